This is an optimization exercise on Yosys and OpenROAD, whose aim is a short achievable clock period, not a production implementation. Where RTL was checked, it was by simulation tests only, not by an equivalence proof against the original. Order is by start time. A run may have started before the one above it ended, and the first run may already hold edits. Some runs may be left out. An edit can pass the tests and still lose a function that they never use. The RTL of runs 4, 5, 7 and 8 was laid out without a check of its function. The clock cells of runs 7 to 14 come from the design's own scripts or RTL, not from TritonCTS. The flow treats the clock pin as an ideal source. Dropping or thinning the clock tree relies on that and would not hold on a real chip.

$ cat design.v
module mtm_Alu_deserializer (
  input wire clk,
  input wire rst_n,
  input wire sin,
  output reg [31:0] A,
  output reg [31:0] B,
  output reg [7:0] CTL
);
localparam IDLE = 2'd0;
localparam LOAD = 2'd1;
localparam DATA_ERR = 2'd2;
localparam STOP = 2'd3;
reg [7:0] bit_counter;
reg [1:0] state;
reg [98:0] OUT;
reg [7:0] bit_counter_v;
reg [1:0] state_v;
reg [3:0] CRC_v;
reg [98:0] OUT_v;
reg [7:0] CTL_v;
reg [31:0] A_v;
reg [31:0] B_v;
always @(posedge clk) begin
  state_v = state;
  bit_counter_v = bit_counter;
  CRC_v = 4'b0000;
  OUT_v = OUT;
  CTL_v = CTL;
  A_v = A;
  B_v = B;
  if (!rst_n) begin
    state_v = IDLE;
    bit_counter_v = 0;
    CTL_v = 8'b11111111;
    OUT_v = 99'b111111111111111111111111111111111111111111111111111111111111111111111111111111111111111111111111111;
  end
  else begin
    case(state_v)
      IDLE: begin
        if (sin == 0) begin
          bit_counter_v = 97;
          state_v = LOAD;
          OUT_v = {OUT_v,sin};
        end
        else begin
          state_v = IDLE;
        end
      end
      LOAD: begin
        if (bit_counter_v % 11 == 10 && sin == 1) begin
          state_v = LOAD;
        end
        else if (bit_counter_v == 9 && sin == 0) begin
          state_v = DATA_ERR;
          bit_counter_v = 9;
          CTL_v = 8'b11001001;
        end
        else if (bit_counter_v != 9 && bit_counter_v % 11 == 9 && sin == 1) begin
          state_v = DATA_ERR;
          bit_counter_v = 9;
          CTL_v = 8'b11001001;
        end
        else if (bit_counter_v % 11 == 0 && sin == 0) begin
          state_v = DATA_ERR;
          bit_counter_v = 0;
          CTL_v = 8'b11001001;
        end
        else if (bit_counter_v == 0 && sin == 1) begin
          OUT_v = {OUT_v,sin};
          CRC_v = nextCRC4_D68({OUT_v[96:89],OUT_v[85:78],OUT_v[74:67],OUT_v[63:56],OUT_v[52:45],OUT_v[41:34],OUT_v[30:23],OUT_v[19:12],1'b1,OUT_v[7:5]},4'b0000);
          bit_counter_v = 2;
          if (CRC_v == OUT_v[4:1]) begin
            A_v = {OUT_v[96:89],OUT_v[85:78],OUT_v[74:67],OUT_v[63:56]};
            B_v = {OUT_v[52:45],OUT_v[41:34],OUT_v[30:23],OUT_v[19:12]};
            CTL_v = OUT_v[8:1];
            state_v = STOP;
          end
          else begin
            CTL_v = 8'b10100101;
            state_v = DATA_ERR;
          end
        end
        else begin
          OUT_v = {OUT_v,sin};
          bit_counter_v = bit_counter_v - 1;
        end
      end
      DATA_ERR: begin
        if (bit_counter_v > 0) begin
          bit_counter_v = bit_counter_v - 1;
        end
        else begin
          state_v = IDLE;
          CTL_v = 8'b11111111;
        end
      end
      STOP: begin
        if (bit_counter_v > 0) begin
          bit_counter_v = bit_counter_v - 1;
        end
        else begin
          A_v = 32'b11111111111111111111111111111111;
          B_v = 32'b11111111111111111111111111111111;
          CTL_v = 32'b11111111;
          state_v = IDLE;
        end
      end
      endcase
    end
  state <= state_v;
  bit_counter <= bit_counter_v;
  OUT <= OUT_v;
  CTL <= CTL_v;
  A <= A_v;
  B <= B_v;
end
function [3:0] nextCRC4_D68;
  input [67:0] Data;
  input [3:0] crc;
  reg [67:0] d;
  reg [3:0] c;
  reg [3:0] newcrc;
begin
  d = Data;
  c = crc;
  newcrc[0] = d[66] ^ d[64] ^ d[63] ^ d[60] ^ d[56] ^ d[55] ^ d[54] ^ d[53] ^ d[51] ^ d[49] ^ d[48] ^ d[45] ^ d[41] ^ d[40] ^ d[39] ^ d[38] ^ d[36] ^ d[34] ^ d[33] ^ d[30] ^ d[26] ^ d[25] ^ d[24] ^ d[23] ^ d[21] ^ d[19] ^ d[18] ^ d[15] ^ d[11] ^ d[10] ^ d[9] ^ d[8] ^ d[6] ^ d[4] ^ d[3] ^ d[0] ^ c[0] ^ c[2];
  newcrc[1] = d[67] ^ d[66] ^ d[65] ^ d[63] ^ d[61] ^ d[60] ^ d[57] ^ d[53] ^ d[52] ^ d[51] ^ d[50] ^ d[48] ^ d[46] ^ d[45] ^ d[42] ^ d[38] ^ d[37] ^ d[36] ^ d[35] ^ d[33] ^ d[31] ^ d[30] ^ d[27] ^ d[23] ^ d[22] ^ d[21] ^ d[20] ^ d[18] ^ d[16] ^ d[15] ^ d[12] ^ d[8] ^ d[7] ^ d[6] ^ d[5] ^ d[3] ^ d[1] ^ d[0] ^ c[1] ^ c[2] ^ c[3];
  newcrc[2] = d[67] ^ d[66] ^ d[64] ^ d[62] ^ d[61] ^ d[58] ^ d[54] ^ d[53] ^ d[52] ^ d[51] ^ d[49] ^ d[47] ^ d[46] ^ d[43] ^ d[39] ^ d[38] ^ d[37] ^ d[36] ^ d[34] ^ d[32] ^ d[31] ^ d[28] ^ d[24] ^ d[23] ^ d[22] ^ d[21] ^ d[19] ^ d[17] ^ d[16] ^ d[13] ^ d[9] ^ d[8] ^ d[7] ^ d[6] ^ d[4] ^ d[2] ^ d[1] ^ c[0] ^ c[2] ^ c[3];
  newcrc[3] = d[67] ^ d[65] ^ d[63] ^ d[62] ^ d[59] ^ d[55] ^ d[54] ^ d[53] ^ d[52] ^ d[50] ^ d[48] ^ d[47] ^ d[44] ^ d[40] ^ d[39] ^ d[38] ^ d[37] ^ d[35] ^ d[33] ^ d[32] ^ d[29] ^ d[25] ^ d[24] ^ d[23] ^ d[22] ^ d[20] ^ d[18] ^ d[17] ^ d[14] ^ d[10] ^ d[9] ^ d[8] ^ d[7] ^ d[5] ^ d[3] ^ d[2] ^ c[1] ^ c[3];
  nextCRC4_D68 = newcrc;
end
endfunction
    endmodule
module mtm_Alu_core(
  input wire clk,
  input wire rst_n,
  input wire [31:0] A,
  input wire [31:0] B,
  input wire [7:0] CTL,
  output reg [31:0] C,
  output reg [7:0] CTL_out
  );
wire [2:0] OP;
assign OP = CTL[6:4];
localparam  AND = 3'b000;
localparam OR = 3'b001;
localparam ADD = 3'b100;
localparam SUB = 3'b101;
reg cr,of,zr,neg;
reg cr_v,of_v,zr_v,neg_v;
reg [31:0] C_v;
reg [7:0] CTL_out_v;
always @(posedge clk) begin
  cr_v = cr; of_v = of; zr_v = zr; neg_v = neg;
  C_v = C;
  CTL_out_v = CTL_out;
  if (!rst_n) begin
    cr_v = 0; of_v = 0; zr_v = 0; neg_v = 0;
    CTL_out_v = 8'b11111111;
    C_v = 0;
  end
  else if (CTL[7] == 0) begin
    case(OP)
      AND: begin
        C_v = A & B;
        CTL_out_v = {1'b0,cr_v,of_v,zr_v,neg_v,nextCRC3_D36({C_v,1'b0,cr_v,of_v,zr_v,neg_v},4'b0000)};
      end
      OR: begin
        C_v = A | B;
        CTL_out_v = {1'b0,cr_v,of_v,zr_v,neg_v,nextCRC3_D36({C_v,1'b0,cr_v,of_v,zr_v,neg_v},4'b0000)};
      end
      ADD: begin
        {cr_v,C_v} = A + B;
        zr_v = (C_v == 0);
        of_v = ((A[31] == 0 && B[31] == 0 && C_v[31] == 1) || (A[31] == 1 && B[31] == 1 && C_v[31] == 0));
        neg_v = (C_v[31] == 1);
        CTL_out_v = {1'b0,cr_v,of_v,zr_v,neg_v,nextCRC3_D36({C_v,1'b0,cr_v,of_v,zr_v,neg_v},4'b0000)};
      end
      SUB: begin
        {cr_v,C_v} = A - B;
        zr_v = (C_v == 0);
        of_v = ((A[31] == 0 && B[31] == 0 && C_v[31] == 1) || (A[31] == 1 && B[31] == 1 && C_v[31] == 0));
        neg_v = (A < B);
        CTL_out_v = {1'b0,cr_v,of_v,zr_v,neg_v,nextCRC3_D36({C_v,1'b0,cr_v,of_v,zr_v,neg_v},4'b0000)};
      end
      default: begin
        CTL_out_v = 8'b10010011;
      end
    endcase
    end
    else if( CTL == 8'b10100101 || CTL == 8'b11001001) begin
      CTL_out_v = CTL;
    end
    else begin
    cr_v = 0;  
    of_v = 0;
    zr_v = 0;
    neg_v = 0;
    CTL_out_v = 8'b11111111;
    end
  cr <= cr_v; of <= of_v; zr <= zr_v; neg <= neg_v;
  C <= C_v;
  CTL_out <= CTL_out_v;
end
function [2:0] nextCRC3_D36;
  input [35:0] Data;
  input [2:0] crc;
  reg [35:0] d;
  reg [2:0] c;
  reg [2:0] newcrc;
begin
  d = Data;
  c = crc;
  newcrc[0] = d[35] ^ d[32] ^ d[31] ^ d[30] ^ d[28] ^ d[25] ^ d[24] ^ d[23] ^ d[21] ^ d[18] ^ d[17] ^ d[16] ^ d[14] ^ d[11] ^ d[10] ^ d[9] ^ d[7] ^ d[4] ^ d[3] ^ d[2] ^ d[0] ^ c[2];
  newcrc[1] = d[35] ^ d[33] ^ d[30] ^ d[29] ^ d[28] ^ d[26] ^ d[23] ^ d[22] ^ d[21] ^ d[19] ^ d[16] ^ d[15] ^ d[14] ^ d[12] ^ d[9] ^ d[8] ^ d[7] ^ d[5] ^ d[2] ^ d[1] ^ d[0] ^ c[0] ^ c[2];
  newcrc[2] = d[34] ^ d[31] ^ d[30] ^ d[29] ^ d[27] ^ d[24] ^ d[23] ^ d[22] ^ d[20] ^ d[17] ^ d[16] ^ d[15] ^ d[13] ^ d[10] ^ d[9] ^ d[8] ^ d[6] ^ d[3] ^ d[2] ^ d[1] ^ c[1];
  nextCRC3_D36 = newcrc;
end
endfunction
endmodule
module mtm_Alu_serializer(
  input  wire clk,    
  input  wire rst_n,
  input wire [31:0] C,
  input wire [7:0] CTL_out,
  output reg sout
  );
  localparam IDLE = 4'd0;   
  localparam SERIAL_C = 4'd1;
  localparam SERIAL_CTL = 4'd2;
  localparam BEGIN = 4'd3;  
  localparam BEGIN_2 = 4'd4;   
  localparam FINISH = 4'd5;    
  localparam NEXT = 4'd6;
  reg [7:0] bit_counter;
  reg [7:0] byte_counter;
  reg [2:0] state;
  reg [31:0] C_nxt;
  reg [7:0] CTL_nxt;
  reg [7:0] bit_counter_v;
  reg [7:0] byte_counter_v;
  reg [2:0] state_v;
  reg [31:0] C_nxt_v;
  reg [7:0] CTL_nxt_v;
  reg sout_v;
  always @(posedge clk) begin
    bit_counter_v = bit_counter;
    byte_counter_v = byte_counter;
    state_v = state;
    C_nxt_v = C_nxt;
    CTL_nxt_v = CTL_nxt;
    sout_v = sout;
    if (!rst_n) begin
      state_v = IDLE;
      bit_counter_v = 0;
      byte_counter_v = 0;
      CTL_nxt_v = 0;
      C_nxt_v = 0;
      sout_v = 1;
    end
    else begin
      case(state_v)
        IDLE: begin
          if (CTL_out[7] == 0) begin
            state_v = BEGIN;
            C_nxt_v = C;
            CTL_nxt_v = CTL_out;
            byte_counter_v = 5;
            bit_counter_v = 31;
          end
          else if (CTL_out[7:0] == 8'b11001001 || CTL_out[7:0] == 8'b10010011 || CTL_out[7:0] == 8'b10100101) begin
            state_v = BEGIN;
            C_nxt_v = C;
            CTL_nxt_v = CTL_out;
            byte_counter_v = 1;
          end
          else begin
            sout_v = 1;
          end
        end
        BEGIN: begin
          state_v = BEGIN_2;
          sout_v = 0;
          end
        BEGIN_2: begin
          if (byte_counter_v > 1) begin
            sout_v = 0;
            state_v = SERIAL_C;
          end
          else begin
            sout_v = 1;
            state_v = SERIAL_CTL;
            bit_counter_v = 7;
          end
        end
        SERIAL_C: begin
          if ((bit_counter_v+1)% 8 == 1) begin
            sout_v = C_nxt_v[bit_counter_v];
            state_v = FINISH;
            byte_counter_v = byte_counter_v - 1;
            bit_counter_v = bit_counter_v - 1;
          end
          else begin
            sout_v = C_nxt_v[bit_counter_v];
            bit_counter_v = bit_counter_v - 1;
          end
        end
        SERIAL_CTL: begin
          if (bit_counter_v == 0) begin
            sout_v = CTL_nxt_v[bit_counter_v];
            state_v = FINISH;
            byte_counter_v = byte_counter_v - 1;
          end
          else begin
            sout_v = CTL_nxt_v[bit_counter_v];
            bit_counter_v = bit_counter_v - 1;
          end
        end
        FINISH: begin
          sout_v = 1;
          if (byte_counter_v == 0) begin
            state_v = IDLE;
            end
            else
          state_v = BEGIN;
          end
      endcase
    end
    bit_counter <= bit_counter_v;
    byte_counter <= byte_counter_v;
    state <= state_v;
    C_nxt <= C_nxt_v;
    CTL_nxt <= CTL_nxt_v;
    sout <= sout_v;
  end
endmodule
module mtm_Alu (
    input  wire clk,    
    input  wire rst_n,  
    input  wire sin,    
    output wire sout    
);
wire [31:0] A;
wire [31:0] B;
wire [31:0] C;
wire [7:0] CTL;
wire [7:0] CTL_out;
mtm_Alu_deserializer u_mtm_Alu_deserializer(
  .clk    (clk),
  .rst_n  (rst_n),
  .sin (sin),
  .A (A),
  .B  (B),
  .CTL(CTL)
);
mtm_Alu_core u_mtm_Alu_core(
  .clk    (clk),
  .rst_n  (rst_n),
  .A (A),
  .B  (B),
  .CTL(CTL),
  .C(C),
  .CTL_out(CTL_out)
);
mtm_Alu_serializer u_mtm_Alu_serializer(
  .clk(clk),
  .rst_n(rst_n),
  .C(C),
  .CTL_out(CTL_out),
  .sout(sout)
);
endmodule
$ cat run.sh
#!/bin/bash
# synth_recipe.tcl (not shown) runs the flow's synth.tcl, then flattens the netlist and writes it again
# the make line also repeats each setting of config.mk as NAME=value (left out here)
make -C /OpenROAD-flow-scripts/flow DESIGN_CONFIG=/design/flow/config.mk WORK_HOME=/design/flow/orfs CLKGATE_MAP_FILE= SYNTH_SCRIPT=/design/flow/synth_recipe.tcl finish
$ cat config.mk
export PLATFORM = sky130hd
export DESIGN_NAME = mtm_Alu
export DESIGN_NICKNAME = mtm_Alu
export VERILOG_FILES = /design/flow/design.v
export SDC_FILE = /design/flow/constraint.sdc
export NUM_CORES = 4
export LEC_CHECK = 0
export CAP_MARGIN = 20
export CORE_MARGIN = 2
export CORE_UTILIZATION = 40
export PLACE_DENSITY = 0.6
export SLEW_MARGIN = 20
$ cat constraint.sdc
create_clock -name core_clock -period 8.0 [get_ports {clk}]
set_input_delay 1.6000 -clock core_clock [delete_from_list [all_inputs] [get_ports {clk}]]
set_output_delay 1.6000 -clock core_clock [all_outputs]
set_load 0.01 [all_outputs]
==> results of run 1 <==
-- path summary, 6_finish.rpt --
check	startpoint	to	slack [ns]	cells after the start
max	u_mtm_Alu_deserializer.bit_counter[4]	u_mtm_Alu_deserializer.OUT[54]	0.58	28
min	u_mtm_Alu_core.C[21]	u_mtm_Alu_serializer.C_nxt[21]	0.45	2
max reg2reg	u_mtm_Alu_deserializer.bit_counter[4]	u_mtm_Alu_deserializer.OUT[54]	0.58	28
min reg2reg	u_mtm_Alu_core.C[21]	u_mtm_Alu_serializer.C_nxt[21]	0.45	2
-- Yosys cell counts, types with 7 or more instances --
cell,instances,area share
clkbuf_1,112,0.021
nor2b_1,35,0.011
a2111oi_0,8,0.0035
nor4_1,16,0.0050
and2_1,9,0.0028
mux2_2,16,0.0089
nand2b_1,87,0.027
nand4_1,14,0.0043
or4_1,10,0.0037
nand3b_1,8,0.0030
edfxtp_1,64,0.095
a21oi_1,170,0.042
o22ai_1,7,0.0022
o31ai_1,9,0.0034
nor2_1,146,0.027
o211ai_1,14,0.0052
a21o_1,14,0.0052
buf_1,10,0.0019
or3_1,14,0.0043
inv_1,135,0.025
o21ai_0,76,0.019
a211o_1,8,0.0035
a31oi_1,14,0.0043
a221oi_1,8,0.0035
ha_1,108,0.067
xor2_1,48,0.021
or2_2,7,0.0022
and3_1,11,0.0034
xnor2_1,239,0.10
nor3b_1,7,0.0026
mux2i_1,116,0.058
buf_2,8,0.0020
nand3_1,28,0.0070
dfxtp_1,218,0.22
o21a_1,10,0.0037
nor3_1,51,0.013
o21bai_1,17,0.0063
a211oi_1,42,0.016
mux4_2,27,0.030
nand2_1,284,0.053
a22oi_1,8,0.0030
-- flip-flops by register name (all words and copies together), names as in the netlist --
signal                              flops
u_mtm_Alu_core.C                       32
u_mtm_Alu_core.CTL_out                  8
u_mtm_Alu_core.cr                       1
u_mtm_Alu_core.neg                      1
u_mtm_Alu_core.of                       1
u_mtm_Alu_core.zr                       1
u_mtm_Alu_deserializer.A               32
u_mtm_Alu_deserializer.B               32
u_mtm_Alu_deserializer.CTL              8
u_mtm_Alu_deserializer.OUT             96
u_mtm_Alu_deserializer.bit_counter      8
u_mtm_Alu_deserializer.state            2
u_mtm_Alu_serializer.CTL_nxt            8
u_mtm_Alu_serializer.C_nxt             32
u_mtm_Alu_serializer.bit_counter        8
u_mtm_Alu_serializer.byte_counter       8
u_mtm_Alu_serializer.sout               1
u_mtm_Alu_serializer.state              3
-- per-stage QoR --
stage | util | area (µm²) | setup slack [ns] | std cells
6_report | 0.437 | 21800 | 0.576 | 2968
3_5_place_dp | 0.416 | 20800 | 0.666 | 2910
2_1_floorplan | - | 20300 | -0.101 | 2350
5_1_grt | 0.437 | 21800 | 0.155 | 2968
4_1_cts | 0.437 | 21800 | 0.623 | 2968
3_3_place_gp | 0.416 | 20800 | 0.845 | 2910
-- metal layers --
| layer | vias up | GRT usage | share of wire |
|---|---|---|---|
| li1 | 8027 | - | - |
| met1 | 7923 | 0.289 | 0.45 |
| met2 | 481 | 0.360 | 0.47 |
| met3 | 114 | 0.0247 | 0.045 |
| met4 | 0 | 0.0770 | 0.038 |
| met5 | - | 0 | 0 |
-- final cells by class --
cell class	instances	area [µm²]	share of cell area
clock buffers	36	805	0.0368
clock inverters	22	260	0.0119
inverters	137	514	0.0235
multi-input cells	1794	12900	0.590
flip-flops and latches	282	6290	0.288
well taps	672	841	0.0385
repair buffers	25	243	0.0111
-- kinds of logic (layout without fill, tap and decap cells) --
group,count (synthesis),count (layout),synth area share
buf+inv,274,220,0.0540
xor+xnor,292,292,0.130
fa+ha+maj,110,110,0.0691
flops,282,282,0.312
simple gates,751,751,0.180
mux,159,159,0.0968
compound gates,482,482,0.157
-- critical path: cells and delay by family (launching register included) --
kind | cells | cell delay, ns
AND/OR/NAND/NOR | 8 | 1.88
multiplexers | 2 | 0.34
flip-flops | 1 | 0.33
adder cells (fa/ha/maj) | 3 | 0.63
AO/OA/AOI/OAI | 11 | 3.12
XOR/XNOR | 1 | 0.26
buffers and inverters | 3 | 0.62
==> results.cfg, run 1 <==
[worst_setup_path]
cp-start-kind = flop
critical_path_arrival_ns = 7.85
slowest_stage = nor4_2
worstPathMaxFanout = 31
crit_required_ns = 8.43
endpoint_kind = flop
worst-setup-path-type = reg2reg
slowest_delay_ns = 0.59

[cts]
worstSkewPairLatency_ns = 0.60
post-cts-setup-buffers = 0
cts_tree = yes
root_buffer = clkbuf_16
cts.htree.levels = 1
postCtsHoldBufs = 0
cts.sinks = 282
path_clk_slew_ns = 0.06
cts_made_buffers = 31
cts_buffer_depth = 3
cts_resized = 0

[flow_run]
cap_violations = 0

[synthesis]
synthDistinctLibCells = 91
yosysSeqAreaShare = 0.312
yosys_register_bits = 282
ys_async_sr_fraction = 0
syn_inst = 2350
ys.flop_type = dfxtp_1
avgSynthCellArea_um2 = 8.57
synth-edff-count = 64
syn-cell-area_mm2 = 0.0201
synth_warnings = 3
syn_nets = 2463

[run_status]
status = timing/DRC/antenna clean

[grt]
track_usage = 0.216
antenna_found_initial = 0
overflow = 0
grt_max_degree = 103
grt_pass1_wl_um = 91000
grt_pass1_vias = 15800

[timing]
slew_violations = 0
rsz0062_at_grt = false
hold_viol_final = 0
slew_headroom = 0.311
fin_crit_ns = 7.42
setup-violations-final = 0
tightestPinTransition_ns = 1.03
whs_ns = 0.450
clock.fmax_ghz = 0.135
tns_ns = 0
fin_crit_sh = 0.928
finClkSkew_ns = 0.0147

[floorplanning]
die_area_mm2 = 0.0522
start_util = 0.403
die_x_um = 228
io_pins = 4
die_h_um = 228
num_rows = 82
core_area_mm2 = 0.0500

[routing]
wl_um = 57400
drtPass1Iterations = 6
ant_nets = 0
avgRoutedWirePerCell_um = 19.4
vias = 16500
avgViaCountPerCell = 5.57
drt_iter0_drc = 1432
drc = 0

[layout]
fin_nets = 2384
layout_common_cells = nand2_1, xnor2_1, dfxtp_1, a21oi_1, nor2_1
diodes = 0
n_fill_cell = 4906
syn2layout_area_growth_pct = 8.48
layout-drive-gt1-share = 0.0701
layout_commonest_cell = nand2_1

[min_path]
hold_class = reg2reg

[placement]
port_buffers = 3
dp_hpwl_um = 44100
routabilityCongestion = 0.989
Power of run 1 is not shown: the default activity estimate is doubtful for this run.
==> inputs of run 2 (changes only) <==
==> design.v (replaced) <==
module mtm_Alu_deserializer (
  input  wire       clk,
  input  wire       rst_n,
  input  wire       sin,
  output wire       ab_shift,  
  output wire [3:0] step,      
  output reg  [2:0] op,
  output reg        res,       
  output reg        e_c9,      
  output reg        e_a5,      
  output reg        e_93       
);
localparam IDLE     = 2'd0;
localparam LOAD     = 2'd1;
localparam DATA_ERR = 2'd2;
localparam STOP     = 2'd3;
reg [1:0] state;
reg [3:0] q;
reg [3:0] r;
reg [3:0] crc;
reg [7:0] ctl;
wire load    = (state == LOAD);
wire payload = load && (r != 4'd0) && (r <= 4'd8);
wire last    = (q == 4'd0);
assign ab_shift = payload && !last;
assign step[0]  = load && last && (r == 4'd4);
assign step[1]  = load && last && (r == 4'd3);
assign step[2]  = load && last && (r == 4'd2);
assign step[3]  = load && last && (r == 4'd1);
wire       crc_in = (last && r == 4'd8) ? 1'b1 : sin;
wire       fb     = crc[3] ^ crc_in;
wire [3:0] crc_nx = {crc[2:0], 1'b0} ^ {2'b00, fb, fb};
wire op_ok = (ctl[6:4] == 3'b000) || (ctl[6:4] == 3'b001) ||
             (ctl[6:4] == 3'b100) || (ctl[6:4] == 3'b101);
always @(posedge clk) begin
  if (!rst_n) begin
    state <= IDLE;
    q     <= 4'd0;
    r     <= 4'd0;
    res   <= 1'b0;
    e_c9  <= 1'b0;
    e_a5  <= 1'b0;
    e_93  <= 1'b0;
  end
  else begin
    case (state)
      IDLE: begin
        if (!sin) begin
          state <= LOAD;
          q     <= 4'd8;
          r     <= 4'd9;
          crc   <= 4'd0;
        end
      end
      LOAD: begin
        if (r == 4'd10) begin
          if (!sin) r <= 4'd9;
        end
        else if (r == 4'd9) begin
          if (last ? !sin : sin) begin
            state <= DATA_ERR;
            e_c9  <= 1'b1;
          end
          else begin
            r <= 4'd8;
          end
        end
        else if (r == 4'd0) begin
          if (!sin) begin
            state <= DATA_ERR;
            e_c9  <= 1'b1;
          end
          else if (!last) begin
            r <= 4'd10;
            q <= q - 4'd1;
          end
          else begin
            r <= 4'd2;
            if (crc == 4'd0) begin
              state <= STOP;
              if (!ctl[7]) begin
                if (op_ok) res  <= 1'b1;
                else       e_93 <= 1'b1;
              end
              else if (ctl == 8'b10100101) e_a5 <= 1'b1;
              else if (ctl == 8'b11001001) e_c9 <= 1'b1;
            end
            else begin
              state <= DATA_ERR;
              e_a5  <= 1'b1;
            end
          end
        end
        else begin
          r   <= r - 4'd1;
          crc <= crc_nx;
          if (last) ctl <= {ctl[6:0], sin};
          if (last && (r == 4'd7 || r == 4'd6 || r == 4'd5)) op <= {op[1:0], sin};
        end
      end
      default: begin  
        if (r != 4'd0) begin
          r <= r - 4'd1;
        end
        else begin
          state <= IDLE;
          res   <= 1'b0;
          e_c9  <= 1'b0;
          e_a5  <= 1'b0;
          e_93  <= 1'b0;
        end
      end
    endcase
  end
end
endmodule
module mtm_Alu_core(
  input  wire        clk,
  input  wire        rst_n,
  input  wire        sin,
  input  wire        ab_shift,
  input  wire [3:0]  step,
  input  wire [2:0]  op,
  input  wire        d_res,
  input  wire        d_c9,
  input  wire        d_a5,
  input  wire        d_93,
  output wire [31:0] C,
  output wire [7:0]  ctl_byte,
  output reg         o_res,
  output reg         o_c9,
  output reg         o_a5,
  output reg         o_93
);
reg [63:0] ab;
reg        cy;
reg        a31;
reg        cr, of, zr, neg;
reg [2:0]  crc3;
wire [31:0] A = ab[63:32];
wire [31:0] B = ab[31:0];
wire arith = op[2];
wire sub   = op[0];
wire [31:0] Bx    = sub ? ~B : B;
wire [31:0] lgc = sub ? (A | B) : (A & B);
wire [16:0] lo_sum = {1'b0, A[15:0]}  + {1'b0, Bx[15:0]}  + {16'd0, sub};
wire [16:0] hi_sum = {1'b0, A[31:16]} + {1'b0, Bx[31:16]} + {16'd0, cy};
assign C        = A;
assign ctl_byte = {1'b0, cr, of, zr, neg, crc3};
always @(posedge clk) begin
  if (ab_shift)
    ab <= {ab[62:0], sin};
  if (step[0]) begin
    ab[47:32] <= arith ? lo_sum[15:0] : lgc[15:0];
    cy        <= lo_sum[16];
    a31       <= A[31];
  end
  if (step[1]) begin
    ab[63:48] <= arith ? hi_sum[15:0] : lgc[31:16];
    cy        <= hi_sum[16];
  end
  if (step[2]) begin
    cr  <= arith && (sub ? !cy : cy);
    of  <= arith && (a31 == B[31]) && (A[31] != a31);
    zr  <= arith && (A == 32'd0);
    neg <= arith && (sub ? !cy : A[31]);
  end
  if (step[3])
    crc3 <= nextCRC3_D36({A, 1'b0, cr, of, zr, neg}, 3'b000);
end
always @(posedge clk) begin
  if (!rst_n) begin
    o_res <= 1'b0;
    o_c9  <= 1'b0;
    o_a5  <= 1'b0;
    o_93  <= 1'b0;
  end
  else begin
    o_res <= d_res;
    o_c9  <= d_c9;
    o_a5  <= d_a5;
    o_93  <= d_93;
  end
end
function [2:0] nextCRC3_D36;
  input [35:0] Data;
  input [2:0] crc;
  reg [35:0] d;
  reg [2:0] c;
  reg [2:0] newcrc;
begin
  d = Data;
  c = crc;
  newcrc[0] = d[35] ^ d[32] ^ d[31] ^ d[30] ^ d[28] ^ d[25] ^ d[24] ^ d[23] ^ d[21] ^ d[18] ^ d[17] ^ d[16] ^ d[14] ^ d[11] ^ d[10] ^ d[9] ^ d[7] ^ d[4] ^ d[3] ^ d[2] ^ d[0] ^ c[2];
  newcrc[1] = d[35] ^ d[33] ^ d[30] ^ d[29] ^ d[28] ^ d[26] ^ d[23] ^ d[22] ^ d[21] ^ d[19] ^ d[16] ^ d[15] ^ d[14] ^ d[12] ^ d[9] ^ d[8] ^ d[7] ^ d[5] ^ d[2] ^ d[1] ^ d[0] ^ c[0] ^ c[2];
  newcrc[2] = d[34] ^ d[31] ^ d[30] ^ d[29] ^ d[27] ^ d[24] ^ d[23] ^ d[22] ^ d[20] ^ d[17] ^ d[16] ^ d[15] ^ d[13] ^ d[10] ^ d[9] ^ d[8] ^ d[6] ^ d[3] ^ d[2] ^ d[1] ^ c[1];
  nextCRC3_D36 = newcrc;
end
endfunction
endmodule
module mtm_Alu_serializer(
  input  wire        clk,    
  input  wire        rst_n,
  input  wire [31:0] C,
  input  wire [7:0]  ctl_byte,
  input  wire        res,
  input  wire        e_c9,
  input  wire        e_a5,
  input  wire        e_93,
  output reg         sout
  );
  reg        idle;
  reg [3:0]  ph;    
  reg [2:0]  npk;   
  reg [31:0] sh;
  always @(posedge clk) begin
    if (!rst_n) begin
      idle <= 1'b1;
      sout <= 1'b1;
    end
    else if (idle) begin
      sout <= 1'b1;
      ph   <= 4'd0;
      if (res) begin
        idle <= 1'b0;
        npk  <= 3'd5;
        sh   <= C;
      end
      else if (e_c9 || e_a5 || e_93) begin
        idle <= 1'b0;
        npk  <= 3'd1;
        sh[31:24] <= e_c9 ? 8'b11001001 : (e_a5 ? 8'b10100101 : 8'b10010011);
      end
    end
    else begin
      if (ph == 4'd0)
        sout <= 1'b0;
      else if (ph == 4'd1)
        sout <= (npk == 3'd1);
      else if (ph == 4'd10)
        sout <= 1'b1;
      else begin
        sout <= sh[31];
        sh   <= {sh[30:0], 1'b0};
      end
      if (ph == 4'd10) begin
        ph  <= 4'd0;
        npk <= npk - 3'd1;
        if (npk == 3'd1) idle <= 1'b1;
        if (npk == 3'd2) sh[31:24] <= ctl_byte;
      end
      else begin
        ph <= ph + 4'd1;
      end
    end
  end
endmodule
module mtm_Alu (
    input  wire clk,    
    input  wire rst_n,  
    input  wire sin,    
    output wire sout    
);
wire        ab_shift;
wire [3:0]  step;
wire [2:0]  op;
wire        d_res, d_c9, d_a5, d_93;
wire        o_res, o_c9, o_a5, o_93;
wire [31:0] C;
wire [7:0]  ctl_byte;
mtm_Alu_deserializer u_mtm_Alu_deserializer(
  .clk      (clk),
  .rst_n    (rst_n),
  .sin      (sin),
  .ab_shift (ab_shift),
  .step     (step),
  .op       (op),
  .res      (d_res),
  .e_c9     (d_c9),
  .e_a5     (d_a5),
  .e_93     (d_93)
);
mtm_Alu_core u_mtm_Alu_core(
  .clk      (clk),
  .rst_n    (rst_n),
  .sin      (sin),
  .ab_shift (ab_shift),
  .step     (step),
  .op       (op),
  .d_res    (d_res),
  .d_c9     (d_c9),
  .d_a5     (d_a5),
  .d_93     (d_93),
  .C        (C),
  .ctl_byte (ctl_byte),
  .o_res    (o_res),
  .o_c9     (o_c9),
  .o_a5     (o_a5),
  .o_93     (o_93)
);
mtm_Alu_serializer u_mtm_Alu_serializer(
  .clk      (clk),
  .rst_n    (rst_n),
  .C        (C),
  .ctl_byte (ctl_byte),
  .res      (o_res),
  .e_c9     (o_c9),
  .e_a5     (o_a5),
  .e_93     (o_93),
  .sout     (sout)
);
endmodule
==> run 2 against run 1 <==
Compared with the run above: non-clock buffer count down 15; maximum frequency up 85%; synthesized cell count down 61%; still clean on timing, DRC and antenna; critical path depth down 15; die area down 53%; worst setup slack better by 3.4 ns; flip-flop and latch count down 135; first-iteration DRC count down 73%; global-route usage down 4.6 points; register-to-register slack better by 3.4 ns; cell area down 54%; wire length down 65%.
==> results.cfg, run 2 <==
[worst_setup_path]
crit_required_ns = 8.18
cp-start-kind = flop
critical_path_arrival_ns = 4.20
reg2regPathDepth = 13
worstPathMaxFanout = 48
worst_r2r_endpoint = u_mtm_Alu_core.ab[62]
reg2reg_slack_ns = 3.98
worst-setup-path-type = reg2reg
rr_startpoint = u_mtm_Alu_deserializer.op[0]
endpoint_kind = flop

[layout]
stdcell_count = 1189
diodes = 0
top_regs = u_mtm_Alu_core.ab (64), u_mtm_Alu_serializer.sh (32), u_mtm_Alu_deserializer.ctl (8)
regMostFlops = u_mtm_Alu_core.ab
layout_commonest_cell = edfxtp_1
layout_common_cells = edfxtp_1, a21oi_1, nand2_1, nor2_1, o21ai_0
layout-drive-gt1-share = 0.0985
fin_nets = 943
syn2layout_area_growth_pct = 9.08
largest_register_ffs = 64

[routing]
vias = 6532
drtPass1Iterations = 4
drc = 0
wl_um = 19900
avgViaCountPerCell = 5.49
drt_iter0_drc = 381
avgRoutedWirePerCell_um = 16.8
ant_nets = 0

[synthesis]
synth_top_cell_by_area = edfxtp_1
synth-edff-count = 127
yosysSeqAreaShare = 0.454
synth_top_area_frac = 0.411
ys.flop_type = edfxtp_1
synthMostInstantiatedCell = edfxtp_1
synthDistinctLibCells = 77
avgSynthCellArea_um2 = 10.2
syn-cell-area_mm2 = 0.00928
yosys_register_bits = 147
synth_warnings = 3
synth_common_cells = edfxtp_1, a21oi_1, nand2_1
syn_nets = 957
synth.area.top_cells = edfxtp_1, ha_1, a21oi_1
syn_inst = 905
ys_async_sr_fraction = 0

[min_path]
hold_depth = 0
min_from = u_mtm_Alu_deserializer.op[1]
hold_class = reg2reg
holdPathEnd = u_mtm_Alu_deserializer.op[2]

[cts]
postCtsHoldBufs = 0
path_clk_slew_ns = 0.06
cts.sinks = 147
worstSkewPairLatency_ns = 0.43
post-cts-setup-buffers = 0
cts.htree.levels = 4
cts_resized = 0
root_buffer = clkbuf_16
cts_tree = yes
cts_made_buffers = 17
cts_buffer_depth = 2

[floorplanning]
core_area_mm2 = 0.0227
io_pins = 4
die_area_mm2 = 0.0244
start_util = 0.408
num_rows = 55
die_h_um = 156
die_x_um = 156

[timing]
clock.fmax_ghz = 0.249
slew_violations = 0
tightestPinTransition_ns = 0.903
slew_headroom = 0.397
finClkSkew_ns = 0.00759
rsz0062_at_grt = false
fin_crit_ns = 4.02
hold_viol_final = 0
fin_crit_sh = 0.503
setup-violations-final = 0
tns_ns = 0

[grt]
antenna_found_initial = 0
grt_pass1_vias = 6356
overflow = 0
track_usage = 0.171
grt_max_degree = 53
grt_pass1_wl_um = 33100

[placement]
dp_cells = 1157
routabilityCongestion = 0.826
port_buffers = 3
dp_hpwl_um = 13600

[flow_run]
cap_violations = 0

[run_status]
status = timing/DRC/antenna clean
-- run 2: worst max-delay path by stage --
stage	from	end	cells past startpoint
6_report	u_mtm_Alu_deserializer.op[0]	u_mtm_Alu_core.ab[62]	13
3_3_place_gp	rst_n	u_mtm_Alu_deserializer.crc[2]	3
5_1_grt	u_mtm_Alu_deserializer.op[0]	u_mtm_Alu_core.ab[62]	13
3_5_place_dp	u_mtm_Alu_deserializer.op[0]	u_mtm_Alu_core.ab[62]	13
4_1_cts	u_mtm_Alu_deserializer.op[0]	u_mtm_Alu_core.ab[62]	13
2_1_floorplan	rst_n	u_mtm_Alu_serializer.sh[0]	3
-- run 2: routing by layer --
metal | wire length, µm | track usage | up-vias
met5 | 0 | 0 | -
met4 | 242 | 0.0454 | 0
met3 | 563 | 0.0260 | 21
met2 | 9200 | 0.275 | 97
met1 | 9910 | 0.239 | 3119
li1 | - | - | 3295
-- run 2: final cells by class --
type                       count  area (µm²)
clock buffer                  21         514
inverter                      31         116
timing repair buffer          10        82.6
multi-input combinational    684        4750
tap                          285         357
fill                        2111       12600
clock inverter                11        85.1
sequential                   147        4210
-- run 2: logic make-up (layout without fill, tap and decap cells) --
| logic type | after synthesis | after routing | share of synthesized area |
|---|---|---|---|
| compound gates | 250 | 250 | 0.168 |
| mux | 36 | 36 | 0.0424 |
| fa+ha+maj | 54 | 54 | 0.0739 |
| flops | 147 | 147 | 0.454 |
| simple gates | 250 | 250 | 0.139 |
| buf+inv | 74 | 73 | 0.0343 |
| xor+xnor | 94 | 94 | 0.0888 |
-- run 2: worst max-delay path: stages, from the launching register on --
cell and delay [ns]:
edfxtp_1 0.32, buf_4 0.43, buf_4 0.56, xor2_1 0.18
fa_1 0.44, inv_1 0.10, fa_1 0.19, nand2b_1 0.15
a21oi_1 0.13, o31ai_1 0.34, a21oi_1 0.16, a221oi_1 0.45
mux2i_1 0.23, nand2_1 0.06
-- run 2: metrics by stage --
step	setup WS, ns	hold WS (ns)	instance area, µm²	utilization
after global placement	3.88	0.403	9520	0.419
final	3.98	0.422	10100	0.446
after floorplan	4.43	0.400	9280	-
after detailed placement	3.98	0.408	9520	0.419
after global routing	3.59	0.428	10100	0.446
after CTS	3.96	0.422	10100	0.446
Power of run 2 is not shown: the default activity estimate is doubtful for this run.
==> inputs of run 3 (changes only) <==
==> flow/run.sh (new file) <==
#!/bin/bash
# Standard layout, with timing repair aimed below the clock period.
set -euo pipefail
bash standard.sh SETUP_SLACK_MARGIN=6 finish > standard_flow.log 2>&1
==> standard.sh (new file) <==
#!/bin/bash
# synth_recipe.tcl (not shown) runs the flow's synth.tcl, then flattens the netlist and writes it again
# the make line also repeats each setting of config.mk as NAME=value (left out here)
make -C /OpenROAD-flow-scripts/flow DESIGN_CONFIG=/design/flow/config.mk WORK_HOME=/design/flow/orfs CLKGATE_MAP_FILE= SYNTH_SCRIPT=/design/flow/synth_recipe.tcl "${@:-finish}"
removed: run.sh
==> run 3 against run 2 <==
Compared with the run above: cell count increased by 9.7%; first-iteration DRC count increased by 38%; critical path depth decreased by 2; still clean; via count increased by 15%; critical endpoint is now u_mtm_Alu_core.ab[46]; flip-flop and latch count unchanged; count of clock-buffer cells in the layout decreased by 3; core utilization increased by 9.7 points; maximum frequency increased by 37%; worst setup slack improved by 1.1 ns; synthesized area unchanged; non-clock buffer count increased by 106.
==> results.cfg, run 3 <==
[grt]
globalRouteMet1Util = 0.280
use_met3 = 0.0421
overflow = 0
grt_max_degree = 53
antenna_found_initial = 0
gr-usage-met2 = 0.346
grt_pass1_wl_um = 39000
grt_pass1_vias = 6927
track_usage = 0.208
top_usage_layer = met2

[layout]
top_regs = u_mtm_Alu_core.ab (64), u_mtm_Alu_serializer.sh (32), u_mtm_Alu_deserializer.ctl (8)
syn2layout_area_growth_pct = 32.8
regMostFlops = u_mtm_Alu_core.ab
layout_commonest_cell = edfxtp_1
layout_common_cells = edfxtp_1, a21oi_1, buf_4, nand2_1, nor2_1
largest_register_ffs = 64
diodes = 0
layout-drive-gt1-share = 0.322
fin_nets = 1058

[routing]
vias = 7481
drtPass1Iterations = 5
ant_nets = 0
drc = 0
avgViaCountPerCell = 5.74
wl_um = 25800
drt_iter0_drc = 527
avgRoutedWirePerCell_um = 19.8

[timing]
clock.fmax_ghz = 0.342
fin_crit_ns = 2.93
fin_crit_sh = 0.366
rsz0062_at_grt = true
hold_viol_final = 0
tightestPinTransition_ns = 0.754
tns_ns = 0
slew_headroom = 0.494
slew_violations = 0
setup-violations-final = 0
finClkSkew_ns = 0.0107

[placement]
routabilityCongestion = 0.780
dp_hpwl_um = 13900
port_buffers = 3

[cts]
cts_tree = yes
root_buffer = clkbuf_16
path_clk_slew_ns = 0.06
cts_made_buffers = 17
cts.htree.levels = 4
cts_buffer_depth = 2
cts.sinks = 147
postCtsHoldBufs = 0
worstSkewPairLatency_ns = 0.43

[synthesis]
yosys_register_bits = 147
synth_top_cell_by_area = edfxtp_1
synth_top_area_frac = 0.411
ys_async_sr_fraction = 0
synth-edff-count = 127
synthMostInstantiatedCell = edfxtp_1
syn-cell-area_mm2 = 0.00928
syn_inst = 905
synthDistinctLibCells = 77
avgSynthCellArea_um2 = 10.2
synth.area.top_cells = edfxtp_1, ha_1, a21oi_1
ys.flop_type = edfxtp_1
synth_warnings = 3
synth_common_cells = edfxtp_1, a21oi_1, nand2_1
yosysSeqAreaShare = 0.454
syn_nets = 957

[worst_setup_path]
slowest_stage = edfxtp_1
critical_path_arrival_ns = 3.22
worstPathMaxFanout = 12
setup.worst_path.start = u_mtm_Alu_deserializer.op[0]
crit_path_end = u_mtm_Alu_core.ab[46]
worst-setup-path-type = reg2reg
slowest_delay_ns = 0.46
worst_r2r_endpoint = u_mtm_Alu_core.ab[46]
crit_required_ns = 8.30
cp-start-kind = flop
reg2regPathDepth = 11
rr_startpoint = u_mtm_Alu_deserializer.op[0]
reg2reg_slack_ns = 5.07
endpoint_kind = flop
crit_chain = buf_4 > buf_4 > bufbuf_16 > xor2_1 > ha_2 > nand2_1 > a32oi_2 > o21ai_2 > xor2_1 > a221oi_1 > a21o_1

[run_status]
status = timing/DRC/antenna clean

[flow_run]
cap_violations = 0

[min_path]
hold_class = reg2reg

[floorplanning]
num_rows = 55
die_x_um = 156
die_area_mm2 = 0.0244
io_pins = 4
die_h_um = 156
core_area_mm2 = 0.0227
start_util = 0.408
-- run 3: cells by family (layout without fill, tap and decap cells) --
kind of cell	after synthesis	after routing	synth area share
DFF	147	147	0.454
buffers and inverters	74	180	0.0343
and+or+nand+nor	250	256	0.139
adders and majority gates	54	54	0.0739
muxes	36	36	0.0424
AOI/OAI and AO/OA	250	252	0.168
xor gates and xnor gates	94	94	0.0888
-- run 3: worst min path at each step --
stage | startpoint | to | slack (ns) | cells past startpoint
5_1_grt | u_mtm_Alu_deserializer.op[1] | u_mtm_Alu_deserializer.op[2] | 0.45 | 0
2_1_floorplan | u_mtm_Alu_deserializer.op[1] | u_mtm_Alu_deserializer.op[2] | 0.40 | 0
3_3_place_gp | u_mtm_Alu_deserializer.op[1] | u_mtm_Alu_deserializer.op[2] | 0.40 | 0
6_report | u_mtm_Alu_deserializer.ctl[0] | u_mtm_Alu_deserializer.ctl[1] | 0.45 | 0
4_1_cts | u_mtm_Alu_deserializer.op[1] | u_mtm_Alu_deserializer.op[2] | 0.42 | 0
3_5_place_dp | u_mtm_Alu_deserializer.op[1] | u_mtm_Alu_deserializer.op[2] | 0.41 | 0
-- run 3: metrics by stage --
stage,cells,utilization,hold WS (ns),worst slack [ns],instance area (µm²)
final,1304,0.542,0.448,5.07,12300
after global routing,1304,0.542,0.451,4.96,12300
after CTS,1270,0.514,0.422,5.13,11700
after detailed placement,1154,0.434,0.408,4.16,9850
after global placement,1154,0.434,0.400,4.15,9850
after floorplan,905,-,0.400,5.06,9770
-- run 3: cell type report --
cell class	count	area, µm²
Multi-Input combinational cell	692	5710
Tap cell	285	357
Clock inverter	14	140
Timing Repair Buffer	116	1300
Sequential cell	147	4230
Timing Repair inverter	1	7.51
Fill cell	1915	10400
Inverter	31	145
Clock buffer	18	429
-- run 3: timing repair --
| action | CTS | global route |
|---|---|---|
| resized for setup | 112 | 73 |
| gates cloned | 12 | 3 |
| setup buffers | 72 | 31 |
| endpoints found under the setup margin | 195 | 139 |
| pin swaps | 70 | 58 |
-- run 3: worst max-delay path: cells and delay by family (launching register included) --
family	cells	cell delay (ns)
AOI/OAI and AO/OA	4	0.79
buffers and inverters	3	0.63
DFF	1	0.46
adders and majority gates	1	0.42
xor gates and xnor gates	2	0.33
and+or+nand+nor	1	0.16
-- run 3: layer usage --
metal,part of all wire,wire length [µm],vias up
met5,0,0,-
met4,0.014,355,0
met3,0.044,1140,27
met2,0.49,12600,197
met1,0.45,11700,3709
li1,-,-,3548
Power of run 3 is not shown: the default activity estimate is doubtful for this run.
==> inputs of run 4 (changes only) <==
--- a/design.v
+++ b/design.v
@@ -3,11 +3,13 @@
   input  wire       rst_n,
   input  wire       sin,
-  output wire       ab_shift,  
-  output wire [3:0] step,      
-  output reg  [2:0] op,
-  output reg        res,       
-  output reg        e_c9,      
-  output reg        e_a5,      
-  output reg        e_93       
+  output wire       ab_shift,    
+  output wire [3:0] step,        
+  output wire       step_flags,  
+  output wire       step_crc,    
+  output wire [2:0] op,
+  output reg        res,         
+  output reg        e_c9,        
+  output reg        e_a5,        
+  output reg        e_93         
 );
 localparam IDLE     = 2'd0;
@@ -19,18 +21,22 @@
 reg [3:0] r;
 reg [3:0] crc;
-reg [7:0] ctl;
+reg [3:0] ctl;
+reg       m_a5, m_c9;
 wire load    = (state == LOAD);
 wire payload = load && (r != 4'd0) && (r <= 4'd8);
 wire last    = (q == 4'd0);
-assign ab_shift = payload && !last;
-assign step[0]  = load && last && (r == 4'd4);
-assign step[1]  = load && last && (r == 4'd3);
-assign step[2]  = load && last && (r == 4'd2);
-assign step[3]  = load && last && (r == 4'd1);
+assign ab_shift   = payload && !last;
+assign step[0]    = load && last && (r == 4'd4);
+assign step[1]    = load && last && (r == 4'd3);
+assign step[2]    = load && last && (r == 4'd2);
+assign step[3]    = load && last && (r == 4'd1);
+assign step_flags = load && last && (r == 4'd0);
+assign step_crc   = (state == STOP) && (r == 4'd2);
+assign op         = ctl[2:0];
 wire       crc_in = (last && r == 4'd8) ? 1'b1 : sin;
 wire       fb     = crc[3] ^ crc_in;
 wire [3:0] crc_nx = {crc[2:0], 1'b0} ^ {2'b00, fb, fb};
-wire op_ok = (ctl[6:4] == 3'b000) || (ctl[6:4] == 3'b001) ||
-             (ctl[6:4] == 3'b100) || (ctl[6:4] == 3'b101);
+wire op_ok = (ctl[2:0] == 3'b000) || (ctl[2:0] == 3'b001) ||
+             (ctl[2:0] == 3'b100) || (ctl[2:0] == 3'b101);
 always @(posedge clk) begin
   if (!rst_n) begin
@@ -79,10 +85,10 @@
             if (crc == 4'd0) begin
               state <= STOP;
-              if (!ctl[7]) begin
+              if (!ctl[3]) begin
                 if (op_ok) res  <= 1'b1;
                 else       e_93 <= 1'b1;
               end
-              else if (ctl == 8'b10100101) e_a5 <= 1'b1;
-              else if (ctl == 8'b11001001) e_c9 <= 1'b1;
+              else if (ctl == 4'b1010 && m_a5) e_a5 <= 1'b1;
+              else if (ctl == 4'b1100 && m_c9) e_c9 <= 1'b1;
             end
             else begin
@@ -95,6 +101,14 @@
           r   <= r - 4'd1;
           crc <= crc_nx;
-          if (last) ctl <= {ctl[6:0], sin};
-          if (last && (r == 4'd7 || r == 4'd6 || r == 4'd5)) op <= {op[1:0], sin};
+          if (last) begin
+            if (r >= 4'd5) ctl <= {ctl[2:0], sin};
+            case (r)
+              4'd4: begin m_a5 <= !sin;          m_c9 <= sin;          end
+              4'd3: begin m_a5 <= m_a5 && sin;   m_c9 <= m_c9 && !sin; end
+              4'd2: begin m_a5 <= m_a5 && !sin;  m_c9 <= m_c9 && !sin; end
+              4'd1: begin m_a5 <= m_a5 && sin;   m_c9 <= m_c9 && sin;  end
+              default: ;
+            endcase
+          end
         end
       end
@@ -121,4 +135,6 @@
   input  wire        ab_shift,
   input  wire [3:0]  step,
+  input  wire        step_flags,
+  input  wire        step_crc,
   input  wire [2:0]  op,
   input  wire        d_res,
@@ -142,8 +158,45 @@
 wire arith = op[2];
 wire sub   = op[0];
-wire [31:0] Bx    = sub ? ~B : B;
-wire [31:0] lgc = sub ? (A | B) : (A & B);
-wire [16:0] lo_sum = {1'b0, A[15:0]}  + {1'b0, Bx[15:0]}  + {16'd0, sub};
-wire [16:0] hi_sum = {1'b0, A[31:16]} + {1'b0, Bx[31:16]} + {16'd0, cy};
+function [8:0] add8;
+  input [7:0] a;
+  input [7:0] b;
+  input       ci;
+  reg   [7:0] g, p, gg, pp, g2, p2;
+  reg   [8:0] c;
+  integer i, d;
+begin
+  p = a ^ b;
+  g = a & b;
+  g[0] = g[0] | (p[0] & ci);
+  gg = g;
+  pp = p;
+  for (d = 1; d < 8; d = d * 2) begin
+    g2 = gg;
+    p2 = pp;
+    for (i = d; i < 8; i = i + 1) begin
+      g2[i] = gg[i] | (pp[i] & gg[i-d]);
+      p2[i] = pp[i] & pp[i-d];
+    end
+    gg = g2;
+    pp = p2;
+  end
+  c = {gg, ci};
+  add8 = {c[8], p ^ c[7:0]};
+end
+endfunction
+wire [7:0] a_byte [0:3];
+wire [7:0] b_byte [0:3];
+wire [7:0] r_byte [0:3];
+wire [3:0] co;
+genvar k;
+generate
+  for (k = 0; k < 4; k = k + 1) begin : g_byte
+    assign a_byte[k] = A[8*k+7:8*k];
+    assign b_byte[k] = B[8*k+7:8*k];
+    wire [8:0] s = add8(a_byte[k], b_byte[k] ^ {8{sub}}, (k == 0) ? sub : cy);
+    assign co[k]     = s[8];
+    assign r_byte[k] = arith ? s[7:0] : (sub ? (a_byte[k] | b_byte[k]) : (a_byte[k] & b_byte[k]));
+  end
+endgenerate
 assign C        = A;
 assign ctl_byte = {1'b0, cr, of, zr, neg, crc3};
@@ -152,13 +205,21 @@
     ab <= {ab[62:0], sin};
   if (step[0]) begin
-    ab[47:32] <= arith ? lo_sum[15:0] : lgc[15:0];
-    cy        <= lo_sum[16];
+    ab[39:32] <= r_byte[0];
+    cy        <= co[0];
     a31       <= A[31];
   end
   if (step[1]) begin
-    ab[63:48] <= arith ? hi_sum[15:0] : lgc[31:16];
-    cy        <= hi_sum[16];
+    ab[47:40] <= r_byte[1];
+    cy        <= co[1];
   end
   if (step[2]) begin
+    ab[55:48] <= r_byte[2];
+    cy        <= co[2];
+  end
+  if (step[3]) begin
+    ab[63:56] <= r_byte[3];
+    cy        <= co[3];
+  end
+  if (step_flags) begin
     cr  <= arith && (sub ? !cy : cy);
     of  <= arith && (a31 == B[31]) && (A[31] != a31);
@@ -166,5 +227,5 @@
     neg <= arith && (sub ? !cy : A[31]);
   end
-  if (step[3])
+  if (step_crc)
     crc3 <= nextCRC3_D36({A, 1'b0, cr, of, zr, neg}, 3'b000);
 end
@@ -264,4 +325,6 @@
 wire        ab_shift;
 wire [3:0]  step;
+wire        step_flags;
+wire        step_crc;
 wire [2:0]  op;
 wire        d_res, d_c9, d_a5, d_93;
@@ -270,32 +333,36 @@
 wire [7:0]  ctl_byte;
 mtm_Alu_deserializer u_mtm_Alu_deserializer(
-  .clk      (clk),
-  .rst_n    (rst_n),
-  .sin      (sin),
-  .ab_shift (ab_shift),
-  .step     (step),
-  .op       (op),
-  .res      (d_res),
-  .e_c9     (d_c9),
-  .e_a5     (d_a5),
-  .e_93     (d_93)
+  .clk        (clk),
+  .rst_n      (rst_n),
+  .sin        (sin),
+  .ab_shift   (ab_shift),
+  .step       (step),
+  .step_flags (step_flags),
+  .step_crc   (step_crc),
+  .op         (op),
+  .res        (d_res),
+  .e_c9       (d_c9),
+  .e_a5       (d_a5),
+  .e_93       (d_93)
 );
 mtm_Alu_core u_mtm_Alu_core(
-  .clk      (clk),
-  .rst_n    (rst_n),
-  .sin      (sin),
-  .ab_shift (ab_shift),
-  .step     (step),
-  .op       (op),
-  .d_res    (d_res),
-  .d_c9     (d_c9),
-  .d_a5     (d_a5),
-  .d_93     (d_93),
-  .C        (C),
-  .ctl_byte (ctl_byte),
-  .o_res    (o_res),
-  .o_c9     (o_c9),
-  .o_a5     (o_a5),
-  .o_93     (o_93)
+  .clk        (clk),
+  .rst_n      (rst_n),
+  .sin        (sin),
+  .ab_shift   (ab_shift),
+  .step       (step),
+  .step_flags (step_flags),
+  .step_crc   (step_crc),
+  .op         (op),
+  .d_res      (d_res),
+  .d_c9       (d_c9),
+  .d_a5       (d_a5),
+  .d_93       (d_93),
+  .C          (C),
+  .ctl_byte   (ctl_byte),
+  .o_res      (o_res),
+  .o_c9       (o_c9),
+  .o_a5       (o_a5),
+  .o_93       (o_93)
 );
 mtm_Alu_serializer u_mtm_Alu_serializer(
--- a/config.mk
+++ b/config.mk
@@ -8,5 +8,7 @@
 export CAP_MARGIN = 20
 export CORE_MARGIN = 2
-export CORE_UTILIZATION = 40
-export PLACE_DENSITY = 0.6
+export CORE_UTILIZATION = 60
+export CTS_CLUSTER_DIAMETER = 300
+export CTS_CLUSTER_SIZE = 50
+export PLACE_DENSITY = 0.7
 export SLEW_MARGIN = 20
==> run 4 against run 3 <==
Compared with the run above: still clean; first-iteration DRC count up 45%; count of clock-buffer cells in the layout up 2; non-clock buffer count up 16; flip-flop and latch count down 5; cell area down 2.3%; worst setup slack better by 0.11 ns; critical path depth unchanged; synthesized cell count down 0.77%; sequential share of layout area down 0.42 points; die area down 35%; core utilization up 29 points; critical path type unchanged; largest cell class unchanged.
==> results.cfg, run 4 <==
[run_status]
status = timing/DRC/antenna clean

[placement]
port_buffers = 3
dp_hpwl_um = 14200
post_dp_cell_area_mm2 = 0.00940
routabilityCongestion = 0.832
pre_cts_slack_ns = 4.05

[worst_setup_path]
slowest_delay_ns = 0.54
crit_chain = buf_6 > buf_6 > buf_6 > buf_16 > xor2_1 > ha_2 > a21oi_2 > nor3_1 > or4_1 > o32ai_2 > o21ai_1
slowest_stage = or4_1
critical_path_arrival_ns = 3.00
critPathTopFamily = simple AND/OR/NAND/NOR gates
cp.buffers_inverters = 4
cp-start-kind = flop
reg2reg_slack_ns = 5.18
worstPathMaxFanout = 8
crit_required_ns = 8.18
critPathMostFrequentCell = buf_6
endpoint_kind = flop
worst-setup-path-type = reg2reg

[synthesis]
synth_top_cell_by_area = edfxtp_1
ys_async_sr_fraction = 0
synth-edff-count = 122
yosysSeqAreaShare = 0.454
synth_warnings = 3
ys.flop_type = edfxtp_1
syn-cell-area_mm2 = 0.00896
syn_nets = 950
synthMostInstantiatedCell = edfxtp_1
synth_top_area_frac = 0.409
synth_common_cells = edfxtp_1, a21oi_1, nand2_1
avgSynthCellArea_um2 = 9.98
yosys_register_bits = 142
synthDistinctLibCells = 64
syn_inst = 898
synth.area.top_cells = edfxtp_1, ha_1, a21oi_1

[routing]
drc = 0
avgRoutedWirePerCell_um = 22.6
route.met3.wl_um = 2330
ant_nets = 0
wl_um = 27300
drt_iter0_drc = 766
wl_met2_um = 13200
wl_met1_um = 10900
vias = 7903
drtPass1Iterations = 5
avgViaCountPerCell = 6.55
topRoutingLayerUsed = met4

[cts]
root_buffer = clkbuf_16
worstSkewPairLatency_ns = 0.44
cts_buffer_depth = 2
cts.htree.levels = 4
cts.sinks = 142
cts_tree = yes
cts_made_buffers = 17
path_clk_slew_ns = 0.07

[grt]
grt_max_degree = 57
grt_pass1_vias = 7270
antenna_found_initial = 0
track_usage = 0.313
overflow = 0
grt_pass1_wl_um = 39000

[timing]
finClkSkew_ns = 0.0107
fin_crit_sh = 0.352
hold_viol_final = 0
setup-violations-final = 0
tightestPinTransition_ns = 1.19
fin_crit_ns = 2.82
setup_slack_ns = 5.18
tns_ns = 0
clock.fmax_ghz = 0.355
slew_headroom = 0.202
slew_violations = 0
rsz0062_at_grt = true

[layout]
layout_commonest_cell = edfxtp_1
fin_util = 0.828
top_regs = u_mtm_Alu_core.ab (64), u_mtm_Alu_serializer.sh (32)
layout_common_cells = edfxtp_1, buf_4, a21oi_1, nand2_1, nor2_1
design_area_mm2 = 0.0120
fin_nets = 1062
syn2layout_area_growth_pct = 34.4
layout-drive-gt1-share = 0.326
regMostFlops = u_mtm_Alu_core.ab
largest_register_ffs = 64
diodes = 0

[floorplanning]
start_util = 0.616
core_area_mm2 = 0.0145
num_rows = 44
die_h_um = 126
io_pins = 4
die_x_um = 126
die_area_mm2 = 0.0159

[min_path]
hold_class = reg2reg

[flow_run]
cap_violations = 0
[run 4: cell count changes after synthesis, moves of 6 or more]
cell,delta
nor2_1,+9
xor2_1,-10
o211a_1,+6
or3_1,+6
a21oi_1,-6
inv_1,+6
clkbuf_1,+11
a21o_1,-7
buf_2,-8
[run 4: final cells by class]
class / count / area (µm²)
multi-input combinational: 679 / 5490
sequential: 142 / 4080
fill: 758 / 2500
timing repair buffer: 132 / 1440
clock buffer: 20 / 437
tap: 184 / 230
clock inverter: 12 / 191
inverter: 37 / 158
timing repair inverter: 1 / 7.51
[run 4: path summary, 6_finish.rpt]
path,start,end,cells past startpoint
setup / recovery,u_mtm_Alu_deserializer.ctl[0],u_mtm_Alu_core.ab[39],11
hold / removal,u_mtm_Alu_deserializer.res,u_mtm_Alu_deserializer.res,2
setup reg to reg,u_mtm_Alu_deserializer.ctl[0],u_mtm_Alu_core.ab[39],11
hold reg to reg,u_mtm_Alu_deserializer.res,u_mtm_Alu_deserializer.res,2
[run 4: metal layers]
| layer | vias to the layer above | GRT usage |
|---|---|---|
| met2 | 441 | 0.515 |
| met4 | 0 | 0.0950 |
| li1 | 3507 | - |
| met3 | 89 | 0.0612 |
| met5 | - | 0 |
| met1 | 3866 | 0.424 |
[run 4: metrics by stage]
| stage | hold WS (ns) | cells |
|---|---|---|
| after global routing | 0.498 | 1207 |
| after detailed placement | 0.454 | 1047 |
| after CTS | 0.470 | 1165 |
| final | 0.483 | 1207 |
| after global placement | 0.450 | 1047 |
| after floorplan | 0.428 | 898 |
[run 4: logic make-up after synthesis]
kind of cell | count (synthesis) | share of synthesized area
AOI/OAI and AO/OA | 237 | 0.161
xor gates and xnor gates | 83 | 0.0811
adders and majority gates | 59 | 0.0855
buffers and inverters | 80 | 0.0344
DFF | 142 | 0.454
muxes | 36 | 0.0436
and+or+nand+nor | 261 | 0.141
[run 4: repair_timing]
action | 4_1_cts | 5_1_grt
pin swaps | 54 | 69
endpoints found under the setup margin | 188 | 129
cloned | 9 | 0
resized for setup | 115 | 114
buffers inserted | 77 | 42
hold buffers | 0 | 0
[run 4: worst min-delay path: cells and delay by family (launching register included)]
| family | cells | cell delay (ns) |
|---|---|---|
| AND/OR/NAND/NOR | 1 | 0.07 |
| AO/OA/AOI/OAI | 1 | 0.04 |
| flip-flops | 1 | 0.34 |
Power of run 4 is not shown: the default activity estimate is doubtful for this run.
==> inputs of run 5 (changes only) <==
--- a/config.mk
+++ b/config.mk
@@ -8,7 +8,5 @@
 export CAP_MARGIN = 20
 export CORE_MARGIN = 2
-export CORE_UTILIZATION = 60
-export CTS_CLUSTER_DIAMETER = 300
-export CTS_CLUSTER_SIZE = 50
-export PLACE_DENSITY = 0.7
+export CORE_UTILIZATION = 40
+export PLACE_DENSITY = 0.6
 export SLEW_MARGIN = 20
==> run 5 against run 4 <==
Compared with the run above: still clean on timing, DRC and antenna; flip-flop and latch count is the same; count of clock-buffer cells in the layout grew 4; register-to-register slack gained 0.05 ns; sequential share of layout area grew 0.91 points; critical path depth grew 1; critical path type unchanged; critical endpoint is now u_mtm_Alu_core.cy; largest cell class unchanged.
==> results.cfg, run 5 <==
[grt]
grt_pass1_vias = 6989
grt_max_degree = 58
globalRouteMet1Util = 0.280
overflow = 0
gr-usage-met2 = 0.334
antenna_found_initial = 0
grt_pass1_wl_um = 38100
use_met3 = 0.0395
top_usage_layer = met2
track_usage = 0.205

[synthesis]
synth-edff-count = 122
yosys_register_bits = 142
ys.flop_type = edfxtp_1
synth_top_area_frac = 0.409
synth_warnings = 3
synthXorXnorAreaFrac = 0.0811
ys_async_sr_fraction = 0
yosys.area_share.simple = 0.141
syn_inst = 898
synth.area.top_cells = edfxtp_1, ha_1, a21oi_1
syn_nets = 950
synth_common_cells = edfxtp_1, a21oi_1, nand2_1
synthMuxAreaShare = 0.0436
yosysSeqAreaShare = 0.454
synth_top_cell_by_area = edfxtp_1
synthDistinctLibCells = 64
avgSynthCellArea_um2 = 9.98
syn-cell-area_mm2 = 0.00896
synthMostInstantiatedCell = edfxtp_1
synth_top_family_by_area = compound AO/OA/AOI/OAI gates
yosys.area_share.adder = 0.0855
synth-compound-area-share = 0.161

[placement]
routabilityCongestion = 0.807
dp_hpwl_um = 14100
port_buffers = 3

[timing]
rsz0062_at_grt = true
tns_ns = 0
fin_crit_sh = 0.346
slew_headroom = 0.337
hold_viol_final = 0
fin_crit_ns = 2.77
whs_ns = 0.466
setup-violations-final = 0
tightestPinTransition_ns = 0.986
clock.fmax_ghz = 0.361
finClkSkew_ns = 0.0147
slew_violations = 0

[layout]
largest_register_ffs = 64
layout_common_cells = edfxtp_1, a21oi_1, buf_4, nand2_1, nor2_1
fin_nets = 1038
regMostFlops = u_mtm_Alu_core.ab
regArea_mm2 = 0.00408
syn2layout_area_growth_pct = 30.9
n_fill_cell = 1894
layout_commonest_cell = edfxtp_1
top_regs = u_mtm_Alu_core.ab (64), u_mtm_Alu_serializer.sh (32)
diodes = 0
layout-drive-gt1-share = 0.307
multi_input_area_mm2 = 0.00542

[worst_setup_path]
slowest_stage = edfxtp_1
cp-start-kind = flop
cp.buffers_inverters = 3
crit_required_ns = 8.17
endpoint_kind = flop
worstPathMaxFanout = 6
worst-setup-path-type = reg2reg
slowest_delay_ns = 0.44
critPathTopFamily = compound AO/OA/AOI/OAI gates
critical_path_arrival_ns = 2.95
crit_chain = buf_12 > buf_16 > xor2_2 > fa_2 > inv_2 > fa_2 > nand2b_4 > a21boi_4 > o31a_1 > o31a_1 > nor4_2 > a21oi_1

[floorplanning]
die_x_um = 154
num_rows = 54
start_util = 0.409
io_pins = 4
die_area_mm2 = 0.0236
die_h_um = 154
core_area_mm2 = 0.0219

[routing]
drc = 0
drtPass1Iterations = 5
vias = 7301
avgRoutedWirePerCell_um = 19.5
drt_iter0_drc = 569
avgViaCountPerCell = 5.71
wl_um = 24900
ant_nets = 0

[cts]
postCtsHoldBufs = 0
worstSkewPairLatency_ns = 0.43
root_buffer = clkbuf_16
path_clk_slew_ns = 0.06
cts.htree.levels = 4
cts.sinks = 142
cts_made_buffers = 17
cts_buffer_depth = 2
cts_tree = yes

[flow_run]
cap_violations = 0

[run_status]
status = timing/DRC/antenna clean

[min_path]
hold_class = reg2reg
==> run 5: final timing paths <==
check             cells after the start  slack, ns                   to                          start
hold / removal                        1       0.47  u_mtm_Alu_core.o_a5    u_mtm_Alu_deserializer.e_a5
setup reg to reg                     12       5.23    u_mtm_Alu_core.cy  u_mtm_Alu_deserializer.ctl[0]
hold reg to reg                       1       0.47  u_mtm_Alu_core.o_a5    u_mtm_Alu_deserializer.e_a5
setup / recovery                     12       5.23    u_mtm_Alu_core.cy  u_mtm_Alu_deserializer.ctl[0]
==> run 5: what timing repair did <==
item                       in CTS  in global routing
gates cloned                    9                  2
pin swaps                      61                 47
buffers inserted               64                 27
gates resized for setup       105                 70
setup endpoints to repair     191                162
==> run 5: logic make-up after synthesis <==
logic type,count (synthesis)
xor gates and xnor gates,83
adders and majority gates,59
buffers and inverters,80
and+or+nand+nor,261
muxes,36
DFF,142
AOI/OAI and AO/OA,237
==> run 5: per-stage QoR <==
step	instance area, µm²	utilization	setup slack (ns)	std cells
floorplan	9420	-	5.21	898
global placement	9530	0.435	4.52	1145
detailed placement	9530	0.435	4.46	1145
CTS	11100	0.509	5.26	1250
global route	11700	0.536	5.10	1279
finish	11700	0.536	5.23	1279
==> run 5: routing by layer <==
layer	wire, µm	share of wire
met1	11200	0.45
met2	12100	0.48
met3	1260	0.050
met4	410	0.016
met5	0	0
==> run 5: final cells by class <==
type                       instances  area share
timing repair buffer             107      0.0978
sequential                       142       0.348
timing repair inverter             1    0.000640
clock buffer                      24      0.0437
inverter                          37      0.0133
multi-input combinational        680       0.462
clock inverter                     8     0.00448
tap                              280      0.0299
Power of run 5 is not shown: the default activity estimate is doubtful for this run.
==> inputs of run 6 (changes only) <==
==> design.v (replaced) <==
module mtm_Alu_deserializer (
  input  wire       clk,
  input  wire       rst_n,
  input  wire       sin,
  output reg        rst_q_n,     
  output wire       ab_write,    
  output wire [3:0] ab_slot,
  output reg  [7:0] ab_byte,
  output wire [4:0] step,        
  output wire       step_flags,  
  output wire       step_crc,    
  output wire [2:0] op,
  output reg        res,         
  output reg        e_c9,        
  output reg        e_a5,        
  output reg        e_93         
);
localparam IDLE     = 2'd0;
localparam LOAD     = 2'd1;
localparam DATA_ERR = 2'd2;
localparam STOP     = 2'd3;
reg       sin_q;
reg [1:0] state;
reg [3:0] q;
reg [3:0] r;
reg [3:0] crc;
reg [3:0] ctl;
reg       m_a5, m_c9;
wire load    = (state == LOAD);
wire payload = load && (r != 4'd0) && (r <= 4'd8);
wire last    = (q == 4'd0);
assign ab_write   = load && !last && (r == 4'd0);
assign ab_slot    = q;
assign step[0]    = load && last && (r == 4'd4);
assign step[1]    = load && last && (r == 4'd3);
assign step[2]    = load && last && (r == 4'd2);
assign step[3]    = load && last && (r == 4'd1);
assign step[4]    = load && last && (r == 4'd0);
assign step_flags = (state == STOP) && (r == 4'd2);
assign step_crc   = (state == STOP) && (r == 4'd1);
assign op         = ctl[2:0];
wire       crc_in = (last && r == 4'd8) ? 1'b1 : sin_q;
wire       fb     = crc[3] ^ crc_in;
wire [3:0] crc_nx = {crc[2:0], 1'b0} ^ {2'b00, fb, fb};
wire op_ok = (ctl[2:0] == 3'b000) || (ctl[2:0] == 3'b001) ||
             (ctl[2:0] == 3'b100) || (ctl[2:0] == 3'b101);
always @(posedge clk) begin
  sin_q   <= sin;
  rst_q_n <= rst_n;
end
always @(posedge clk) begin
  if (!rst_q_n) begin
    state <= IDLE;
    q     <= 4'd0;
    r     <= 4'd0;
    res   <= 1'b0;
    e_c9  <= 1'b0;
    e_a5  <= 1'b0;
    e_93  <= 1'b0;
  end
  else begin
    case (state)
      IDLE: begin
        if (!sin_q) begin
          state <= LOAD;
          q     <= 4'd8;
          r     <= 4'd9;
          crc   <= 4'd0;
        end
      end
      LOAD: begin
        if (r == 4'd10) begin
          if (!sin_q) r <= 4'd9;
        end
        else if (r == 4'd9) begin
          if (last ? !sin_q : sin_q) begin
            state <= DATA_ERR;
            e_c9  <= 1'b1;
          end
          else begin
            r <= 4'd8;
          end
        end
        else if (r == 4'd0) begin
          if (!sin_q) begin
            state <= DATA_ERR;
            e_c9  <= 1'b1;
          end
          else if (!last) begin
            r <= 4'd10;
            q <= q - 4'd1;
          end
          else begin
            r <= 4'd2;
            if (crc == 4'd0) begin
              state <= STOP;
              if (!ctl[3]) begin
                if (op_ok) res  <= 1'b1;
                else       e_93 <= 1'b1;
              end
              else if (ctl == 4'b1010 && m_a5) e_a5 <= 1'b1;
              else if (ctl == 4'b1100 && m_c9) e_c9 <= 1'b1;
            end
            else begin
              state <= DATA_ERR;
              e_a5  <= 1'b1;
            end
          end
        end
        else begin
          r       <= r - 4'd1;
          crc     <= crc_nx;
          ab_byte <= {ab_byte[6:0], sin_q};
          if (last) begin
            if (r >= 4'd5) ctl <= {ctl[2:0], sin_q};
            case (r)
              4'd4: begin m_a5 <= !sin_q;           m_c9 <= sin_q;           end
              4'd3: begin m_a5 <= m_a5 && sin_q;    m_c9 <= m_c9 && !sin_q;  end
              4'd2: begin m_a5 <= m_a5 && !sin_q;   m_c9 <= m_c9 && !sin_q;  end
              4'd1: begin m_a5 <= m_a5 && sin_q;    m_c9 <= m_c9 && sin_q;   end
              default: ;
            endcase
          end
        end
      end
      default: begin  
        if (r != 4'd0) begin
          r <= r - 4'd1;
        end
        else begin
          state <= IDLE;
          res   <= 1'b0;
          e_c9  <= 1'b0;
          e_a5  <= 1'b0;
          e_93  <= 1'b0;
        end
      end
    endcase
  end
end
endmodule
module mtm_Alu_core(
  input  wire        clk,
  input  wire        ab_write,
  input  wire [3:0]  ab_slot,
  input  wire [7:0]  ab_byte,
  input  wire [4:0]  step,
  input  wire        step_flags,
  input  wire        step_crc,
  input  wire [2:0]  op,
  output wire [31:0] C,
  output wire [7:0]  ctl_byte
);
reg [63:0] ab;
reg        cy;
reg        a31;
reg        cr, of, zr, neg;
reg [2:0]  crc3;
wire [31:0] A = ab[63:32];
wire [31:0] B = ab[31:0];
wire arith = op[2];
wire sub   = op[0];
wire inv   = arith && sub;    
function [8:0] add8;
  input [7:0] a;
  input [7:0] b;
  input       ci;
  reg   [7:0] g, p, gg, pp, g2, p2;
  reg   [8:0] c;
  integer i, d;
begin
  p = a ^ b;
  g = a & b;
  g[0] = g[0] | (p[0] & ci);
  gg = g;
  pp = p;
  for (d = 1; d < 8; d = d * 2) begin
    g2 = gg;
    p2 = pp;
    for (i = d; i < 8; i = i + 1) begin
      g2[i] = gg[i] | (pp[i] & gg[i-d]);
      p2[i] = pp[i] & pp[i-d];
    end
    gg = g2;
    pp = p2;
  end
  c = {gg, ci};
  add8 = {c[8], p ^ c[7:0]};
end
endfunction
wire [7:0] r_byte [0:3];
wire [3:0] co;
genvar k;
generate
  for (k = 0; k < 4; k = k + 1) begin : g_byte
    wire [7:0] a = A[8*k+7:8*k];
    wire [7:0] b = B[8*k+7:8*k];
    wire [8:0] s = add8(a, b, (k == 0) ? inv : cy);
    assign co[k]     = s[8];
    assign r_byte[k] = arith ? s[7:0] : (sub ? (a | b) : (a & b));
  end
endgenerate
assign C        = A;
assign ctl_byte = {1'b0, cr, of, zr, neg, crc3};
integer j;
always @(posedge clk) begin
  for (j = 0; j < 8; j = j + 1)
    if (ab_write && ab_slot == j + 1)
      ab[8*j +: 8] <= ab_byte;
  if (step[0]) begin
    if (inv) ab[31:0] <= ~ab[31:0];
    a31 <= A[31];
  end
  if (step[1]) begin
    ab[39:32] <= r_byte[0];
    cy        <= co[0];
  end
  if (step[2]) begin
    ab[47:40] <= r_byte[1];
    cy        <= co[1];
  end
  if (step[3]) begin
    ab[55:48] <= r_byte[2];
    cy        <= co[2];
  end
  if (step[4]) begin
    ab[63:56] <= r_byte[3];
    cy        <= co[3];
  end
  if (step_flags) begin
    cr  <= arith && (sub ? !cy : cy);
    of  <= arith && (a31 == (B[31] ^ sub)) && (A[31] != a31);
    zr  <= arith && (A == 32'd0);
    neg <= arith && (sub ? !cy : A[31]);
  end
  if (step_crc)
    crc3 <= nextCRC3_D36({A, 1'b0, cr, of, zr, neg}, 3'b000);
end
function [2:0] nextCRC3_D36;
  input [35:0] Data;
  input [2:0] crc;
  reg [35:0] d;
  reg [2:0] c;
  reg [2:0] newcrc;
begin
  d = Data;
  c = crc;
  newcrc[0] = d[35] ^ d[32] ^ d[31] ^ d[30] ^ d[28] ^ d[25] ^ d[24] ^ d[23] ^ d[21] ^ d[18] ^ d[17] ^ d[16] ^ d[14] ^ d[11] ^ d[10] ^ d[9] ^ d[7] ^ d[4] ^ d[3] ^ d[2] ^ d[0] ^ c[2];
  newcrc[1] = d[35] ^ d[33] ^ d[30] ^ d[29] ^ d[28] ^ d[26] ^ d[23] ^ d[22] ^ d[21] ^ d[19] ^ d[16] ^ d[15] ^ d[14] ^ d[12] ^ d[9] ^ d[8] ^ d[7] ^ d[5] ^ d[2] ^ d[1] ^ d[0] ^ c[0] ^ c[2];
  newcrc[2] = d[34] ^ d[31] ^ d[30] ^ d[29] ^ d[27] ^ d[24] ^ d[23] ^ d[22] ^ d[20] ^ d[17] ^ d[16] ^ d[15] ^ d[13] ^ d[10] ^ d[9] ^ d[8] ^ d[6] ^ d[3] ^ d[2] ^ d[1] ^ c[1];
  nextCRC3_D36 = newcrc;
end
endfunction
endmodule
module mtm_Alu_serializer(
  input  wire        clk,    
  input  wire        rst_n,
  input  wire        rst_q_n,
  input  wire [31:0] C,
  input  wire [7:0]  ctl_byte,
  input  wire        res,
  input  wire        e_c9,
  input  wire        e_a5,
  input  wire        e_93,
  output reg         sout
  );
  reg       idle;
  reg [3:0] ph;    
  reg [2:0] pk;    
  reg       err;   
  reg [1:0] ecode;  
  wire       last  = err || (pk == 3'd4);
  wire [2:0] bi    = 3'd7 - (ph[2:0] - 3'd2);         
  wire [7:0] cbyte = C[8*(3 - pk[1:0]) +: 8];
  wire [7:0] code  = (ecode == 2'd0) ? 8'b11001001 : ((ecode == 2'd1) ? 8'b10100101 : 8'b10010011);
  wire [7:0] dbyte = err ? code : ((pk == 3'd4) ? ctl_byte : cbyte);
  wire       go    = rst_q_n && (res || e_c9 || e_a5 || e_93);
  always @(posedge clk) begin
    if (!rst_n) begin
      idle <= 1'b1;
      sout <= 1'b1;
    end
    else if (idle) begin
      sout <= 1'b1;
      ph   <= 4'd0;
      pk   <= 3'd0;
      err  <= !res;
      ecode <= e_c9 ? 2'd0 : (e_a5 ? 2'd1 : 2'd2);
      if (go) idle <= 1'b0;
    end
    else begin
      if (ph == 4'd0)
        sout <= 1'b0;
      else if (ph == 4'd1)
        sout <= last;
      else if (ph == 4'd10)
        sout <= 1'b1;
      else
        sout <= dbyte[bi];
      if (ph == 4'd10) begin
        ph <= 4'd0;
        pk <= pk + 3'd1;
        if (last) idle <= 1'b1;
      end
      else begin
        ph <= ph + 4'd1;
      end
    end
  end
endmodule
module mtm_Alu (
    input  wire clk,    
    input  wire rst_n,  
    input  wire sin,    
    output wire sout    
);
wire        ab_shift;
wire        ab_write;
wire [3:0]  ab_slot;
wire [7:0]  ab_byte;
wire [4:0]  step;
wire        step_flags;
wire        step_crc;
wire [2:0]  op;
wire        rst_q_n;
wire        d_res, d_c9, d_a5, d_93;
wire [31:0] C;
wire [7:0]  ctl_byte;
mtm_Alu_deserializer u_mtm_Alu_deserializer(
  .clk        (clk),
  .rst_n      (rst_n),
  .sin        (sin),
  .rst_q_n    (rst_q_n),
  .ab_write   (ab_write),
  .ab_slot    (ab_slot),
  .ab_byte    (ab_byte),
  .step       (step),
  .step_flags (step_flags),
  .step_crc   (step_crc),
  .op         (op),
  .res        (d_res),
  .e_c9       (d_c9),
  .e_a5       (d_a5),
  .e_93       (d_93)
);
mtm_Alu_core u_mtm_Alu_core(
  .clk        (clk),
  .ab_write   (ab_write),
  .ab_slot    (ab_slot),
  .ab_byte    (ab_byte),
  .step       (step),
  .step_flags (step_flags),
  .step_crc   (step_crc),
  .op         (op),
  .C          (C),
  .ctl_byte   (ctl_byte)
);
mtm_Alu_serializer u_mtm_Alu_serializer(
  .clk      (clk),
  .rst_n    (rst_n),
  .rst_q_n  (rst_q_n),
  .C        (C),
  .ctl_byte (ctl_byte),
  .res      (d_res),
  .e_c9     (d_c9),
  .e_a5     (d_a5),
  .e_93     (d_93),
  .sout     (sout)
);
endmodule
==> run 6 against run 5 <==
Compared with the run above: worst hold slack better by 0.021 ns; cell area is 0.28% higher; cell count up 7.3%; first-iteration DRC count increased by 41%; die area decreased by 0.60%; worst setup slack better by 0.17 ns; core utilization grew 0.31 points; sequential share of layout area is 8.4 points lower; global-route usage rose by 1.5 points; synthesized cell count up 10%.
==> results.cfg, run 6 <==
[synthesis]
syn_nets = 1083
synth-edff-count = 69
synthDistinctLibCells = 73
yosysSeqAreaShare = 0.345
yosys_register_bits = 119
syn_inst = 992
synth_warnings = 3
avgSynthCellArea_um2 = 8.98
synth_common_cells = nor2_1, inv_1, ha_1
synth_top_area_frac = 0.233
synth.area.top_cells = edfxtp_1, dfxtp_1, ha_1
ys.flop_type = edfxtp_1
synthMostInstantiatedCell = nor2_1
ys_async_sr_fraction = 0
synth_top_cell_by_area = edfxtp_1
syn-cell-area_mm2 = 0.00890

[routing]
ant_nets = 0
wl_um = 27100
drc = 0
drt_iter0_drc = 801
avgViaCountPerCell = 5.69
drtPass1Iterations = 7
avgRoutedWirePerCell_um = 19.7
vias = 7813

[cts]
cts_made_buffers = 17
worstSkewPairLatency_ns = 0.43
cts_tree = yes
path_clk_slew_ns = 0.06
root_buffer = clkbuf_16
cts_buffer_depth = 2
cts.sinks = 119
cts.htree.levels = 4
postCtsHoldBufs = 0

[placement]
port_buffers = 3
routabilityCongestion = 0.887
dp_hpwl_um = 16400

[layout]
top_regs = u_mtm_Alu_core.ab (64), u_mtm_Alu_deserializer.ab_byte (8)
layout_common_cells = inv_1, buf_4, nor2_1, ha_1, edfxtp_1
n_fill_cell = 1839
layout-drive-gt1-share = 0.302
multi_input_area_mm2 = 0.00610
syn2layout_area_growth_pct = 32.1
regMostFlops = u_mtm_Alu_core.ab
largest_register_ffs = 64
fin_nets = 1171
diodes = 0
layout_commonest_cell = inv_1
regArea_mm2 = 0.00310

[worst_setup_path]
critPathTopFamily = compound AO/OA/AOI/OAI gates
slowest_delay_ns = 0.42
crit_required_ns = 8.17
cp.buffers_inverters = 3
worstPathMaxFanout = 3
cp-start-kind = flop
slowest_stage = edfxtp_1
worst-setup-path-type = reg2reg
endpoint_kind = flop
crit_chain = inv_2 > buf_12 > fa_2 > inv_2 > fa_2 > a211oi_2 > nor2_2 > o31ai_4 > a211oi_2 > nor3b_2 > a21oi_1
critical_path_arrival_ns = 2.77

[floorplanning]
die_area_mm2 = 0.0235
die_h_um = 153
core_area_mm2 = 0.0218
num_rows = 54
start_util = 0.408
die_x_um = 153
io_pins = 4

[timing]
slew_violations = 0
clock.fmax_ghz = 0.384
finClkSkew_ns = 0.0129
hold_viol_final = 0
tightestPinTransition_ns = 0.715
rsz0062_at_grt = true
tns_ns = 0
fin_crit_sh = 0.325
setup-violations-final = 0
slew_headroom = 0.519
fin_crit_ns = 2.60

[grt]
antenna_found_initial = 0
grt_pass1_wl_um = 40300
overflow = 0
track_usage = 0.221
grt_max_degree = 64
grt_pass1_vias = 7201

[run_status]
status = timing/DRC/antenna clean

[flow_run]
cap_violations = 0

[min_path]
hold_class = reg2reg
run 6: cell types whose count changed in the layout (fill, tap and decap cells not counted), moves of 23 or more:
cell	delta
a221o_1	+34
xor2_1	-26
inv_1	+66
dfxtp_1	+23
a21oi_1	-30
nor2_4	+30
edfxtp_1	-53
ha_1	+38
run 6: what timing repair did:
| action | 4_1_cts | 5_1_grt |
|---|---|---|
| pin swaps | 36 | 49 |
| hold endpoints to repair | 0 | 0 |
| buffers inserted | 75 | 36 |
| cloned | 4 | 3 |
| gates resized for setup | 123 | 115 |
| endpoints found under the setup margin | 141 | 111 |
run 6: area by class of cell:
class                           instances  share of cell area
Tap cell                              280              0.0298
Multi-Input combinational cell        717               0.518
Inverter                              103              0.0338
Clock inverter                         10              0.0129
Timing Repair Buffer                  122               0.103
Sequential cell                       119               0.264
Clock buffer                           22              0.0386
run 6: final timing paths:
| check | slack, ns | endpoint | start | cells after the start |
|---|---|---|---|---|
| hold reg to reg | 0.49 | u_mtm_Alu_serializer.err | u_mtm_Alu_deserializer.res | 1 |
| setup / recovery | 5.40 | u_mtm_Alu_core.cy | u_mtm_Alu_core.cy | 11 |
| hold / removal | 0.49 | u_mtm_Alu_serializer.err | u_mtm_Alu_deserializer.res | 1 |
| setup reg to reg | 5.40 | u_mtm_Alu_core.cy | u_mtm_Alu_core.cy | 11 |
run 6: worst register-to-register path: cells and delay by family (launching register included):
family                   cells  cell delay (ns)
AO/OA/AOI/OAI                4             0.74
adder cells (fa/ha/maj)      2             0.57
buffers and inverters        3             0.28
flip-flops                   1             0.42
AND/OR/NAND/NOR              2             0.33
run 6: routing by layer:
layer	part of all wire	track usage
met1	0.44	0.304
met2	0.47	0.351
met3	0.060	0.0386
met4	0.031	0.0780
met5	0	0
run 6: kinds of logic after synthesis:
group / count (synthesis) / synth area share
xor gates and xnor gates: 56 / 0.0551
adders and majority gates: 88 / 0.130
muxes: 33 / 0.0493
DFF: 119 / 0.345
AOI/OAI and AO/OA: 234 / 0.180
buffers and inverters: 158 / 0.0715
and+or+nand+nor: 304 / 0.168
run 6: metrics by stage:
step           std cells  hold WS, ns  setup slack [ns]  utilization  instance area (µm²)
2_1_floorplan        992        0.424              5.65            -                 9110
3_3_place_gp        1223        0.467              5.14        0.422                 9210
3_5_place_dp        1223        0.471              5.06        0.422                 9210
4_1_cts             1334        0.487              5.46        0.500                10900
5_1_grt             1373        0.505              5.33        0.539                11800
6_report            1373        0.486              5.40        0.539                11800
Power of run 6 is not shown: the default activity estimate is doubtful for this run.
==> inputs of run 7 (changes only) <==
==> design.v (replaced) <==
module mtm_Alu_deserializer (
  input  wire       clk,
  input  wire       rst_n,
  input  wire       sin,
  output reg        rst_q_n,     
  output wire [7:0] ab_wr,       
  output wire [7:0] ab_byte,
  output wire       step_inv,
  output wire [6:0] step,
  output reg  [2:0] op,
  output reg        res,         
  output reg        e_c9,        
  output reg        e_a5,        
  output reg        e_93         
);
localparam IDLE     = 2'd0;
localparam LOAD     = 2'd1;
localparam DATA_ERR = 2'd2;
localparam STOP     = 2'd3;
reg       sin_q;
reg [1:0] state;
reg [3:0] q;
reg [3:0] r;
reg [3:0] crc;
reg [7:0] pbyte;
assign ab_byte = pbyte;
wire idle_s = (state == IDLE);
wire load_s = (state == LOAD);
wire derr_s = (state == DATA_ERR);
wire stop_s = (state == STOP);
wire last   = (q == 4'd0);
wire r0     = (r == 4'd0);
wire r9     = (r == 4'd9);
wire r10    = (r == 4'd10);
wire rpay   = !r0 && !r9 && !r10;
wire pay    = load_s && rpay;
wire terr   = load_s && r9 && (last ? !sin_q : sin_q);   
wire serr   = load_s && r0 && !sin_q;                    
wire pnext  = load_s && r0 && sin_q && !last;            
wire fin    = load_s && r0 && sin_q && last;             
wire crc_ok = (crc == 4'd0);
wire done   = (derr_s || stop_s) && r0;
genvar i;
generate
  for (i = 0; i < 8; i = i + 1) begin : g_wr
    assign ab_wr[i] = pnext && (q == i + 1);
  end
endgenerate
assign step_inv = load_s && last && (r == 4'd4);
assign step[0]  = load_s && last && (r == 4'd3);
assign step[1]  = load_s && last && (r == 4'd2);
assign step[2]  = load_s && last && (r == 4'd1);
assign step[3]  = load_s && last && r0;
assign step[4]  = stop_s && (r == 4'd2);
assign step[5]  = stop_s && (r == 4'd1);
assign step[6]  = stop_s && r0;
function [3:0] dec4;
  input [3:0] x;
  case (x)
    4'd1:  dec4 = 4'd0;
    4'd2:  dec4 = 4'd1;
    4'd3:  dec4 = 4'd2;
    4'd4:  dec4 = 4'd3;
    4'd5:  dec4 = 4'd4;
    4'd6:  dec4 = 4'd5;
    4'd7:  dec4 = 4'd6;
    4'd8:  dec4 = 4'd7;
    4'd9:  dec4 = 4'd8;
    4'd10: dec4 = 4'd9;
    default: dec4 = 4'd0;
  endcase
endfunction
wire       crc_in = (last && r == 4'd8) ? 1'b1 : sin_q;
wire       fb     = crc[3] ^ crc_in;
wire [3:0] crc_nx = {crc[2:0], 1'b0} ^ {2'b00, fb, fb};
wire op_ok = (pbyte[6:4] == 3'b000) || (pbyte[6:4] == 3'b001) ||
             (pbyte[6:4] == 3'b100) || (pbyte[6:4] == 3'b101);
reg [1:0] state_nx;
reg [3:0] r_nx;
always @(*) begin
  state_nx = IDLE;
  r_nx     = 4'd9;
  case (state)
    IDLE: begin
      state_nx = sin_q ? IDLE : LOAD;
      r_nx     = 4'd9;
    end
    LOAD: begin
      state_nx = LOAD;
      if (r10) begin
        r_nx = sin_q ? 4'd10 : 4'd9;
      end
      else if (r9) begin
        r_nx = terr ? 4'd9 : 4'd8;
        if (terr) state_nx = DATA_ERR;
      end
      else if (r0) begin
        if (!sin_q) begin
          r_nx     = 4'd0;
          state_nx = DATA_ERR;
        end
        else if (!last) begin
          r_nx = 4'd10;
        end
        else begin
          r_nx     = 4'd2;
          state_nx = crc_ok ? STOP : DATA_ERR;
        end
      end
      else begin
        r_nx = dec4(r);
      end
    end
    DATA_ERR: begin
      r_nx     = dec4(r);
      state_nx = r0 ? IDLE : DATA_ERR;
    end
    default: begin
      r_nx     = dec4(r);
      state_nx = r0 ? IDLE : STOP;
    end
  endcase
end
wire       q_ld   = idle_s || pnext;
wire [3:0] q_new  = idle_s ? 4'd8 : dec4(q);
wire       crc_ld = idle_s || pay;
wire [3:0] crc_new = idle_s ? 4'd0 : crc_nx;
wire       op_ld  = pay && last && (r == 4'd5);
wire [2:0] op_new = {pbyte[1:0], sin_q};
wire       cls_ld  = terr || serr || fin || done;
wire       res_new = fin && crc_ok && !pbyte[7] && op_ok;
wire       e93_new = fin && crc_ok && !pbyte[7] && !op_ok;
wire       a5_new  = fin && (!crc_ok || pbyte == 8'b10100101);
wire       c9_new  = terr || serr || (fin && crc_ok && pbyte == 8'b11001001);
always @(posedge clk) begin
  sin_q   <= sin;
  rst_q_n <= rst_n;
  pbyte   <= {pbyte[6:0], sin_q};
  op      <= ({3{op_ld}} & op_new) | ({3{!op_ld}} & op);
  crc     <= ({4{crc_ld}} & crc_new) | ({4{!crc_ld}} & crc);
  if (!rst_q_n) begin
    state <= IDLE;
    q     <= 4'd0;
    r     <= 4'd0;
    res   <= 1'b0;
    e_c9  <= 1'b0;
    e_a5  <= 1'b0;
    e_93  <= 1'b0;
  end
  else begin
    state <= state_nx;
    r     <= r_nx;
    q     <= ({4{q_ld}} & q_new) | ({4{!q_ld}} & q);
    res   <= (cls_ld & res_new) | (!cls_ld & res);
    e_c9  <= (cls_ld & c9_new)  | (!cls_ld & e_c9);
    e_a5  <= (cls_ld & a5_new)  | (!cls_ld & e_a5);
    e_93  <= (cls_ld & e93_new) | (!cls_ld & e_93);
  end
end
endmodule
module mtm_Alu_core(
  input  wire        clk,
  input  wire [7:0]  ab_wr,
  input  wire [7:0]  ab_byte,
  input  wire        step_inv,
  input  wire [6:0]  step,
  input  wire        step_flags,
  input  wire        step_crc,
  input  wire [2:0]  op,
  output wire [31:0] C,
  output wire [7:0]  ctl_byte
);
reg [63:0] ab;
reg        cy;
reg        a31;
reg        cr, of, zr, neg;
reg [2:0]  crc3;
wire [31:0] A = ab[63:32];
wire [31:0] B = ab[31:0];
wire arith = op[2];
wire sub   = op[0];
wire inv   = arith && sub;    
function [5:0] add5;
  input [4:0] a;
  input [4:0] b;
  input       ci;
  reg   [4:0] g, t;
  reg   [5:0] c;
begin
  g = a & b;
  t = a | b;
  c[0] = ci;
  c[1] = g[0] | (t[0] & ci);
  c[2] = g[1] | (t[1] & g[0]) | (t[1] & t[0] & ci);
  c[3] = g[2] | (t[2] & g[1]) | (t[2] & t[1] & g[0]) | (t[2] & t[1] & t[0] & ci);
  c[4] = g[3] | (t[3] & g[2]) | (t[3] & t[2] & g[1]) | (t[3] & t[2] & t[1] & g[0]) |
         (t[3] & t[2] & t[1] & t[0] & ci);
  c[5] = g[4] | (t[4] & g[3]) | (t[4] & t[3] & g[2]) | (t[4] & t[3] & t[2] & g[1]) |
         (t[4] & t[3] & t[2] & t[1] & g[0]) | (t[4] & t[3] & t[2] & t[1] & t[0] & ci);
  add5 = {c[5], a ^ b ^ c[4:0]};
end
endfunction
function integer glo;
  input integer k;
  glo = (k < 4) ? 5 * k : 20 + 4 * (k - 4);
endfunction
function integer gw;
  input integer k;
  gw = (k < 4) ? 5 : 4;
endfunction
wire [31:0] rs;      
wire [6:0]  co;
genvar k;
generate
  for (k = 0; k < 7; k = k + 1) begin : g_grp
    localparam integer L = glo(k);
    localparam integer W = gw(k);
    wire [4:0] a = A[L +: W];
    wire [4:0] b = B[L +: W];
    wire [5:0] s = add5(a, b, (k == 0) ? inv : cy);
    assign co[k] = s[W];
    assign rs[L +: W] = arith ? s[W-1:0] : (sub ? (a[W-1:0] | b[W-1:0]) : (a[W-1:0] & b[W-1:0]));
  end
endgenerate
wire [31:0] st_a;
generate
  for (k = 0; k < 7; k = k + 1) begin : g_st
    assign st_a[glo(k) +: gw(k)] = {gw(k){step[k]}};
  end
endgenerate
wire [63:0] wr;
generate
  for (k = 0; k < 8; k = k + 1) begin : g_wrb
    assign wr[8*k +: 8] = {8{ab_wr[k]}};
  end
endgenerate
wire [63:0] byte8 = {8{ab_byte}};
wire        do_inv = step_inv && inv;
wire [63:0] ab_nx;
assign ab_nx[63:32] = (wr[63:32] & byte8[63:32]) | (st_a & rs) |
                      (~wr[63:32] & ~st_a & ab[63:32]);
assign ab_nx[31:0]  = (wr[31:0] & byte8[31:0]) | ({32{do_inv}} & ~ab[31:0]) |
                      (~wr[31:0] & {32{!do_inv}} & ab[31:0]);
wire any_step = |step;
wire cy_nx    = (|(step & co)) | (!any_step & cy);
wire cr_new  = arith && (sub ? !cy : cy);
wire of_new  = arith && (a31 == (B[31] ^ sub)) && (A[31] != a31);
wire zr_new  = arith && (A == 32'd0);
wire neg_new = arith && (sub ? !cy : A[31]);
wire [2:0] crc_new = nextCRC3_D36({A, 1'b0, cr, of, zr, neg}, 3'b000);
assign C        = A;
assign ctl_byte = {1'b0, cr, of, zr, neg, crc3};
always @(posedge clk) begin
  ab   <= ab_nx;
  cy   <= cy_nx;
  a31  <= (step_inv & A[31]) | (!step_inv & a31);
  cr   <= (step_flags & cr_new)  | (!step_flags & cr);
  of   <= (step_flags & of_new)  | (!step_flags & of);
  zr   <= (step_flags & zr_new)  | (!step_flags & zr);
  neg  <= (step_flags & neg_new) | (!step_flags & neg);
  crc3 <= ({3{step_crc}} & crc_new) | ({3{!step_crc}} & crc3);
end
function [2:0] nextCRC3_D36;
  input [35:0] Data;
  input [2:0] crc;
  reg [35:0] d;
  reg [2:0] c;
  reg [2:0] newcrc;
begin
  d = Data;
  c = crc;
  newcrc[0] = d[35] ^ d[32] ^ d[31] ^ d[30] ^ d[28] ^ d[25] ^ d[24] ^ d[23] ^ d[21] ^ d[18] ^ d[17] ^ d[16] ^ d[14] ^ d[11] ^ d[10] ^ d[9] ^ d[7] ^ d[4] ^ d[3] ^ d[2] ^ d[0] ^ c[2];
  newcrc[1] = d[35] ^ d[33] ^ d[30] ^ d[29] ^ d[28] ^ d[26] ^ d[23] ^ d[22] ^ d[21] ^ d[19] ^ d[16] ^ d[15] ^ d[14] ^ d[12] ^ d[9] ^ d[8] ^ d[7] ^ d[5] ^ d[2] ^ d[1] ^ d[0] ^ c[0] ^ c[2];
  newcrc[2] = d[34] ^ d[31] ^ d[30] ^ d[29] ^ d[27] ^ d[24] ^ d[23] ^ d[22] ^ d[20] ^ d[17] ^ d[16] ^ d[15] ^ d[13] ^ d[10] ^ d[9] ^ d[8] ^ d[6] ^ d[3] ^ d[2] ^ d[1] ^ c[1];
  nextCRC3_D36 = newcrc;
end
endfunction
endmodule
module mtm_Alu_serializer(
  input  wire        clk,    
  input  wire        rst_n,
  input  wire        rst_q_n,
  input  wire [31:0] C,
  input  wire [7:0]  ctl_byte,
  input  wire        res,
  input  wire        e_c9,
  input  wire        e_a5,
  input  wire        e_93,
  output wire        step_flags,
  output wire        step_crc,
  output reg         sout
  );
  reg       idle;
  reg [3:0] ph;     
  reg [2:0] pk;     
  reg       err;    
  reg [1:0] ecode;  
  wire ph0  = (ph == 4'd0);
  wire ph1  = (ph == 4'd1);
  wire ph10 = (ph == 4'd10);
  wire last = err || (pk == 3'd4);
  wire go   = rst_q_n && (res || e_c9 || e_a5 || e_93);
  assign step_flags = !idle && !err && (pk == 3'd0) && (ph == 4'd3);
  assign step_crc   = !idle && !err && (pk == 3'd0) && (ph == 4'd4);
  reg [7:0] dbyte;
  always @(*) begin
    if (err)
      case (ecode)
        2'd0:    dbyte = 8'b11001001;
        2'd1:    dbyte = 8'b10100101;
        default: dbyte = 8'b10010011;
      endcase
    else
      case (pk)
        3'd0:    dbyte = C[31:24];
        3'd1:    dbyte = C[23:16];
        3'd2:    dbyte = C[15:8];
        3'd3:    dbyte = C[7:0];
        default: dbyte = ctl_byte;
      endcase
  end
  reg dbit;
  always @(*) begin
    case (ph)
      4'd2:    dbit = dbyte[7];
      4'd3:    dbit = dbyte[6];
      4'd4:    dbit = dbyte[5];
      4'd5:    dbit = dbyte[4];
      4'd6:    dbit = dbyte[3];
      4'd7:    dbit = dbyte[2];
      4'd8:    dbit = dbyte[1];
      default: dbit = dbyte[0];
    endcase
  end
  reg [3:0] ph_inc;
  always @(*) begin
    case (ph)
      4'd0:    ph_inc = 4'd1;
      4'd1:    ph_inc = 4'd2;
      4'd2:    ph_inc = 4'd3;
      4'd3:    ph_inc = 4'd4;
      4'd4:    ph_inc = 4'd5;
      4'd5:    ph_inc = 4'd6;
      4'd6:    ph_inc = 4'd7;
      4'd7:    ph_inc = 4'd8;
      4'd8:    ph_inc = 4'd9;
      4'd9:    ph_inc = 4'd10;
      default: ph_inc = 4'd0;
    endcase
  end
  reg [2:0] pk_inc;
  always @(*) begin
    case (pk)
      3'd0:    pk_inc = 3'd1;
      3'd1:    pk_inc = 3'd2;
      3'd2:    pk_inc = 3'd3;
      default: pk_inc = 3'd4;
    endcase
  end
  wire       sout_busy = ph0 ? 1'b0 : (ph1 ? last : (ph10 ? 1'b1 : dbit));
  wire       idle_nx   = idle ? !go : (ph10 && last);
  wire [3:0] ph_nx     = idle ? 4'd0 : ph_inc;
  wire       pk_ld     = idle || ph10;
  wire [2:0] pk_new    = idle ? 3'd0 : pk_inc;
  wire [1:0] ecode_new = e_c9 ? 2'd0 : (e_a5 ? 2'd1 : 2'd2);
  always @(posedge clk) begin
    sout  <= !rst_n || idle || sout_busy;
    idle  <= !rst_n || idle_nx;
    ph    <= ph_nx;
    pk    <= ({3{pk_ld}} & pk_new) | ({3{!pk_ld}} & pk);
    err   <= (idle & !res) | (!idle & err);
    ecode <= ({2{idle}} & ecode_new) | ({2{!idle}} & ecode);
  end
endmodule
module mtm_Alu (
    input  wire clk,    
    input  wire rst_n,  
    input  wire sin,    
    output wire sout    
);
wire [7:0]  ab_wr;
wire [7:0]  ab_byte;
wire        step_inv;
wire [6:0]  step;
wire        step_flags;
wire        step_crc;
wire [2:0]  op;
wire        rst_q_n;
wire        d_res, d_c9, d_a5, d_93;
wire [31:0] C;
wire [7:0]  ctl_byte;
mtm_Alu_deserializer u_mtm_Alu_deserializer(
  .clk        (clk),
  .rst_n      (rst_n),
  .sin        (sin),
  .rst_q_n    (rst_q_n),
  .ab_wr      (ab_wr),
  .ab_byte    (ab_byte),
  .step_inv   (step_inv),
  .step       (step),
  .op         (op),
  .res        (d_res),
  .e_c9       (d_c9),
  .e_a5       (d_a5),
  .e_93       (d_93)
);
mtm_Alu_core u_mtm_Alu_core(
  .clk        (clk),
  .ab_wr      (ab_wr),
  .ab_byte    (ab_byte),
  .step_inv   (step_inv),
  .step       (step),
  .step_flags (step_flags),
  .step_crc   (step_crc),
  .op         (op),
  .C          (C),
  .ctl_byte   (ctl_byte)
);
mtm_Alu_serializer u_mtm_Alu_serializer(
  .clk        (clk),
  .rst_n      (rst_n),
  .rst_q_n    (rst_q_n),
  .C          (C),
  .ctl_byte   (ctl_byte),
  .res        (d_res),
  .e_c9       (d_c9),
  .e_a5       (d_a5),
  .e_93       (d_93),
  .step_flags (step_flags),
  .step_crc   (step_crc),
  .sout       (sout)
);
endmodule
==> flow/run.sh (replaced) <==
#!/bin/bash
# Standard layout with two changes:
#  - timing repair aims below the clock period (SETUP_SLACK_MARGIN),
#  - after CTS, flow/cts_post.tcl rebuilds the clock tree as two levels
#    of clock inverters: the clock port drives 4, each drives 2, each
#    drives a cluster of flip-flops.
# All tool output goes to standard_flow.log here and ORFS's own logs.
set -euo pipefail
here=$(pwd)
bash standard.sh SETUP_SLACK_MARGIN=6 POST_CTS_TCL="$here/flow/cts_post.tcl" finish > standard_flow.log 2>&1
==> flow/cts_post.tcl (new file) <==
# POST_CTS hook: replace the clock tree TritonCTS built with a shallow,
# balanced tree of clock inverter pairs: the clock port drives 4 clock
# inverters (level 1), each at the middle of a quarter of the flip-flops
# (balanced k-means on their placed locations); each drives 2 clock
# inverters (level 2), each at the middle of half of that quarter and
# driving its flip-flops. Every flip-flop sees the clock through the same
# two inversions. Then legalize and repair timing again.
set n1 4
set n2 2
set cell1 sky130_fd_sc_hd__clkinv_16
set cell2 sky130_fd_sc_hd__clkinv_8

set db [ord::get_db]
set block [ord::get_db_block]
set clk [$block findNet clk]

# walk the clock network from the port: buffers, their nets, the sinks
set sinks {}
set bufs {}
set nets {}
set todo [list $clk]
while {[llength $todo]} {
  set n [lindex $todo 0]
  set todo [lrange $todo 1 end]
  foreach it [$n getITerms] {
    if {![$it isInputSignal] && [$it getIoType] ne "INPUT"} { continue }
    set inst [$it getInst]
    set m [$inst getMaster]
    set mname [$m getName]
    if {[$m isSequential] || [string match "*df*" $mname]} {
      lappend sinks $it
    } else {
      lappend bufs $inst
      foreach ot [$inst getITerms] {
        if {[$ot getIoType] eq "OUTPUT"} {
          set on [$ot getNet]
          if {$on ne "NULL"} { lappend nets $on; lappend todo $on }
        }
      }
    }
  }
}
puts "MYCTS: [llength $sinks] sinks, [llength $bufs] tree cells removed, [llength $nets] nets"
foreach it $sinks { $it disconnect }
foreach b $bufs { odb::dbInst_destroy $b }
foreach n $nets { odb::dbNet_destroy $n }


# balanced k-means: pts is a list of {x y}; returns {assignment centers}
proc kmeans {pts k} {
  set n [llength $pts]
  set order [lsort -real -indices [lmap p $pts {expr {[lindex $p 0] + 0.7 * [lindex $p 1]}}]]
  set cs {}
  for {set j 0} {$j < $k} {incr j} {
    lappend cs [lindex $pts [lindex $order [expr {int(($j + 0.5) * $n / $k)}]]]
  }
  set cap [expr {int(ceil(1.0 * $n / $k))}]
  set asg [lrepeat $n 0]
  for {set iter 0} {$iter < 40} {incr iter} {
    set cand {}
    for {set i 0} {$i < $n} {incr i} {
      set p [lindex $pts $i]
      for {set j 0} {$j < $k} {incr j} {
        set c [lindex $cs $j]
        lappend cand [list [expr {abs([lindex $p 0] - [lindex $c 0]) + abs([lindex $p 1] - [lindex $c 1])}] $i $j]
      }
    }
    set cand [lsort -real -index 0 $cand]
    set asg [lrepeat $n -1]
    set cnt [lrepeat $k 0]
    foreach c $cand {
      lassign $c d i j
      if {[lindex $asg $i] >= 0 || [lindex $cnt $j] >= $cap} { continue }
      lset asg $i $j
      lset cnt $j [expr {[lindex $cnt $j] + 1}]
    }
    set ncs {}
    for {set j 0} {$j < $k} {incr j} {
      set sx 0.0; set sy 0.0; set m 0
      for {set i 0} {$i < $n} {incr i} {
        if {[lindex $asg $i] == $j} {
          set sx [expr {$sx + [lindex $pts $i 0]}]
          set sy [expr {$sy + [lindex $pts $i 1]}]
          incr m
        }
      }
      if {$m} { lappend ncs [list [expr {$sx / $m}] [expr {$sy / $m}]] } else { lappend ncs [lindex $cs $j] }
    }
    set cs $ncs
  }
  return [list $asg $cs]
}

proc place_at {inst master xy} {
  lassign $xy x y
  $inst setLocation [expr {int($x - [$master getWidth] / 2)}] [expr {int($y - [$master getHeight] / 2)}]
  $inst setPlacementStatus PLACED
}

set pts {}
foreach it $sinks {
  set bb [[$it getInst] getBBox]
  lappend pts [list [expr {([$bb xMin] + [$bb xMax]) / 2.0}] [expr {([$bb yMin] + [$bb yMax]) / 2.0}]]
}
set m1 [$db findMaster $cell1]
set m2 [$db findMaster $cell2]
lassign [kmeans $pts $n1] asg1 cs1
for {set a 0} {$a < $n1} {incr a} {
  set idx {}
  for {set i 0} {$i < [llength $pts]} {incr i} {
    if {[lindex $asg1 $i] == $a} { lappend idx $i }
  }
  set inv1 [odb::dbInst_create $block $m1 "clkinv_my_$a"]
  set net1 [odb::dbNet_create $block "clknet_my_$a"]
  $net1 setSigType CLOCK
  [$inv1 findITerm A] connect $clk
  [$inv1 findITerm Y] connect $net1
  place_at $inv1 $m1 [lindex $cs1 $a]
  lassign [kmeans [lmap i $idx {lindex $pts $i}] $n2] asg2 cs2
  for {set b 0} {$b < $n2} {incr b} {
    set inv2 [odb::dbInst_create $block $m2 "clkinv_my_${a}_$b"]
    set net2 [odb::dbNet_create $block "clknet_my_${a}_$b"]
    $net2 setSigType CLOCK
    [$inv2 findITerm A] connect $net1
    [$inv2 findITerm Y] connect $net2
    place_at $inv2 $m2 [lindex $cs2 $b]
    set c 0
    for {set j 0} {$j < [llength $idx]} {incr j} {
      if {[lindex $asg2 $j] == $b} {
        [lindex $sinks [lindex $idx $j]] connect $net2
        incr c
      }
    }
    puts "MYCTS: group $a.$b: $c flip-flops"
  }
}
$clk setSigType CLOCK

detailed_placement
check_placement -verbose
estimate_parasitics -placement
report_clock_skew
repair_timing_helper
detailed_placement
check_placement -verbose
estimate_parasitics -placement
report_clock_skew
report_worst_slack -max
report_worst_slack -min
--- a/config.mk
+++ b/config.mk
@@ -8,5 +8,5 @@
 export CAP_MARGIN = 20
 export CORE_MARGIN = 2
-export CORE_UTILIZATION = 40
-export PLACE_DENSITY = 0.6
+export CORE_UTILIZATION = 60
+export PLACE_DENSITY = 0.75
 export SLEW_MARGIN = 20
==> run 7 against run 6 <==
Compared with the run above: still clean; worst setup slack improved by 0.25 ns; first-iteration DRC count increased by 2.2%; die area decreased by 36%; largest cell class unchanged.
==> results.cfg, run 7 <==
[timing]
hold_viol_final = 0
fin_crit_sh = 0.293
setup-violations-final = 0
finClkSkew_ns = 0.0136
fin_crit_ns = 2.35
slew_headroom = 0.384
tightestPinTransition_ns = 0.914
rsz0062_at_grt = true
tns_ns = 0
slew_violations = 0
clock.fmax_ghz = 0.426

[worst_setup_path]
endpoint_kind = flop
cp-start-kind = flop
critical_path_arrival_ns = 2.35
rr_startpoint = u_mtm_Alu_deserializer.q[0]
reg2regPathDepth = 12
crit_chain = nor4_4 > inv_2 > ha_4 > nor3b_4 > o21ai_1 > a21oi_1 > a21oi_2 > nor2_2 > inv_2 > ha_4 > mux2i_1 > o22ai_1
cp.buffers_inverters = 2
slowest_delay_ns = 0.35
critPathTopFamily = simple AND/OR/NAND/NOR gates
worstPathMaxFanout = 4
worst-setup-path-type = reg2reg
reg2reg_slack_ns = 5.65
slowest_stage = dfxtp_4
crit_required_ns = 8.01

[min_path]
hold_class = reg2reg
hold_depth = 1

[cts]
cts.sinks = 123
worstSkewPairLatency_ns = 0.13
path_clk_slew_ns = 0.07

[run_status]
status = timing/DRC/antenna clean

[layout]
stdcell_count = 1195
fin_nets = 1103
layout_common_cells = nor2_1, inv_1, dfxtp_1, ha_1, a21oi_1
diodes = 0
syn2layout_area_growth_pct = 21.8
layout_commonest_cell = nor2_1
layout-drive-gt1-share = 0.224

[floorplanning]
core_area_mm2 = 0.0138
start_util = 0.608
die_area_mm2 = 0.0149
die_x_um = 122
io_pins = 4
num_rows = 43
die_h_um = 122

[synthesis]
synth_warnings = 3
syn_nets = 1050
yosysSeqAreaShare = 0.318
ys.flop_type = dfxtp_1
synthMostInstantiatedCell = nor2_1
syn_inst = 964
synth.area.top_cells = dfxtp_1, ha_1, edfxtp_1
ys_async_sr_fraction = 0
yosys_register_bits = 123
synth_top_area_frac = 0.246
syn-cell-area_mm2 = 0.00837
synthDistinctLibCells = 68
synth_common_cells = nor2_1, dfxtp_1, inv_1
synth_top_cell_by_area = dfxtp_1
avgSynthCellArea_um2 = 8.68
synth-edff-count = 20

[grt]
grt_pass1_vias = 7376
overflow = 0
grt_max_degree = 35
antenna_found_initial = 0
grt_pass1_wl_um = 40200
track_usage = 0.350

[routing]
ant_nets = 0
wl_um = 26700
drtPass1Iterations = 6
avgViaCountPerCell = 6.71
drc = 0
drt_iter0_drc = 819
vias = 8015
avgRoutedWirePerCell_um = 22.3

[flow_run]
cap_violations = 0

[placement]
dp_hpwl_um = 15300
routabilityCongestion = 0.918
dp_cells = 1105
port_buffers = 3
-- run 7: cell count changes in the layout (fill, tap and decap cells not counted), moves of 12 or more --
cell,before,now
nand2_1,61,29
clkbuf_16,19,0
dfxtp_1,35,88
a21oi_1,46,58
nor2_1,82,110
mux2i_1,18,6
a211oi_1,12,24
edfxtp_1,69,20
nor2_4,33,11
buf_4,89,53
-- run 7: logic make-up after synthesis --
family / count (synthesis) / share of synthesized area
buf+inv: 140 / 0.0647
flops: 123 / 0.318
mux: 16 / 0.0312
simple gates: 284 / 0.177
fa+ha+maj: 83 / 0.130
compound gates: 254 / 0.211
xor+xnor: 64 / 0.0670
-- run 7: per-layer routing --
| layer | track usage | wire length, µm |
|---|---|---|
| met5 | 0 | 0 |
| met4 | 0.187 | 1530 |
| met3 | 0.0538 | 2300 |
| met2 | 0.582 | 12600 |
| met1 | 0.439 | 10200 |
-- run 7: metrics by stage --
step | worst slack (ns) | cell area (µm²) | hold slack, ns | util
floorplan | 5.67 | 8550 | 0.329 | -
global placement | 5.06 | 8620 | 0.455 | 0.626
global route | 5.52 | 10200 | 0.509 | 0.740
finish | 5.65 | 10200 | 0.480 | 0.740
detailed placement | 5.05 | 8620 | 0.452 | 0.626
-- run 7: cell type report --
type | instances | area [µm²]
fillers | 958 | 3580
inverters | 105 | 601
multi-input cells | 701 | 5790
flip-flops and latches | 123 | 2700
well taps | 180 | 225
repair buffers | 86 | 875
-- run 7: worst max path at each step --
stage | startpoint | to | slack [ns] | cells after the start
floorplan | rst_n | u_mtm_Alu_serializer.sout | 5.67 | 4
global placement | rst_n | u_mtm_Alu_serializer.sout | 5.06 | 5
detailed placement | rst_n | u_mtm_Alu_serializer.sout | 5.05 | 5
global route | u_mtm_Alu_deserializer.q[0] | flop | 5.52 | 12
finish | u_mtm_Alu_deserializer.q[0] | flop | 5.65 | 12
Power of run 7 is not shown: the default activity estimate is doubtful for this run.
==> inputs of run 8 (changes only) <==
--- a/design.v
+++ b/design.v
@@ -55,20 +55,30 @@
 assign step[5]  = stop_s && (r == 4'd1);
 assign step[6]  = stop_s && r0;
-function [3:0] dec4;
-  input [3:0] x;
-  case (x)
-    4'd1:  dec4 = 4'd0;
-    4'd2:  dec4 = 4'd1;
-    4'd3:  dec4 = 4'd2;
-    4'd4:  dec4 = 4'd3;
-    4'd5:  dec4 = 4'd4;
-    4'd6:  dec4 = 4'd5;
-    4'd7:  dec4 = 4'd6;
-    4'd8:  dec4 = 4'd7;
-    4'd9:  dec4 = 4'd8;
-    4'd10: dec4 = 4'd9;
-    default: dec4 = 4'd0;
+reg [3:0] r_dec, q_dec;
+always @(*) begin
+  case (r)
+    4'd1:  r_dec = 4'd0;
+    4'd2:  r_dec = 4'd1;
+    4'd3:  r_dec = 4'd2;
+    4'd4:  r_dec = 4'd3;
+    4'd5:  r_dec = 4'd4;
+    4'd6:  r_dec = 4'd5;
+    4'd7:  r_dec = 4'd6;
+    4'd8:  r_dec = 4'd7;
+    4'd9:  r_dec = 4'd8;
+    4'd10: r_dec = 4'd9;
+    default: r_dec = 4'd0;
   endcase
-endfunction
+  case (q)
+    4'd2:  q_dec = 4'd1;
+    4'd3:  q_dec = 4'd2;
+    4'd4:  q_dec = 4'd3;
+    4'd5:  q_dec = 4'd4;
+    4'd6:  q_dec = 4'd5;
+    4'd7:  q_dec = 4'd6;
+    4'd8:  q_dec = 4'd7;
+    default: q_dec = 4'd0;
+  endcase
+end
 wire       crc_in = (last && r == 4'd8) ? 1'b1 : sin_q;
 wire       fb     = crc[3] ^ crc_in;
@@ -109,13 +119,13 @@
       end
       else begin
-        r_nx = dec4(r);
+        r_nx = r_dec;
       end
     end
     DATA_ERR: begin
-      r_nx     = dec4(r);
+      r_nx     = r_dec;
       state_nx = r0 ? IDLE : DATA_ERR;
     end
     default: begin
-      r_nx     = dec4(r);
+      r_nx     = r_dec;
       state_nx = r0 ? IDLE : STOP;
     end
@@ -123,5 +133,5 @@
 end
 wire       q_ld   = idle_s || pnext;
-wire [3:0] q_new  = idle_s ? 4'd8 : dec4(q);
+wire [3:0] q_new  = idle_s ? 4'd8 : q_dec;
 wire       crc_ld = idle_s || pay;
 wire [3:0] crc_new = idle_s ? 4'd0 : crc_nx;
@@ -137,6 +147,6 @@
   rst_q_n <= rst_n;
   pbyte   <= {pbyte[6:0], sin_q};
-  op      <= ({3{op_ld}} & op_new) | ({3{!op_ld}} & op);
-  crc     <= ({4{crc_ld}} & crc_new) | ({4{!crc_ld}} & crc);
+  if (op_ld)  op  <= op_new;
+  if (crc_ld) crc <= crc_new;
   if (!rst_q_n) begin
     state <= IDLE;
@@ -151,9 +161,11 @@
     state <= state_nx;
     r     <= r_nx;
-    q     <= ({4{q_ld}} & q_new) | ({4{!q_ld}} & q);
-    res   <= (cls_ld & res_new) | (!cls_ld & res);
-    e_c9  <= (cls_ld & c9_new)  | (!cls_ld & e_c9);
-    e_a5  <= (cls_ld & a5_new)  | (!cls_ld & e_a5);
-    e_93  <= (cls_ld & e93_new) | (!cls_ld & e_93);
+    if (q_ld) q <= q_new;
+    if (cls_ld) begin
+      res  <= res_new;
+      e_c9 <= c9_new;
+      e_a5 <= a5_new;
+      e_93 <= e93_new;
+    end
   end
 end
@@ -254,10 +266,12 @@
   ab   <= ab_nx;
   cy   <= cy_nx;
-  a31  <= (step_inv & A[31]) | (!step_inv & a31);
-  cr   <= (step_flags & cr_new)  | (!step_flags & cr);
-  of   <= (step_flags & of_new)  | (!step_flags & of);
-  zr   <= (step_flags & zr_new)  | (!step_flags & zr);
-  neg  <= (step_flags & neg_new) | (!step_flags & neg);
-  crc3 <= ({3{step_crc}} & crc_new) | ({3{!step_crc}} & crc3);
+  if (step_inv) a31 <= A[31];
+  if (step_flags) begin
+    cr  <= cr_new;
+    of  <= of_new;
+    zr  <= zr_new;
+    neg <= neg_new;
+  end
+  if (step_crc) crc3 <= crc_new;
 end
 function [2:0] nextCRC3_D36;
@@ -368,7 +382,9 @@
     idle  <= !rst_n || idle_nx;
     ph    <= ph_nx;
-    pk    <= ({3{pk_ld}} & pk_new) | ({3{!pk_ld}} & pk);
-    err   <= (idle & !res) | (!idle & err);
-    ecode <= ({2{idle}} & ecode_new) | ({2{!idle}} & ecode);
+    if (pk_ld) pk <= pk_new;
+    if (idle) begin
+      err   <= !res;
+      ecode <= ecode_new;
+    end
   end
 endmodule
==> run 8 against run 7 <==
Compared with the run above: via count shrank 5.6%; critical path type is now in2reg; still clean on timing, DRC and antenna; first-iteration DRC count grew 19%; global-route usage shrank 0.068 points; critical path depth shrank 6; cell count shrank 3.0%.
==> results.cfg, run 8 <==
[flow_run]
cap_violations = 0

[layout]
stdcell_count = 1159
fin_nets = 1068
layout-drive-gt1-share = 0.165
n_fill_cell = 978
top_regs = u_mtm_Alu_core.ab (64), u_mtm_Alu_deserializer.pbyte (8)
regArea_mm2 = 0.00263
design_area_mm2 = 0.00950
layout_common_cells = nor2_1, inv_1, dfxtp_1, ha_1, a21oi_1
syn2layout_area_growth_pct = 15.6
layout_commonest_cell = nor2_1
diodes = 0
multi_input_area_mm2 = 0.00537
largest_register_ffs = 64
regMostFlops = u_mtm_Alu_core.ab

[synthesis]
ys_async_sr_fraction = 0
synthDistinctLibCells = 75
avgSynthCellArea_um2 = 8.60
synth-edff-count = 20
synth_top_cell_by_area = dfxtp_1
syn-cell-area_mm2 = 0.00822
ys.flop_type = dfxtp_1
synthMostInstantiatedCell = nor2_1
synth_common_cells = nor2_1, dfxtp_1, inv_1
yosysSeqAreaShare = 0.314
synth_top_area_frac = 0.241
syn_inst = 956
synth_warnings = 3
yosys_register_bits = 119
synth.area.top_cells = dfxtp_1, ha_1, edfxtp_1
syn_nets = 1039

[routing]
avgRoutedWirePerCell_um = 22.0
avgViaCountPerCell = 6.53
vias = 7568
drc = 0
drtPass1Iterations = 7
wl_um = 25600
drt_iter0_drc = 977
ant_nets = 0

[placement]
dp_hpwl_um = 15300
pre_cts_slack_ns = 5.05
routabilityCongestion = 0.928
dp_cells = 1092
post_dp_cell_area_mm2 = 0.00833
port_buffers = 3

[grt]
gr-usage-met2 = 0.556
top_usage_layer = met2
track_usage = 0.350
antenna_found_initial = 0
use_met3 = 0.0667
grt_max_degree = 34
grt_pass1_wl_um = 39700
grt_pass1_vias = 7286
overflow = 0
globalRouteMet1Util = 0.450

[floorplanning]
io_pins = 4
core_area_mm2 = 0.0133
start_util = 0.618
die_area_mm2 = 0.0147
die_h_um = 121
num_rows = 42
die_x_um = 121

[worst_setup_path]
rr_startpoint = u_mtm_Alu_deserializer.q[3]
worst_r2r_endpoint = u_mtm_Alu_deserializer.e_93
worstPathMaxFanout = 3
cp-start-kind = input port
endpoint_kind = flop
reg2reg_slack_ns = 5.74
crit_path_end = u_mtm_Alu_serializer.sout
setup.worst_path.start = rst_n
critical_path_arrival_ns = 2.40
worst-setup-path-type = in2reg
reg2regPathDepth = 10
crit_required_ns = 8.01

[timing]
slew_violations = 0
clock.fmax_ghz = 0.418
setup_slack_ns = 5.61
fin_crit_sh = 0.299
setup-violations-final = 0
tightestPinTransition_ns = 0.758
rsz0062_at_grt = true
fin_crit_ns = 2.39
slew_headroom = 0.494
tns_ns = 0
hold_viol_final = 0
finClkSkew_ns = 0.0266

[min_path]
hold_class = reg2reg

[cts]
worstSkewPairLatency_ns = 0.14
cts.sinks = 119
path_clk_slew_ns = 0.07

[run_status]
status = timing/DRC/antenna clean
run 8: worst min path at each step:
| stage | depth (start not counted) | end | slack, ns | start |
|---|---|---|---|---|
| after floorplan | 0 | u_mtm_Alu_deserializer.pbyte[1] | 0.33 | u_mtm_Alu_deserializer.pbyte[0] |
| after global placement | 1 | u_mtm_Alu_serializer.err | 0.46 | u_mtm_Alu_deserializer.res |
| after detailed placement | 1 | u_mtm_Alu_serializer.err | 0.46 | u_mtm_Alu_deserializer.res |
| after global routing | 0 | u_mtm_Alu_deserializer.pbyte[0] | 0.47 | u_mtm_Alu_deserializer.sin_q |
| final | 0 | u_mtm_Alu_deserializer.pbyte[0] | 0.46 | u_mtm_Alu_deserializer.sin_q |
run 8: kinds of logic (layout without fill, tap and decap cells):
logic type / after synthesis / in the layout / share of synthesized area
AOI/OAI and AO/OA: 249 / 249 / 0.218
xor gates and xnor gates: 66 / 66 / 0.0703
adders and majority gates: 80 / 80 / 0.128
buffers and inverters: 143 / 170 / 0.0705
DFF: 119 / 119 / 0.314
muxes: 20 / 20 / 0.0259
and+or+nand+nor: 279 / 279 / 0.173
run 8: final cells by class:
cell class / count / area share
Tap cell: 176 / 0.0232
Sequential cell: 119 / 0.277
Inverter: 108 / 0.0645
Timing Repair Buffer: 62 / 0.0706
Multi-Input combinational cell: 694 / 0.565
run 8: per-layer routing:
| layer | part of all wire | vias up |
|---|---|---|
| met4 | 0.053 | 0 |
| met3 | 0.084 | 125 |
| met2 | 0.46 | 435 |
| li1 | - | 3451 |
| met5 | 0 | - |
| met1 | 0.40 | 3557 |
run 8: worst max-delay path, cell delays in order:
cell and delay [ns]:
buf_6 0.07, nor2b_4 0.13, o21ai_1 0.08, a31oi_1 0.15, nand4_1 0.09, o32a_1 0.29
run 8: through the flow:
step                       util  hold WS [ns]
after global placement    0.627         0.456
after detailed placement  0.627         0.465
after global routing      0.715         0.466
final                     0.715         0.460
after floorplan               -         0.329
Power of run 8 is not shown: the default activity estimate is doubtful for this run.
==> inputs of run 9 (changes only) <==
--- a/design.v
+++ b/design.v
@@ -378,7 +378,10 @@
   wire [2:0] pk_new    = idle ? 3'd0 : pk_inc;
   wire [1:0] ecode_new = e_c9 ? 2'd0 : (e_a5 ? 2'd1 : 2'd2);
+  wire sout_d, idle_d;
+  mtm_Alu_rst_or u_sout_rst (.rst_n(rst_n), .a(idle || sout_busy), .y(sout_d));
+  mtm_Alu_rst_or u_idle_rst (.rst_n(rst_n), .a(idle_nx), .y(idle_d));
   always @(posedge clk) begin
-    sout  <= !rst_n || idle || sout_busy;
-    idle  <= !rst_n || idle_nx;
+    sout  <= sout_d;
+    idle  <= idle_d;
     ph    <= ph_nx;
     if (pk_ld) pk <= pk_new;
@@ -389,4 +392,11 @@
   end
 endmodule
+module mtm_Alu_rst_or(
+  input  wire rst_n,
+  input  wire a,
+  output wire y
+  );
+  assign y = !rst_n || a;
+endmodule
 module mtm_Alu (
     input  wire clk,    
--- a/config.mk
+++ b/config.mk
@@ -11,2 +11,4 @@
 export PLACE_DENSITY = 0.75
 export SLEW_MARGIN = 20
+export SYNTH_HIERARCHICAL = 1
+export SYNTH_MINIMUM_KEEP_SIZE = 0
==> run 9 against run 8 <==
Compared with the run above: critical path depth grew 5; first-iteration DRC count shrank 23%; critical path type is now reg2reg; die area grew 1.5%; via count shrank 0.38%; register-to-register slack is essentially flat; flip-flop and latch count is the same; clock skew shrank 0.0034 ns.
==> results.cfg, run 9 <==
[run_status]
status = timing/DRC/antenna clean

[timing]
clock.fmax_ghz = 0.440
tns_ns = 0
slew_headroom = 0.428
hold_viol_final = 0
finClkSkew_ns = 0.0231
fin_crit_ns = 2.27
fin_crit_sh = 0.284
setup-violations-final = 0
slew_violations = 0
tightestPinTransition_ns = 0.857
rsz0062_at_grt = true

[cts]
worstSkewPairLatency_ns = 0.13
cts.sinks = 119
path_clk_slew_ns = 0.06

[floorplanning]
start_util = 0.609
io_pins = 4
core_area_mm2 = 0.0137
die_area_mm2 = 0.0149
num_rows = 43
die_h_um = 122
die_x_um = 122

[worst_setup_path]
worst-setup-path-type = reg2reg
endpoint_kind = flop
crit_required_ns = 8.00
critical_path_arrival_ns = 2.27
cp-start-kind = flop
worstPathMaxFanout = 3

[layout]
top_regs = u_mtm_Alu_core.ab (64), u_mtm_Alu_deserializer.pbyte (8)
layout_common_cells = nor2_1, inv_1, dfxtp_1, ha_1, buf_4
regArea_mm2 = 0.00262
syn2layout_area_growth_pct = 19.8
multi_input_area_mm2 = 0.00571
diodes = 0
fin_nets = 1085
n_fill_cell = 973
largest_register_ffs = 64
regMostFlops = u_mtm_Alu_core.ab
layout_commonest_cell = nor2_1
layout-drive-gt1-share = 0.233

[routing]
vias = 7539
wl_um = 24100
avgViaCountPerCell = 6.39
ant_nets = 0
avgRoutedWirePerCell_um = 20.4
drtPass1Iterations = 5
drc = 0
drt_iter0_drc = 750

[synthesis]
syn_nets = 1044
avgSynthCellArea_um2 = 8.69
syn-cell-area_mm2 = 0.00835
syn_inst = 961
synth_warnings = 9

[flow_run]
cap_violations = 0

[grt]
grt_max_degree = 66
overflow = 0
grt_pass1_wl_um = 36900
grt_pass1_vias = 6900
antenna_found_initial = 0
track_usage = 0.318

[placement]
routabilityCongestion = 0.927
port_buffers = 3
dp_hpwl_um = 15000

[min_path]
hold_class = reg2reg
## run 9: final cells by class
| cell class | instances | area share |
|---|---|---|
| multi-input cells | 684 | 0.571 |
| flip-flops and latches | 119 | 0.261 |
| inverters | 112 | 0.0628 |
| repair buffers | 85 | 0.0824 |
| well taps | 180 | 0.0225 |
## run 9: routing by layer
layer,wire [µm],GRT usage
met5,0,0
met4,940,0.106
met3,2040,0.0510
met2,11200,0.510
met1,9970,0.437
## run 9: worst max-delay path, stage by stage (launching register included)
cell and delay [ns]:
dfxtp_4 0.35, nor4_4 0.37, inv_2 0.11, ha_4 0.25, inv_4 0.06, o22ai_4 0.06, a2111oi_4 0.36, inv_2 0.09
ha_4 0.28, inv_1 0.03, mux2i_1 0.12, o21ai_1 0.07
## run 9: path summary, 6_finish.rpt
path,from,to,slack (ns),cells past startpoint
max,u_mtm_Alu_deserializer.q[0],u_mtm_Alu_deserializer.r_dec[1],5.73,11
max reg2reg,u_mtm_Alu_deserializer.q[0],u_mtm_Alu_deserializer.r_dec[1],5.73,11
min reg2reg,u_mtm_Alu_deserializer.e_93,u_mtm_Alu_deserializer.e_93,0.47,2
min,u_mtm_Alu_deserializer.e_93,u_mtm_Alu_deserializer.e_93,0.47,2
## run 9: metrics by stage
stage | instance area [µm²] | worst slack [ns] | std cells | hold slack [ns] | utilization
floorplan | 8560 | 5.71 | 961 | 0.342 | -
global placement | 8500 | 4.97 | 1092 | 0.458 | 0.620
detailed placement | 8500 | 4.87 | 1092 | 0.463 | 0.620
global route | 10000 | 5.60 | 1180 | 0.501 | 0.729
finish | 10000 | 5.73 | 1180 | 0.466 | 0.729
Power of run 9 is not shown: the default activity estimate is doubtful for this run.
==> inputs of run 10 (changes only) <==
--- a/design.v
+++ b/design.v
@@ -14,127 +14,52 @@
   output reg        e_93         
 );
-localparam IDLE     = 2'd0;
-localparam LOAD     = 2'd1;
-localparam DATA_ERR = 2'd2;
-localparam STOP     = 2'd3;
-reg       sin_q;
-reg [1:0] state;
-reg [3:0] q;
-reg [3:0] r;
-reg [3:0] crc;
-reg [7:0] pbyte;
-assign ab_byte = pbyte;
-wire idle_s = (state == IDLE);
-wire load_s = (state == LOAD);
-wire derr_s = (state == DATA_ERR);
-wire stop_s = (state == STOP);
-wire last   = (q == 4'd0);
-wire r0     = (r == 4'd0);
-wire r9     = (r == 4'd9);
-wire r10    = (r == 4'd10);
-wire rpay   = !r0 && !r9 && !r10;
-wire pay    = load_s && rpay;
-wire terr   = load_s && r9 && (last ? !sin_q : sin_q);   
-wire serr   = load_s && r0 && !sin_q;                    
-wire pnext  = load_s && r0 && sin_q && !last;            
-wire fin    = load_s && r0 && sin_q && last;             
+reg        sin_q;
+reg        idle_s, load_s, derr_s, stop_s;
+reg [8:0]  qh;
+reg [10:0] rh;
+reg [3:0]  crc;
+reg [7:0]  pbyte;
+reg        wr;
+reg [7:0]  stp;
+assign ab_byte  = pbyte;
+assign ab_wr    = {8{wr}} & qh[8:1];
+assign step_inv = stp[0];
+assign step     = stp[7:1];
+wire last  = qh[0];
+wire rpay  = |rh[8:1];
+wire pay   = load_s && rpay;
+wire terr  = load_s && rh[9] && (last ? !sin_q : sin_q);   
+wire serr  = load_s && rh[0] && !sin_q;                    
+wire pnext = load_s && rh[0] && sin_q && !last;            
+wire fin   = load_s && rh[0] && sin_q && last;             
 wire crc_ok = (crc == 4'd0);
-wire done   = (derr_s || stop_s) && r0;
-genvar i;
-generate
-  for (i = 0; i < 8; i = i + 1) begin : g_wr
-    assign ab_wr[i] = pnext && (q == i + 1);
-  end
-endgenerate
-assign step_inv = load_s && last && (r == 4'd4);
-assign step[0]  = load_s && last && (r == 4'd3);
-assign step[1]  = load_s && last && (r == 4'd2);
-assign step[2]  = load_s && last && (r == 4'd1);
-assign step[3]  = load_s && last && r0;
-assign step[4]  = stop_s && (r == 4'd2);
-assign step[5]  = stop_s && (r == 4'd1);
-assign step[6]  = stop_s && r0;
-reg [3:0] r_dec, q_dec;
-always @(*) begin
-  case (r)
-    4'd1:  r_dec = 4'd0;
-    4'd2:  r_dec = 4'd1;
-    4'd3:  r_dec = 4'd2;
-    4'd4:  r_dec = 4'd3;
-    4'd5:  r_dec = 4'd4;
-    4'd6:  r_dec = 4'd5;
-    4'd7:  r_dec = 4'd6;
-    4'd8:  r_dec = 4'd7;
-    4'd9:  r_dec = 4'd8;
-    4'd10: r_dec = 4'd9;
-    default: r_dec = 4'd0;
-  endcase
-  case (q)
-    4'd2:  q_dec = 4'd1;
-    4'd3:  q_dec = 4'd2;
-    4'd4:  q_dec = 4'd3;
-    4'd5:  q_dec = 4'd4;
-    4'd6:  q_dec = 4'd5;
-    4'd7:  q_dec = 4'd6;
-    4'd8:  q_dec = 4'd7;
-    default: q_dec = 4'd0;
-  endcase
-end
-wire       crc_in = (last && r == 4'd8) ? 1'b1 : sin_q;
+wire done  = (derr_s || stop_s) && rh[0];
+wire       crc_in = (last && rh[8]) ? 1'b1 : sin_q;
 wire       fb     = crc[3] ^ crc_in;
 wire [3:0] crc_nx = {crc[2:0], 1'b0} ^ {2'b00, fb, fb};
 wire op_ok = (pbyte[6:4] == 3'b000) || (pbyte[6:4] == 3'b001) ||
              (pbyte[6:4] == 3'b100) || (pbyte[6:4] == 3'b101);
-reg [1:0] state_nx;
-reg [3:0] r_nx;
+wire to_load = idle_s && !sin_q;
+wire to_derr = terr || serr || (fin && !crc_ok);
+wire to_stop = fin && crc_ok;
+wire to_idle = done;
+reg [10:0] rh_nx;
 always @(*) begin
-  state_nx = IDLE;
-  r_nx     = 4'd9;
-  case (state)
-    IDLE: begin
-      state_nx = sin_q ? IDLE : LOAD;
-      r_nx     = 4'd9;
-    end
-    LOAD: begin
-      state_nx = LOAD;
-      if (r10) begin
-        r_nx = sin_q ? 4'd10 : 4'd9;
-      end
-      else if (r9) begin
-        r_nx = terr ? 4'd9 : 4'd8;
-        if (terr) state_nx = DATA_ERR;
-      end
-      else if (r0) begin
-        if (!sin_q) begin
-          r_nx     = 4'd0;
-          state_nx = DATA_ERR;
-        end
-        else if (!last) begin
-          r_nx = 4'd10;
-        end
-        else begin
-          r_nx     = 4'd2;
-          state_nx = crc_ok ? STOP : DATA_ERR;
-        end
-      end
-      else begin
-        r_nx = r_dec;
-      end
-    end
-    DATA_ERR: begin
-      r_nx     = r_dec;
-      state_nx = r0 ? IDLE : DATA_ERR;
-    end
-    default: begin
-      r_nx     = r_dec;
-      state_nx = r0 ? IDLE : STOP;
-    end
-  endcase
+  if (idle_s)
+    rh_nx = 11'b010_0000_0000;                           
+  else if (load_s && rh[10])
+    rh_nx = sin_q ? 11'b100_0000_0000 : 11'b010_0000_0000;
+  else if (load_s && rh[9])
+    rh_nx = terr ? 11'b010_0000_0000 : 11'b001_0000_0000;
+  else if (load_s && rh[0])
+    rh_nx = !sin_q ? 11'b000_0000_0001 : (last ? 11'b000_0000_0100 : 11'b100_0000_0000);
+  else
+    rh_nx = {1'b0, rh[10:1]};
 end
 wire       q_ld   = idle_s || pnext;
-wire [3:0] q_new  = idle_s ? 4'd8 : q_dec;
+wire [8:0] q_new  = idle_s ? 9'b1_0000_0000 : {1'b0, qh[8:1]};
 wire       crc_ld = idle_s || pay;
 wire [3:0] crc_new = idle_s ? 4'd0 : crc_nx;
-wire       op_ld  = pay && last && (r == 4'd5);
+wire       op_ld  = pay && last && rh[5];
 wire [2:0] op_new = {pbyte[1:0], sin_q};
 wire       cls_ld  = terr || serr || fin || done;
@@ -147,19 +72,27 @@
   rst_q_n <= rst_n;
   pbyte   <= {pbyte[6:0], sin_q};
+  wr      <= load_s && rh[1] && !last;
+  stp     <= {stp[6:0], load_s && last && rh[5]};
   if (op_ld)  op  <= op_new;
   if (crc_ld) crc <= crc_new;
   if (!rst_q_n) begin
-    state <= IDLE;
-    q     <= 4'd0;
-    r     <= 4'd0;
-    res   <= 1'b0;
-    e_c9  <= 1'b0;
-    e_a5  <= 1'b0;
-    e_93  <= 1'b0;
+    idle_s <= 1'b1;
+    load_s <= 1'b0;
+    derr_s <= 1'b0;
+    stop_s <= 1'b0;
+    qh     <= 9'd0;
+    rh     <= 11'd0;
+    res    <= 1'b0;
+    e_c9   <= 1'b0;
+    e_a5   <= 1'b0;
+    e_93   <= 1'b0;
   end
   else begin
-    state <= state_nx;
-    r     <= r_nx;
-    if (q_ld) q <= q_new;
+    idle_s <= (idle_s && sin_q) || to_idle;
+    load_s <= to_load || (load_s && !to_derr && !to_stop);
+    derr_s <= to_derr || (derr_s && !to_idle);
+    stop_s <= to_stop || (stop_s && !to_idle);
+    rh     <= rh_nx;
+    if (q_ld) qh <= q_new;
     if (cls_ld) begin
       res  <= res_new;
==> run 10 against run 9 <==
Compared with the run above: maximum frequency up 6.0%; clock skew up 0.0052 ns; critical path depth shrank 10; flip-flop and latch count grew 19; cell count decreased by 7.5%; synthesized cell count down 2.2%; die area rose by 1.7%; core utilization is 9.0 points lower; register-to-register slack better by 0.24 ns; critical path type is now reg2out; critical endpoint is now sout; largest cell class unchanged.
==> results.cfg, run 10 <==
[run_status]
status = timing/DRC/antenna clean

[synthesis]
synth_warnings = 9
syn_inst = 940
avgSynthCellArea_um2 = 9.04
syn-cell-area_mm2 = 0.00850
syn_nets = 1021

[timing]
hold_viol_final = 0
slew_violations = 0
tns_ns = 0
rsz0062_at_grt = true
fin_crit_sh = 0.268
finClkSkew_ns = 0.0283
slew_headroom = 0.460
fin_crit_ns = 2.14
setup_slack_ns = 5.86
setup-violations-final = 0
tightestPinTransition_ns = 0.808
clock.fmax_ghz = 0.466

[worst_setup_path]
slowest_delay_ns = 0.29
crit_chain = buf_2
cp.buffers_inverters = 1
rr_startpoint = u_mtm_Alu_serializer.pk[0]
slowest_stage = dfxtp_1
worst-setup-path-type = reg2out
setup.worst_path.start = u_mtm_Alu_serializer.sout
endpoint_kind = output port
worstPathMaxFanout = 1
critPathTopFamily = flip-flops
cp-start-kind = flop
crit_required_ns = 6.40
critical_path_arrival_ns = 0.54

[placement]
routabilityCongestion = 0.902
port_buffers = 3
dp_hpwl_um = 14600
pre_cts_slack_ns = 5.59

[grt]
track_usage = 0.283
overflow = 0
grt_max_degree = 67
grt_pass1_vias = 6309
grt_pass1_wl_um = 33300
antenna_found_initial = 0

[min_path]
hold_class = reg2reg
min_from = u_mtm_Alu_deserializer.stp[5]

[layout]
regMostFlops = u_mtm_Alu_core.ab
diodes = 0
syn2layout_area_growth_pct = 4.42
fin_nets = 994
fin_util = 0.639
layout_commonest_cell = dfxtp_1
layout-drive-gt1-share = 0.0681
largest_register_ffs = 64
top_regs = u_mtm_Alu_core.ab (64), u_mtm_Alu_deserializer.rh (11), u_mtm_Alu_deserializer.qh (9)
layout_common_cells = dfxtp_1, nor2_1, inv_1, ha_1, a21oi_1

[routing]
wl_um = 21000
ant_nets = 0
drtPass1Iterations = 5
avgViaCountPerCell = 6.22
drc = 0
avgRoutedWirePerCell_um = 19.2
drt_iter0_drc = 648
vias = 6784

[floorplanning]
start_util = 0.612
die_x_um = 123
die_h_um = 123
core_area_mm2 = 0.0139
num_rows = 43
io_pins = 4
die_area_mm2 = 0.0151

[cts]
worstSkewPairLatency_ns = 0.14
path_clk_slew_ns = 0.07
cts.sinks = 138

[flow_run]
cap_violations = 0
[run 10: worst register-to-register path: cells and delay by family, from the launching register on]
kind	cells	cell delay (ns)
flip-flops	1	0.42
AND/OR/NAND/NOR	2	0.43
multiplexers	1	0.61
AO/OA/AOI/OAI	3	0.47
[run 10: final cells by class]
| class | instances | area [µm²] |
|---|---|---|
| fillers | 1150 | 5010 |
| inverters | 104 | 596 |
| flip-flops and latches | 138 | 2980 |
| well taps | 180 | 225 |
| multi-input cells | 655 | 4950 |
| repair buffers | 14 | 133 |
[run 10: through the flow]
| stage | instance area [µm²] | std cells | hold slack [ns] |
|---|---|---|---|
| 2_1_floorplan | 8500 | 940 | 0.329 |
| 3_3_place_gp | 8500 | 1071 | 0.403 |
| 3_5_place_dp | 8500 | 1071 | 0.411 |
| 5_1_grt | 8870 | 1091 | 0.443 |
| 6_report | 8870 | 1091 | 0.422 |
[run 10: final timing paths]
path | to | slack (ns) | cells after the start
setup / recovery | sout | 5.86 | 1
hold / removal | u_mtm_Alu_deserializer.stp[6] | 0.42 | 0
setup reg to reg | u_mtm_Alu_serializer.sout | 5.97 | 6
hold reg to reg | u_mtm_Alu_deserializer.stp[6] | 0.42 | 0
[run 10: per-layer routing]
metal	routed length (µm)	GRT usage	vias up
met5	0	0	-
met4	702	0.111	0
met3	1410	0.0503	52
met2	9620	0.455	236
met1	9250	0.378	3256
li1	-	-	3240
Power of run 10 is not shown: the default activity estimate is doubtful for this run.
==> inputs of run 11 (changes only) <==
--- a/flow/run.sh
+++ b/flow/run.sh
@@ -8,3 +8,4 @@
 set -euo pipefail
 here=$(pwd)
+export MY_CTS_N2=3
 bash standard.sh SETUP_SLACK_MARGIN=6 POST_CTS_TCL="$here/flow/cts_post.tcl" finish > standard_flow.log 2>&1
--- a/flow/cts_post.tcl
+++ b/flow/cts_post.tcl
@@ -10,4 +10,6 @@
 set cell1 sky130_fd_sc_hd__clkinv_16
 set cell2 sky130_fd_sc_hd__clkinv_8
+if {[info exists ::env(MY_CTS_N2)]} { set n2 $::env(MY_CTS_N2) }
+if {[info exists ::env(MY_CTS_CELL2)]} { set cell2 $::env(MY_CTS_CELL2) }
 
 set db [ord::get_db]
==> run 11 against run 10 <==
Compared with the run above: still clean on timing, DRC and antenna; maximum frequency is essentially flat; first-iteration DRC count shrank 1.4%; synthesized cell count is the same; worst setup slack gained 0.00051 ns; synthesized area is the same; sequential share of layout area shrank 0.27 points.
==> results.cfg, run 11 <==
[placement]
dp_hpwl_um = 14600
pre_cts_slack_ns = 5.59
routabilityCongestion = 0.902
port_buffers = 3

[min_path]
min_from = u_mtm_Alu_deserializer.stp[5]
hold_depth = 0
hold_class = reg2reg
holdPathEnd = u_mtm_Alu_deserializer.stp[6]

[worst_setup_path]
slowest_stage = dfxtp_1
worstPathMaxFanout = 1
cp.buffers_inverters = 1
endpoint_kind = output port
worst-setup-path-type = reg2out
crit_chain = buf_2
slowest_delay_ns = 0.29
critPathTopFamily = flip-flops
worst_r2r_endpoint = u_mtm_Alu_serializer.sout
cp-start-kind = flop
reg2regPathDepth = 6
cp.depth = 1
critical_path_arrival_ns = 0.54
crit_required_ns = 6.40
reg2reg_slack_ns = 5.98
rr_startpoint = u_mtm_Alu_serializer.pk[0]

[layout]
regArea_mm2 = 0.00297
syn2layout_area_growth_pct = 5.23
top_regs = u_mtm_Alu_core.ab (64), u_mtm_Alu_deserializer.rh (11), u_mtm_Alu_deserializer.qh (9)
largest_register_ffs = 64
layout_common_cells = dfxtp_1, nor2_1, inv_1, ha_1
layout_commonest_cell = dfxtp_1
layout-drive-gt1-share = 0.0710
multi_input_area_mm2 = 0.00495
fin_nets = 998
n_fill_cell = 1148
diodes = 0
regMostFlops = u_mtm_Alu_core.ab

[routing]
avgRoutedWirePerCell_um = 19.2
ant_nets = 0
avgViaCountPerCell = 6.21
wl_um = 21000
vias = 6800
drt_iter0_drc = 639
drc = 0
drtPass1Iterations = 7

[timing]
slew_headroom = 0.474
clock.fmax_ghz = 0.466
hold_viol_final = 0
fin_crit_ns = 2.14
slew_violations = 0
fin_crit_sh = 0.268
tns_ns = 0
tightestPinTransition_ns = 0.786
finClkSkew_ns = 0.0365
setup-violations-final = 0
rsz0062_at_grt = true
setup_slack_ns = 5.86

[floorplanning]
die_x_um = 123
io_pins = 4
die_h_um = 123
start_util = 0.612
die_area_mm2 = 0.0151
core_area_mm2 = 0.0139
num_rows = 43

[flow_run]
cap_violations = 0

[grt]
overflow = 0
antenna_found_initial = 0
grt_pass1_vias = 6360
grt_pass1_wl_um = 33400
grt_max_degree = 67
track_usage = 0.283

[cts]
worstSkewPairLatency_ns = 0.15
path_clk_slew_ns = 0.05
cts.sinks = 138

[synthesis]
synth_warnings = 9
syn_inst = 940
syn_nets = 1021
avgSynthCellArea_um2 = 9.04
syn-cell-area_mm2 = 0.00850

[run_status]
status = timing/DRC/antenna clean
## run 11: how the worst max path moves through the flow
stage | slack, ns | endpoint | start
final | 5.86 | sout | u_mtm_Alu_serializer.sout
after global routing | 5.83 | sout | u_mtm_Alu_serializer.sout
after detailed placement | 5.59 | sout | u_mtm_Alu_serializer.sout
after global placement | 5.59 | sout | u_mtm_Alu_serializer.sout
after floorplan | 6.07 | sout | u_mtm_Alu_serializer.sout
## run 11: area by class of cell
| type | instances | share of cell area |
|---|---|---|
| Multi-Input combinational cell | 655 | 0.553 |
| Tap cell | 180 | 0.0252 |
| Inverter | 108 | 0.0739 |
| Sequential cell | 138 | 0.333 |
| Timing Repair Buffer | 14 | 0.0150 |
## run 11: through the flow
stage,cells,area (µm²),hold slack (ns),utilization
finish,1095,8940,0.420,0.644
global route,1095,8940,0.440,0.644
detailed placement,1071,8500,0.411,0.612
global placement,1071,8500,0.403,0.612
floorplan,940,8500,0.329,-
## run 11: per-layer routing
metal,share of wire,vias to the layer above,track usage
met1,0.43,3216,0.374
met4,0.032,0,0.112
li1,-,3255,-
met3,0.076,52,0.0586
met2,0.46,277,0.454
met5,0,-,0
Power of run 11 is not shown: the default activity estimate is doubtful for this run.
==> inputs of run 12 (changes only) <==
--- a/flow/run.sh
+++ b/flow/run.sh
@@ -8,4 +8,3 @@
 set -euo pipefail
 here=$(pwd)
-export MY_CTS_N2=3
 bash standard.sh SETUP_SLACK_MARGIN=6 POST_CTS_TCL="$here/flow/cts_post.tcl" finish > standard_flow.log 2>&1
--- a/config.mk
+++ b/config.mk
@@ -8,6 +8,6 @@
 export CAP_MARGIN = 20
 export CORE_MARGIN = 2
-export CORE_UTILIZATION = 60
-export PLACE_DENSITY = 0.75
+export CORE_UTILIZATION = 75
+export PLACE_DENSITY = 0.85
 export SLEW_MARGIN = 20
 export SYNTH_HIERARCHICAL = 1
==> run 12 against run 11 <==
Compared with the run above: still clean; synthesized area unchanged; sequential share of layout area grew 0.39 points; critical path depth stayed put; worst hold slack worse by 0.0046 ns.
==> results.cfg, run 12 <==
[run_status]
status = timing/DRC/antenna clean

[worst_setup_path]
reg2regPathDepth = 7
worstPathMaxFanout = 1
cp.buffers_inverters = 1
slowest_stage = dfxtp_1
crit_required_ns = 6.40
worst-setup-path-type = reg2out
crit_chain = buf_2
critical_path_arrival_ns = 0.56
slowest_delay_ns = 0.31
cp-start-kind = flop
endpoint_kind = output port
worst_r2r_endpoint = u_mtm_Alu_serializer.sout
reg2reg_slack_ns = 5.87
rr_startpoint = u_mtm_Alu_serializer.pk[0]
critPathTopFamily = flip-flops

[layout]
diodes = 0
layout_common_cells = dfxtp_1, nor2_1, inv_1, ha_1
n_fill_cell = 690
syn2layout_area_growth_pct = 4.27
layout_commonest_cell = dfxtp_1
fin_nets = 993
regMostFlops = u_mtm_Alu_core.ab
layout-drive-gt1-share = 0.0813
top_regs = u_mtm_Alu_core.ab (64), u_mtm_Alu_deserializer.rh (11), u_mtm_Alu_deserializer.qh (9)
largest_register_ffs = 64

[routing]
drtPass1Iterations = 6
avgViaCountPerCell = 6.96
ant_nets = 0
drt_iter0_drc = 859
avgRoutedWirePerCell_um = 22.2
vias = 7303
drc = 0
wl_um = 23300

[timing]
clock.fmax_ghz = 0.462
tns_ns = 0
hold_viol_final = 0
tightestPinTransition_ns = 0.845
fin_crit_sh = 0.270
finClkSkew_ns = 0.0266
fin_crit_ns = 2.16
rsz0062_at_grt = true
slew_violations = 0
whs_ns = 0.416
slew_headroom = 0.435
setup-violations-final = 0

[min_path]
min_from = u_mtm_Alu_deserializer.stp[5]
hold_class = reg2reg
hold_depth = 0
holdPathEnd = u_mtm_Alu_deserializer.stp[6]

[synthesis]
avgSynthCellArea_um2 = 9.04
synth_warnings = 9
syn-cell-area_mm2 = 0.00850
syn_inst = 940
syn_nets = 1021

[cts]
cts.sinks = 138
path_clk_slew_ns = 0.08
worstSkewPairLatency_ns = 0.14

[grt]
overflow = 0
grt_max_degree = 67
grt_pass1_vias = 7255
antenna_found_initial = 0
track_usage = 0.376
grt_pass1_wl_um = 37800

[placement]
port_buffers = 3
routabilityCongestion = 0.967
dp_hpwl_um = 14900

[floorplanning]
die_area_mm2 = 0.0122
core_area_mm2 = 0.0109
start_util = 0.777
io_pins = 4
die_x_um = 110
die_h_um = 110
num_rows = 38

[flow_run]
cap_violations = 0
## run 12: how the worst max path moves through the flow
stage	startpoint	end	slack, ns	cells after the start
final	u_mtm_Alu_serializer.sout	sout	5.84	1
after detailed placement	u_mtm_Alu_serializer.sout	sout	5.59	1
after floorplan	u_mtm_Alu_serializer.sout	sout	6.07	0
after global routing	u_mtm_Alu_serializer.sout	sout	5.83	1
after global placement	u_mtm_Alu_serializer.sout	sout	5.59	1
## run 12: through the flow
| stage | setup slack, ns | instance area (µm²) | cells | util |
|---|---|---|---|---|
| after global routing | 5.83 | 8860 | 1050 | 0.810 |
| after floorplan | 6.07 | 8500 | 940 | - |
| after detailed placement | 5.59 | 8450 | 1031 | 0.773 |
| final | 5.84 | 8860 | 1050 | 0.810 |
| after global placement | 5.59 | 8450 | 1031 | 0.773 |
## run 12: cell type report
cell class	instances	area, µm²	area share
Tap cell	140	175	0.0198
Inverter	104	596	0.0672
Sequential cell	138	2980	0.336
Timing Repair Buffer	13	140	0.0158
Multi-Input combinational cell	655	4970	0.561
## run 12: layer usage
metal	wire, µm	vias to the layer above	part of all wire	GRT usage
met3	2060	118	0.089	0.0697
li1	-	3236	-	-
met4	1170	0	0.050	0.170
met2	10900	469	0.47	0.615
met1	9140	3480	0.39	0.488
met5	0	-	0	0
## run 12: worst reg2reg max path, cell delays in order (launching register included)
cell and delay (ns):
edfxtp_1 0.45, buf_12 0.15, mux4_1 0.59, nand4b_1 0.15
a31oi_1 0.12, a32oi_2 0.22, a31oi_1 0.14, nand2b_1 0.19
Power of run 12 is not shown: the default activity estimate is doubtful for this run.
==> inputs of run 13 (changes only) <==
--- a/flow/run.sh
+++ b/flow/run.sh
@@ -8,3 +8,4 @@
 set -euo pipefail
 here=$(pwd)
+export MY_CTS_N2=4 MY_CTS_CELL2=sky130_fd_sc_hd__clkinv_4
 bash standard.sh SETUP_SLACK_MARGIN=6 POST_CTS_TCL="$here/flow/cts_post.tcl" finish > standard_flow.log 2>&1
--- a/config.mk
+++ b/config.mk
@@ -8,6 +8,6 @@
 export CAP_MARGIN = 20
 export CORE_MARGIN = 2
-export CORE_UTILIZATION = 75
-export PLACE_DENSITY = 0.85
+export CORE_UTILIZATION = 60
+export PLACE_DENSITY = 0.75
 export SLEW_MARGIN = 20
 export SYNTH_HIERARCHICAL = 1
==> run 13 against run 12 <==
Compared with the run above: first-iteration DRC count decreased by 27%; critical path type unchanged; core utilization fell by 17 points; worst hold slack better by 0.0094 ns; register-to-register slack improved by 0.10 ns; via count fell by 6.4%; still clean; sequential share of layout area decreased by 0.15 points; largest cell class unchanged.
==> results.cfg, run 13 <==
[cts]
path_clk_slew_ns = 0.06
worstSkewPairLatency_ns = 0.16
cts.sinks = 138

[timing]
slew_violations = 0
clock.fmax_ghz = 0.468
tns_ns = 0
tightestPinTransition_ns = 0.781
slew_headroom = 0.477
setup-violations-final = 0
fin_crit_sh = 0.267
rsz0062_at_grt = true
hold_viol_final = 0
fin_crit_ns = 2.14
finClkSkew_ns = 0.0493

[floorplanning]
start_util = 0.612
die_h_um = 123
io_pins = 4
num_rows = 43
die_x_um = 123
core_area_mm2 = 0.0139
die_area_mm2 = 0.0151

[synthesis]
syn_nets = 1021
syn-cell-area_mm2 = 0.00850
avgSynthCellArea_um2 = 9.04
synth_warnings = 9
syn_inst = 940

[routing]
wl_um = 21100
drtPass1Iterations = 6
ant_nets = 0
avgRoutedWirePerCell_um = 19.2
drt_iter0_drc = 630
drc = 0
avgViaCountPerCell = 6.22
vias = 6834

[placement]
dp_hpwl_um = 14600
routabilityCongestion = 0.902
port_buffers = 3
post_dp_cell_area_mm2 = 0.00850

[worst_setup_path]
endpoint_kind = output port
slowest_delay_ns = 0.29
crit_required_ns = 6.40
crit_chain = buf_2
worst-setup-path-type = reg2out
cp.buffers_inverters = 1
worstPathMaxFanout = 1
cp-start-kind = flop
slowest_stage = dfxtp_1
critPathTopFamily = flip-flops
critical_path_arrival_ns = 0.54

[grt]
overflow = 0
grt_pass1_wl_um = 33600
grt_pass1_vias = 6387
track_usage = 0.284
antenna_found_initial = 0
grt_max_degree = 67

[min_path]
hold_class = reg2reg

[run_status]
status = timing/DRC/antenna clean

[layout]
regMostFlops = u_mtm_Alu_core.ab
diodes = 0
largest_register_ffs = 64
layout_commonest_cell = dfxtp_1
top_regs = u_mtm_Alu_core.ab (64), u_mtm_Alu_deserializer.rh (11), u_mtm_Alu_deserializer.qh (9)
fin_nets = 1002
syn2layout_area_growth_pct = 4.52
layout-drive-gt1-share = 0.0762
layout_common_cells = dfxtp_1, nor2_1, inv_1, ha_1
design_area_mm2 = 0.00888

[flow_run]
cap_violations = 0
run 13: metal layers:
metal	GRT usage	routed length (µm)	share of wire
met1	0.379	9270	0.44
met2	0.453	9720	0.46
met3	0.0577	1510	0.071
met4	0.114	634	0.030
met5	0	0	0
run 13: final cells by class:
cell class | instances | area, µm²
Multi-Input combinational cell | 655 | 4940
Fill cell | 1152 | 5000
Tap cell | 180 | 225
Sequential cell | 138 | 2980
Timing Repair Buffer | 14 | 134
Inverter | 112 | 606
run 13: through the flow:
step	cells	hold WS, ns	utilization	setup WS [ns]
3_5_place_dp	1071	0.411	0.612	5.59
6_report	1099	0.425	0.640	5.86
2_1_floorplan	940	0.329	-	6.07
5_1_grt	1099	0.436	0.640	5.83
3_3_place_gp	1071	0.403	0.612	5.59
run 13: final timing paths:
check,start,endpoint,slack (ns),depth (start not counted)
hold reg to reg,u_mtm_Alu_deserializer.stp[5],u_mtm_Alu_deserializer.stp[6],0.43,0
setup / recovery,u_mtm_Alu_serializer.sout,sout,5.86,1
setup reg to reg,u_mtm_Alu_serializer.pk[0],u_mtm_Alu_serializer.sout,5.97,6
hold / removal,u_mtm_Alu_deserializer.stp[5],u_mtm_Alu_deserializer.stp[6],0.43,0
Power of run 13 is not shown: the default activity estimate is doubtful for this run.
==> inputs of run 14 (changes only) <==
--- a/flow/run.sh
+++ b/flow/run.sh
@@ -3,6 +3,7 @@
 #  - timing repair aims below the clock period (SETUP_SLACK_MARGIN),
 #  - after CTS, flow/cts_post.tcl rebuilds the clock tree as two levels
-#    of clock inverters: the clock port drives 4, each drives 2, each
-#    drives a cluster of flip-flops.
+#    of clock inverters: the clock port drives 4 (clkinv_16), each drives
+#    4 (clkinv_4), each drives a cluster of about 9 flip-flops; every
+#    flip-flop sees the clock through the same two inversions.
 # All tool output goes to standard_flow.log here and ORFS's own logs.
 set -euo pipefail
==> run 14 against run 13 <==
Compared with the run above: global-route usage unchanged; maximum frequency stayed put; core utilization stayed put; register-to-register slack barely moved; die area did not move; flip-flop and latch count unchanged; critical path depth stayed put; first-iteration DRC count stayed put; highest routed layer unchanged.
==> results.cfg, run 14 <==
[run_status]
status = timing/DRC/antenna clean

[floorplanning]
num_rows = 43
die_area_mm2 = 0.0151
core_area_mm2 = 0.0139
die_x_um = 123
start_util = 0.612
io_pins = 4
die_h_um = 123

[worst_setup_path]
critical_path_arrival_ns = 0.54
cp.buffers_inverters = 1
cp.depth = 1
worstPathMaxFanout = 1
crit_required_ns = 6.40
slowest_stage = dfxtp_1
slowest_delay_ns = 0.29
cp-start-kind = flop
reg2regPathDepth = 6
critPathTopFamily = flip-flops
endpoint_kind = output port
worst-setup-path-type = reg2out
crit_chain = buf_2

[min_path]
hold_depth = 0
hold_class = reg2reg

[layout]
diodes = 0
regArea_mm2 = 0.00298
regMostFlops = u_mtm_Alu_core.ab
top_regs = u_mtm_Alu_core.ab (64), u_mtm_Alu_deserializer.rh (11), u_mtm_Alu_deserializer.qh (9)
multi_input_area_mm2 = 0.00494
layout_commonest_cell = dfxtp_1
layout_common_cells = dfxtp_1, nor2_1, inv_1, ha_1
n_fill_cell = 1152
largest_register_ffs = 64
fin_nets = 1002
syn2layout_area_growth_pct = 4.52
layout-drive-gt1-share = 0.0762

[synthesis]
syn_nets = 1021
syn-cell-area_mm2 = 0.00850
synth_warnings = 9
avgSynthCellArea_um2 = 9.04
syn_inst = 940

[placement]
dp_hpwl_um = 14600
port_buffers = 3
routabilityCongestion = 0.902

[routing]
vias = 6834
wl_um = 21100
drt_iter0_drc = 630
ant_nets = 0
avgRoutedWirePerCell_um = 19.2
avgViaCountPerCell = 6.22
drc = 0
drtPass1Iterations = 6

[cts]
cts.sinks = 138
worstSkewPairLatency_ns = 0.16
path_clk_slew_ns = 0.06

[grt]
grt_pass1_wl_um = 33600
overflow = 0
antenna_found_initial = 0
track_usage = 0.284
grt_max_degree = 67
grt_pass1_vias = 6387

[timing]
slew_violations = 0
tightestPinTransition_ns = 0.781
tns_ns = 0
whs_ns = 0.425
slew_headroom = 0.477
fin_crit_sh = 0.267
fin_crit_ns = 2.14
clock.fmax_ghz = 0.468
finClkSkew_ns = 0.0493
setup-violations-final = 0
rsz0062_at_grt = true
hold_viol_final = 0

[flow_run]
cap_violations = 0
run 14: cell counts in the layout (fill, tap and decap cells not counted):
No cell type changed its count.
run 14: area by class of cell:
cell class	count	area share
tap	180	0.0254
sequential	138	0.335
inverter	112	0.0682
timing repair buffer	14	0.0151
multi-input combinational	655	0.556
run 14: worst paths after layout:
path	slack, ns	from	end
setup reg to reg	5.97	u_mtm_Alu_serializer.pk[0]	u_mtm_Alu_serializer.sout
hold reg to reg	0.43	u_mtm_Alu_deserializer.stp[5]	u_mtm_Alu_deserializer.stp[6]
hold / removal	0.43	u_mtm_Alu_deserializer.stp[5]	u_mtm_Alu_deserializer.stp[6]
setup / recovery	5.86	u_mtm_Alu_serializer.sout	sout
run 14: per-stage QoR:
stage | setup slack [ns] | utilization | cells | instance area [µm²]
5_1_grt | 5.83 | 0.640 | 1099 | 8880
2_1_floorplan | 6.07 | - | 940 | 8500
6_report | 5.86 | 0.640 | 1099 | 8880
3_5_place_dp | 5.59 | 0.612 | 1071 | 8500
3_3_place_gp | 5.59 | 0.612 | 1071 | 8500
run 14: metal layers:
layer	up-vias	GRT usage	wire length [µm]
li1	3266	-	-
met2	276	0.453	9720
met1	3246	0.379	9270
met5	-	0	0
met3	46	0.0577	1510
met4	0	0.114	634
Power of run 14 is not shown: the default activity estimate is doubtful for this run.

-- port drivers added, routing unchanged --
In the flow no input, the clock included, has a driving cell. The finished layouts below were timed again as built, in two steps.
Step 1 (the two cells are an assumption about what drives the block):
set clk [get_ports {clk}]
set_driving_cell -lib_cell sky130_fd_sc_hd__clkbuf_16 $clk
set_driving_cell -lib_cell sky130_fd_sc_hd__buf_2 [delete_from_list [all_inputs] $clk]
Step 2 adds t to the input delays and takes it off the output delays; t is the mean of the earliest and latest rising clock arrival at the registers after step 1. Input paths then give back, and output paths get back, about the clock's delay inside the block.
a / b / c = no drivers / after step 1 / after step 2; a / b = the first two.
run	t, ns	setup slack, ns	slew at the worst register clock pin (ns)	pins driven straight from the clock port
run 1	0.644	0.576 / 0.576 / 0.576	0.07 / 0.07	1
run 2	0.469	3.979 / 3.979 / 3.979	0.07 / 0.07	1
run 3	0.475	5.074 / 5.074 / 5.074	0.06 / 0.06	1
run 4	0.479	5.183 / 5.183 / 4.989	0.07 / 0.07	1
run 5	0.471	5.228 / 5.228 / 5.072	0.07 / 0.07	1
run 6	0.472	5.398 / 5.398 / 5.398	0.06 / 0.06	1
run 7	0.331	5.652 / 5.633 / 5.562	0.07 / 0.07	4
run 8	0.347	5.610 / 5.617 / 5.443	0.08 / 0.09	4
run 9	0.328	5.728 / 5.659 / 5.727	0.08 / 0.08	4
run 10	0.337	5.856 / 5.649 / 5.856	0.09 / 0.09	4
run 11	0.349	5.856 / 5.640 / 5.849	0.08 / 0.08	4
run 12	0.335	5.837 / 5.628 / 5.866	0.09 / 0.09	4
run 13	0.347	5.861 / 5.650 / 5.843	0.10 / 0.11	4
run 14	0.347	5.861 / 5.650 / 5.843	0.10 / 0.11	4
After both steps every run listed still meets setup and hold. The setup slack of run 4, which loses most, moves by 0.000 ns with the drivers and by -0.194 ns with both steps.
